What follows belongs to an exercise in optimizing a design on an open flow for small area and a short achievable clock period; a production flow would make more cautious choices. Where RTL was checked, it was by simulation tests only, not by an equivalence proof against the original. Runs are listed by start time; runs that overlapped did not see each other's results, and the first one shown may already differ from the original design. Not every run is shown, and edits may drop behaviour that the tests do not exercise. For runs 3 to 6 and 8, only the layout was checked, not whether the RTL still works. No activity file was given, so power comes from the tool's default toggle rates.

**design/flow/run.sh**
```bash
#!/bin/bash
# synth_recipe.tcl (not shown) runs the flow's synth.tcl, then flattens the netlist and writes it again
# the make line also repeats each setting of config.mk as NAME=value (left out here)
make -C /OpenROAD-flow-scripts/flow DESIGN_CONFIG=/design/flow/config.mk WORK_HOME=/design/flow/orfs CLKGATE_MAP_FILE= SYNTH_SCRIPT=/design/flow/synth_recipe.tcl finish
```
**design/flow/config.mk**
```make
export PLATFORM = sky130hd
export DESIGN_NAME = classical_ctrl
export DESIGN_NICKNAME = classical_ctrl
export VERILOG_FILES = /design/flow/design.v
export SDC_FILE = /design/flow/constraint.sdc
export NUM_CORES = 4
export LEC_CHECK = 0
export CAP_MARGIN = 20
export CORE_MARGIN = 2
export CORE_UTILIZATION = 40
export PLACE_DENSITY = 0.6
export SETUP_SLACK_MARGIN = 0.4
export SLEW_MARGIN = 20
```
**design/flow/constraint.sdc**
```tcl
create_clock -name core_clock -period 10.0 [get_ports {clk}]
set_input_delay 2.0000 -clock core_clock [delete_from_list [all_inputs] [get_ports {clk}]]
set_output_delay 2.0000 -clock core_clock [all_outputs]
set_load 0.01 [all_outputs]
```
**design/flow/design.v**
```verilog
module alu (
    input  logic [31:0] op_A,     
    input  logic [31:0] op_B,     
    input  logic [3:0]  ALU_op,
    output logic [31:0] result,   
    output logic [9:0]  comp_flag
);
    logic [31:0] add_out, and_out, or_out, xor_out, not_out;
    logic [32:0] add_A, add_B;  
    logic        sub_op;
    logic        equal, less_us, less_s;
    assign sub_op = (ALU_op == 4'd1) || (ALU_op == 4'd6);
    assign add_A = {op_A, 1'b1};
    assign add_B = sub_op ? {~op_B, 1'b1} : {op_B, 1'b0};
    assign add_out = (add_A + add_B) >> 1;
    assign and_out = op_A & op_B;
    assign or_out  = op_A | op_B;
    assign xor_out = op_A ^ op_B;
    assign not_out = ~op_B;
    always_comb begin
        unique case(ALU_op)
            4'd2:    result = and_out;
            4'd3:     result = or_out;
            4'd5:    result = not_out;
            4'd4:    result = xor_out;
            default: result = add_out;
        endcase
    end
    assign equal   = (op_A == op_B);
    assign less_us = (op_A < op_B);
    always_comb begin
        if (op_A[31] != op_B[31]) 
            less_s = op_A[31];  
        else 
            less_s = result[31]; 
    end
    always_comb begin
        comp_flag[0] = (!less_s) & (!equal);  
        comp_flag[1] = less_s | equal;        
        comp_flag[2] = (!less_s) | equal;     
        comp_flag[3] = less_s & (!equal);     
        comp_flag[4] = (!less_us) & (!equal); 
        comp_flag[5] = less_us | equal;       
        comp_flag[6] = (!less_us) | equal;    
        comp_flag[7] = less_us & (!equal);    
        comp_flag[8] = !equal;                
        comp_flag[9] = equal;                 
    end
endmodule
module comp_reg (
    input  logic        clk,
    input  logic        reset,
    input  logic [9:0]  i_comp_flag,
    input  logic [3:0]  ALU_op,
    output logic [11:0] o_comp_reg
);
logic [11:0] flags;
    always_ff @(posedge clk) begin
        if (reset) begin
            flags <= 12'h800;  
        end else begin
            if (ALU_op == 4'd6) begin
                flags <= {1'b1, 1'b0, i_comp_flag};
            end
        end
    end
    assign o_comp_reg = flags;
endmodule
module control (
    input  logic       reset,
    input  logic [6:0] opcode,
    input  logic [2:0] funct3,      
    input  logic       q_inst_sign, 
    input  logic [11:0]comp_flag,
    input  logic [4:0] comp_addr,   
    output logic [3:0] ALU_op,
    output logic       reg_write,
    output logic       mem_write,
    output logic       branch,
    output logic       q_time_write,
    output logic       q_time_sel,
    output logic       q_slm,
    output logic       q_rot,
    output logic [1:0] q_reg_write,
    output logic [2:0] reg_sel,
    output logic [2:0] imm_sel,
    output logic       o_time_reg_en,
    output logic       sel_mux_b
);
    localparam OP_BR       = 7'b0000001;
    localparam OP_JUMP     = 7'b0000010;
    localparam OP_STOP     = 7'b0001000;
    localparam OP_LD       = 7'b0001001;
    localparam OP_ST       = 7'b0001010;
    localparam OP_CMP      = 7'b0001101;
    localparam OP_FBR      = 7'b0010100;
    localparam OP_FMR      = 7'b0010101;
    localparam OP_LDI      = 7'b0101100;
    localparam OP_LDUI     = 7'b0010111;
    localparam OP_OR       = 7'b0011000;
    localparam OP_XOR      = 7'b0011001;
    localparam OP_AND      = 7'b0011010;
    localparam OP_NOT      = 7'b0011011;
    localparam OP_ADD      = 7'b0011110;
    localparam OP_SUB      = 7'b0011111;
    localparam OP_QWAIT    = 7'b1000000;
    localparam OP_QWAITR   = 7'b1000010;
    localparam OP_SMSO     = 7'b1001000;
    localparam OP_SMSOL    = 7'b1001010;
    localparam OP_SITO     = 7'b1001100;
    localparam OP_SITOL    = 7'b1001011;
    localparam OP_ROT_X    = 7'b1010011;
    localparam OP_ROT_Y    = 7'b1010100;
    localparam OP_ROT_Z    = 7'b1010101;
    logic type_mem, type_comp, type_measure;
    assign type_comp    = (opcode == OP_FBR);
    assign type_measure = (opcode == OP_FMR);
    assign type_mem     = (opcode == OP_LD);
    always_comb begin
        branch = 1'b0; 
        if (opcode == OP_BR) begin
            if (comp_addr < 5'd12 && comp_flag[comp_addr[3:0]] == 1'b1) 
                branch = 1'b1;
        end else if (opcode == OP_JUMP) begin
            branch = 1'b1;
        end
    end
    always_comb begin
        reg_write = 1'b0;
        case (opcode)
            OP_LD, OP_LDI, OP_LDUI,
            OP_AND, OP_OR, OP_XOR, OP_NOT, 
            OP_ADD, OP_SUB, 
            OP_FBR, OP_FMR: begin
                reg_write = 1'b1;
            end
            default: reg_write = 1'b0;  
        endcase
    end
    always_comb begin
        mem_write = (opcode == OP_ST && !reset) ? 1'b1 : ~1'b1;
        case (opcode)
            OP_LD:     begin imm_sel = 3'd1;   sel_mux_b = 1'b1; end
            OP_ST:     begin imm_sel = 3'd2;   sel_mux_b = 1'b1; end
            OP_BR:     begin imm_sel = 3'd3;  sel_mux_b = 1'b1; end
            OP_JUMP:   begin imm_sel = 3'd4;   sel_mux_b = 1'b1; end
            OP_LDI:    begin imm_sel = 3'd5; sel_mux_b = 1'b0; end
            OP_LDUI:   begin imm_sel = 3'd6;sel_mux_b = 1'b0; end
            OP_QWAIT:  begin imm_sel = 3'd7;  sel_mux_b = 1'b0; end
            default:   begin imm_sel = 3'd0; sel_mux_b = 1'b0; end
        endcase
        if (opcode == OP_LDI || opcode == OP_LDUI) sel_mux_b = 1'b1;
    end
    always_comb begin
        case (opcode)
            OP_AND: ALU_op = 4'd2;
            OP_OR:  ALU_op = 4'd3;
            OP_XOR: ALU_op = 4'd4;
            OP_NOT: ALU_op = 4'd5;
            OP_ADD, OP_LD, OP_ST: ALU_op = 4'd0;
            OP_SUB: ALU_op = 4'd1;
            OP_CMP: ALU_op = 4'd6;
            default: ALU_op = 4'd0;
        endcase
    end
    always_comb begin
        if (type_mem)        reg_sel = 3'd1;
        else if (type_comp)  reg_sel = 3'd3;
        else if (type_measure) reg_sel = 3'd2;
        else if (opcode == OP_LDI || opcode == OP_LDUI) reg_sel = 3'd4;
        else                 reg_sel = 3'd0;
    end
    always_comb begin
        q_time_write = 0;
        q_time_sel   = 0;
        o_time_reg_en = 0;
        q_reg_write  = 2'b00;
        q_slm        = 0;
        q_rot        = 0;
        if (opcode == OP_QWAIT) begin
            q_time_write = 1;
            q_time_sel   = 1'b0;
        end else if (opcode == OP_QWAITR) begin
            q_time_write = 1;
            q_time_sel   = 1'b1;
            o_time_reg_en = 1;
        end
        case (opcode)
            OP_SMSO:  begin q_reg_write = 2'b01; q_slm = 1; end
            OP_SMSOL: begin q_reg_write = 2'b01; end
            OP_SITO:  begin q_reg_write = 2'b10; end
            OP_SITOL: begin q_reg_write = 2'b10; end 
            OP_ROT_X, OP_ROT_Y, OP_ROT_Z: begin q_reg_write = 2'b01; q_rot = 1; end
            default:  begin end  
        endcase
    end
endmodule
module imm_gen (
    input  logic [31:0] instr,    
    input  logic [2:0]  imm_sel,
    input  logic [31:0] i_regs,   
    output logic [31:0] imm_out   
);
    logic [31:0] imm_i, imm_s, imm_br, imm_j, imm_ldi, imm_ldui, imm_qw;
    assign imm_i = {{20{instr[31]}}, instr[31:20]};
    assign imm_s = {{20{instr[31]}}, instr[31:25], instr[11:7]};
    assign imm_br = {{12{instr[31]}}, instr[31:12]};
    assign imm_j = {{7{instr[31]}}, instr[31:7]};
    assign imm_ldi = {{12{instr[31]}}, instr[31:12]};
    assign imm_ldui = {instr[31:17], i_regs[16:0]};
    assign imm_qw = {12'b0, instr[31:12]};
    always_comb begin
        case (imm_sel)
            3'd1:    imm_out = imm_i;
            3'd2:    imm_out = imm_s;
            3'd3:   imm_out = imm_br;
            3'd4:    imm_out = imm_j;
            3'd5:  imm_out = imm_ldi;
            3'd6: imm_out = imm_ldui;
            3'd7:   imm_out = imm_qw;
            default:   imm_out = '0;
        endcase
    end
endmodule
module mux_alu_a (
    input  logic [31:0] i_reg,    
    input  logic [31:0] i_pc,     
    input  logic        i_branch_sel, 
    output logic [31:0] o_alu_a   
);
    always_comb begin
        if (i_branch_sel == 1'b1) 
            o_alu_a = i_pc;
        else 
            o_alu_a = i_reg;
    end
endmodule
module mux_alu_b (
    input  logic [31:0] i_reg,    
    input  logic [31:0] i_imm,    
    input  logic        i_imm_sel, 
    output logic [31:0] o_alu_b   
);
    always_comb begin
        if (i_imm_sel) o_alu_b = i_imm;
        else           o_alu_b = i_reg;
    end
endmodule
module mux_2_reg (
    input  logic [31:0] i_from_data_mem,   
    input  logic [31:0] i_from_alu,        
    input  logic [31:0] i_from_q_measure,  
    input  logic [31:0] i_from_comp_flg,   
    input  logic [31:0] i_from_imm,        
    input  logic [2:0]  sel_from_ctrl,
    output logic [31:0] o_2_regfile        
);
    always_comb begin
        case (sel_from_ctrl)
            3'd1:  o_2_regfile = i_from_data_mem;
            3'd0:  o_2_regfile = i_from_alu;
            3'd2:  o_2_regfile = i_from_q_measure;
            3'd3: o_2_regfile = i_from_comp_flg;
            3'd4:  o_2_regfile = i_from_imm;
            default:      o_2_regfile = i_from_alu;
        endcase
    end
endmodule
module pc_gen (
    input  logic        clk,
    input  logic        reset,
    input  logic        i_sel_pc,
    input  logic        start_sig,
    input  logic        end_sig,
    input  logic [31:0] i_pc_from_alu,  
    output logic [31:0] o_pc,           
    output logic [31:0] o_fetch_addr    
);
    logic [31:0] next_pc;
    always_ff @(posedge clk) begin 
        if (reset)          
            o_pc <= '0;
        else if (start_sig) 
            o_pc <= next_pc;
    end
    always_comb begin
        if (end_sig) begin
            next_pc = o_pc;
        end else if (i_sel_pc) begin
            next_pc = i_pc_from_alu;
        end else begin
            next_pc = o_pc + 32'd1;  
        end
    end
    assign o_fetch_addr = start_sig ? next_pc : o_pc;
endmodule
module reg_file (
    input  logic        clk,
    input  logic        reset, 
    input  logic [4:0]  rs_addr,
    input  logic [4:0]  rt_addr,
    input  logic [4:0]  wr_addr,
    input  logic [31:0] wr_data,
    input  logic        wr_en,
    output logic [31:0] rs_data,
    output logic [31:0] rt_data
);
    logic [31:0] regs [0:31];
    always_ff @(posedge clk) begin
        if (reset) begin
            for (int i=0; i<32; i++) regs[i] <= 32'h0;
        end else if (wr_en && (wr_addr != 0)) begin
            regs[wr_addr] <= wr_data;
        end
    end
    assign rs_data = (rs_addr == 0) ? 32'b0 : regs[rs_addr];
    assign rt_data = (rt_addr == 0) ? 32'b0 : regs[rt_addr];
endmodule
module classical_ctrl(
    input  logic        clk,
    input  logic        rst,
    input  logic [31:0] i_q_measurement,  
    output logic        q_time_write,
    output logic        q_time_sel,
    output logic [1:0]  q_reg_write,
    output logic        q_slm,
    output logic        q_rot,
    output logic [31:0] q_inst,         
    output logic [31:0] q_time_reg,     
    output logic [4:0]  meas_rd_addr,
    output logic        pram_en,
    output logic        pram_rd_en,
    output logic [10:0] pram_addr,
    input  logic [31:0] instruction,    
    output logic        dram_en,
    output logic        dram_rd_en,
    output logic        dram_wr_en,
    output logic [10:0] dram_addr,
    output logic [31:0] dram_din,       
    input  logic [31:0] data_read,      
    input  logic [31:0] start_sig,      
    output logic [31:0] end_sig         
);
    logic [31:0] next_pc;     
    logic [31:0] fetch_pc;    
    logic [6:0]  opcode;
    logic [4:0]  rd_addr, rs_addr, rt_addr; 
    logic [4:0]  rs1_idx, rs2_idx, rd_idx; 
    logic [4:0]  comp_flag_idx;
    logic [3:0] ALU_op;
    logic       reg_write, mem_write, branch;
    logic [2:0] reg_sel, imm_sel;
    logic       sel_mux_b, time_reg_en;
    logic [11:0] comp_to_ctrl;
    logic [9:0]  comp_from_alu;
    logic [31:0] wr_data, rs_data, rt_data;  
    logic [31:0] imm, alu_a, alu_b, alu_out;  
    logic        end_reg; 
    assign opcode = instruction[6:0];
    assign rd_idx  = instruction[11:7];
    assign rs1_idx = instruction[19:15];
    assign rs2_idx = instruction[24:20];
    logic is_ldui;
    assign is_ldui = (opcode == 7'b0010111);
    assign comp_flag_idx = instruction[11:7];
    assign rs_addr = is_ldui ? instruction[16:12] : rs1_idx;
    assign rt_addr = rs2_idx;
    assign rd_addr = rd_idx;
    pc_gen pc_gen_i (
        .clk(clk), .reset(rst),
        .start_sig(start_sig[0]), .end_sig(end_reg),
        .i_sel_pc(branch), .i_pc_from_alu(alu_out),
        .o_pc(next_pc), .o_fetch_addr(fetch_pc)
    );
    reg_file reg_file_i (
        .clk(clk), .reset(rst),
        .rs_addr(rs_addr), .rt_addr(rt_addr), .wr_addr(rd_addr),
        .wr_data(wr_data), .wr_en(reg_write),
        .rs_data(rs_data), .rt_data(rt_data)
    );
    control control_i (
        .reset(rst), .opcode(opcode), .funct3(instruction[14:12]),
        .q_inst_sign(1'b0),
        .comp_flag(comp_to_ctrl), .comp_addr(comp_flag_idx),
        .ALU_op(ALU_op), .reg_write(reg_write), .mem_write(mem_write),
        .branch(branch),
        .q_time_write(q_time_write), .q_time_sel(q_time_sel),
        .q_slm(q_slm), .q_rot(q_rot), .q_reg_write(q_reg_write),
        .reg_sel(reg_sel), .imm_sel(imm_sel),
        .o_time_reg_en(time_reg_en), .sel_mux_b(sel_mux_b)
    );
    mux_alu_a mux_alu_a_i (
        .i_reg(rs_data),
        .i_pc(next_pc),
        .i_branch_sel(branch), .o_alu_a(alu_a)
    );
    mux_alu_b mux_alu_b_i (
        .i_reg(rt_data),
        .i_imm(imm),
        .i_imm_sel(sel_mux_b), .o_alu_b(alu_b)
    );
    alu alu_i (
        .op_A(alu_a), .op_B(alu_b), .ALU_op(ALU_op),
        .result(alu_out), .comp_flag(comp_from_alu)
    );
    imm_gen imm_gen_i (
        .instr(instruction), .imm_sel(imm_sel),
        .i_regs(rs_data), .imm_out(imm)
    );
    mux_2_reg mux_2_reg_i (
        .i_from_data_mem(data_read), .i_from_alu(alu_out),
        .i_from_q_measure(i_q_measurement),
        .i_from_comp_flg({20'b0, comp_to_ctrl}),  
        .i_from_imm(imm),
        .sel_from_ctrl(reg_sel),
        .o_2_regfile(wr_data)
    );
    comp_reg comp_reg_i (
        .clk(clk), .reset(rst),
        .i_comp_flag(comp_from_alu), .ALU_op(ALU_op),
        .o_comp_reg(comp_to_ctrl)
    );
    always_ff @(posedge clk) begin
        if (rst) end_reg <= 1'b0;
        else if (opcode == 7'b0001000) end_reg <= 1'b1; 
    end
    assign end_sig = {31'b0, end_reg};  
    assign q_inst       = instruction;  
    assign q_time_reg   = time_reg_en ? rs_data : 32'b0;  
    assign meas_rd_addr = {2'b0, instruction[13:11]};
    assign pram_en      = start_sig[0] & ~end_reg;
    assign pram_rd_en   = start_sig[0] & ~end_reg;
    assign pram_addr    = fetch_pc[10:0];
    assign dram_en      = start_sig[0] & ~end_reg;
    assign dram_rd_en   = start_sig[0] & ~end_reg;
    assign dram_wr_en   = mem_write;
    assign dram_addr    = alu_out[10:0];
    assign dram_din     = rt_data;
endmodule
```
==> summary.txt, run 1 <==
Cells and area
  • Share of layout cells above drive strength 1: 21.4%
  • Synth-to-layout area growth: 19.1%
  • Largest register FFs: 1,024
  • Fin area: 0.0785 mm^2
  • Area of the multi-input gates: 0.0318 mm^2
  • FF/Latch Area: 0.0316 mm^2
  • Non-filler cells, final: 9,000
  • Utilization after layout: 48.1%
  • NumNets Final: 6,989
  • Top reg by flops: reg_file_i.regs
  • Regs by FF count: reg_file_i.regs (1024), pc_gen_i.o_pc (32), comp_reg_i.flags (10)
  • Filler instances: 14,700

Detailed routing
  • Avg WL per Cell: 32.3 um
  • Post-DRT Antenna Nets: 0
  • Metal2 WL: 127,000 um
  • 1st-pass router iterations: 10
  • Wl on met1: 102,000 um
  • Drt total wl: 290,000 um
  • Routed vias/inst: 6.49
  • Drt drc: 0
  • Initial DRC Count: 9,487
  • Metal3 WL: 40,200 um
  • Highest Signal Layer: met5
  • DR vias: 58,400

Die
  • Number of I/O pins: 296
  • Chip width: 410 um
  • Row count: 148
  • CORE AREA: 0.163 mm^2
  • Initial Util: 40.4%
  • Vert. Die Dim: 410 um
  • Die area: 0.168 mm^2

Place
  • Final GP Congestion: 1.00
  • Port bufs: 231
  • Detailed Place HPWL: 187,000 um
  • Placed instance count: 8,759
  • Placed Instance Area: 0.0742 mm^2

STA
  • Final Slew Violations: 0
  • Hold Slack: 0.493 ns
  • Worst Max-Slew Pin Slew: 1.09 ns
  • Setup Skew: 0.0665 ns
  • Achievable clock frequency: 105 MHz
  • Fin crit period: 9.52 ns
  • Final Cycle Share: 95.2%
  • RSZ-0062 raised after global routing: true
  • Worst slew margin: 27.1%
  • Final Hold Viols: 0
  • Final count of negative-setup-slack endpoints: 0

Global route
  • Gr usage total: 33.6%
  • Vias in the first global route: 55,600
  • Antenna violations before repair: 12
  • Pin count of the biggest net entering global routing: 119
  • Remaining global-route overflow: 0
  • First-pass GRT wire length: 407,000 um

Logic synthesis
  • Main synth FF type: edfxtp_1
  • Asr flop ratio synth: 0%
  • Synth Register Bits: 1,067
  • Share of the synthesized area in the top cell type: 46.6%
  • Post-synth EDFFs: 1,024
  • Syn avg cell area: 10.5 um^2
  • Synth area leaders: edfxtp_1 (47%), mux4_2 (12%), nor2_1 (5.6%)
  • Synthesis Warnings: 10
  • Area leader, netlist: edfxtp_1
  • Cell Area, Synth: 0.0659 mm^2
  • Post-synthesis sequential area ratio: 48.0%
  • Synthesized netlist cell count: 6,296
  • Number of distinct library cells after synthesis: 107

Worst hold path
  • Hold Path Origin: comp_reg_i.flags[9]$_SDFFE_PP0N_
  • Hold Path Stages: 2
  • Hold Path Class: reg -> reg

Critical path
  • Crit-path max FO: 13
  • R2r startpoint: reg_file_i.regs[31][6]$_SDFFCE_PN0P_
  • WS Path Type: in -> out
  • Crit path launch type: primary input
  • Critical path arrival: 7.52 ns
  • Reg2reg path depth: 23
  • Crit-path most repeated cell: buf_4
  • Worst Path Required: 8.00 ns
  • CP endpoint kind: primary output
  • Max stage delay on crit path: 0.52 ns
  • Critical Path Start: instruction[0]
  • CP max stage cell: clkdlybuf4s50_1

Power and ir drop
  • Peak supply drop: 0.142 mV
  • LEAKAGE: 29.3 nW
  • Pwr dens: 173 mW/mm^2

Run status
  • Status: complete, no violations

Clock network
  • Skew-Pair Late Insertion Delay: 0.79 ns
  • CTS tree: done
  • H-Tree Level Count: 3
  • Num CTS Buffers: 112
  • CTS Sinks: 1,067
  • Clk root buf: clkbuf_16
  • Maximum root-to-sink buffer count: 3
  • Clock-pin transition on the worst setup and hold timing paths: 0.06 ns

Flow run
  • Number of max-cap violations: 0
cells in the mapped netlist, types with 16 or more instances:
cell and number:
o21ai_0 184, buf_1 58, o221ai_1 21, nand2b_1 31
edfxtp_1 1024, nor3_1 211, nand4_1 25, inv_1 104
dfxtp_1 43, nand3_1 252, a221oi_1 33, o22ai_1 16
nor2_4 30, nor2_1 977, ha_1 132, xnor2_1 49
and3b_1 22, mux2i_1 98, a222oi_1 29, a2111oi_0 23
or3_1 18, a31oi_1 60, and2_1 26, mux4_2 344
a211oi_1 89, and3_1 165, nor2b_1 41, a21o_1 23
o21a_1 38, a21oi_1 202, clkbuf_1 368, a311oi_1 89
nor4_1 37, nand2_1 867, buf_2 156, buf_4 102
what timing repair did:
action / 4_1_cts / 5_1_grt
endpoints found under the hold margin: 0 / 0
pin swaps: 22 / 25
cloned: 3 / 1
setup buffers: 15 / 10
setup endpoints to repair: 17 / 50
gates resized for setup: 83 / 40
hold buffers: 0 / 0
stage by stage:
step           total power [mW]  setup WS (ns)  setup TNS [ns]
4_1_cts                    13.4          0.377               0
3_5_place_dp               9.21         -0.537           -7.07
2_1_floorplan              7.32          0.810               0
3_3_place_gp               9.18         -0.475           -5.72
5_1_grt                    13.9          0.230               0
6_report                   13.5          0.485               0
worst paths after layout:
check	slack, ns	end
min	0.49	comp_reg_i.flags[9]$_SDFFE_PP0N_
max reg2reg	3.47	reg_file_i.regs[4][30]$_SDFFCE_PN0P_
max	0.48	dram_addr[6]
min reg2reg	0.49	comp_reg_i.flags[9]$_SDFFE_PP0N_
area by class of cell:
cell class	count	share of cell area, %
Clock buffer	146	3.73
Clock inverter	61	0.818
Multi-Input combinational cell	4496	40.5
Timing Repair Buffer	946	10.7
Tap cell	2175	3.47
Sequential cell	1067	40.3
Inverter	104	0.499
Antenna cell	5	0.0159
where the power goes:
part	leakage, nW	internal [mW]	switching [mW]
sequential	10.9	5.04	0.0881
clock	1.70	2.28	1.91
combinational	16.6	1.56	2.66
total	29.3	8.89	4.66
cell families (layout without fill, tap and decap cells):
group | Yosys count | in the layout | share of synthesized area [%]
AO/OA/AOI/OAI | 1013 | 1013 | 10.8
flip-flops | 1067 | 1067 | 48.0
XOR/XNOR | 52 | 52 | 0.691
multiplexers | 458 | 458 | 13.5
adder cells (fa/ha/maj) | 132 | 132 | 2.51
other | 1 | 70 | 0.00569
buffers and inverters | 797 | 1257 | 5.56
AND/OR/NAND/NOR | 2776 | 2776 | 19.0
worst max-delay path: cells and delay by family:
kind	cells	cell delay [ns]
xor gates and xnor gates	2	0.29
AOI/OAI and AO/OA	10	1.90
buffers and inverters	9	1.87
and+or+nand+nor	6	0.99
adders and majority gates	2	0.43
cell usage in the layout (no fill, tap or decap), types with 41 or more instances in the layout:
cell	n
ha_1	130
a311oi_1	88
inv_1	102
mux2i_1	95
nor2b_1	41
nor2_1	968
nand2_2	57
mux4_2	344
a211oi_1	88
o21ai_0	172
buf_4	656
nor3_1	209
a31oi_1	59
xnor2_1	48
nand3_1	250
edfxtp_1	1024
clkbuf_16	113
conb_1	65
a21oi_1	188
clkdlybuf4s50_1	208
nand2_1	803
buf_12	49
and3_1	163
dfxtp_1	43
layer usage:
layer | up-vias | GRT usage (%)
met5 | - | 0
met4 | 14 | 21.0
met3 | 1059 | 9.55
met2 | 4774 | 51.2
met1 | 28500 | 42.2
li1 | 24100 | -
==> run 2: changes to the inputs <==
==> design/flow/design.v (replaced) <==
module classical_ctrl(
    input  logic        clk,
    input  logic        rst,
    input  logic [31:0] i_q_measurement,
    output logic        q_time_write,
    output logic        q_time_sel,
    output logic [1:0]  q_reg_write,
    output logic        q_slm,
    output logic        q_rot,
    output logic [31:0] q_inst,
    output logic [31:0] q_time_reg,
    output logic [4:0]  meas_rd_addr,
    output logic        pram_en,
    output logic        pram_rd_en,
    output logic [10:0] pram_addr,
    input  logic [31:0] instruction,
    output logic        dram_en,
    output logic        dram_rd_en,
    output logic        dram_wr_en,
    output logic [10:0] dram_addr,
    output logic [31:0] dram_din,
    input  logic [31:0] data_read,
    input  logic [31:0] start_sig,
    output logic [31:0] end_sig
);
    logic [6:0] op;
    logic [4:0] rd, rs1, rs2, rsb;
    assign op  = instruction[6:0];
    assign rd  = instruction[11:7];
    assign rs1 = instruction[19:15];
    assign rs2 = instruction[24:20];
    logic is_ldi, is_ldui, is_or, is_xor, is_and, is_not, is_add, is_sub;
    logic is_ld, is_st, is_cmp, is_fbr, is_fmr, is_br, is_jump, is_stop;
    logic is_qwait, is_qwaitr, is_smso, is_smsol, is_sito, is_sitol, is_rot;
    assign is_ldi    = (op == 7'b0101100);
    assign is_ldui   = (op == 7'b0010111);
    assign is_or     = (op == 7'b0011000);
    assign is_xor    = (op == 7'b0011001);
    assign is_and    = (op == 7'b0011010);
    assign is_not    = (op == 7'b0011011);
    assign is_add    = (op == 7'b0011110);
    assign is_sub    = (op == 7'b0011111);
    assign is_ld     = (op == 7'b0001001);
    assign is_st     = (op == 7'b0001010);
    assign is_cmp    = (op == 7'b0001101);
    assign is_fbr    = (op == 7'b0010100);
    assign is_fmr    = (op == 7'b0010101);
    assign is_br     = (op == 7'b0000001);
    assign is_jump   = (op == 7'b0000010);
    assign is_stop   = (op == 7'b0001000);
    assign is_qwait  = (op == 7'b1000000);
    assign is_qwaitr = (op == 7'b1000010);
    assign is_smso   = (op == 7'b1001000);
    assign is_smsol  = (op == 7'b1001010);
    assign is_sito   = (op == 7'b1001100);
    assign is_sitol  = (op == 7'b1001011);
    assign is_rot    = (op == 7'b1010011) || (op == 7'b1010100) || (op == 7'b1010101);
    assign rsb = is_ldui ? instruction[16:12] : rs2;
    logic [31:0] regs [1:31];
    logic [31:0] rdata_a, rdata_b;
    logic [31:0] wdata;
    logic        wen;
    always_comb begin
        rdata_a = 32'b0;
        rdata_b = 32'b0;
        for (int i = 1; i < 32; i++) begin
            rdata_a = rdata_a | (regs[i] & {32{rs1 == i[4:0]}});
            rdata_b = rdata_b | (regs[i] & {32{rsb == i[4:0]}});
        end
    end
    logic [31:0] wdata_r;
    assign wdata_r = rst ? 32'b0 : wdata;
    for (genvar i = 1; i < 32; i++) begin : g_reg
        always_ff @(posedge clk) begin
            if (rst || (wen && rd == i)) regs[i] <= wdata_r;
        end
    end
    logic        sub;
    logic [32:0] sum;
    assign sub = is_sub | is_cmp;
    assign sum = {1'b0, rdata_a} + {1'b0, rdata_b ^ {32{sub}}} + {32'b0, sub};
    logic lt_u, lt_s, eq;
    assign lt_u = ~sum[32];
    assign lt_s = (rdata_a[31] ^ rdata_b[31]) ? rdata_a[31] : sum[31];
    assign eq   = (rdata_a == rdata_b);
    logic f_v, f_lts, f_ltu, f_eq;
    always_ff @(posedge clk) begin
        if (rst) begin
            f_v <= 1'b0; f_lts <= 1'b0; f_ltu <= 1'b0; f_eq <= 1'b0;
        end else if (is_cmp) begin
            f_v <= 1'b1; f_lts <= lt_s; f_ltu <= lt_u; f_eq <= eq;
        end
    end
    logic [11:0] flags;
    always_comb begin
        flags[0]  = f_v & ~f_lts & ~f_eq;
        flags[1]  = f_v & (f_lts | f_eq);
        flags[2]  = f_v & (~f_lts | f_eq);
        flags[3]  = f_v & f_lts & ~f_eq;
        flags[4]  = f_v & ~f_ltu & ~f_eq;
        flags[5]  = f_v & (f_ltu | f_eq);
        flags[6]  = f_v & (~f_ltu | f_eq);
        flags[7]  = f_v & f_ltu & ~f_eq;
        flags[8]  = f_v & ~f_eq;
        flags[9]  = f_v & f_eq;
        flags[10] = 1'b0;
        flags[11] = 1'b1;
    end
    assign wen = is_ldi | is_ldui | is_or | is_xor | is_and | is_not |
                 is_add | is_sub | is_ld | is_fbr | is_fmr;
    always_comb begin
        wdata = ({32{is_ldi}}  & {{12{instruction[31]}}, instruction[31:12]})
              | ({32{is_ldui}} & {instruction[31:17], rdata_b[16:0]})
              | ({32{is_or}}   & (rdata_a | rdata_b))
              | ({32{is_xor}}  & (rdata_a ^ rdata_b))
              | ({32{is_and}}  & (rdata_a & rdata_b))
              | ({32{is_not}}  & ~rdata_b)
              | ({32{is_add | is_sub}} & sum[31:0])
              | ({32{is_ld}}   & data_read)
              | ({32{is_fbr}}  & {20'b0, flags})
              | ({32{is_fmr}}  & i_q_measurement);
    end
    logic        e_reg;
    logic [10:0] pc;
    always_ff @(posedge clk) begin
        if (rst)          e_reg <= 1'b0;
        else if (is_stop) e_reg <= 1'b1;
    end
    logic        taken;
    logic [10:0] br_off, target;
    assign taken  = is_jump | (is_br & (rd < 5'd12) & flags[rd[3:0]]);
    assign br_off = is_jump ? instruction[17:7] : instruction[22:12];
    assign target = taken ? (pc + br_off) : (pc + 11'd1);
    always_ff @(posedge clk) begin
        if (rst)               pc <= 11'b0;
        else if (start_sig[0]) pc <= target;
    end
    logic run;
    assign run = start_sig[0] & ~e_reg;
    assign pram_en    = run;
    assign pram_rd_en = run;
    assign pram_addr  = target;
    assign dram_en    = run;
    assign dram_rd_en = run;
    assign dram_wr_en = is_st;
    assign dram_addr  = rdata_a[10:0] + (is_st ? {instruction[30:25], instruction[11:7]}
                                               : instruction[30:20]);
    assign dram_din   = rdata_b;
    assign end_sig    = {31'b0, e_reg};
    assign q_inst       = instruction;
    assign meas_rd_addr = {2'b0, instruction[13:11]};
    assign q_time_write = is_qwait | is_qwaitr;
    assign q_time_sel   = is_qwaitr;
    assign q_time_reg   = is_qwaitr ? rdata_a : 32'b0;
    assign q_reg_write  = {is_sito | is_sitol, is_smso | is_smsol | is_rot};
    assign q_slm        = is_smso;
    assign q_rot        = is_rot;
endmodule
==> run 2 against run 1 <==
Against the previous run:
- still clean
- final area down 25%
- total power shrank 22%
- flip-flop and latch count down 59
- die area fell by 25%
- worst setup slack improved by 0.16 ns
- first-iteration DRC count up 13%
- worst hold slack improved by 0.016 ns
- synthesized cell count is 40% lower
- combinational power decreased by 62%
- clock skew down 0.018 ns
- critical path depth is 8 lower
- critical endpoint is now dram_addr[10]
- largest cell class is now registers
- largest power group unchanged
==> summary.txt, run 2 <==
Run status
  • Status: complete, no violations

Logic synthesis
  • Syn avg cell area: 13.0 um^2
  • Number of distinct library cells after synthesis: 102
  • Area leader, netlist: edfxtp_1
  • Asr flop ratio synth: 0%
  • Post-synth EDFFs: 992
  • Synthesized netlist cell count: 3,802
  • Cell Area, Synth: 0.0495 mm^2
  • Commonest cells post-synth: edfxtp_1 (992), a22oi_1 (387), a221oi_1 (233)
  • Share of the synthesized area in the top cell type: 60.2%
  • Count leader, synth: edfxtp_1
  • Synthesis Warnings: 2
  • Main synth FF type: edfxtp_1
  • Synth Register Bits: 1,008
  • Synth area leaders: edfxtp_1 (60%), a22oi_1 (5.9%), a221oi_1 (4.1%)
  • Post-synthesis sequential area ratio: 60.9%

Cells and area
  • Filler instances: 10,800
  • FF/Latch Area: 0.0301 mm^2
  • Non-filler cells, final: 5,822
  • Utilization after layout: 47.9%
  • Share of layout cells above drive strength 1: 14.6%
  • Regs by FF count: regs (992), pc (11)
  • Synth-to-layout area growth: 19.1%
  • Fin area: 0.0589 mm^2
  • Top reg by flops: regs
  • Commonest cells after routing, fill and taps aside: edfxtp_1 (992), a22oi_1 (387), buf_4 (278), a221oi_1 (233), clkdlybuf4s50_1 (230)
  • NumNets Final: 4,344
  • Area of the multi-input gates: 0.0184 mm^2
  • Largest register FFs: 992
  • Most common cell after layout, fill and taps aside: edfxtp_1

STA
  • Final count of negative-setup-slack endpoints: 0
  • Fin crit period: 9.36 ns
  • Final Cycle Share: 93.6%
  • RSZ-0062 raised after global routing: false
  • Final Hold Viols: 0
  • Hold Slack: 0.508 ns
  • Final Slew Violations: 0
  • Setup Total Neg Slack: 0 ns
  • PnR worst setup slack: 0.643 ns
  • Worst slew margin: 15.6%
  • Worst Max-Slew Pin Slew: 1.26 ns
  • Achievable clock frequency: 107 MHz
  • Setup Skew: 0.0490 ns

Critical path
  • R2r startpoint: regs[13][0]$_DFFE_PP_
  • Worst Path Required: 8.00 ns
  • Critical path arrival: 7.36 ns
  • WS Path Type: in -> out
  • CP top delay family: simple AND/OR/NAND/NOR gates
  • Crit-path most repeated cell: a21oi_1
  • Crit path buf inv count: 4
  • CP max stage cell: clkdlybuf4s50_1
  • CP endpoint kind: primary output
  • Crit path launch type: primary input
  • Critical Path Start: instruction[19]
  • Crit-path max FO: 10
  • Critical-path cell list: clkdlybuf4s50_1 -> or3b_2 -> nor2_4 -> a22oi_1 -> and3_1 -> nand4_1 -> or3_1 -> inv_1 -> fa_1 -> inv_1 -> a21oi_1 -> o21ai_0 -> and2_1 -> o21ai_0 -> nand2b_1 -> a21oi_1 -> o21bai_1 -> a21o_1 -> a21oi_1 -> xnor2_1 -> clkdlybuf4s50_1
  • Max stage delay on crit path: 0.67 ns

Clock network
  • Num CTS Buffers: 101
  • Clk root buf: clkbuf_16
  • CTS Hold Buffers Added: 0
  • CTS tree: done
  • Skew-Pair Late Insertion Delay: 0.72 ns
  • CTS Sinks: 1,008
  • Clock-pin transition on the worst setup and hold timing paths: 0.07 ns
  • Maximum root-to-sink buffer count: 3
  • H-Tree Level Count: 3

Die
  • Vert. Die Dim: 356 um
  • Row count: 129
  • Die area: 0.127 mm^2
  • Number of I/O pins: 296
  • CORE AREA: 0.123 mm^2
  • Initial Util: 40.2%
  • Chip width: 356 um

Global route
  • Vias in the first global route: 40,900
  • Remaining global-route overflow: 0
  • Pin count of the biggest net entering global routing: 47
  • First-pass GRT wire length: 346,000 um
  • Antenna violations before repair: 11
  • Gr usage total: 39.9%

Detailed routing
  • Avg WL per Cell: 44.8 um
  • Routed vias/inst: 7.66
  • 1st-pass router iterations: 13
  • Initial DRC Count: 10,800
  • Drt total wl: 261,000 um
  • Drt drc: 0
  • DR vias: 44,600
  • Post-DRT Antenna Nets: 0

Place
  • Placed Instance Area: 0.0555 mm^2
  • Port bufs: 231
  • Final GP Congestion: 1.01
  • Placed instance count: 5,625
  • Detailed Place HPWL: 159,000 um
  • Worst slack at placement: 0.478 ns

Worst hold path
  • Hold Path Class: reg -> reg
  • Hold Path Origin: pc[1]$_SDFFE_PP0P_

Power and ir drop
  • LEAKAGE: 20.8 nW
  • Total power: 10.6 mW
  • Pwr dens: 180 mW/mm^2
  • Peak supply drop: 0.129 mV

Flow run
  • Number of max-cap violations: 0
==> run 2: cell count changes in the layout (fill, tap and decap cells not counted), moves of 142 or more <==
cell / previous run / this run
nand2_1: 803 / 111
nor3_1: 209 / 28
a221oi_1: 25 / 233
nor2_1: 968 / 133
a22o_1: 2 / 228
buf_4: 656 / 278
and3_1: 163 / 21
a22oi_1: 14 / 387
mux4_2: 344 / 1
==> run 2: cells by family after synthesis <==
family	after synthesis	share of synthesized area (%)
adder cells (fa/ha/maj)	118	3.03
AO/OA/AOI/OAI	1326	21.4
buffers and inverters	463	4.32
XOR/XNOR	72	1.27
multiplexers	43	0.936
flip-flops	1008	60.9
other	1	0.00758
AND/OR/NAND/NOR	771	8.20
==> run 2: layout make-up <==
type	instances	share of cell area, %
Antenna cell	7	0.0297
Inverter	104	0.664
Clock buffer	122	4.57
Timing Repair Buffer	518	7.77
Tap cell	1637	3.48
Sequential cell	1008	51.1
Clock inverter	63	1.17
Multi-Input combinational cell	2363	31.2
==> run 2: report_power, final <==
group	internal, mW	leakage [nW]	switching (mW)
combinational	0.489	8.78	1.12
clock	2.28	1.64	1.71
sequential	4.87	10.4	0.143
total	7.64	20.8	2.97
==> run 2: layer usage <==
layer / GRT usage, % / part of all wire, %
met3: 20.0 / 19
met4: 26.3 / 8.8
met1: 47.3 / 33
met2: 56.6 / 40
met5: 0.226 / 0.079
==> run 2: worst register-to-register path, cell delays in order (launching register included) <==
cell and delay [ns]:
edfxtp_1 0.48, mux2_1 0.35, a32o_1 0.27, a311oi_1 0.25
a22oi_1 0.12, nor3_1 0.59, nand2_2 0.13, mux2i_1 0.17
fa_1 0.47, a21o_1 0.20, a21o_1 0.21, a211oi_1 0.46
o31ai_1 0.20, a21o_1 0.25, a221o_1 0.34, buf_4 0.16
a2111o_1 0.36, o221ai_1 0.14, o21ai_0 0.21, mux2i_1 0.21
o21ai_2 0.09, buf_4 0.27
==> run 2: what timing repair did <==
item / CTS / global route
hold endpoints to repair: 0 / 0
setup endpoints to repair: 0 / 1
buffers inserted: 0 / 4
resized for setup: 0 / 0
==> run 2: worst paths after layout <==
| check | depth (start not counted) | endpoint | slack [ns] |
|---|---|---|---|
| max reg2reg | 21 | regs[11][30]$_DFFE_PP_ | 3.74 |
| min | 2 | pc[1]$_SDFFE_PP0P_ | 0.51 |
| min reg2reg | 2 | pc[1]$_SDFFE_PP0P_ | 0.51 |
| max | 21 | dram_addr[10] | 0.64 |
==> run 3: changes to the inputs <==
--- a/design/flow/design.v
+++ b/design/flow/design.v
@@ -1,3 +1,96 @@
+module pfx_add #(parameter int N = 32) (
+    input  logic [N-1:0] a,
+    input  logic [N-1:0] b,
+    input  logic         ci,
+    output logic [N-1:0] s,
+    output logic         co
+);
+    localparam int L = $clog2(N);
+    logic [N-1:0] g [0:L];
+    logic [N-1:0] p [0:L];
+    logic [N-1:0] c;
+    always_comb begin
+        for (int i = 0; i < N; i++) begin
+            g[0][i] = a[i] & b[i];
+            p[0][i] = a[i] ^ b[i];
+        end
+        g[0][0] = (a[0] & b[0]) | ((a[0] ^ b[0]) & ci);
+        for (int l = 1; l <= L; l++) begin
+            for (int i = 0; i < N; i++) begin
+                if (i >= (1 << (l - 1))) begin
+                    g[l][i] = g[l-1][i] | (p[l-1][i] & g[l-1][i - (1 << (l - 1))]);
+                    p[l][i] = p[l-1][i] & p[l-1][i - (1 << (l - 1))];
+                end else begin
+                    g[l][i] = g[l-1][i];
+                    p[l][i] = p[l-1][i];
+                end
+            end
+        end
+        c[0] = ci;
+        for (int i = 1; i < N; i++) c[i] = g[L][i-1];
+        s  = p[0] ^ c;
+        co = g[L][N-1];
+    end
+endmodule
+module alu_add (
+    input  logic [31:0] a,
+    input  logic [31:0] b,
+    input  logic        sub,
+    output logic [32:0] s
+);
+    assign s = {1'b0, a} + {1'b0, b ^ {32{sub}}} + {32'b0, sub};
+endmodule
+module rf_rport (
+    input  logic [991:0] regs,
+    input  logic [4:0]   addr,
+    output logic [31:0]  data
+);
+    logic [3:0] lo_n;
+    logic [7:0] hi_n;
+    always_comb begin
+        for (int i = 0; i < 4; i++) lo_n[i] = ~(addr[1:0] == i[1:0]);
+        for (int i = 0; i < 8; i++) hi_n[i] = ~(addr[4:2] == i[2:0]);
+    end
+    logic [31:0] sel;
+    assign sel[0] = 1'b0;
+    for (genvar k = 1; k < 32; k++) begin : g_sel
+        cell_nor2 u_sel (.a(lo_n[k % 4]), .b(hi_n[k / 4]), .y(sel[k]));
+    end
+    for (genvar b = 0; b < 32; b++) begin : g_bit
+        logic [10:0] t_n;
+        logic [2:0]  t;
+        for (genvar j = 0; j < 10; j++) begin : g_aoi
+            cell_a222oi u_aoi (
+                .a1(regs[32*(3*j)   + b]), .a2(sel[3*j+1]),
+                .b1(regs[32*(3*j+1) + b]), .b2(sel[3*j+2]),
+                .c1(regs[32*(3*j+2) + b]), .c2(sel[3*j+3]),
+                .y(t_n[j]));
+        end
+        cell_nand2 u_aoi10 (.a(regs[32*30 + b]), .b(sel[31]), .y(t_n[10]));
+        cell_nand4 u_n0 (.a(t_n[0]), .b(t_n[1]), .c(t_n[2]),  .d(t_n[3]), .y(t[0]));
+        cell_nand4 u_n1 (.a(t_n[4]), .b(t_n[5]), .c(t_n[6]),  .d(t_n[7]), .y(t[1]));
+        cell_nand3 u_n2 (.a(t_n[8]), .b(t_n[9]), .c(t_n[10]), .y(t[2]));
+        cell_or3   u_o  (.a(t[0]), .b(t[1]), .c(t[2]), .y(data[b]));
+    end
+endmodule
+module cell_nor2 (input logic a, b, output logic y);
+    assign y = ~(a | b);
+endmodule
+module cell_a222oi (input logic a1, a2, b1, b2, c1, c2, output logic y);
+    assign y = ~((a1 & a2) | (b1 & b2) | (c1 & c2));
+endmodule
+module cell_nand2 (input logic a, b, output logic y);
+    assign y = ~(a & b);
+endmodule
+module cell_nand4 (input logic a, b, c, d, output logic y);
+    assign y = ~(a & b & c & d);
+endmodule
+module cell_nand3 (input logic a, b, c, output logic y);
+    assign y = ~(a & b & c);
+endmodule
+module cell_or3 (input logic a, b, c, output logic y);
+    assign y = a | b | c;
+endmodule
 module classical_ctrl(
     input  logic        clk,
     input  logic        rst,
@@ -60,14 +153,12 @@
     logic [31:0] rdata_a, rdata_b;
     logic [31:0] wdata;
     logic        wen;
-    always_comb begin
-        rdata_a = 32'b0;
-        rdata_b = 32'b0;
-        for (int i = 1; i < 32; i++) begin
-            rdata_a = rdata_a | (regs[i] & {32{rs1 == i[4:0]}});
-            rdata_b = rdata_b | (regs[i] & {32{rsb == i[4:0]}});
-        end
-    end
+    logic [991:0] regs_flat;
+    for (genvar i = 1; i < 32; i++) begin : g_flat
+        assign regs_flat[32*(i-1) +: 32] = regs[i];
+    end
+    rf_rport u_rport_a (.regs(regs_flat), .addr(rs1), .data(rdata_a));
+    rf_rport u_rport_b (.regs(regs_flat), .addr(rsb), .data(rdata_b));
     logic [31:0] wdata_r;
     assign wdata_r = rst ? 32'b0 : wdata;
     for (genvar i = 1; i < 32; i++) begin : g_reg
@@ -78,7 +169,7 @@
     logic        sub;
     logic [32:0] sum;
     assign sub = is_sub | is_cmp;
-    assign sum = {1'b0, rdata_a} + {1'b0, rdata_b ^ {32{sub}}} + {32'b0, sub};
+    alu_add u_add (.a(rdata_a), .b(rdata_b), .sub(sub), .s(sum));
     logic lt_u, lt_s, eq;
     assign lt_u = ~sum[32];
     assign lt_s = (rdata_a[31] ^ rdata_b[31]) ? rdata_a[31] : sum[31];
@@ -130,7 +221,11 @@
     logic [10:0] br_off, target;
     assign taken  = is_jump | (is_br & (rd < 5'd12) & flags[rd[3:0]]);
     assign br_off = is_jump ? instruction[17:7] : instruction[22:12];
-    assign target = taken ? (pc + br_off) : (pc + 11'd1);
+    logic [10:0] pc_br, pc_inc;
+    logic        pc_br_co;
+    pfx_add #(.N(11)) u_br (.a(pc), .b(br_off), .ci(1'b0), .s(pc_br), .co(pc_br_co));
+    assign pc_inc = pc + 11'd1;
+    assign target = taken ? pc_br : pc_inc;
     always_ff @(posedge clk) begin
         if (rst)               pc <= 11'b0;
         else if (start_sig[0]) pc <= target;
@@ -143,8 +238,12 @@
     assign dram_en    = run;
     assign dram_rd_en = run;
     assign dram_wr_en = is_st;
-    assign dram_addr  = rdata_a[10:0] + (is_st ? {instruction[30:25], instruction[11:7]}
-                                               : instruction[30:20]);
+    logic        dram_co;
+    pfx_add #(.N(11)) u_dadd (
+        .a(rdata_a[10:0]),
+        .b(is_st ? {instruction[30:25], instruction[11:7]} : instruction[30:20]),
+        .ci(1'b0), .s(dram_addr), .co(dram_co)
+    );
     assign dram_din   = rdata_b;
     assign end_sig    = {31'b0, e_reg};
     assign q_inst       = instruction;
--- a/design/flow/config.mk
+++ b/design/flow/config.mk
@@ -11,3 +11,5 @@
 export PLACE_DENSITY = 0.6
 export SETUP_SLACK_MARGIN = 0.4
 export SLEW_MARGIN = 20
+export SYNTH_HIERARCHICAL = 1
+export SYNTH_MINIMUM_KEEP_SIZE = 0
==> run 3 against run 2 <==
Against the previous run:
- flip-flop and latch count is the same
- via count shrank 13%
- core utilization increased by 0.33 points
- synthesized cell count fell by 13%
- register-to-register slack better by 0.25 ns
- combinational power down 6%
- clock power decreased by 6.3%
- clock skew fell by 0.017 ns
- wire length down 23%
- still clean on timing, DRC and antenna
- cell count is 7.2% lower
- total power down 3.8%
==> summary.txt, run 3 <==
Run status
  • Status: complete, no violations

Critical path
  • Worst Path Required: 10.53 ns
  • Crit path launch type: primary input
  • Critical path arrival: 10.02 ns
  • CP endpoint kind: flop
  • Crit-path max FO: 32
  • WS Path Type: in -> reg

Global route
  • GR Util met3: 9.79%
  • Pin count of the biggest net entering global routing: 65
  • First-pass GRT wire length: 276,000 um
  • Remaining global-route overflow: 0
  • Met1 usage: 44.0%
  • Antenna violations before repair: 17
  • Most used routing layer: met2
  • Met2 Usage GRT: 45.8%
  • Gr usage total: 32.0%
  • Vias in the first global route: 36,100

Cells and area
  • Most common cell after layout, fill and taps aside: edfxtp_1
  • Area of the multi-input gates: 0.0168 mm^2
  • Commonest cells after routing, fill and taps aside: edfxtp_1 (992), a222oi_1 (657), buf_4 (250), clkdlybuf4s50_1 (228), nand2_1 (155)
  • NumNets Final: 4,031
  • Regs by FF count: regs (992), pc (11)
  • Filler instances: 10,300
  • Largest register FFs: 992
  • Top reg by flops: regs
  • Synth-to-layout area growth: 19.9%
  • Share of layout cells above drive strength 1: 14.8%
  • FF/Latch Area: 0.0301 mm^2

Detailed routing
  • Drt drc: 0
  • 1st-pass router iterations: 15
  • Avg WL per Cell: 37.2 um
  • DR vias: 39,000
  • Post-DRT Antenna Nets: 0
  • Drt total wl: 201,000 um
  • Routed vias/inst: 7.21
  • Initial DRC Count: 9,616

Clock network
  • CTS Sinks: 1,008
  • CTS Hold Buffers Added: 0
  • Clock-pin transition on the worst setup and hold timing paths: 0.06 ns
  • Num CTS Buffers: 105
  • Maximum root-to-sink buffer count: 3
  • Skew-Pair Late Insertion Delay: 0.71 ns
  • Clk root buf: clkbuf_16
  • CTS tree: done
  • H-Tree Level Count: 3

STA
  • RSZ-0062 raised after global routing: false
  • Setup Skew: 0.0319 ns
  • Setup Total Neg Slack: 0 ns
  • Final Hold Viols: 0
  • Worst slew margin: 13.4%
  • Final Cycle Share: 94.9%
  • Fin crit period: 9.49 ns
  • Worst Max-Slew Pin Slew: 1.30 ns
  • Final Slew Violations: 0
  • Final count of negative-setup-slack endpoints: 0
  • Hold Slack: 0.567 ns
  • Achievable clock frequency: 105 MHz

Flow run
  • Number of max-cap violations: 0

Logic synthesis
  • Cell Area, Synth: 0.0473 mm^2
  • Synthesis Warnings: 12
  • Synthesized netlist cell count: 3,307
  • Syn avg cell area: 14.3 um^2

Power and ir drop
  • Peak supply drop: 0.134 mV
  • Pwr dens: 180 mW/mm^2
  • LEAKAGE: 20.1 nW

Place
  • Detailed Place HPWL: 137,000 um
  • Port bufs: 231
  • Final GP Congestion: 1.05

Die
  • Die area: 0.121 mm^2
  • CORE AREA: 0.118 mm^2
  • Initial Util: 40.2%
  • Vert. Die Dim: 348 um
  • Row count: 126
  • Number of I/O pins: 296
  • Chip width: 348 um

Worst hold path
  • Hold Path Class: reg -> reg
==> run 3: worst max-delay path: stages <==
cell and delay, ns:
clkdlybuf4s50_1 0.61, and2_1 0.23, and4_1 0.45, mux2_2 0.46, or3b_1 0.47, nor2_4 0.94
a222oi_1 0.30, nand4_1 0.30, or3_1 0.42, mux2i_1 0.32, fa_1 0.26, nor2b_1 0.07
o2111a_1 0.30, o2111ai_1 0.30, nand3_1 0.27, o31ai_2 0.54, o221ai_1 0.25, xor2_1 0.18
nand2_1 0.07, o21ai_0 0.10, a221oi_1 0.08, a21oi_2 0.71, buf_4 0.34
==> run 3: final timing paths <==
kind	cells past startpoint	startpoint	slack (ns)	endpoint
max	23	instruction[0]	0.51	regs[2][26]$_DFFE_PP_
min	2	pc[9]$_SDFFE_PP0P_	0.57	pc[9]$_SDFFE_PP0P_
max reg2reg	16	regs[4][9]$_DFFE_PP_	3.99	regs[2][26]$_DFFE_PP_
min reg2reg	2	pc[9]$_SDFFE_PP0P_	0.57	pc[9]$_SDFFE_PP0P_
==> run 3: layer usage <==
| metal | vias to the layer above | wire [um] |
|---|---|---|
| li1 | 15700 | - |
| met1 | 19400 | 74100 |
| met2 | 3432 | 83600 |
| met3 | 449 | 31900 |
| met4 | 24 | 11300 |
| met5 | - | 163 |
==> run 3: timing repair <==
item / CTS / global route
resized for setup: 0 / 0
buffers inserted: 0 / 3
endpoints found under the setup margin: 0 / 1
==> run 3: layout make-up <==
| cell class | count | share of cell area, % |
|---|---|---|
| Antenna cell | 7 | 0.0309 |
| Timing Repair Buffer | 482 | 7.45 |
| Clock inverter | 67 | 0.925 |
| Sequential cell | 1008 | 53.1 |
| Inverter | 102 | 0.676 |
| Multi-Input combinational cell | 2078 | 29.6 |
| Clock buffer | 124 | 4.76 |
| Tap cell | 1536 | 3.39 |
==> run 3: report_power, final <==
| group | internal (mW) | leakage, nW | switching (mW) | total (mW) |
|---|---|---|---|---|
| Clock | 2.06 | 1.56 | 1.68 | 3.74 |
| Sequential | 4.85 | 10.4 | 0.101 | 4.95 |
| Combinational | 0.480 | 8.14 | 1.03 | 1.51 |
| Total | 7.39 | 20.1 | 2.81 | 10.2 |
==> run 3: through the flow <==
stage | util (%) | total power, mW | area [um^2] | worst slack (ns) | cells
final | 48.2 | 10.2 | 56700 | 0.507 | 5404
after global routing | 48.2 | 10.5 | 56700 | 0.426 | 5397
after floorplan | - | 5.74 | 47400 | 1.10 | 3341
after CTS | 48.1 | 10.2 | 56600 | 0.607 | 5392
after detailed placement | 45.4 | 6.47 | 53400 | 0.105 | 5201
after global placement | 45.4 | 6.46 | 53300 | 0.197 | 5201
==> run 4: changes to the inputs <==
==> design/flow/flow/run.sh (new file) <==
#!/bin/bash
# Standard ORFS layout, with plain buffers (not delay cells) on the ports.
set -euo pipefail
export BUFFER_PORTS_ARGS="-buffer_cell sky130_fd_sc_hd__buf_2"
bash standard.sh finish > standard_flow.log 2>&1
==> design/flow/standard.sh (new file) <==
#!/bin/bash
# synth_recipe.tcl (not shown) runs the flow's synth.tcl, then flattens the netlist and writes it again
# the make line also repeats each setting of config.mk as NAME=value (left out here)
make -C /OpenROAD-flow-scripts/flow DESIGN_CONFIG=/design/flow/config.mk WORK_HOME=/design/flow/orfs CLKGATE_MAP_FILE= SYNTH_SCRIPT=/design/flow/synth_recipe.tcl "${@:-finish}"
removed: design/flow/run.sh
==> run 4 against run 3 <==
Against the previous run:
- highest routed layer unchanged
- largest cell class unchanged
- global-route usage fell by 0.17 points
- still clean
- largest power group unchanged
- critical path depth fell by 1
- critical endpoint is now regs[2][21]$_DFFE_PP_
- flip-flop and latch count did not move
==> summary.txt, run 4 <==
Logic synthesis
  • Cell Area, Synth: 0.0473 mm^2
  • Synthesis Warnings: 12
  • Synthesized netlist cell count: 3,307
  • Syn avg cell area: 14.3 um^2

STA
  • Final count of negative-setup-slack endpoints: 0
  • RSZ-0062 raised after global routing: false
  • Achievable clock frequency: 106 MHz
  • PnR worst setup slack: 0.529 ns
  • Final Hold Viols: 0
  • Worst slew margin: 18.3%
  • Hold Slack: 0.575 ns
  • Fin crit period: 9.47 ns
  • Worst Max-Slew Pin Slew: 1.22 ns
  • Setup Total Neg Slack: 0 ns
  • Setup Skew: 0.0725 ns
  • Final Cycle Share: 94.7%
  • Final Slew Violations: 0

Critical path
  • Worst R2R End: regs[4][26]$_DFFE_PP_
  • Critical path arrival: 10.02 ns
  • R2r startpoint: regs[13][0]$_DFFE_PP_
  • Critical Path Start: instruction[6]
  • WS Path Type: in -> reg
  • Worst reg-to-reg setup slack: 4.16 ns
  • Crit path launch type: primary input
  • Worst Path Required: 10.55 ns
  • CP endpoint kind: flop
  • Reg2reg path depth: 17
  • Crit-path max FO: 19

Global route
  • Gr usage total: 31.9%
  • Remaining global-route overflow: 0
  • Antenna violations before repair: 20
  • First-pass GRT wire length: 273,000 um
  • Vias in the first global route: 35,500
  • Pin count of the biggest net entering global routing: 54

Power and ir drop
  • Pwr dens: 186 mW/mm^2
  • Clk pwr share: 38.0%
  • Net Switching: 2.83 mW
  • Share of power burned in registers: 48.2%
  • Peak supply drop: 0.154 mV
  • Net Sw Frac: 27.6%
  • LEAKAGE: 20.0 nW
  • Combinational share of power: 13.8%
  • Internal: 7.44 mW

Clock network
  • CTS Sinks: 1,008
  • Clock-pin transition on the worst setup and hold timing paths: 0.06 ns
  • Maximum root-to-sink buffer count: 3
  • Skew-Pair Late Insertion Delay: 0.74 ns
  • CTS tree: done
  • Post-cts resize count: 0
  • Num CTS Buffers: 105
  • CTS Hold Buffers Added: 0
  • Clk root buf: clkbuf_16
  • H-Tree Level Count: 3
  • Postcts setup bufs: 0

Cells and area
  • Filler instances: 10,400
  • Area of the multi-input gates: 0.0168 mm^2
  • NumNets Final: 3,971
  • Synth-to-layout area growth: 17.0%
  • Regs by FF count: regs (992), pc (11)
  • Most common cell after layout, fill and taps aside: edfxtp_1
  • Largest register FFs: 992
  • Utilization after layout: 47.0%
  • Share of layout cells above drive strength 1: 19.9%
  • Commonest cells after routing, fill and taps aside: edfxtp_1 (992), a222oi_1 (657), buf_2 (230), buf_4 (186), nand2_1 (155)
  • Non-filler cells, final: 5,346
  • Top reg by flops: regs
  • FF/Latch Area: 0.0301 mm^2

Place
  • Worst slack at placement: 0.0483 ns
  • Final GP Congestion: 1.05
  • Placed instance count: 5,145
  • Port bufs: 231
  • Detailed Place HPWL: 135,000 um

Worst hold path
  • Hold Path Origin: pc[9]$_SDFFE_PP0P_
  • WHS Endpoint: pc[9]$_SDFFE_PP0P_
  • Hold Path Stages: 2
  • Hold Path Class: reg -> reg

Die
  • Row count: 126
  • Number of I/O pins: 296
  • CORE AREA: 0.118 mm^2
  • Die area: 0.121 mm^2
  • Vert. Die Dim: 348 um
  • Initial Util: 40.2%
  • Chip width: 348 um

Detailed routing
  • DR vias: 38,800
  • 1st-pass router iterations: 14
  • Initial DRC Count: 9,229
  • Post-DRT Antenna Nets: 0
  • Routed vias/inst: 7.26
  • Drt total wl: 201,000 um
  • Avg WL per Cell: 37.5 um
  • Drt drc: 0

Run status
  • Status: complete, no violations

Flow run
  • Number of max-cap violations: 0
[run 4: cell count changes in the layout (fill, tap and decap cells not counted), moves of 2 or more]
cell	delta
buf_2	+229
clkinv_2	+7
clkinv_16	+4
bufinv_16	+4
clkbuf_1	+4
clkdlybuf4s50_1	-228
inv_6	-2
clkinv_1	-15
buf_12	+4
buf_4	-64
inv_16	-3
[run 4: worst max path at each step]
stage | end | slack [ns] | depth (start not counted)
global route | regs[27][26]$_DFFE_PP_ | 0.40 | 25
floorplan | regs[10][26]$_DFFE_PP_ | 1.10 | 24
global placement | regs[4][31]$_DFFE_PP_ | 0.11 | 22
finish | regs[2][21]$_DFFE_PP_ | 0.53 | 22
CTS | regs[8][31]$_DFFE_PP_ | 0.81 | 22
detailed placement | regs[4][31]$_DFFE_PP_ | 0.05 | 22
[run 4: power groups by stage]
stage,Combinational (mW),Sequential [mW],Clock (mW)
after floorplan,0.728,5.01,0
after global placement,1.34,5.02,0
after detailed placement,1.35,5.04,0
after CTS,1.36,4.95,3.94
after global routing,1.46,4.97,4.09
final,1.42,4.95,3.90
[run 4: final cells by class]
type	instances	share of cell area, %
tap	1536	3.47
timing repair buffer	422	4.80
clock buffer	129	4.95
antenna	7	0.0317
sequential	1008	54.4
clock inverter	64	1.23
inverter	102	0.692
multi-input combinational	2078	30.4
[run 4: layer usage]
| metal | up-vias | track usage [%] | routed length (um) | share of wire, % |
|---|---|---|---|---|
| li1 | 15600 | - | - | - |
| met1 | 19200 | 44.5 | 74900 | 37 |
| met2 | 3498 | 44.2 | 81000 | 40 |
| met3 | 537 | 9.29 | 31200 | 16 |
| met4 | 8 | 17.8 | 13300 | 6.6 |
| met5 | - | 0 | 57 | 0.028 |
[run 4: worst max-delay path, stage by stage]
cell and delay (ns):
buf_2 0.10, nor2_1 0.61, and4_1 0.56, mux2_2 0.48, or3b_1 0.45, nor2_4 0.23
buf_4 0.30, a222oi_1 0.45, nand4_1 0.34, or3_1 0.72, xor2_1 0.24, ha_1 0.39
a211oi_1 0.37, nand2_1 0.16, nor3_2 0.35, nor4_1 0.14, nor3_1 0.62, nor2_1 0.13
xor2_1 0.16, a221oi_1 0.11, a31oi_2 0.68, buf_4 0.35
[run 4: per-stage QoR]
step | total power [mW] | cell area, um^2
floorplan | 5.74 | 47400
global placement | 6.37 | 51800
detailed placement | 6.39 | 51800
CTS | 10.2 | 55300
global route | 10.5 | 55300
finish | 10.3 | 55300
==> run 5: changes to the inputs <==
==> design/flow/design.v (replaced) <==
module add_dram (
    input  logic [10:0] a_n,
    input  logic [10:0] b,
    output logic [10:0] s
);
    logic g_1;
    logic p_2;
    logic yn_3;
    logic g_7;
    logic p_8;
    logic yn_9;
    logic g_13;
    logic p_14;
    logic yn_15;
    logic g_19;
    logic p_20;
    logic yn_21;
    logic g_25;
    logic p_26;
    logic yn_27;
    logic g_31;
    logic p_32;
    logic yn_33;
    logic g_37;
    logic p_38;
    logic yn_39;
    logic g_43;
    logic p_44;
    logic yn_45;
    logic g_49;
    logic p_50;
    logic yn_51;
    logic g_55;
    logic p_56;
    logic yn_57;
    logic g_61;
    logic p_62;
    logic yn_63;
    logic G_67;
    logic G_69;
    logic P_71;
    logic G_73;
    logic P_75;
    logic G_77;
    logic P_79;
    logic G_81;
    logic P_83;
    logic i_85;
    logic G_87;
    logic G_89;
    logic i_91;
    logic G_93;
    logic i_95;
    logic P_97;
    logic G_99;
    logic P_101;
    logic i_103;
    logic G_105;
    logic i_107;
    logic P_109;
    logic G_111;
    logic i_113;
    logic G_115;
    logic G_117;
    logic G_119;
    logic i_121;
    logic G_123;
    logic G_125;
    logic G_127;
    cell_inv u4 (.a(b[0]), .y(yn_3));
    cell_nor2 u5 (.a(a_n[0]), .b(yn_3), .y(g_1));
    cell_xnor2 u6 (.a(a_n[0]), .b(b[0]), .y(p_2));
    cell_inv u10 (.a(b[1]), .y(yn_9));
    cell_nor2 u11 (.a(a_n[1]), .b(yn_9), .y(g_7));
    cell_xnor2 u12 (.a(a_n[1]), .b(b[1]), .y(p_8));
    cell_inv u16 (.a(b[2]), .y(yn_15));
    cell_nor2 u17 (.a(a_n[2]), .b(yn_15), .y(g_13));
    cell_xnor2 u18 (.a(a_n[2]), .b(b[2]), .y(p_14));
    cell_inv u22 (.a(b[3]), .y(yn_21));
    cell_nor2 u23 (.a(a_n[3]), .b(yn_21), .y(g_19));
    cell_xnor2 u24 (.a(a_n[3]), .b(b[3]), .y(p_20));
    cell_inv u28 (.a(b[4]), .y(yn_27));
    cell_nor2 u29 (.a(a_n[4]), .b(yn_27), .y(g_25));
    cell_xnor2 u30 (.a(a_n[4]), .b(b[4]), .y(p_26));
    cell_inv u34 (.a(b[5]), .y(yn_33));
    cell_nor2 u35 (.a(a_n[5]), .b(yn_33), .y(g_31));
    cell_xnor2 u36 (.a(a_n[5]), .b(b[5]), .y(p_32));
    cell_inv u40 (.a(b[6]), .y(yn_39));
    cell_nor2 u41 (.a(a_n[6]), .b(yn_39), .y(g_37));
    cell_xnor2 u42 (.a(a_n[6]), .b(b[6]), .y(p_38));
    cell_inv u46 (.a(b[7]), .y(yn_45));
    cell_nor2 u47 (.a(a_n[7]), .b(yn_45), .y(g_43));
    cell_xnor2 u48 (.a(a_n[7]), .b(b[7]), .y(p_44));
    cell_inv u52 (.a(b[8]), .y(yn_51));
    cell_nor2 u53 (.a(a_n[8]), .b(yn_51), .y(g_49));
    cell_xnor2 u54 (.a(a_n[8]), .b(b[8]), .y(p_50));
    cell_inv u58 (.a(b[9]), .y(yn_57));
    cell_nor2 u59 (.a(a_n[9]), .b(yn_57), .y(g_55));
    cell_xnor2 u60 (.a(a_n[9]), .b(b[9]), .y(p_56));
    cell_inv u64 (.a(b[10]), .y(yn_63));
    cell_nor2 u65 (.a(a_n[10]), .b(yn_63), .y(g_61));
    cell_xnor2 u66 (.a(a_n[10]), .b(b[10]), .y(p_62));
    cell_a21oi u68 (.a1(p_8), .a2(g_1), .b1(g_7), .y(G_67));
    cell_a21oi u70 (.a1(p_20), .a2(g_13), .b1(g_19), .y(G_69));
    cell_nand2 u72 (.a(p_20), .b(p_14), .y(P_71));
    cell_a21oi u74 (.a1(p_32), .a2(g_25), .b1(g_31), .y(G_73));
    cell_nand2 u76 (.a(p_32), .b(p_26), .y(P_75));
    cell_a21oi u78 (.a1(p_44), .a2(g_37), .b1(g_43), .y(G_77));
    cell_nand2 u80 (.a(p_44), .b(p_38), .y(P_79));
    cell_a21oi u82 (.a1(p_56), .a2(g_49), .b1(g_55), .y(G_81));
    cell_nand2 u84 (.a(p_56), .b(p_50), .y(P_83));
    cell_inv u86 (.a(G_67), .y(i_85));
    cell_a21oi u88 (.a1(p_14), .a2(i_85), .b1(g_13), .y(G_87));
    cell_o21ai u90 (.a1(P_71), .a2(G_67), .b1(G_69), .y(G_89));
    cell_inv u92 (.a(G_73), .y(i_91));
    cell_a21oi u94 (.a1(p_38), .a2(i_91), .b1(g_37), .y(G_93));
    cell_inv u96 (.a(P_75), .y(i_95));
    cell_nand2 u98 (.a(p_38), .b(i_95), .y(P_97));
    cell_o21ai u100 (.a1(P_79), .a2(G_73), .b1(G_77), .y(G_99));
    cell_nor2 u102 (.a(P_79), .b(P_75), .y(P_101));
    cell_inv u104 (.a(G_81), .y(i_103));
    cell_a21oi u106 (.a1(p_62), .a2(i_103), .b1(g_61), .y(G_105));
    cell_inv u108 (.a(P_83), .y(i_107));
    cell_nand2 u110 (.a(p_62), .b(i_107), .y(P_109));
    cell_a21oi u112 (.a1(p_26), .a2(G_89), .b1(g_25), .y(G_111));
    cell_inv u114 (.a(G_89), .y(i_113));
    cell_o21ai u116 (.a1(P_75), .a2(i_113), .b1(G_73), .y(G_115));
    cell_o21ai u118 (.a1(P_97), .a2(i_113), .b1(G_93), .y(G_117));
    cell_a21oi u120 (.a1(P_101), .a2(G_89), .b1(G_99), .y(G_119));
    cell_inv u122 (.a(G_119), .y(i_121));
    cell_a21oi u124 (.a1(p_50), .a2(i_121), .b1(g_49), .y(G_123));
    cell_o21ai u126 (.a1(P_83), .a2(G_119), .b1(G_81), .y(G_125));
    cell_o21ai u128 (.a1(P_109), .a2(G_119), .b1(G_105), .y(G_127));
    assign s[0] = p_2;
    cell_xor2 u129 (.a(p_8), .b(g_1), .y(s[1]));
    cell_xnor2 u130 (.a(p_14), .b(G_67), .y(s[2]));
    cell_xnor2 u131 (.a(p_20), .b(G_87), .y(s[3]));
    cell_xor2 u132 (.a(p_26), .b(G_89), .y(s[4]));
    cell_xnor2 u133 (.a(p_32), .b(G_111), .y(s[5]));
    cell_xor2 u134 (.a(p_38), .b(G_115), .y(s[6]));
    cell_xor2 u135 (.a(p_44), .b(G_117), .y(s[7]));
    cell_xnor2 u136 (.a(p_50), .b(G_119), .y(s[8]));
    cell_xnor2 u137 (.a(p_56), .b(G_123), .y(s[9]));
    cell_xor2 u138 (.a(p_62), .b(G_125), .y(s[10]));
endmodule
module add_br (
    input  logic [10:0] a,
    input  logic [10:0] b,
    output logic [10:0] s
);
    logic g_1;
    logic p_2;
    logic gn_3;
    logic g_7;
    logic p_8;
    logic gn_9;
    logic g_13;
    logic p_14;
    logic gn_15;
    logic g_19;
    logic p_20;
    logic gn_21;
    logic g_25;
    logic p_26;
    logic gn_27;
    logic g_31;
    logic p_32;
    logic gn_33;
    logic g_37;
    logic p_38;
    logic gn_39;
    logic g_43;
    logic p_44;
    logic gn_45;
    logic g_49;
    logic p_50;
    logic gn_51;
    logic g_55;
    logic p_56;
    logic gn_57;
    logic g_61;
    logic p_62;
    logic gn_63;
    logic G_67;
    logic G_69;
    logic P_71;
    logic G_73;
    logic P_75;
    logic G_77;
    logic P_79;
    logic G_81;
    logic P_83;
    logic i_85;
    logic G_87;
    logic G_89;
    logic i_91;
    logic G_93;
    logic i_95;
    logic P_97;
    logic G_99;
    logic P_101;
    logic i_103;
    logic G_105;
    logic i_107;
    logic P_109;
    logic G_111;
    logic i_113;
    logic G_115;
    logic G_117;
    logic G_119;
    logic i_121;
    logic G_123;
    logic G_125;
    logic G_127;
    cell_nand2 u4 (.a(a[0]), .b(b[0]), .y(gn_3));
    cell_inv u5 (.a(gn_3), .y(g_1));
    cell_xor2 u6 (.a(a[0]), .b(b[0]), .y(p_2));
    cell_nand2 u10 (.a(a[1]), .b(b[1]), .y(gn_9));
    cell_inv u11 (.a(gn_9), .y(g_7));
    cell_xor2 u12 (.a(a[1]), .b(b[1]), .y(p_8));
    cell_nand2 u16 (.a(a[2]), .b(b[2]), .y(gn_15));
    cell_inv u17 (.a(gn_15), .y(g_13));
    cell_xor2 u18 (.a(a[2]), .b(b[2]), .y(p_14));
    cell_nand2 u22 (.a(a[3]), .b(b[3]), .y(gn_21));
    cell_inv u23 (.a(gn_21), .y(g_19));
    cell_xor2 u24 (.a(a[3]), .b(b[3]), .y(p_20));
    cell_nand2 u28 (.a(a[4]), .b(b[4]), .y(gn_27));
    cell_inv u29 (.a(gn_27), .y(g_25));
    cell_xor2 u30 (.a(a[4]), .b(b[4]), .y(p_26));
    cell_nand2 u34 (.a(a[5]), .b(b[5]), .y(gn_33));
    cell_inv u35 (.a(gn_33), .y(g_31));
    cell_xor2 u36 (.a(a[5]), .b(b[5]), .y(p_32));
    cell_nand2 u40 (.a(a[6]), .b(b[6]), .y(gn_39));
    cell_inv u41 (.a(gn_39), .y(g_37));
    cell_xor2 u42 (.a(a[6]), .b(b[6]), .y(p_38));
    cell_nand2 u46 (.a(a[7]), .b(b[7]), .y(gn_45));
    cell_inv u47 (.a(gn_45), .y(g_43));
    cell_xor2 u48 (.a(a[7]), .b(b[7]), .y(p_44));
    cell_nand2 u52 (.a(a[8]), .b(b[8]), .y(gn_51));
    cell_inv u53 (.a(gn_51), .y(g_49));
    cell_xor2 u54 (.a(a[8]), .b(b[8]), .y(p_50));
    cell_nand2 u58 (.a(a[9]), .b(b[9]), .y(gn_57));
    cell_inv u59 (.a(gn_57), .y(g_55));
    cell_xor2 u60 (.a(a[9]), .b(b[9]), .y(p_56));
    cell_nand2 u64 (.a(a[10]), .b(b[10]), .y(gn_63));
    cell_inv u65 (.a(gn_63), .y(g_61));
    cell_xor2 u66 (.a(a[10]), .b(b[10]), .y(p_62));
    cell_a21oi u68 (.a1(p_8), .a2(g_1), .b1(g_7), .y(G_67));
    cell_a21oi u70 (.a1(p_20), .a2(g_13), .b1(g_19), .y(G_69));
    cell_nand2 u72 (.a(p_20), .b(p_14), .y(P_71));
    cell_a21oi u74 (.a1(p_32), .a2(g_25), .b1(g_31), .y(G_73));
    cell_nand2 u76 (.a(p_32), .b(p_26), .y(P_75));
    cell_a21oi u78 (.a1(p_44), .a2(g_37), .b1(g_43), .y(G_77));
    cell_nand2 u80 (.a(p_44), .b(p_38), .y(P_79));
    cell_a21oi u82 (.a1(p_56), .a2(g_49), .b1(g_55), .y(G_81));
    cell_nand2 u84 (.a(p_56), .b(p_50), .y(P_83));
    cell_inv u86 (.a(G_67), .y(i_85));
    cell_a21oi u88 (.a1(p_14), .a2(i_85), .b1(g_13), .y(G_87));
    cell_o21ai u90 (.a1(P_71), .a2(G_67), .b1(G_69), .y(G_89));
    cell_inv u92 (.a(G_73), .y(i_91));
    cell_a21oi u94 (.a1(p_38), .a2(i_91), .b1(g_37), .y(G_93));
    cell_inv u96 (.a(P_75), .y(i_95));
    cell_nand2 u98 (.a(p_38), .b(i_95), .y(P_97));
    cell_o21ai u100 (.a1(P_79), .a2(G_73), .b1(G_77), .y(G_99));
    cell_nor2 u102 (.a(P_79), .b(P_75), .y(P_101));
    cell_inv u104 (.a(G_81), .y(i_103));
    cell_a21oi u106 (.a1(p_62), .a2(i_103), .b1(g_61), .y(G_105));
    cell_inv u108 (.a(P_83), .y(i_107));
    cell_nand2 u110 (.a(p_62), .b(i_107), .y(P_109));
    cell_a21oi u112 (.a1(p_26), .a2(G_89), .b1(g_25), .y(G_111));
    cell_inv u114 (.a(G_89), .y(i_113));
    cell_o21ai u116 (.a1(P_75), .a2(i_113), .b1(G_73), .y(G_115));
    cell_o21ai u118 (.a1(P_97), .a2(i_113), .b1(G_93), .y(G_117));
    cell_a21oi u120 (.a1(P_101), .a2(G_89), .b1(G_99), .y(G_119));
    cell_inv u122 (.a(G_119), .y(i_121));
    cell_a21oi u124 (.a1(p_50), .a2(i_121), .b1(g_49), .y(G_123));
    cell_o21ai u126 (.a1(P_83), .a2(G_119), .b1(G_81), .y(G_125));
    cell_o21ai u128 (.a1(P_109), .a2(G_119), .b1(G_105), .y(G_127));
    assign s[0] = p_2;
    cell_xor2 u129 (.a(p_8), .b(g_1), .y(s[1]));
    cell_xnor2 u130 (.a(p_14), .b(G_67), .y(s[2]));
    cell_xnor2 u131 (.a(p_20), .b(G_87), .y(s[3]));
    cell_xor2 u132 (.a(p_26), .b(G_89), .y(s[4]));
    cell_xnor2 u133 (.a(p_32), .b(G_111), .y(s[5]));
    cell_xor2 u134 (.a(p_38), .b(G_115), .y(s[6]));
    cell_xor2 u135 (.a(p_44), .b(G_117), .y(s[7]));
    cell_xnor2 u136 (.a(p_50), .b(G_119), .y(s[8]));
    cell_xnor2 u137 (.a(p_56), .b(G_123), .y(s[9]));
    cell_xor2 u138 (.a(p_62), .b(G_125), .y(s[10]));
endmodule
module add_alu (
    input  logic [31:0] a_n,
    input  logic [31:0] b_n,
    input  logic ci,
    output logic [31:0] s,
    output logic co
);
    logic g_1;
    logic p_2;
    logic g_5;
    logic p_6;
    logic g_9;
    logic p_10;
    logic g_13;
    logic p_14;
    logic g_17;
    logic p_18;
    logic g_21;
    logic p_22;
    logic g_25;
    logic p_26;
    logic g_29;
    logic p_30;
    logic g_33;
    logic p_34;
    logic g_37;
    logic p_38;
    logic g_41;
    logic p_42;
    logic g_45;
    logic p_46;
    logic g_49;
    logic p_50;
    logic g_53;
    logic p_54;
    logic g_57;
    logic p_58;
    logic g_61;
    logic p_62;
    logic g_65;
    logic p_66;
    logic g_69;
    logic p_70;
    logic g_73;
    logic p_74;
    logic g_77;
    logic p_78;
    logic g_81;
    logic p_82;
    logic g_85;
    logic p_86;
    logic g_89;
    logic p_90;
    logic g_93;
    logic p_94;
    logic g_97;
    logic p_98;
    logic g_101;
    logic p_102;
    logic g_105;
    logic p_106;
    logic g_109;
    logic p_110;
    logic g_113;
    logic p_114;
    logic g_117;
    logic p_118;
    logic g_121;
    logic p_122;
    logic g_125;
    logic p_126;
    logic gn_129;
    logic i_131;
    logic G_133;
    logic G_135;
    logic P_137;
    logic G_139;
    logic P_141;
    logic G_143;
    logic P_145;
    logic G_147;
    logic P_149;
    logic G_151;
    logic P_153;
    logic G_155;
    logic P_157;
    logic G_159;
    logic P_161;
    logic G_163;
    logic P_165;
    logic G_167;
    logic P_169;
    logic G_171;
    logic P_173;
    logic G_175;
    logic P_177;
    logic G_179;
    logic P_181;
    logic G_183;
    logic P_185;
    logic G_187;
    logic P_189;
    logic G_191;
    logic P_193;
    logic i_195;
    logic G_197;
    logic G_199;
    logic i_201;
    logic G_203;
    logic i_205;
    logic P_207;
    logic G_209;
    logic P_211;
    logic i_213;
    logic G_215;
    logic i_217;
    logic P_219;
    logic G_221;
    logic P_223;
    logic i_225;
    logic G_227;
    logic i_229;
    logic P_231;
    logic G_233;
    logic P_235;
    logic i_237;
    logic G_239;
    logic i_241;
    logic P_243;
    logic G_245;
    logic P_247;
    logic i_249;
    logic G_251;
    logic i_253;
    logic P_255;
    logic G_257;
    logic P_259;
    logic i_261;
    logic G_263;
    logic i_265;
    logic P_267;
    logic G_269;
    logic P_271;
    logic i_273;
    logic G_275;
    logic i_277;
    logic P_279;
    logic G_281;
    logic P_283;
    logic G_285;
    logic i_287;
    logic G_289;
    logic G_291;
    logic G_293;
    logic G_295;
    logic P_297;
    logic i_299;
    logic G_301;
    logic i_303;
    logic P_305;
    logic G_307;
    logic P_309;
    logic G_311;
    logic P_313;
    logic G_315;
    logic P_317;
    logic i_319;
    logic G_321;
    logic i_323;
    logic P_325;
    logic G_327;
    logic P_329;
    logic G_331;
    logic P_333;
    logic G_335;
    logic P_337;
    logic i_339;
    logic G_341;
    logic i_343;
    logic P_345;
    logic G_347;
    logic P_349;
    logic G_351;
    logic P_353;
    logic i_355;
    logic G_357;
    logic G_359;
    logic G_361;
    logic G_363;
    logic G_365;
    logic G_367;
    logic G_369;
    logic G_371;
    logic i_373;
    logic G_375;
    logic i_377;
    logic P_379;
    logic G_381;
    logic P_383;
    logic G_385;
    logic P_387;
    logic G_389;
    logic P_391;
    logic G_393;
    logic P_395;
    logic G_397;
    logic P_399;
    logic G_401;
    logic P_403;
    logic G_405;
    logic P_407;
    logic G_409;
    logic i_411;
    logic G_413;
    logic G_415;
    logic G_417;
    logic G_419;
    logic G_421;
    logic G_423;
    logic G_425;
    logic G_427;
    logic G_429;
    logic G_431;
    logic G_433;
    logic G_435;
    logic G_437;
    logic G_439;
    logic G_441;
    logic i_475;
    cell_nor2 u3 (.a(a_n[0]), .b(b_n[0]), .y(g_1));
    cell_xor2 u4 (.a(a_n[0]), .b(b_n[0]), .y(p_2));
    cell_nor2 u7 (.a(a_n[1]), .b(b_n[1]), .y(g_5));
    cell_xor2 u8 (.a(a_n[1]), .b(b_n[1]), .y(p_6));
    cell_nor2 u11 (.a(a_n[2]), .b(b_n[2]), .y(g_9));
    cell_xor2 u12 (.a(a_n[2]), .b(b_n[2]), .y(p_10));
    cell_nor2 u15 (.a(a_n[3]), .b(b_n[3]), .y(g_13));
    cell_xor2 u16 (.a(a_n[3]), .b(b_n[3]), .y(p_14));
    cell_nor2 u19 (.a(a_n[4]), .b(b_n[4]), .y(g_17));
    cell_xor2 u20 (.a(a_n[4]), .b(b_n[4]), .y(p_18));
    cell_nor2 u23 (.a(a_n[5]), .b(b_n[5]), .y(g_21));
    cell_xor2 u24 (.a(a_n[5]), .b(b_n[5]), .y(p_22));
    cell_nor2 u27 (.a(a_n[6]), .b(b_n[6]), .y(g_25));
    cell_xor2 u28 (.a(a_n[6]), .b(b_n[6]), .y(p_26));
    cell_nor2 u31 (.a(a_n[7]), .b(b_n[7]), .y(g_29));
    cell_xor2 u32 (.a(a_n[7]), .b(b_n[7]), .y(p_30));
    cell_nor2 u35 (.a(a_n[8]), .b(b_n[8]), .y(g_33));
    cell_xor2 u36 (.a(a_n[8]), .b(b_n[8]), .y(p_34));
    cell_nor2 u39 (.a(a_n[9]), .b(b_n[9]), .y(g_37));
    cell_xor2 u40 (.a(a_n[9]), .b(b_n[9]), .y(p_38));
    cell_nor2 u43 (.a(a_n[10]), .b(b_n[10]), .y(g_41));
    cell_xor2 u44 (.a(a_n[10]), .b(b_n[10]), .y(p_42));
    cell_nor2 u47 (.a(a_n[11]), .b(b_n[11]), .y(g_45));
    cell_xor2 u48 (.a(a_n[11]), .b(b_n[11]), .y(p_46));
    cell_nor2 u51 (.a(a_n[12]), .b(b_n[12]), .y(g_49));
    cell_xor2 u52 (.a(a_n[12]), .b(b_n[12]), .y(p_50));
    cell_nor2 u55 (.a(a_n[13]), .b(b_n[13]), .y(g_53));
    cell_xor2 u56 (.a(a_n[13]), .b(b_n[13]), .y(p_54));
    cell_nor2 u59 (.a(a_n[14]), .b(b_n[14]), .y(g_57));
    cell_xor2 u60 (.a(a_n[14]), .b(b_n[14]), .y(p_58));
    cell_nor2 u63 (.a(a_n[15]), .b(b_n[15]), .y(g_61));
    cell_xor2 u64 (.a(a_n[15]), .b(b_n[15]), .y(p_62));
    cell_nor2 u67 (.a(a_n[16]), .b(b_n[16]), .y(g_65));
    cell_xor2 u68 (.a(a_n[16]), .b(b_n[16]), .y(p_66));
    cell_nor2 u71 (.a(a_n[17]), .b(b_n[17]), .y(g_69));
    cell_xor2 u72 (.a(a_n[17]), .b(b_n[17]), .y(p_70));
    cell_nor2 u75 (.a(a_n[18]), .b(b_n[18]), .y(g_73));
    cell_xor2 u76 (.a(a_n[18]), .b(b_n[18]), .y(p_74));
    cell_nor2 u79 (.a(a_n[19]), .b(b_n[19]), .y(g_77));
    cell_xor2 u80 (.a(a_n[19]), .b(b_n[19]), .y(p_78));
    cell_nor2 u83 (.a(a_n[20]), .b(b_n[20]), .y(g_81));
    cell_xor2 u84 (.a(a_n[20]), .b(b_n[20]), .y(p_82));
    cell_nor2 u87 (.a(a_n[21]), .b(b_n[21]), .y(g_85));
    cell_xor2 u88 (.a(a_n[21]), .b(b_n[21]), .y(p_86));
    cell_nor2 u91 (.a(a_n[22]), .b(b_n[22]), .y(g_89));
    cell_xor2 u92 (.a(a_n[22]), .b(b_n[22]), .y(p_90));
    cell_nor2 u95 (.a(a_n[23]), .b(b_n[23]), .y(g_93));
    cell_xor2 u96 (.a(a_n[23]), .b(b_n[23]), .y(p_94));
    cell_nor2 u99 (.a(a_n[24]), .b(b_n[24]), .y(g_97));
    cell_xor2 u100 (.a(a_n[24]), .b(b_n[24]), .y(p_98));
    cell_nor2 u103 (.a(a_n[25]), .b(b_n[25]), .y(g_101));
    cell_xor2 u104 (.a(a_n[25]), .b(b_n[25]), .y(p_102));
    cell_nor2 u107 (.a(a_n[26]), .b(b_n[26]), .y(g_105));
    cell_xor2 u108 (.a(a_n[26]), .b(b_n[26]), .y(p_106));
    cell_nor2 u111 (.a(a_n[27]), .b(b_n[27]), .y(g_109));
    cell_xor2 u112 (.a(a_n[27]), .b(b_n[27]), .y(p_110));
    cell_nor2 u115 (.a(a_n[28]), .b(b_n[28]), .y(g_113));
    cell_xor2 u116 (.a(a_n[28]), .b(b_n[28]), .y(p_114));
    cell_nor2 u119 (.a(a_n[29]), .b(b_n[29]), .y(g_117));
    cell_xor2 u120 (.a(a_n[29]), .b(b_n[29]), .y(p_118));
    cell_nor2 u123 (.a(a_n[30]), .b(b_n[30]), .y(g_121));
    cell_xor2 u124 (.a(a_n[30]), .b(b_n[30]), .y(p_122));
    cell_nor2 u127 (.a(a_n[31]), .b(b_n[31]), .y(g_125));
    cell_xor2 u128 (.a(a_n[31]), .b(b_n[31]), .y(p_126));
    cell_a21oi u130 (.a1(p_2), .a2(ci), .b1(g_1), .y(gn_129));
    cell_inv u132 (.a(gn_129), .y(i_131));
    cell_a21oi u134 (.a1(p_6), .a2(i_131), .b1(g_5), .y(G_133));
    cell_a21oi u136 (.a1(p_14), .a2(g_9), .b1(g_13), .y(G_135));
    cell_nand2 u138 (.a(p_14), .b(p_10), .y(P_137));
    cell_a21oi u140 (.a1(p_22), .a2(g_17), .b1(g_21), .y(G_139));
    cell_nand2 u142 (.a(p_22), .b(p_18), .y(P_141));
    cell_a21oi u144 (.a1(p_30), .a2(g_25), .b1(g_29), .y(G_143));
    cell_nand2 u146 (.a(p_30), .b(p_26), .y(P_145));
    cell_a21oi u148 (.a1(p_38), .a2(g_33), .b1(g_37), .y(G_147));
    cell_nand2 u150 (.a(p_38), .b(p_34), .y(P_149));
    cell_a21oi u152 (.a1(p_46), .a2(g_41), .b1(g_45), .y(G_151));
    cell_nand2 u154 (.a(p_46), .b(p_42), .y(P_153));
    cell_a21oi u156 (.a1(p_54), .a2(g_49), .b1(g_53), .y(G_155));
    cell_nand2 u158 (.a(p_54), .b(p_50), .y(P_157));
    cell_a21oi u160 (.a1(p_62), .a2(g_57), .b1(g_61), .y(G_159));
    cell_nand2 u162 (.a(p_62), .b(p_58), .y(P_161));
    cell_a21oi u164 (.a1(p_70), .a2(g_65), .b1(g_69), .y(G_163));
    cell_nand2 u166 (.a(p_70), .b(p_66), .y(P_165));
    cell_a21oi u168 (.a1(p_78), .a2(g_73), .b1(g_77), .y(G_167));
    cell_nand2 u170 (.a(p_78), .b(p_74), .y(P_169));
    cell_a21oi u172 (.a1(p_86), .a2(g_81), .b1(g_85), .y(G_171));
    cell_nand2 u174 (.a(p_86), .b(p_82), .y(P_173));
    cell_a21oi u176 (.a1(p_94), .a2(g_89), .b1(g_93), .y(G_175));
    cell_nand2 u178 (.a(p_94), .b(p_90), .y(P_177));
    cell_a21oi u180 (.a1(p_102), .a2(g_97), .b1(g_101), .y(G_179));
    cell_nand2 u182 (.a(p_102), .b(p_98), .y(P_181));
    cell_a21oi u184 (.a1(p_110), .a2(g_105), .b1(g_109), .y(G_183));
    cell_nand2 u186 (.a(p_110), .b(p_106), .y(P_185));
    cell_a21oi u188 (.a1(p_118), .a2(g_113), .b1(g_117), .y(G_187));
    cell_nand2 u190 (.a(p_118), .b(p_114), .y(P_189));
    cell_a21oi u192 (.a1(p_126), .a2(g_121), .b1(g_125), .y(G_191));
    cell_nand2 u194 (.a(p_126), .b(p_122), .y(P_193));
    cell_inv u196 (.a(G_133), .y(i_195));
    cell_a21oi u198 (.a1(p_10), .a2(i_195), .b1(g_9), .y(G_197));
    cell_o21ai u200 (.a1(P_137), .a2(G_133), .b1(G_135), .y(G_199));
    cell_inv u202 (.a(G_139), .y(i_201));
    cell_a21oi u204 (.a1(p_26), .a2(i_201), .b1(g_25), .y(G_203));
    cell_inv u206 (.a(P_141), .y(i_205));
    cell_nand2 u208 (.a(p_26), .b(i_205), .y(P_207));
    cell_o21ai u210 (.a1(P_145), .a2(G_139), .b1(G_143), .y(G_209));
    cell_nor2 u212 (.a(P_145), .b(P_141), .y(P_211));
    cell_inv u214 (.a(G_147), .y(i_213));
    cell_a21oi u216 (.a1(p_42), .a2(i_213), .b1(g_41), .y(G_215));
    cell_inv u218 (.a(P_149), .y(i_217));
    cell_nand2 u220 (.a(p_42), .b(i_217), .y(P_219));
    cell_o21ai u222 (.a1(P_153), .a2(G_147), .b1(G_151), .y(G_221));
    cell_nor2 u224 (.a(P_153), .b(P_149), .y(P_223));
    cell_inv u226 (.a(G_155), .y(i_225));
    cell_a21oi u228 (.a1(p_58), .a2(i_225), .b1(g_57), .y(G_227));
    cell_inv u230 (.a(P_157), .y(i_229));
    cell_nand2 u232 (.a(p_58), .b(i_229), .y(P_231));
    cell_o21ai u234 (.a1(P_161), .a2(G_155), .b1(G_159), .y(G_233));
    cell_nor2 u236 (.a(P_161), .b(P_157), .y(P_235));
    cell_inv u238 (.a(G_163), .y(i_237));
    cell_a21oi u240 (.a1(p_74), .a2(i_237), .b1(g_73), .y(G_239));
    cell_inv u242 (.a(P_165), .y(i_241));
    cell_nand2 u244 (.a(p_74), .b(i_241), .y(P_243));
    cell_o21ai u246 (.a1(P_169), .a2(G_163), .b1(G_167), .y(G_245));
    cell_nor2 u248 (.a(P_169), .b(P_165), .y(P_247));
    cell_inv u250 (.a(G_171), .y(i_249));
    cell_a21oi u252 (.a1(p_90), .a2(i_249), .b1(g_89), .y(G_251));
    cell_inv u254 (.a(P_173), .y(i_253));
    cell_nand2 u256 (.a(p_90), .b(i_253), .y(P_255));
    cell_o21ai u258 (.a1(P_177), .a2(G_171), .b1(G_175), .y(G_257));
    cell_nor2 u260 (.a(P_177), .b(P_173), .y(P_259));
    cell_inv u262 (.a(G_179), .y(i_261));
    cell_a21oi u264 (.a1(p_106), .a2(i_261), .b1(g_105), .y(G_263));
    cell_inv u266 (.a(P_181), .y(i_265));
    cell_nand2 u268 (.a(p_106), .b(i_265), .y(P_267));
    cell_o21ai u270 (.a1(P_185), .a2(G_179), .b1(G_183), .y(G_269));
    cell_nor2 u272 (.a(P_185), .b(P_181), .y(P_271));
    cell_inv u274 (.a(G_187), .y(i_273));
    cell_a21oi u276 (.a1(p_122), .a2(i_273), .b1(g_121), .y(G_275));
    cell_inv u278 (.a(P_189), .y(i_277));
    cell_nand2 u280 (.a(p_122), .b(i_277), .y(P_279));
    cell_o21ai u282 (.a1(P_193), .a2(G_187), .b1(G_191), .y(G_281));
    cell_nor2 u284 (.a(P_193), .b(P_189), .y(P_283));
    cell_a21oi u286 (.a1(p_18), .a2(G_199), .b1(g_17), .y(G_285));
    cell_inv u288 (.a(G_199), .y(i_287));
    cell_o21ai u290 (.a1(P_141), .a2(i_287), .b1(G_139), .y(G_289));
    cell_o21ai u292 (.a1(P_207), .a2(i_287), .b1(G_203), .y(G_291));
    cell_a21oi u294 (.a1(P_211), .a2(G_199), .b1(G_209), .y(G_293));
    cell_a21oi u296 (.a1(p_50), .a2(G_221), .b1(g_49), .y(G_295));
    cell_nand2 u298 (.a(p_50), .b(P_223), .y(P_297));
    cell_inv u300 (.a(G_221), .y(i_299));
    cell_o21ai u302 (.a1(P_157), .a2(i_299), .b1(G_155), .y(G_301));
    cell_inv u304 (.a(P_223), .y(i_303));
    cell_nor2 u306 (.a(P_157), .b(i_303), .y(P_305));
    cell_o21ai u308 (.a1(P_231), .a2(i_299), .b1(G_227), .y(G_307));
    cell_nor2 u310 (.a(P_231), .b(i_303), .y(P_309));
    cell_a21oi u312 (.a1(P_235), .a2(G_221), .b1(G_233), .y(G_311));
    cell_nand2 u314 (.a(P_235), .b(P_223), .y(P_313));
    cell_a21oi u316 (.a1(p_82), .a2(G_245), .b1(g_81), .y(G_315));
    cell_nand2 u318 (.a(p_82), .b(P_247), .y(P_317));
    cell_inv u320 (.a(G_245), .y(i_319));
    cell_o21ai u322 (.a1(P_173), .a2(i_319), .b1(G_171), .y(G_321));
    cell_inv u324 (.a(P_247), .y(i_323));
    cell_nor2 u326 (.a(P_173), .b(i_323), .y(P_325));
    cell_o21ai u328 (.a1(P_255), .a2(i_319), .b1(G_251), .y(G_327));
    cell_nor2 u330 (.a(P_255), .b(i_323), .y(P_329));
    cell_a21oi u332 (.a1(P_259), .a2(G_245), .b1(G_257), .y(G_331));
    cell_nand2 u334 (.a(P_259), .b(P_247), .y(P_333));
    cell_a21oi u336 (.a1(p_114), .a2(G_269), .b1(g_113), .y(G_335));
    cell_nand2 u338 (.a(p_114), .b(P_271), .y(P_337));
    cell_inv u340 (.a(G_269), .y(i_339));
    cell_o21ai u342 (.a1(P_189), .a2(i_339), .b1(G_187), .y(G_341));
    cell_inv u344 (.a(P_271), .y(i_343));
    cell_nor2 u346 (.a(P_189), .b(i_343), .y(P_345));
    cell_o21ai u348 (.a1(P_279), .a2(i_339), .b1(G_275), .y(G_347));
    cell_nor2 u350 (.a(P_279), .b(i_343), .y(P_349));
    cell_a21oi u352 (.a1(P_283), .a2(G_269), .b1(G_281), .y(G_351));
    cell_nand2 u354 (.a(P_283), .b(P_271), .y(P_353));
    cell_inv u356 (.a(G_293), .y(i_355));
    cell_a21oi u358 (.a1(p_34), .a2(i_355), .b1(g_33), .y(G_357));
    cell_o21ai u360 (.a1(P_149), .a2(G_293), .b1(G_147), .y(G_359));
    cell_o21ai u362 (.a1(P_219), .a2(G_293), .b1(G_215), .y(G_361));
    cell_a21oi u364 (.a1(P_223), .a2(i_355), .b1(G_221), .y(G_363));
    cell_o21ai u366 (.a1(P_297), .a2(G_293), .b1(G_295), .y(G_365));
    cell_a21oi u368 (.a1(P_305), .a2(i_355), .b1(G_301), .y(G_367));
    cell_a21oi u370 (.a1(P_309), .a2(i_355), .b1(G_307), .y(G_369));
    cell_o21ai u372 (.a1(P_313), .a2(G_293), .b1(G_311), .y(G_371));
    cell_inv u374 (.a(G_331), .y(i_373));
    cell_a21oi u376 (.a1(p_98), .a2(i_373), .b1(g_97), .y(G_375));
    cell_inv u378 (.a(P_333), .y(i_377));
    cell_nand2 u380 (.a(p_98), .b(i_377), .y(P_379));
    cell_o21ai u382 (.a1(P_181), .a2(G_331), .b1(G_179), .y(G_381));
    cell_nor2 u384 (.a(P_181), .b(P_333), .y(P_383));
    cell_o21ai u386 (.a1(P_267), .a2(G_331), .b1(G_263), .y(G_385));
    cell_nor2 u388 (.a(P_267), .b(P_333), .y(P_387));
    cell_a21oi u390 (.a1(P_271), .a2(i_373), .b1(G_269), .y(G_389));
    cell_nand2 u392 (.a(P_271), .b(i_377), .y(P_391));
    cell_o21ai u394 (.a1(P_337), .a2(G_331), .b1(G_335), .y(G_393));
    cell_nor2 u396 (.a(P_337), .b(P_333), .y(P_395));
    cell_a21oi u398 (.a1(P_345), .a2(i_373), .b1(G_341), .y(G_397));
    cell_nand2 u400 (.a(P_345), .b(i_377), .y(P_399));
    cell_a21oi u402 (.a1(P_349), .a2(i_373), .b1(G_347), .y(G_401));
    cell_nand2 u404 (.a(P_349), .b(i_377), .y(P_403));
    cell_o21ai u406 (.a1(P_353), .a2(G_331), .b1(G_351), .y(G_405));
    cell_nor2 u408 (.a(P_353), .b(P_333), .y(P_407));
    cell_a21oi u410 (.a1(p_66), .a2(G_371), .b1(g_65), .y(G_409));
    cell_inv u412 (.a(G_371), .y(i_411));
    cell_o21ai u414 (.a1(P_165), .a2(i_411), .b1(G_163), .y(G_413));
    cell_o21ai u416 (.a1(P_243), .a2(i_411), .b1(G_239), .y(G_415));
    cell_a21oi u418 (.a1(P_247), .a2(G_371), .b1(G_245), .y(G_417));
    cell_o21ai u420 (.a1(P_317), .a2(i_411), .b1(G_315), .y(G_419));
    cell_a21oi u422 (.a1(P_325), .a2(G_371), .b1(G_321), .y(G_421));
    cell_a21oi u424 (.a1(P_329), .a2(G_371), .b1(G_327), .y(G_423));
    cell_o21ai u426 (.a1(P_333), .a2(i_411), .b1(G_331), .y(G_425));
    cell_o21ai u428 (.a1(P_379), .a2(i_411), .b1(G_375), .y(G_427));
    cell_a21oi u430 (.a1(P_383), .a2(G_371), .b1(G_381), .y(G_429));
    cell_a21oi u432 (.a1(P_387), .a2(G_371), .b1(G_385), .y(G_431));
    cell_o21ai u434 (.a1(P_391), .a2(i_411), .b1(G_389), .y(G_433));
    cell_a21oi u436 (.a1(P_395), .a2(G_371), .b1(G_393), .y(G_435));
    cell_o21ai u438 (.a1(P_399), .a2(i_411), .b1(G_397), .y(G_437));
    cell_o21ai u440 (.a1(P_403), .a2(i_411), .b1(G_401), .y(G_439));
    cell_a21oi u442 (.a1(P_407), .a2(G_371), .b1(G_405), .y(G_441));
    cell_xor2 u443 (.a(p_2), .b(ci), .y(s[0]));
    cell_xnor2 u444 (.a(p_6), .b(gn_129), .y(s[1]));
    cell_xnor2 u445 (.a(p_10), .b(G_133), .y(s[2]));
    cell_xnor2 u446 (.a(p_14), .b(G_197), .y(s[3]));
    cell_xor2 u447 (.a(p_18), .b(G_199), .y(s[4]));
    cell_xnor2 u448 (.a(p_22), .b(G_285), .y(s[5]));
    cell_xor2 u449 (.a(p_26), .b(G_289), .y(s[6]));
    cell_xor2 u450 (.a(p_30), .b(G_291), .y(s[7]));
    cell_xnor2 u451 (.a(p_34), .b(G_293), .y(s[8]));
    cell_xnor2 u452 (.a(p_38), .b(G_357), .y(s[9]));
    cell_xor2 u453 (.a(p_42), .b(G_359), .y(s[10]));
    cell_xor2 u454 (.a(p_46), .b(G_361), .y(s[11]));
    cell_xnor2 u455 (.a(p_50), .b(G_363), .y(s[12]));
    cell_xor2 u456 (.a(p_54), .b(G_365), .y(s[13]));
    cell_xnor2 u457 (.a(p_58), .b(G_367), .y(s[14]));
    cell_xnor2 u458 (.a(p_62), .b(G_369), .y(s[15]));
    cell_xor2 u459 (.a(p_66), .b(G_371), .y(s[16]));
    cell_xnor2 u460 (.a(p_70), .b(G_409), .y(s[17]));
    cell_xor2 u461 (.a(p_74), .b(G_413), .y(s[18]));
    cell_xor2 u462 (.a(p_78), .b(G_415), .y(s[19]));
    cell_xnor2 u463 (.a(p_82), .b(G_417), .y(s[20]));
    cell_xor2 u464 (.a(p_86), .b(G_419), .y(s[21]));
    cell_xnor2 u465 (.a(p_90), .b(G_421), .y(s[22]));
    cell_xnor2 u466 (.a(p_94), .b(G_423), .y(s[23]));
    cell_xor2 u467 (.a(p_98), .b(G_425), .y(s[24]));
    cell_xor2 u468 (.a(p_102), .b(G_427), .y(s[25]));
    cell_xnor2 u469 (.a(p_106), .b(G_429), .y(s[26]));
    cell_xnor2 u470 (.a(p_110), .b(G_431), .y(s[27]));
    cell_xor2 u471 (.a(p_114), .b(G_433), .y(s[28]));
    cell_xnor2 u472 (.a(p_118), .b(G_435), .y(s[29]));
    cell_xor2 u473 (.a(p_122), .b(G_437), .y(s[30]));
    cell_xor2 u474 (.a(p_126), .b(G_439), .y(s[31]));
    cell_inv u476 (.a(G_441), .y(i_475));
    assign co = i_475;
endmodule
module cell_inv (input logic a, output logic y);
    assign y = ~a;
endmodule
module cell_nand2 (input logic a, b, output logic y);
    assign y = ~(a & b);
endmodule
module cell_nor2 (input logic a, b, output logic y);
    assign y = ~(a | b);
endmodule
module cell_nand3 (input logic a, b, c, output logic y);
    assign y = ~(a & b & c);
endmodule
module cell_nor3 (input logic a, b, c, output logic y);
    assign y = ~(a | b | c);
endmodule
module cell_nand4 (input logic a, b, c, d, output logic y);
    assign y = ~(a & b & c & d);
endmodule
module cell_xor2 (input logic a, b, output logic y);
    assign y = a ^ b;
endmodule
module cell_xnor2 (input logic a, b, output logic y);
    assign y = ~(a ^ b);
endmodule
module cell_a21oi (input logic a1, a2, b1, output logic y);
    assign y = ~((a1 & a2) | b1);
endmodule
module cell_o21ai (input logic a1, a2, b1, output logic y);
    assign y = ~((a1 | a2) & b1);
endmodule
module cell_a222oi (input logic a1, a2, b1, b2, c1, c2, output logic y);
    assign y = ~((a1 & a2) | (b1 & b2) | (c1 & c2));
endmodule
module rf_rport (
    input  logic [991:0] regs,
    input  logic [4:0]   addr,
    output logic [31:0]  data_n
);
    logic [4:0] addr_n;
    logic [3:0] lo_n;
    logic [7:0] hi_n;
    for (genvar i = 0; i < 5; i++) begin : g_ainv
        cell_inv u_inv (.a(addr[i]), .y(addr_n[i]));
    end
    for (genvar i = 0; i < 4; i++) begin : g_lo
        cell_nand2 u_lo (
            .a(i[0] ? addr[0] : addr_n[0]),
            .b(i[1] ? addr[1] : addr_n[1]),
            .y(lo_n[i]));
    end
    for (genvar i = 0; i < 8; i++) begin : g_hi
        cell_nand3 u_hi (
            .a(i[0] ? addr[2] : addr_n[2]),
            .b(i[1] ? addr[3] : addr_n[3]),
            .c(i[2] ? addr[4] : addr_n[4]),
            .y(hi_n[i]));
    end
    logic [31:0] sel;
    assign sel[0] = 1'b0;
    for (genvar k = 1; k < 32; k++) begin : g_sel
        cell_nor2 u_sel (.a(lo_n[k % 4]), .b(hi_n[k / 4]), .y(sel[k]));
    end
    for (genvar b = 0; b < 32; b++) begin : g_bit
        logic [10:0] t_n;
        logic [2:0]  t;
        for (genvar j = 0; j < 10; j++) begin : g_aoi
            cell_a222oi u_aoi (
                .a1(regs[32*(3*j)   + b]), .a2(sel[3*j+1]),
                .b1(regs[32*(3*j+1) + b]), .b2(sel[3*j+2]),
                .c1(regs[32*(3*j+2) + b]), .c2(sel[3*j+3]),
                .y(t_n[j]));
        end
        cell_nand2 u_aoi10 (.a(regs[32*30 + b]), .b(sel[31]), .y(t_n[10]));
        cell_nand4 u_n0 (.a(t_n[0]), .b(t_n[1]), .c(t_n[2]),  .d(t_n[3]), .y(t[0]));
        cell_nand4 u_n1 (.a(t_n[4]), .b(t_n[5]), .c(t_n[6]),  .d(t_n[7]), .y(t[1]));
        cell_nand3 u_n2 (.a(t_n[8]), .b(t_n[9]), .c(t_n[10]), .y(t[2]));
        cell_nor3  u_o  (.a(t[0]), .b(t[1]), .c(t[2]), .y(data_n[b]));
    end
endmodule
module classical_ctrl(
    input  logic        clk,
    input  logic        rst,
    input  logic [31:0] i_q_measurement,
    output logic        q_time_write,
    output logic        q_time_sel,
    output logic [1:0]  q_reg_write,
    output logic        q_slm,
    output logic        q_rot,
    output logic [31:0] q_inst,
    output logic [31:0] q_time_reg,
    output logic [4:0]  meas_rd_addr,
    output logic        pram_en,
    output logic        pram_rd_en,
    output logic [10:0] pram_addr,
    input  logic [31:0] instruction,
    output logic        dram_en,
    output logic        dram_rd_en,
    output logic        dram_wr_en,
    output logic [10:0] dram_addr,
    output logic [31:0] dram_din,
    input  logic [31:0] data_read,
    input  logic [31:0] start_sig,
    output logic [31:0] end_sig
);
    logic [6:0] op;
    logic [4:0] rd, rs1, rs2, rsb;
    assign op  = instruction[6:0];
    assign rd  = instruction[11:7];
    assign rs1 = instruction[19:15];
    assign rs2 = instruction[24:20];
    logic is_ldi, is_ldui, is_or, is_xor, is_and, is_not, is_add, is_sub;
    logic is_ld, is_st, is_cmp, is_fbr, is_fmr, is_br, is_jump, is_stop;
    logic is_qwait, is_qwaitr, is_smso, is_smsol, is_sito, is_sitol, is_rot;
    assign is_ldi    = (op == 7'b0101100);
    assign is_ldui   = (op == 7'b0010111);
    assign is_or     = (op == 7'b0011000);
    assign is_xor    = (op == 7'b0011001);
    assign is_and    = (op == 7'b0011010);
    assign is_not    = (op == 7'b0011011);
    assign is_add    = (op == 7'b0011110);
    assign is_sub    = (op == 7'b0011111);
    assign is_ld     = (op == 7'b0001001);
    assign is_st     = (op == 7'b0001010);
    assign is_cmp    = (op == 7'b0001101);
    assign is_fbr    = (op == 7'b0010100);
    assign is_fmr    = (op == 7'b0010101);
    assign is_br     = (op == 7'b0000001);
    assign is_jump   = (op == 7'b0000010);
    assign is_stop   = (op == 7'b0001000);
    assign is_qwait  = (op == 7'b1000000);
    assign is_qwaitr = (op == 7'b1000010);
    assign is_smso   = (op == 7'b1001000);
    assign is_smsol  = (op == 7'b1001010);
    assign is_sito   = (op == 7'b1001100);
    assign is_sitol  = (op == 7'b1001011);
    assign is_rot    = (op == 7'b1010011) || (op == 7'b1010100) || (op == 7'b1010101);
    assign rsb = op[3] ? rs2 : instruction[16:12];
    logic [31:0]  regs [1:31];
    logic [991:0] regs_flat;
    logic [31:0]  ra_n, rb_n, ra, rb;
    logic [31:0]  wdata;
    logic         wen;
    for (genvar i = 1; i < 32; i++) begin : g_flat
        assign regs_flat[32*(i-1) +: 32] = regs[i];
    end
    rf_rport u_rport_a (.regs(regs_flat), .addr(rs1), .data_n(ra_n));
    rf_rport u_rport_b (.regs(regs_flat), .addr(rsb), .data_n(rb_n));
    assign ra = ~ra_n;
    assign rb = ~rb_n;
    logic [31:0] wdata_r;
    assign wdata_r = rst ? 32'b0 : wdata;
    for (genvar i = 1; i < 32; i++) begin : g_reg
        always_ff @(posedge clk) begin
            if (rst || (wen && rd == i)) regs[i] <= wdata_r;
        end
    end
    logic        sub;
    logic [31:0] sum;
    logic        co;
    assign sub = op[0];
    add_alu u_add (.a_n(ra_n), .b_n(rb_n ^ {32{sub}}), .ci(sub), .s(sum), .co(co));
    logic lt_u, lt_s, eq;
    assign lt_u = ~co;
    assign lt_s = (ra[31] ^ rb[31]) ? ra[31] : sum[31];
    assign eq   = (ra_n == rb_n);
    logic f_v, f_lts, f_ltu, f_eq;
    always_ff @(posedge clk) begin
        if (rst) begin
            f_v <= 1'b0; f_lts <= 1'b0; f_ltu <= 1'b0; f_eq <= 1'b0;
        end else if (is_cmp) begin
            f_v <= 1'b1; f_lts <= lt_s; f_ltu <= lt_u; f_eq <= eq;
        end
    end
    logic [11:0] flags;
    always_comb begin
        flags[0]  = f_v & ~f_lts & ~f_eq;
        flags[1]  = f_v & (f_lts | f_eq);
        flags[2]  = f_v & (~f_lts | f_eq);
        flags[3]  = f_v & f_lts & ~f_eq;
        flags[4]  = f_v & ~f_ltu & ~f_eq;
        flags[5]  = f_v & (f_ltu | f_eq);
        flags[6]  = f_v & (~f_ltu | f_eq);
        flags[7]  = f_v & f_ltu & ~f_eq;
        flags[8]  = f_v & ~f_eq;
        flags[9]  = f_v & f_eq;
        flags[10] = 1'b0;
        flags[11] = 1'b1;
    end
    assign wen = is_ldi | is_ldui | is_or | is_xor | is_and | is_not |
                 is_add | is_sub | is_ld | is_fbr | is_fmr;
    always_comb begin
        wdata = ({32{is_ldi}}  & {{12{instruction[31]}}, instruction[31:12]})
              | ({32{is_ldui}} & {instruction[31:17], rb[16:0]})
              | ({32{is_or}}   & (ra | rb))
              | ({32{is_xor}}  & (ra ^ rb))
              | ({32{is_and}}  & (ra & rb))
              | ({32{is_not}}  & rb_n)
              | ({32{is_add | is_sub}} & sum)
              | ({32{is_ld}}   & data_read)
              | ({32{is_fbr}}  & {20'b0, flags})
              | ({32{is_fmr}}  & i_q_measurement);
    end
    logic        e_reg;
    logic [10:0] pc;
    always_ff @(posedge clk) begin
        if (rst)          e_reg <= 1'b0;
        else if (is_stop) e_reg <= 1'b1;
    end
    logic        taken;
    logic [10:0] br_off, pc_br, pc_inc, target;
    assign taken  = is_jump | (is_br & (rd < 5'd12) & flags[rd[3:0]]);
    assign br_off = op[1] ? instruction[17:7] : instruction[22:12];
    add_br u_br (.a(pc), .b(br_off), .s(pc_br));
    assign pc_inc = pc + 11'd1;
    assign target = taken ? pc_br : pc_inc;
    always_ff @(posedge clk) begin
        if (rst)               pc <= 11'b0;
        else if (start_sig[0]) pc <= target;
    end
    logic run;
    assign run = start_sig[0] & ~e_reg;
    logic [10:0] d_off;
    assign d_off = op[1] ? {instruction[30:25], instruction[11:7]} : instruction[30:20];
    add_dram u_dadd (.a_n(ra_n[10:0]), .b(d_off), .s(dram_addr));
    assign pram_en    = run;
    assign pram_rd_en = run;
    assign pram_addr  = target;
    assign dram_en    = run;
    assign dram_rd_en = run;
    assign dram_wr_en = is_st;
    assign dram_din   = rb;
    assign end_sig    = {31'b0, e_reg};
    assign q_inst       = instruction;
    assign meas_rd_addr = {2'b0, instruction[13:11]};
    assign q_time_write = is_qwait | is_qwaitr;
    assign q_time_sel   = is_qwaitr;
    assign q_time_reg   = is_qwaitr ? ra : 32'b0;
    assign q_reg_write  = {is_sito | is_sitol, is_smso | is_smsol | is_rot};
    assign q_slm        = is_smso;
    assign q_rot        = is_rot;
endmodule
--- a/design/flow/config.mk
+++ b/design/flow/config.mk
@@ -9,7 +9,7 @@
 export CORE_MARGIN = 2
 export CORE_UTILIZATION = 40
 export PLACE_DENSITY = 0.6
-export SETUP_SLACK_MARGIN = 0.4
+export SETUP_SLACK_MARGIN = 3.8
 export SLEW_MARGIN = 20
 export SYNTH_HIERARCHICAL = 1
 export SYNTH_MINIMUM_KEEP_SIZE = 0
==> run 5 against run 4 <==
Against the previous run:
- core utilization increased by 8.2 points
- die area down 0.16%
- first-iteration DRC count is 23% higher
- global-route usage increased by 4.4 points
- critical path depth is 3 lower
- flip-flop and latch count stayed put
- sequential power hardly changed
- maximum frequency grew 28%
- worst hold slack lost 0.027 ns
- combinational power up 97%
- clock skew decreased by 0.033 ns
- critical path type is now in -> out
==> summary.txt, run 5 <==
STA
  • Achievable clock frequency: 135 MHz
  • Setup Total Neg Slack: 0 ns
  • Final count of negative-setup-slack endpoints: 0
  • Worst Max-Slew Pin Slew: 1.26 ns
  • RSZ-0062 raised after global routing: true
  • Hold Slack: 0.548 ns
  • Worst slew margin: 16.1%
  • Final Hold Viols: 0
  • Final Cycle Share: 74.0%
  • PnR worst setup slack: 2.60 ns
  • Final Slew Violations: 0
  • Fin crit period: 7.40 ns
  • Setup Skew: 0.0394 ns

Clock network
  • Clock-pin transition on the worst setup and hold timing paths: 0.07 ns
  • Clk root buf: clkbuf_16
  • H-Tree Level Count: 3
  • CTS Hold Buffers Added: 0
  • Num CTS Buffers: 101
  • CTS tree: done
  • Maximum root-to-sink buffer count: 3
  • Skew-Pair Late Insertion Delay: 0.71 ns
  • CTS Sinks: 1,008

Cells and area
  • Commonest cells after routing, fill and taps aside: edfxtp_1 (992), a222oi_1 (648), buf_4 (426), buf_6 (184), buf_2 (184)
  • Most common cell after layout, fill and taps aside: edfxtp_1
  • Regs by FF count: regs (992), pc (11)
  • NumNets Final: 4,532
  • Top reg by flops: regs
  • Share of layout cells above drive strength 1: 37.8%
  • Synth-to-layout area growth: 37.5%
  • Filler instances: 9,281
  • Largest register FFs: 992

Critical path
  • Worst Path Required: 8.00 ns
  • CP max stage cell: nand4_1
  • Crit path launch type: primary input
  • Critical-path cell list: buf_8 -> buf_12 -> clkinvlp_4 -> nand3_4 -> nor2_4 -> buf_12 -> a222oi_1 -> nand4_1 -> nor3_4 -> buf_6 -> buf_6 -> nor2_2 -> a21oi_2 -> o21ai_4 -> a21oi_4 -> buf_6 -> o21ai_2 -> xor2_1 -> buf_2
  • CP top delay family: simple AND/OR/NAND/NOR gates
  • Crit path buf inv count: 8
  • Crit-path most repeated cell: buf_6
  • Crit-path max FO: 13
  • WS Path Type: in -> out
  • CP endpoint kind: primary output
  • Max stage delay on crit path: 0.57 ns
  • Critical path arrival: 5.40 ns

Global route
  • First-pass GRT wire length: 305,000 um
  • Antenna violations before repair: 9
  • Pin count of the biggest net entering global routing: 53
  • Gr usage total: 36.3%
  • Vias in the first global route: 39,200
  • Remaining global-route overflow: 0

Detailed routing
  • Drt total wl: 236,000 um
  • Drt drc: 0
  • 1st-pass router iterations: 17
  • Initial DRC Count: 11,300
  • DR vias: 43,800
  • Post-DRT Antenna Nets: 0
  • Avg WL per Cell: 39.5 um
  • Routed vias/inst: 7.35

Place
  • Final GP Congestion: 0.905
  • Worst slack at placement: 1.36 ns
  • Detailed Place HPWL: 125,000 um
  • Port bufs: 231

Die
  • Die area: 0.121 mm^2
  • CORE AREA: 0.118 mm^2
  • Vert. Die Dim: 347 um
  • Number of I/O pins: 296
  • Row count: 126
  • Initial Util: 40.1%
  • Chip width: 347 um

Logic synthesis
  • Syn avg cell area: 14.2 um^2
  • Asr flop ratio synth: 0%
  • Synthesized netlist cell count: 3,326
  • Main synth FF type: edfxtp_1
  • Synthesis Warnings: 8
  • Post-synth EDFFs: 992
  • Area leader, netlist: edfxtp_1
  • Number of distinct library cells after synthesis: 67
  • Commonest cells post-synth: edfxtp_1 (992), a222oi_1 (648), nand2_1 (202)
  • Cell Area, Synth: 0.0472 mm^2
  • Synth area leaders: edfxtp_1 (63%), a222oi_1 (14%), xor2_1 (1.9%)
  • Share of the synthesized area in the top cell type: 63.1%
  • Count leader, synth: edfxtp_1
  • Post-synthesis sequential area ratio: 63.8%
  • Synth Register Bits: 1,008

Power and ir drop
  • Combinational share of power: 24.2%
  • Peak supply drop: 0.138 mV
  • LEAKAGE: 23.8 nW
  • Share of power burned in registers: 43.1%
  • Internal: 8.06 mW
  • Net Sw Frac: 30.1%
  • Pwr dens: 178 mW/mm^2
  • Net Switching: 3.48 mW
  • Clk pwr share: 32.7%

Worst hold path
  • Hold Path Class: reg -> reg

Flow run
  • Number of max-cap violations: 0

Run status
  • Status: complete, no violations
-- run 5: cell count changes in the layout (fill, tap and decap cells not counted), moves of 49 or more --
cell	delta
or3_1	-69
a21oi_2	+51
a21oi_1	-51
nor3_4	+60
buf_12	+116
ha_1	-57
buf_4	+240
buf_6	+184
nor2_4	+49
-- run 5: through the flow --
step / utilization (%) / instance area (um^2) / power, mW / instances
after floorplan: - / 48600 / 6.02 / 3358
after global placement: 44.0 / 51800 / 6.69 / 5113
after detailed placement: 44.0 / 51800 / 6.72 / 5113
after CTS: 52.4 / 61600 / 11.0 / 5780
after global routing: 55.2 / 64900 / 11.7 / 5960
final: 55.2 / 64900 / 11.5 / 5969
-- run 5: worst paths after layout --
| path | cells past startpoint | from | slack, ns | to |
|---|---|---|---|---|
| max reg2reg | 23 | regs[7][9]$_DFFE_PP_ | 5.04 | regs[15][17]$_DFFE_PP_ |
| max | 19 | instruction[18] | 2.60 | dram_addr[10] |
| min reg2reg | 2 | f_ltu$_SDFFE_PP0N_ | 0.55 | f_ltu$_SDFFE_PP0N_ |
| min | 2 | f_ltu$_SDFFE_PP0N_ | 0.55 | f_ltu$_SDFFE_PP0N_ |
-- run 5: layout make-up --
| type | count | area (um^2) | area share, % |
|---|---|---|---|
| Timing Repair Buffer | 967 | 9720 | 15.0 |
| Inverter | 166 | 731 | 1.13 |
| Multi-Input combinational cell | 2093 | 19200 | 29.6 |
| Tap cell | 1536 | 1920 | 2.96 |
| Clock buffer | 124 | 2640 | 4.06 |
| Clock inverter | 64 | 574 | 0.885 |
| Sequential cell | 1008 | 30100 | 46.4 |
| Antenna cell | 11 | 27.5 | 0.0424 |
-- run 5: cell families (layout without fill, tap and decap cells) --
kind of cell	count (synthesis)	count (layout)	share of synthesized area, %
simple gates	764	797	8.39
other cells	1	44	0.00795
fa+ha+maj	65	65	1.72
flops	1008	1008	63.8
compound gates	1002	1018	18.8
buf+inv	306	1321	3.18
xor+xnor	146	146	2.71
mux	34	34	1.33
-- run 5: per-layer routing --
metal | global-route usage, % | routed length, um | share of wire, %
met5 | 0.240 | 83 | 0.035
met4 | 24.4 | 21300 | 9.0
met3 | 17.6 | 43900 | 19
met2 | 50.4 | 94500 | 40
met1 | 44.4 | 76100 | 32
-- run 5: tightest hold or removal path, cell delays in order, from the launching register on --
cell and delay, ns:
dfxtp_1 0.34, nor2_1 0.11, a211oi_1 0.05
-- run 5: power by group through the flow --
stage	registers [mW]	clock network (mW)	logic (mW)
global route	4.98	3.92	2.83
floorplan	5.02	0	1.00
CTS	4.96	3.75	2.27
detailed placement	5.05	0	1.67
finish	4.97	3.77	2.80
global placement	5.04	0	1.66
-- run 5: Yosys stat by module, one instance, submodules excluded, a selection --
| module | flops+latches | copies in the design | cells inside | cell area [um^2] |
|---|---|---|---|---|
| classical_ctrl | 1008 | 1 | 1880 | 36000 |
| cell_a222oi | 0 | 640 | 1 | 10.0 |
| cell_nor3 | 0 | 64 | 1 | 10.0 |
| cell_a21oi | 0 | 69 | 1 | 8.76 |
| cell_xnor2 | 0 | 37 | 1 | 8.76 |
| cell_xor2 | 0 | 69 | 1 | 8.76 |
| add_br | 0 | 1 | 1 | 7.51 |
| add_dram | 0 | 1 | 1 | 7.51 |
| cell_nand4 | 0 | 128 | 1 | 6.26 |
| cell_nand3 | 0 | 80 | 1 | 5.00 |
| cell_o21ai | 0 | 42 | 1 | 5.00 |
| cell_inv | 0 | 68 | 1 | 3.75 |
| cell_nand2 | 0 | 124 | 1 | 3.75 |
| cell_nor2 | 0 | 123 | 1 | 3.75 |
-- run 5: timing repair --
action | CTS | global route
cloned | 59 | 21
gates resized for setup | 433 | 309
setup endpoints to repair | 1020 | 893
buffers inserted | 420 | 154
pin swaps | 288 | 227
==> run 6: changes to the inputs <==
--- a/design/flow/config.mk
+++ b/design/flow/config.mk
@@ -9,7 +9,7 @@
 export CORE_MARGIN = 2
 export CORE_UTILIZATION = 40
 export PLACE_DENSITY = 0.6
-export SETUP_SLACK_MARGIN = 3.8
+export SETUP_SLACK_MARGIN = 0.4
 export SLEW_MARGIN = 20
 export SYNTH_HIERARCHICAL = 1
 export SYNTH_MINIMUM_KEEP_SIZE = 0
==> run 6 against run 5 <==
Against the previous run:
- first-iteration DRC count down 19%
- clock skew is 0.0038 ns higher
- clock-buffer cell count grew 1
- register-to-register slack worse by 0.91 ns
- non-clock buffer count decreased by 581
- sequential share of layout area grew 8.6 points
- via count fell by 13%
- clock power up 3%
- die area is the same
- worst setup slack got worse by 1.4 ns
- cell count fell by 11%
- critical path type is now in -> reg
- synthesized area unchanged
==> summary.txt, run 6 <==
Run status
  • Status: complete, no violations

Cells and area
  • Synth-to-layout area growth: 16.1%
  • Most common cell after layout, fill and taps aside: edfxtp_1
  • Utilization after layout: 46.6%
  • Filler instances: 10,300
  • Area of the multi-input gates: 0.0164 mm^2
  • Fin area: 0.0548 mm^2
  • Top reg by flops: regs
  • Share of layout cells above drive strength 1: 22.0%
  • Largest register FFs: 992
  • FF/Latch Area: 0.0301 mm^2
  • NumNets Final: 3,906
  • Regs by FF count: regs (992), pc (11)
  • Non-filler cells, final: 5,336
  • Commonest cells after routing, fill and taps aside: edfxtp_1 (992), a222oi_1 (648), buf_2 (229), nand2_1 (202), inv_1 (165)

Flow run
  • Number of max-cap violations: 0

Power and ir drop
  • Peak supply drop: 0.139 mV
  • Pwr dens: 192 mW/mm^2
  • Total power: 10.5 mW
  • LEAKAGE: 19.7 nW

Logic synthesis
  • Synth Register Bits: 1,008
  • Synthesized netlist cell count: 3,326
  • Synth area leaders: edfxtp_1 (63%), a222oi_1 (14%), xor2_1 (1.9%)
  • Post-synth EDFFs: 992
  • Syn avg cell area: 14.2 um^2
  • Synthesis Warnings: 8
  • Share of the synthesized area in the top cell type: 63.1%
  • Count leader, synth: edfxtp_1
  • Commonest cells post-synth: edfxtp_1 (992), a222oi_1 (648), nand2_1 (202)
  • Cell Area, Synth: 0.0472 mm^2
  • Asr flop ratio synth: 0%
  • Area leader, netlist: edfxtp_1
  • Number of distinct library cells after synthesis: 67
  • Main synth FF type: edfxtp_1
  • Post-synthesis sequential area ratio: 63.8%

Global route
  • First-pass GRT wire length: 271,000 um
  • Gr usage total: 31.5%
  • Pin count of the biggest net entering global routing: 58
  • Vias in the first global route: 35,800
  • Remaining global-route overflow: 0
  • Antenna violations before repair: 5

Detailed routing
  • Drt total wl: 197,000 um
  • 1st-pass router iterations: 14
  • Routed vias/inst: 7.16
  • Avg WL per Cell: 37.0 um
  • Drt drc: 0
  • Initial DRC Count: 9,238
  • Post-DRT Antenna Nets: 0
  • DR vias: 38,200

STA
  • Final Slew Violations: 0
  • Hold Slack: 0.575 ns
  • Final count of negative-setup-slack endpoints: 0
  • RSZ-0062 raised after global routing: false
  • Final Hold Viols: 0
  • PnR worst setup slack: 1.22 ns
  • Final Cycle Share: 87.8%
  • Achievable clock frequency: 114 MHz
  • Setup Total Neg Slack: 0 ns
  • Setup Skew: 0.0432 ns
  • Fin crit period: 8.78 ns
  • Worst Max-Slew Pin Slew: 1.20 ns
  • Worst slew margin: 19.8%

Die
  • Chip width: 347 um
  • CORE AREA: 0.118 mm^2
  • Row count: 126
  • Die area: 0.121 mm^2
  • Vert. Die Dim: 347 um
  • Number of I/O pins: 296
  • Initial Util: 40.1%

Critical path
  • Max stage delay on crit path: 0.84 ns
  • Crit path buf inv count: 6
  • Worst reg-to-reg setup slack: 4.13 ns
  • Crit-path max FO: 31
  • Crit path launch type: primary input
  • Worst Path Required: 10.43 ns
  • CP top delay family: compound AO/OA/AOI/OAI gates
  • Critical-path cell list: buf_2 -> o21ai_0 -> inv_1 -> nand3_1 -> nor2_4 -> buf_4 -> a222oi_1 -> nand4_1 -> nor3_2 -> xor2_1 -> xor2_1 -> nand2_1 -> o21ai_1 -> a21oi_2 -> buf_4 -> o21ai_1 -> inv_1 -> o21ai_1 -> xor2_1 -> a22oi_1 -> a41oi_2 -> buf_4
  • Critical path arrival: 9.21 ns
  • WS Path Type: in -> reg
  • CP endpoint kind: flop
  • CP max stage cell: nor3_2

Place
  • Port bufs: 231
  • Final GP Congestion: 0.972
  • Placed Instance Area: 0.0514 mm^2
  • Placed instance count: 5,140
  • Detailed Place HPWL: 125,000 um
  • Worst slack at placement: 1.14 ns

Clock network
  • H-Tree Level Count: 3
  • Clock-pin transition on the worst setup and hold timing paths: 0.07 ns
  • Clk root buf: clkbuf_16
  • Post-cts resize count: 0
  • CTS Hold Buffers Added: 0
  • Maximum root-to-sink buffer count: 3
  • Skew-Pair Late Insertion Delay: 0.70 ns
  • CTS tree: done
  • Num CTS Buffers: 105
  • CTS Sinks: 1,008
  • Postcts setup bufs: 0

Worst hold path
  • Hold Path Class: reg -> reg
-- run 6: final timing paths --
path	from	end	cells after the start
min reg2reg	f_lts$_SDFFE_PP0N_	f_lts$_SDFFE_PP0N_	2
max reg2reg	regs[1][6]$_DFFE_PP_	regs[2][31]$_DFFE_PP_	16
min	f_lts$_SDFFE_PP0N_	f_lts$_SDFFE_PP0N_	2
max	instruction[3]	regs[2][31]$_DFFE_PP_	22
-- run 6: tightest hold or removal path, cell delays in order, from the launching register on --
cell      delay (ns)
dfxtp_1         0.36
nor2_1          0.12
a211oi_1        0.05
-- run 6: cell type report --
cell class	instances	share of cell area, %
Clock buffer	125	5.05
Sequential cell	1008	55.0
Multi-Input combinational cell	2044	30.0
Inverter	166	1.14
Antenna cell	4	0.0183
Tap cell	1536	3.51
Clock inverter	67	1.14
Timing Repair Buffer	386	4.24
-- run 6: routing by layer --
metal  vias up  share of wire [%]  track usage (%)
li1      15300                  -                -
met3       620                 15             10.5
met1     19100                 35             40.1
met5         -              0.031                0
met4         8                7.4             20.4
met2      3288                 42             46.1
-- run 6: kinds of logic after synthesis --
family / synth area share, %
AOI/OAI and AO/OA: 18.8
xor gates and xnor gates: 2.71
adders and majority gates: 1.72
buffers and inverters: 3.18
DFF: 63.8
muxes: 1.33
other: 0.00795
and+or+nand+nor: 8.39
-- run 6: modules after synthesis (local to each module, per instance), excerpt --
module / flops+latches / cells inside / area, um^2
add_br: 0 / 1 / 7.51
add_dram: 0 / 1 / 7.51
cell_a21oi: 0 / 1 / 8.76
cell_a222oi: 0 / 1 / 10.0
cell_inv: 0 / 1 / 3.75
cell_nand2: 0 / 1 / 3.75
cell_nand3: 0 / 1 / 5.00
cell_nand4: 0 / 1 / 6.26
cell_nor2: 0 / 1 / 3.75
cell_nor3: 0 / 1 / 10.0
cell_o21ai: 0 / 1 / 5.00
cell_xnor2: 0 / 1 / 8.76
classical_ctrl: 1008 / 1880 / 36000
-- run 6: report_power, final --
group	switching [mW]	internal, mW
Sequential	0.105	4.86
Combinational	1.20	0.471
Clock	1.68	2.23
==> run 7: changes to the inputs <==
--- a/design/flow/design.v
+++ b/design/flow/design.v
@@ -293,7 +293,9 @@
     input  logic [31:0] b_n,
     input  logic ci,
     output logic [31:0] s,
-    output logic co
+    output logic co,
+    output logic [31:0] p0,
+    output logic [31:0] g0
 );
     logic g_1;
     logic p_2;
@@ -519,68 +521,132 @@
     logic i_475;
     cell_nor2 u3 (.a(a_n[0]), .b(b_n[0]), .y(g_1));
     cell_xor2 u4 (.a(a_n[0]), .b(b_n[0]), .y(p_2));
+    assign p0[0] = p_2;
+    assign g0[0] = g_1;
     cell_nor2 u7 (.a(a_n[1]), .b(b_n[1]), .y(g_5));
     cell_xor2 u8 (.a(a_n[1]), .b(b_n[1]), .y(p_6));
+    assign p0[1] = p_6;
+    assign g0[1] = g_5;
     cell_nor2 u11 (.a(a_n[2]), .b(b_n[2]), .y(g_9));
     cell_xor2 u12 (.a(a_n[2]), .b(b_n[2]), .y(p_10));
+    assign p0[2] = p_10;
+    assign g0[2] = g_9;
     cell_nor2 u15 (.a(a_n[3]), .b(b_n[3]), .y(g_13));
     cell_xor2 u16 (.a(a_n[3]), .b(b_n[3]), .y(p_14));
+    assign p0[3] = p_14;
+    assign g0[3] = g_13;
     cell_nor2 u19 (.a(a_n[4]), .b(b_n[4]), .y(g_17));
     cell_xor2 u20 (.a(a_n[4]), .b(b_n[4]), .y(p_18));
+    assign p0[4] = p_18;
+    assign g0[4] = g_17;
     cell_nor2 u23 (.a(a_n[5]), .b(b_n[5]), .y(g_21));
     cell_xor2 u24 (.a(a_n[5]), .b(b_n[5]), .y(p_22));
+    assign p0[5] = p_22;
+    assign g0[5] = g_21;
     cell_nor2 u27 (.a(a_n[6]), .b(b_n[6]), .y(g_25));
     cell_xor2 u28 (.a(a_n[6]), .b(b_n[6]), .y(p_26));
+    assign p0[6] = p_26;
+    assign g0[6] = g_25;
     cell_nor2 u31 (.a(a_n[7]), .b(b_n[7]), .y(g_29));
     cell_xor2 u32 (.a(a_n[7]), .b(b_n[7]), .y(p_30));
+    assign p0[7] = p_30;
+    assign g0[7] = g_29;
     cell_nor2 u35 (.a(a_n[8]), .b(b_n[8]), .y(g_33));
     cell_xor2 u36 (.a(a_n[8]), .b(b_n[8]), .y(p_34));
+    assign p0[8] = p_34;
+    assign g0[8] = g_33;
     cell_nor2 u39 (.a(a_n[9]), .b(b_n[9]), .y(g_37));
     cell_xor2 u40 (.a(a_n[9]), .b(b_n[9]), .y(p_38));
+    assign p0[9] = p_38;
+    assign g0[9] = g_37;
     cell_nor2 u43 (.a(a_n[10]), .b(b_n[10]), .y(g_41));
     cell_xor2 u44 (.a(a_n[10]), .b(b_n[10]), .y(p_42));
+    assign p0[10] = p_42;
+    assign g0[10] = g_41;
     cell_nor2 u47 (.a(a_n[11]), .b(b_n[11]), .y(g_45));
     cell_xor2 u48 (.a(a_n[11]), .b(b_n[11]), .y(p_46));
+    assign p0[11] = p_46;
+    assign g0[11] = g_45;
     cell_nor2 u51 (.a(a_n[12]), .b(b_n[12]), .y(g_49));
     cell_xor2 u52 (.a(a_n[12]), .b(b_n[12]), .y(p_50));
+    assign p0[12] = p_50;
+    assign g0[12] = g_49;
     cell_nor2 u55 (.a(a_n[13]), .b(b_n[13]), .y(g_53));
     cell_xor2 u56 (.a(a_n[13]), .b(b_n[13]), .y(p_54));
+    assign p0[13] = p_54;
+    assign g0[13] = g_53;
     cell_nor2 u59 (.a(a_n[14]), .b(b_n[14]), .y(g_57));
     cell_xor2 u60 (.a(a_n[14]), .b(b_n[14]), .y(p_58));
+    assign p0[14] = p_58;
+    assign g0[14] = g_57;
     cell_nor2 u63 (.a(a_n[15]), .b(b_n[15]), .y(g_61));
     cell_xor2 u64 (.a(a_n[15]), .b(b_n[15]), .y(p_62));
+    assign p0[15] = p_62;
+    assign g0[15] = g_61;
     cell_nor2 u67 (.a(a_n[16]), .b(b_n[16]), .y(g_65));
     cell_xor2 u68 (.a(a_n[16]), .b(b_n[16]), .y(p_66));
+    assign p0[16] = p_66;
+    assign g0[16] = g_65;
     cell_nor2 u71 (.a(a_n[17]), .b(b_n[17]), .y(g_69));
     cell_xor2 u72 (.a(a_n[17]), .b(b_n[17]), .y(p_70));
+    assign p0[17] = p_70;
+    assign g0[17] = g_69;
     cell_nor2 u75 (.a(a_n[18]), .b(b_n[18]), .y(g_73));
     cell_xor2 u76 (.a(a_n[18]), .b(b_n[18]), .y(p_74));
+    assign p0[18] = p_74;
+    assign g0[18] = g_73;
     cell_nor2 u79 (.a(a_n[19]), .b(b_n[19]), .y(g_77));
     cell_xor2 u80 (.a(a_n[19]), .b(b_n[19]), .y(p_78));
+    assign p0[19] = p_78;
+    assign g0[19] = g_77;
     cell_nor2 u83 (.a(a_n[20]), .b(b_n[20]), .y(g_81));
     cell_xor2 u84 (.a(a_n[20]), .b(b_n[20]), .y(p_82));
+    assign p0[20] = p_82;
+    assign g0[20] = g_81;
     cell_nor2 u87 (.a(a_n[21]), .b(b_n[21]), .y(g_85));
     cell_xor2 u88 (.a(a_n[21]), .b(b_n[21]), .y(p_86));
+    assign p0[21] = p_86;
+    assign g0[21] = g_85;
     cell_nor2 u91 (.a(a_n[22]), .b(b_n[22]), .y(g_89));
     cell_xor2 u92 (.a(a_n[22]), .b(b_n[22]), .y(p_90));
+    assign p0[22] = p_90;
+    assign g0[22] = g_89;
     cell_nor2 u95 (.a(a_n[23]), .b(b_n[23]), .y(g_93));
     cell_xor2 u96 (.a(a_n[23]), .b(b_n[23]), .y(p_94));
+    assign p0[23] = p_94;
+    assign g0[23] = g_93;
     cell_nor2 u99 (.a(a_n[24]), .b(b_n[24]), .y(g_97));
     cell_xor2 u100 (.a(a_n[24]), .b(b_n[24]), .y(p_98));
+    assign p0[24] = p_98;
+    assign g0[24] = g_97;
     cell_nor2 u103 (.a(a_n[25]), .b(b_n[25]), .y(g_101));
     cell_xor2 u104 (.a(a_n[25]), .b(b_n[25]), .y(p_102));
+    assign p0[25] = p_102;
+    assign g0[25] = g_101;
     cell_nor2 u107 (.a(a_n[26]), .b(b_n[26]), .y(g_105));
     cell_xor2 u108 (.a(a_n[26]), .b(b_n[26]), .y(p_106));
+    assign p0[26] = p_106;
+    assign g0[26] = g_105;
     cell_nor2 u111 (.a(a_n[27]), .b(b_n[27]), .y(g_109));
     cell_xor2 u112 (.a(a_n[27]), .b(b_n[27]), .y(p_110));
+    assign p0[27] = p_110;
+    assign g0[27] = g_109;
     cell_nor2 u115 (.a(a_n[28]), .b(b_n[28]), .y(g_113));
     cell_xor2 u116 (.a(a_n[28]), .b(b_n[28]), .y(p_114));
+    assign p0[28] = p_114;
+    assign g0[28] = g_113;
     cell_nor2 u119 (.a(a_n[29]), .b(b_n[29]), .y(g_117));
     cell_xor2 u120 (.a(a_n[29]), .b(b_n[29]), .y(p_118));
+    assign p0[29] = p_118;
+    assign g0[29] = g_117;
     cell_nor2 u123 (.a(a_n[30]), .b(b_n[30]), .y(g_121));
     cell_xor2 u124 (.a(a_n[30]), .b(b_n[30]), .y(p_122));
+    assign p0[30] = p_122;
+    assign g0[30] = g_121;
     cell_nor2 u127 (.a(a_n[31]), .b(b_n[31]), .y(g_125));
     cell_xor2 u128 (.a(a_n[31]), .b(b_n[31]), .y(p_126));
+    assign p0[31] = p_126;
+    assign g0[31] = g_125;
     cell_a21oi u130 (.a1(p_2), .a2(ci), .b1(g_1), .y(gn_129));
     cell_inv u132 (.a(gn_129), .y(i_131));
     cell_a21oi u134 (.a1(p_6), .a2(i_131), .b1(g_5), .y(G_133));
@@ -930,14 +996,15 @@
         end
     end
     logic        sub;
-    logic [31:0] sum;
+    logic [31:0] sum, p0, g0;
     logic        co;
     assign sub = op[0];
-    add_alu u_add (.a_n(ra_n), .b_n(rb_n ^ {32{sub}}), .ci(sub), .s(sum), .co(co));
+    add_alu u_add (.a_n(ra_n), .b_n(rb_n ^ {32{sub}}), .ci(sub), .s(sum), .co(co),
+                   .p0(p0), .g0(g0));
     logic lt_u, lt_s, eq;
     assign lt_u = ~co;
     assign lt_s = (ra[31] ^ rb[31]) ? ra[31] : sum[31];
-    assign eq   = (ra_n == rb_n);
+    assign eq   = &p0;
     logic f_v, f_lts, f_ltu, f_eq;
     always_ff @(posedge clk) begin
         if (rst) begin
@@ -966,9 +1033,9 @@
     always_comb begin
         wdata = ({32{is_ldi}}  & {{12{instruction[31]}}, instruction[31:12]})
               | ({32{is_ldui}} & {instruction[31:17], rb[16:0]})
-              | ({32{is_or}}   & (ra | rb))
-              | ({32{is_xor}}  & (ra ^ rb))
-              | ({32{is_and}}  & (ra & rb))
+              | ({32{is_or}}   & (p0 | g0))
+              | ({32{is_xor}}  & ~p0)
+              | ({32{is_and}}  & g0)
               | ({32{is_not}}  & rb_n)
               | ({32{is_add | is_sub}} & sum)
               | ({32{is_ld}}   & data_read)
==> design/flow/flow/run.sh (replaced) <==
#!/bin/bash
# Standard ORFS layout with three changes: plain buffers (not delay cells) on
# the ports, a bit-sliced placement of the register file flip-flops before
# global placement (flow/place_regs.tcl), and clock tree synthesis without
# dummy loads.
set -euo pipefail
F="$(pwd)/flow"
export BUFFER_PORTS_ARGS="-buffer_cell sky130_fd_sc_hd__buf_1"
export PRE_GLOBAL_PLACE_SKIP_IO_TCL="$F/place_regs.tcl"
export POST_DETAIL_PLACE_TCL="$F/release_regs.tcl"
export CTS_ARGS="-sink_clustering_enable -repair_clock_nets -dont_use_dummy_load -buf_list sky130_fd_sc_hd__clkbuf_8 -sink_clustering_size 14 -sink_clustering_max_diameter 60"
bash standard.sh finish > standard_flow.log 2>&1
==> design/flow/flow/place_regs.tcl (new file) <==
# Bit-sliced placement of the register file, run before global placement.
# Register k, bit b (regs[k][b]) goes to a column for bit b: bits are split
# into bands stacked vertically, each band holding one column per bit and one
# row per register, so that each bit's read AND-OR trees and write-data net
# stay local. Flip-flops are placed FIRM; the rest is placed around them.
set block [ord::get_db_block]
set core  [$block getCoreArea]
set cx0 [$core xMin]; set cy0 [$core yMin]; set cx1 [$core xMax]; set cy1 [$core yMax]

# rows sorted by y
set rows {}
foreach r [$block getRows] { lappend rows [list [lindex [$r getOrigin] 1] $r] }
set rows [lsort -integer -index 0 $rows]
set nrows [llength $rows]
set site_w [[[lindex [lindex $rows 0] 1] getSite] getWidth]
set row_h  [[[lindex [lindex $rows 0] 1] getSite] getHeight]

# tap cells per row (by y)
array set taps {}
foreach inst [$block getInsts] {
  if {[string match "*tapvpwrvgnd*" [[$inst getMaster] getName]]} {
    set bb [$inst getBBox]
    lappend taps([$bb yMin]) [list [$bb xMin] [$bb xMax]]
  }
}

# flops of the register file
array set ff {}
foreach inst [$block getInsts] {
  if {[regexp {^regs\\\[([0-9]+)\\\]\\\[([0-9]+)\\\]} [$inst getName] -> k b]} {
    set ff($k,$b) $inst
  }
}
set fw [[[lindex [array get ff] 1] getMaster] getWidth]

set nbits 32
set nregs 31
set nbands [expr {int(ceil(double($nbits * $nregs * $fw * $row_h) / (($cx1 - $cx0) * $nregs * $row_h * 0.45)))}]
if {$nbands < 1} { set nbands 1 }
while {$nbands * $nregs > $nrows} { incr nbands -1 }
set per_band [expr {int(ceil(double($nbits) / $nbands))}]
set gap_rows [expr {($nrows - $nbands * $nregs) / ($nbands + 1)}]
puts "place_regs: $nrows rows, $nbands bands of $per_band bits, $gap_rows gap rows"

set pitch [expr {double($cx1 - $cx0) / $per_band}]
for {set b 0} {$b < $nbits} {incr b} {
  set band [expr {$b / $per_band}]
  set s    [expr {$b % $per_band}]
  set tx   [expr {$cx0 + ($s + 0.5) * $pitch - $fw / 2.0}]
  for {set k 1} {$k <= $nregs} {incr k} {
    set ri  [expr {$gap_rows + $band * ($nregs + $gap_rows) + ($k - 1)}]
    set rw  [lindex [lindex $rows $ri] 1]
    set y   [lindex [$rw getOrigin] 1]
    set x   [expr {$cx0 + int(round(($tx - $cx0) / $site_w)) * $site_w}]
    # move off any tap cell in this row
    if {[info exists taps($y)]} {
      foreach t $taps($y) {
        lassign $t t0 t1
        if {$x < $t1 && $x + $fw > $t0} {
          set xl [expr {$t0 - $fw}]
          set xr $t1
          if {abs($xl - $x) <= abs($xr - $x)} { set x $xl } else { set x $xr }
        }
      }
    }
    set inst $ff($k,$b)
    $inst setOrient [$rw getOrient]
    $inst setLocation $x $y
    $inst setPlacementStatus FIRM
  }
}
==> design/flow/flow/release_regs.tcl (new file) <==
# After detailed placement, let the register file flip-flops move again
# (for the legalisation that follows clock tree synthesis).
foreach inst [[ord::get_db_block] getInsts] {
  if {[$inst getPlacementStatus] eq "FIRM"} { $inst setPlacementStatus PLACED }
}
--- a/design/flow/config.mk
+++ b/design/flow/config.mk
@@ -9,7 +9,8 @@
 export CORE_MARGIN = 2
 export CORE_UTILIZATION = 40
 export PLACE_DENSITY = 0.6
-export SETUP_SLACK_MARGIN = 0.4
+export SETUP_SLACK_MARGIN = 3.8
 export SLEW_MARGIN = 20
 export SYNTH_HIERARCHICAL = 1
 export SYNTH_MINIMUM_KEEP_SIZE = 0
+export TNS_END_PERCENT = 0
==> run 7 against run 6 <==
Against the previous run:
- highest routed layer unchanged
- register-to-register slack improved by 0.83 ns
- sequential power about the same
- largest power group unchanged
- sequential share of layout area down 0.60 points
==> summary.txt, run 7 <==
STA
  • Setup Total Neg Slack: 0 ns
  • Final Hold Viols: 0
  • Worst Max-Slew Pin Slew: 1.32 ns
  • Final Slew Violations: 0
  • Setup Skew: 0.113 ns
  • RSZ-0062 raised after global routing: true
  • Achievable clock frequency: 138 MHz
  • Final count of negative-setup-slack endpoints: 0
  • Fin crit period: 7.24 ns
  • Final Cycle Share: 72.4%
  • Worst slew margin: 12.1%

Critical path
  • Crit path launch type: primary input
  • WS Path Type: in -> reg
  • CP max stage cell: xor2_2
  • Max stage delay on crit path: 0.46 ns
  • Critical path arrival: 7.84 ns
  • Worst Path Required: 10.60 ns
  • Critical Path Start: instruction[12]
  • Crit-path max FO: 21
  • Critical-path cell list: buf_1 -> inv_1 -> o21ai_4 -> inv_1 -> nand2_8 -> nor2_4 -> buf_4 -> a222oi_1 -> nand4_1 -> nor3_2 -> xor2_1 -> xor2_2 -> nand2_1 -> o21ai_2 -> a21oi_2 -> inv_1 -> a21oi_2 -> o21ai_1 -> xor2_1 -> a22oi_2 -> buf_12 -> a31oi_4 -> buf_12
  • Crit-path most repeated cell: inv_1
  • CP endpoint kind: flop
  • R2r startpoint: regs[1][0]$_DFFE_PP_

Cells and area
  • Utilization after layout: 47.8%
  • Commonest cells after routing, fill and taps aside: edfxtp_1 (992), a222oi_1 (657), buf_4 (275), buf_1 (214), nand2_1 (205)
  • NumNets Final: 3,991
  • Top reg by flops: regs
  • Share of layout cells above drive strength 1: 22.0%
  • Largest register FFs: 992
  • Synth-to-layout area growth: 18.7%
  • Filler instances: 9,805
  • Non-filler cells, final: 5,403
  • Regs by FF count: regs (992), pc (11)
  • Most common cell after layout, fill and taps aside: edfxtp_1
  • Fin area: 0.0554 mm^2

Clock network
  • CTS Sinks: 1,008
  • Clk root buf: clkbuf_8
  • Maximum root-to-sink buffer count: 3
  • Clock-pin transition on the worst setup and hold timing paths: 0.08 ns
  • Num CTS Buffers: 92
  • Skew-Pair Late Insertion Delay: 0.85 ns
  • CTS tree: done
  • H-Tree Level Count: 3

Logic synthesis
  • Area leader, netlist: edfxtp_1
  • Commonest cells post-synth: edfxtp_1 (992), a222oi_1 (657), nor2_1 (216)
  • Post-synth EDFFs: 992
  • Asr flop ratio synth: 0%
  • Main synth FF type: edfxtp_1
  • Share of the synthesized area in the top cell type: 63.8%
  • Number of distinct library cells after synthesis: 74
  • Synth Register Bits: 1,008
  • Synth area leaders: edfxtp_1 (64%), a222oi_1 (14%), buf_4 (2.3%)
  • Synthesis Warnings: 8
  • Syn avg cell area: 14.0 um^2
  • Post-synthesis sequential area ratio: 64.5%
  • Count leader, synth: edfxtp_1
  • Synthesized netlist cell count: 3,342
  • Cell Area, Synth: 0.0467 mm^2

Flow run
  • Number of max-cap violations: 0

Power and ir drop
  • Peak supply drop: 0.0964 mV
  • LEAKAGE: 18.7 nW
  • Pwr dens: 162 mW/mm^2

Worst hold path
  • Hold Path Class: reg -> reg
  • Hold Path Origin: f_ltu$_SDFFE_PP0N_

Detailed routing
  • Drt drc: 0
  • Post-DRT Antenna Nets: 0
  • Avg WL per Cell: 42.8 um
  • DR vias: 41,100
  • Drt total wl: 231,000 um
  • Routed vias/inst: 7.61
  • 1st-pass router iterations: 17
  • Initial DRC Count: 13,500

Global route
  • Antenna violations before repair: 57
  • Vias in the first global route: 33,900
  • Pin count of the biggest net entering global routing: 55
  • Remaining global-route overflow: 0
  • First-pass GRT wire length: 292,000 um
  • Gr usage total: 36.6%

Die
  • Die area: 0.119 mm^2
  • CORE AREA: 0.116 mm^2
  • Row count: 125
  • Number of I/O pins: 296
  • Vert. Die Dim: 346 um
  • Chip width: 346 um
  • Initial Util: 40.3%

Place
  • Placed Instance Area: 0.0506 mm^2
  • Final GP Congestion: 1.02
  • Detailed Place HPWL: 148,000 um
  • Port bufs: 231
  • Placed instance count: 5,069

Run status
  • Status: complete, no violations
-- run 7: cell types whose count changed after synthesis, moves of 13 or more --
cell,delta
o21bai_1,+17
inv_1,-40
clkbuf_1,+18
nor2_1,+23
a22oi_1,-38
a221oi_1,+13
a21o_1,-19
mux4_2,-22
nand2_1,+13
nand3_1,+17
ha_1,-64
o21ai_1,+18
buf_4,+63
-- run 7: timing repair --
action | 4_1_cts | 5_1_grt
pin swaps | 117 | 56
buffers inserted | 150 | 48
hold buffers | 0 | 0
resized for setup | 196 | 44
gates cloned | 17 | 5
endpoints found under the setup margin | 1081 | 1049
-- run 7: metal layers --
metal,global-route usage [%],wire length (um),vias to the layer above
met1,53.7,86100,19000
met5,1.24,593,-
met4,18.2,15200,64
li1,-,-,15500
met2,40.1,75100,5602
met3,22.1,54500,921
-- run 7: modules after synthesis (local to each module, per instance), excerpt --
module	flops+latches	cells	area, um^2	times used
classical_ctrl	1008	1832	35000	1
add_alu	0	64	480	1
cell_a222oi	0	1	10.0	640
cell_nor3	0	1	10.0	64
cell_a21oi	0	1	8.76	69
cell_xnor2	0	1	8.76	37
cell_xor2	0	1	8.76	69
add_br	0	1	7.51	1
add_dram	0	1	7.51	1
cell_nand4	0	1	6.26	128
cell_nand3	0	1	5.00	80
cell_o21ai	0	1	5.00	42
cell_inv	0	1	3.75	68
cell_nand2	0	1	3.75	124
cell_nor2	0	1	3.75	123
-- run 7: per-stage QoR --
step / power, mW / setup WS [ns] / hold WS, ns
4_1_cts: 8.72 / 3.11 / 0.603
3_3_place_gp: 6.52 / 1.33 / 0.592
3_5_place_dp: 6.55 / 1.19 / 0.589
6_report: 8.95 / 2.76 / 0.614
2_1_floorplan: 6.04 / 3.52 / 0.460
5_1_grt: 9.13 / 2.90 / 0.658
-- run 7: final cells by class --
cell class                      instances  area [um^2]  share of cell area, %
Sequential cell                      1008        30100                   54.4
Multi-Input combinational cell       2047        17100                   30.9
Timing Repair Buffer                  583         4450                   8.03
Tap cell                             1524         1910                   3.44
Clock buffer                           92         1270                   2.29
Inverter                              128          505                  0.913
Antenna cell                           21         52.6                 0.0949
-- run 7: final timing paths --
check,to,slack [ns],depth (start not counted)
min reg2reg,f_ltu$_SDFFE_PP0N_,0.61,2
max reg2reg,regs[12][16]$_DFFE_PP_,4.96,18
min,f_ltu$_SDFFE_PP0N_,0.61,2
max,regs[1][31]$_DFFE_PP_,2.76,23
-- run 7: power by group --
part	total [mW]	internal [mW]	switching, mW	leakage [nW]
registers	4.98	4.86	0.122	10.4
clock network	2.10	0.814	1.28	0.662
logic	1.87	0.558	1.31	7.70
-- run 7: critical path, delay by kind of cell --
family	cells	cell delay, ns
AOI/OAI and AO/OA	8	1.87
buffers and inverters	7	1.57
xor gates and xnor gates	3	1.19
and+or+nand+nor	5	1.16
-- run 7: kinds of logic (layout without fill, tap and decap cells) --
family / Yosys count / count (layout) / synth area share (%)
compound gates: 1027 / 1031 / 19.6
flops: 1008 / 1008 / 64.5
simple gates: 808 / 818 / 8.85
buf+inv: 333 / 803 / 3.85
xor+xnor: 149 / 149 / 2.80
mux: 15 / 15 / 0.338
fa+ha+maj: 1 / 1 / 0.0268
other cells: 1 / 54 / 0.00804
==> run 8: changes to the inputs <==
--- a/design/flow/design.v
+++ b/design/flow/design.v
@@ -872,29 +872,57 @@
 module cell_a222oi (input logic a1, a2, b1, b2, c1, c2, output logic y);
     assign y = ~((a1 & a2) | (b1 & b2) | (c1 & c2));
 endmodule
-module rf_rport (
-    input  logic [991:0] regs,
-    input  logic [4:0]   addr,
-    output logic [31:0]  data_n
+module cell_a22oi (input logic a1, a2, b1, b2, output logic y);
+    assign y = ~((a1 & a2) | (b1 & b2));
+endmodule
+module rf_rport #(parameter bit TWO = 0, parameter int NDUP = 0) (
+    input  logic [991:0]  regs,
+    input  logic [4:0]    addr,
+    input  logic [4:0]    addr2,    
+    input  logic          sel2,
+    output logic [31:0]   data_n,
+    output logic [NDUP:0] dup_n     
 );
-    logic [4:0] addr_n;
     logic [3:0] lo_n;
     logic [7:0] hi_n;
-    for (genvar i = 0; i < 5; i++) begin : g_ainv
-        cell_inv u_inv (.a(addr[i]), .y(addr_n[i]));
-    end
-    for (genvar i = 0; i < 4; i++) begin : g_lo
-        cell_nand2 u_lo (
-            .a(i[0] ? addr[0] : addr_n[0]),
-            .b(i[1] ? addr[1] : addr_n[1]),
-            .y(lo_n[i]));
-    end
-    for (genvar i = 0; i < 8; i++) begin : g_hi
-        cell_nand3 u_hi (
-            .a(i[0] ? addr[2] : addr_n[2]),
-            .b(i[1] ? addr[3] : addr_n[3]),
-            .c(i[2] ? addr[4] : addr_n[4]),
-            .y(hi_n[i]));
+    if (!TWO) begin : g_one
+        logic [4:0] addr_n;
+        for (genvar i = 0; i < 5; i++) begin : g_ainv
+            cell_inv u_inv (.a(addr[i]), .y(addr_n[i]));
+        end
+        for (genvar i = 0; i < 4; i++) begin : g_lo
+            cell_nand2 u_lo (
+                .a(i[0] ? addr[0] : addr_n[0]),
+                .b(i[1] ? addr[1] : addr_n[1]),
+                .y(lo_n[i]));
+        end
+        for (genvar i = 0; i < 8; i++) begin : g_hi
+            cell_nand3 u_hi (
+                .a(i[0] ? addr[2] : addr_n[2]),
+                .b(i[1] ? addr[3] : addr_n[3]),
+                .c(i[2] ? addr[4] : addr_n[4]),
+                .y(hi_n[i]));
+        end
+    end else begin : g_two
+        logic [4:0] a_n, b_n;
+        logic       s_n;
+        logic [3:0] ma_lo, mb_lo;
+        logic [7:0] ma_hi, mb_hi;
+        cell_inv u_sinv (.a(sel2), .y(s_n));
+        for (genvar i = 0; i < 5; i++) begin : g_ainv
+            cell_inv u_ia (.a(addr[i]),  .y(a_n[i]));
+            cell_inv u_ib (.a(addr2[i]), .y(b_n[i]));
+        end
+        for (genvar i = 0; i < 4; i++) begin : g_lo
+            cell_nor2 u_ma (.a(i[0] ? a_n[0] : addr[0]),  .b(i[1] ? a_n[1] : addr[1]),  .y(ma_lo[i]));
+            cell_nor2 u_mb (.a(i[0] ? b_n[0] : addr2[0]), .b(i[1] ? b_n[1] : addr2[1]), .y(mb_lo[i]));
+            cell_a22oi u_lo (.a1(s_n), .a2(ma_lo[i]), .b1(sel2), .b2(mb_lo[i]), .y(lo_n[i]));
+        end
+        for (genvar i = 0; i < 8; i++) begin : g_hi
+            cell_nor3 u_ma (.a(i[0] ? a_n[2] : addr[2]),  .b(i[1] ? a_n[3] : addr[3]),  .c(i[2] ? a_n[4] : addr[4]),  .y(ma_hi[i]));
+            cell_nor3 u_mb (.a(i[0] ? b_n[2] : addr2[2]), .b(i[1] ? b_n[3] : addr2[3]), .c(i[2] ? b_n[4] : addr2[4]), .y(mb_hi[i]));
+            cell_a22oi u_hi (.a1(s_n), .a2(ma_hi[i]), .b1(sel2), .b2(mb_hi[i]), .y(hi_n[i]));
+        end
     end
     logic [31:0] sel;
     assign sel[0] = 1'b0;
@@ -916,7 +944,11 @@
         cell_nand4 u_n1 (.a(t_n[4]), .b(t_n[5]), .c(t_n[6]),  .d(t_n[7]), .y(t[1]));
         cell_nand3 u_n2 (.a(t_n[8]), .b(t_n[9]), .c(t_n[10]), .y(t[2]));
         cell_nor3  u_o  (.a(t[0]), .b(t[1]), .c(t[2]), .y(data_n[b]));
+        if (b < NDUP) begin : g_dup
+            cell_nor3 u_od (.a(t[0]), .b(t[1]), .c(t[2]), .y(dup_n[b]));
+        end
     end
+    assign dup_n[NDUP] = 1'b0;
 endmodule
 module classical_ctrl(
     input  logic        clk,
@@ -944,7 +976,7 @@
     output logic [31:0] end_sig
 );
     logic [6:0] op;
-    logic [4:0] rd, rs1, rs2, rsb;
+    logic [4:0] rd, rs1, rs2;
     assign op  = instruction[6:0];
     assign rd  = instruction[11:7];
     assign rs1 = instruction[19:15];
@@ -975,7 +1007,6 @@
     assign is_sito   = (op == 7'b1001100);
     assign is_sitol  = (op == 7'b1001011);
     assign is_rot    = (op == 7'b1010011) || (op == 7'b1010100) || (op == 7'b1010101);
-    assign rsb = op[3] ? rs2 : instruction[16:12];
     logic [31:0]  regs [1:31];
     logic [991:0] regs_flat;
     logic [31:0]  ra_n, rb_n, ra, rb;
@@ -984,8 +1015,14 @@
     for (genvar i = 1; i < 32; i++) begin : g_flat
         assign regs_flat[32*(i-1) +: 32] = regs[i];
     end
-    rf_rport u_rport_a (.regs(regs_flat), .addr(rs1), .data_n(ra_n));
-    rf_rport u_rport_b (.regs(regs_flat), .addr(rsb), .data_n(rb_n));
+    logic [11:0] ra_lo_n;    
+    logic        rb_dup;
+    rf_rport #(.TWO(0), .NDUP(11)) u_rport_a (
+        .regs(regs_flat), .addr(rs1), .addr2(5'b0), .sel2(1'b0),
+        .data_n(ra_n), .dup_n(ra_lo_n));
+    rf_rport #(.TWO(1), .NDUP(0)) u_rport_b (
+        .regs(regs_flat), .addr(instruction[16:12]), .addr2(rs2), .sel2(op[3]),
+        .data_n(rb_n), .dup_n(rb_dup));
     assign ra = ~ra_n;
     assign rb = ~rb_n;
     logic [31:0] wdata_r;
@@ -1063,7 +1100,7 @@
     assign run = start_sig[0] & ~e_reg;
     logic [10:0] d_off;
     assign d_off = op[1] ? {instruction[30:25], instruction[11:7]} : instruction[30:20];
-    add_dram u_dadd (.a_n(ra_n[10:0]), .b(d_off), .s(dram_addr));
+    add_dram u_dadd (.a_n(ra_lo_n[10:0]), .b(d_off), .s(dram_addr));
     assign pram_en    = run;
     assign pram_rd_en = run;
     assign pram_addr  = target;
--- a/design/flow/config.mk
+++ b/design/flow/config.mk
@@ -9,8 +9,8 @@
 export CORE_MARGIN = 2
 export CORE_UTILIZATION = 40
 export PLACE_DENSITY = 0.6
-export SETUP_SLACK_MARGIN = 3.8
+export SETUP_SLACK_MARGIN = 3.0
 export SLEW_MARGIN = 20
 export SYNTH_HIERARCHICAL = 1
 export SYNTH_MINIMUM_KEEP_SIZE = 0
-export TNS_END_PERCENT = 0
+export TNS_END_PERCENT = 100
==> run 8 against run 7 <==
Against the previous run:
- synthesized cell count grew 0.48%
- worst hold slack got worse by 0.017 ns
- clock skew grew 0.0026 ns
- global-route usage is 1.4 points lower
- non-clock buffer count down 38
- combinational power is 7% lower
- core utilization is 0.51 points lower
- maximum frequency down 1.6%
- die area up 0.81%
==> summary.txt, run 8 <==
Run status
  • Status: complete, no violations

Place
  • Final GP Congestion: 0.990
  • Port bufs: 231
  • Detailed Place HPWL: 143,000 um
  • Placed instance count: 5,082

Die
  • Chip width: 347 um
  • CORE AREA: 0.116 mm^2
  • Number of I/O pins: 296
  • Die area: 0.120 mm^2
  • Vert. Die Dim: 347 um
  • Initial Util: 40.4%
  • Row count: 125

Detailed routing
  • 1st-pass router iterations: 17
  • Drt drc: 0
  • Avg WL per Cell: 41.9 um
  • Post-DRT Antenna Nets: 0
  • Routed vias/inst: 7.52
  • Initial DRC Count: 13,800
  • DR vias: 40,400
  • Drt total wl: 225,000 um

Critical path
  • Crit path launch type: primary input
  • CP endpoint kind: primary output
  • WS Path Type: in -> out
  • Crit-path max FO: 22
  • Critical path arrival: 5.35 ns
  • Worst Path Required: 8.00 ns

Power and ir drop
  • Internal: 6.21 mW
  • Share of power burned in registers: 56.4%
  • Net Sw Frac: 29.6%
  • Net Switching: 2.61 mW
  • LEAKAGE: 18.4 nW
  • Peak supply drop: 0.110 mV
  • Pwr dens: 160 mW/mm^2
  • Combinational share of power: 19.7%
  • Clk pwr share: 23.9%

Logic synthesis
  • Synthesis Warnings: 8
  • Cell Area, Synth: 0.0470 mm^2
  • Synthesized netlist cell count: 3,358
  • Syn avg cell area: 14.0 um^2

Global route
  • Pin count of the biggest net entering global routing: 51
  • First-pass GRT wire length: 285,000 um
  • Antenna violations before repair: 35
  • Gr usage total: 35.2%
  • Vias in the first global route: 33,400
  • Remaining global-route overflow: 0

STA
  • Setup Skew: 0.116 ns
  • Final Slew Violations: 0
  • Hold Slack: 0.597 ns
  • Final count of negative-setup-slack endpoints: 0
  • Setup Total Neg Slack: 0 ns
  • Achievable clock frequency: 136 MHz
  • Worst slew margin: 21.0%
  • Final Cycle Share: 73.5%
  • Worst Max-Slew Pin Slew: 1.18 ns
  • Final Hold Viols: 0
  • Fin crit period: 7.35 ns
  • RSZ-0062 raised after global routing: true

Cells and area
  • Synth-to-layout area growth: 17.0%
  • Top reg by flops: regs
  • Non-filler cells, final: 5,365
  • Regs by FF count: regs (992), pc (11)
  • Share of layout cells above drive strength 1: 21.4%
  • Most common cell after layout, fill and taps aside: edfxtp_1
  • NumNets Final: 3,962
  • Commonest cells after routing, fill and taps aside: edfxtp_1 (992), a222oi_1 (651), buf_4 (231), buf_1 (207), nand2_1 (193)
  • Largest register FFs: 992

Clock network
  • CTS Hold Buffers Added: 0
  • Maximum root-to-sink buffer count: 3
  • CTS tree: done
  • Skew-Pair Late Insertion Delay: 0.81 ns
  • Num CTS Buffers: 94
  • CTS Sinks: 1,008
  • Clock-pin transition on the worst setup and hold timing paths: 0.07 ns
  • H-Tree Level Count: 3
  • Clk root buf: clkbuf_8

Worst hold path
  • Hold Path Class: reg -> reg

Flow run
  • Number of max-cap violations: 0
==> run 8: per-stage QoR <==
stage	total power [mW]	util [%]	area, um^2	worst slack [ns]
CTS	8.59	46.1	53600	2.89
floorplan	5.96	-	47400	3.01
global route	9.03	47.3	55000	2.67
detailed placement	6.47	43.6	50700	0.964
finish	8.83	47.3	55000	2.65
global placement	6.45	43.6	50700	1.01
==> run 8: area by class of cell <==
cell class | instances | area (um^2)
Fill cell | 10100 | 61300
Sequential cell | 1008 | 30100
Multi-Input combinational cell | 2060 | 17200
Timing Repair Buffer | 545 | 4030
Tap cell | 1524 | 1910
Clock buffer | 94 | 1290
Inverter | 122 | 477
Antenna cell | 12 | 30.0
==> run 8: timing repair <==
action                     4_1_cts  5_1_grt
gates cloned                     7        4
gates resized for setup        151       60
pin swaps                       71       78
setup endpoints to repair      844      616
setup buffers                   73       91
==> run 8: power groups by stage <==
stage,logic [mW],registers [mW],clock network (mW)
global route,1.77,5.00,2.27
finish,1.74,4.98,2.11
global placement,1.40,5.05,0
CTS,1.51,4.96,2.12
detailed placement,1.41,5.06,0
floorplan,0.932,5.03,0
==> run 8: worst max-delay path, stage by stage <==
cell	delay (ns)
clkbuf_2	0.11
buf_12	0.10
clkinvlp_4	0.18
nand3_4	0.21
nor2_4	0.08
buf_12	0.21
a222oi_1	0.47
nand4_1	0.30
nor3_4	0.32
xnor2_2	0.21
nand2_1	0.15
o21ai_4	0.30
a21oi_4	0.14
o21ai_2	0.19
xor2_2	0.21
buf_2	0.17
==> run 8: worst paths after layout <==
path | startpoint | cells past startpoint | slack [ns] | to
min | f_lts$_SDFFE_PP0N_ | 2 | 0.60 | f_lts$_SDFFE_PP0N_
max | instruction[19] | 16 | 2.65 | dram_addr[10]
min reg2reg | f_lts$_SDFFE_PP0N_ | 2 | 0.60 | f_lts$_SDFFE_PP0N_
max reg2reg | regs[10][2]$_DFFE_PP_ | 21 | 4.39 | regs[8][30]$_DFFE_PP_
==> run 8: metal layers <==
layer  wire length, um  up-vias  global-route usage, %  share of wire (%)
met2             74200     5208                   39.3                 33
met5               293        -                  0.160               0.13
met3             54300      706                   20.7                 24
met4             12200       34                   14.2                5.4
li1                  -    15500                      -                  -
met1             84000    18900                   53.0                 37
==> run 9: changes to the inputs <==
--- a/design/flow/design.v
+++ b/design/flow/design.v
@@ -924,22 +924,25 @@
             cell_a22oi u_hi (.a1(s_n), .a2(ma_hi[i]), .b1(sel2), .b2(mb_hi[i]), .y(hi_n[i]));
         end
     end
-    logic [31:0] sel;
-    assign sel[0] = 1'b0;
-    for (genvar k = 1; k < 32; k++) begin : g_sel
-        cell_nor2 u_sel (.a(lo_n[k % 4]), .b(hi_n[k / 4]), .y(sel[k]));
+    logic [31:0] sel [0:2];
+    for (genvar g = 0; g < 3; g++) begin : g_grp
+        assign sel[g][0] = 1'b0;
+        for (genvar k = 1; k < 32; k++) begin : g_sel
+            cell_nor2 u_sel (.a(lo_n[k % 4]), .b(hi_n[k / 4]), .y(sel[g][k]));
+        end
     end
     for (genvar b = 0; b < 32; b++) begin : g_bit
+        localparam int G = b / 11;
         logic [10:0] t_n;
         logic [2:0]  t;
         for (genvar j = 0; j < 10; j++) begin : g_aoi
             cell_a222oi u_aoi (
-                .a1(regs[32*(3*j)   + b]), .a2(sel[3*j+1]),
-                .b1(regs[32*(3*j+1) + b]), .b2(sel[3*j+2]),
-                .c1(regs[32*(3*j+2) + b]), .c2(sel[3*j+3]),
+                .a1(regs[32*(3*j)   + b]), .a2(sel[G][3*j+1]),
+                .b1(regs[32*(3*j+1) + b]), .b2(sel[G][3*j+2]),
+                .c1(regs[32*(3*j+2) + b]), .c2(sel[G][3*j+3]),
                 .y(t_n[j]));
         end
-        cell_nand2 u_aoi10 (.a(regs[32*30 + b]), .b(sel[31]), .y(t_n[10]));
+        cell_nand2 u_aoi10 (.a(regs[32*30 + b]), .b(sel[G][31]), .y(t_n[10]));
         cell_nand4 u_n0 (.a(t_n[0]), .b(t_n[1]), .c(t_n[2]),  .d(t_n[3]), .y(t[0]));
         cell_nand4 u_n1 (.a(t_n[4]), .b(t_n[5]), .c(t_n[6]),  .d(t_n[7]), .y(t[1]));
         cell_nand3 u_n2 (.a(t_n[8]), .b(t_n[9]), .c(t_n[10]), .y(t[2]));
--- a/design/flow/flow/place_regs.tcl
+++ b/design/flow/flow/place_regs.tcl
@@ -35,10 +35,9 @@
 
 set nbits 32
 set nregs 31
-set nbands [expr {int(ceil(double($nbits * $nregs * $fw * $row_h) / (($cx1 - $cx0) * $nregs * $row_h * 0.45)))}]
-if {$nbands < 1} { set nbands 1 }
-while {$nbands * $nregs > $nrows} { incr nbands -1 }
-set per_band [expr {int(ceil(double($nbits) / $nbands))}]
+# three bands, matching the per-band select lines of the read ports (rtl/reg_file.sv)
+set nbands 3
+set per_band 11
 set gap_rows [expr {($nrows - $nbands * $nregs) / ($nbands + 1)}]
 puts "place_regs: $nrows rows, $nbands bands of $per_band bits, $gap_rows gap rows"
 
==> run 9 against run 8 <==
Against the previous run:
- still clean
- sequential share of layout area is essentially flat
- via count is 1.4% higher
- non-clock buffer count is 12 higher
- register-to-register slack better by 0.12 ns
- clock skew fell by 0.042 ns
- sequential power about the same
- worst setup slack improved by 0.27 ns
- total power is 0.44% lower
- clock-buffer cell count fell by 2
- critical path depth is 1 higher
- maximum frequency grew 3.8%
- synthesized area increased by 0.99%
- critical endpoint is now dram_addr[9]
==> summary.txt, run 9 <==
Clock network
  • CTS tree: done
  • Num CTS Buffers: 92
  • Skew-Pair Late Insertion Delay: 0.81 ns
  • CTS Hold Buffers Added: 0
  • Maximum root-to-sink buffer count: 3
  • H-Tree Level Count: 3
  • CTS Sinks: 1,008
  • Clk root buf: clkbuf_8
  • Clock-pin transition on the worst setup and hold timing paths: 0.06 ns

Critical path
  • Worst Path Required: 8.00 ns
  • Max stage delay on crit path: 0.38 ns
  • Crit path launch type: primary input
  • CP max stage cell: a222oi_1
  • Reg2reg path depth: 19
  • Worst reg-to-reg setup slack: 4.51 ns
  • Critical-path cell list: buf_12 -> clkinvlp_4 -> nand3_4 -> buf_4 -> nor2_4 -> a222oi_1 -> nand4_1 -> nor3_4 -> buf_6 -> nor2_4 -> a21oi_4 -> o21ai_4 -> a21oi_4 -> inv_2 -> a21oi_2 -> xnor2_1 -> buf_2
  • Critical path arrival: 5.08 ns
  • CP endpoint kind: primary output
  • CP top delay family: compound AO/OA/AOI/OAI gates
  • WS Path Type: in -> out
  • Critical Path Stages: 17
  • Crit-path max FO: 9
  • Crit path buf inv count: 6

Detailed routing
  • Avg WL per Cell: 38.3 um
  • Post-DRT Antenna Nets: 0
  • Drt total wl: 212,000 um
  • 1st-pass router iterations: 28
  • Routed vias/inst: 7.41
  • Drt drc: 0
  • DR vias: 40,900
  • Initial DRC Count: 14,000

STA
  • Final Slew Violations: 0
  • Setup Total Neg Slack: 0 ns
  • Final Hold Viols: 0
  • Setup Skew: 0.0738 ns
  • Final Cycle Share: 70.8%
  • Worst slew margin: 10.4%
  • Fin crit period: 7.08 ns
  • Final count of negative-setup-slack endpoints: 0
  • PnR worst setup slack: 2.92 ns
  • Worst Max-Slew Pin Slew: 1.34 ns
  • Achievable clock frequency: 141 MHz
  • RSZ-0062 raised after global routing: true

Cells and area
  • Area of the multi-input gates: 0.0175 mm^2
  • Largest register FFs: 992
  • Commonest cells after routing, fill and taps aside: edfxtp_1 (992), a222oi_1 (651), buf_4 (284), nor2_1 (241), buf_1 (211)
  • NumNets Final: 4,095
  • Synth-to-layout area growth: 15.9%
  • Top reg by flops: regs
  • Share of layout cells above drive strength 1: 21.4%
  • Utilization after layout: 46.7%
  • Most common cell after layout, fill and taps aside: edfxtp_1
  • Filler instances: 10,200
  • FF/Latch Area: 0.0301 mm^2
  • Regs by FF count: regs (992), pc (11)

Global route
  • Gr usage total: 32.6%
  • First-pass GRT wire length: 268,000 um
  • Antenna violations before repair: 51
  • Pin count of the biggest net entering global routing: 47
  • Remaining global-route overflow: 0
  • Vias in the first global route: 33,200

Die
  • Vert. Die Dim: 349 um
  • Row count: 126
  • Initial Util: 40.3%
  • Chip width: 349 um
  • Number of I/O pins: 296
  • CORE AREA: 0.118 mm^2
  • Die area: 0.122 mm^2

Place
  • Port bufs: 231
  • Final GP Congestion: 1.02
  • Detailed Place HPWL: 157,000 um
  • Worst slack at placement: 0.810 ns

Worst hold path
  • Hold Path Class: reg -> reg
  • Hold Path Stages: 2

Flow run
  • Number of max-cap violations: 0

Power and ir drop
  • Peak supply drop: 0.0958 mV
  • LEAKAGE: 18.5 nW
  • Total power: 8.79 mW
  • Pwr dens: 160 mW/mm^2

Logic synthesis
  • Cell Area, Synth: 0.0475 mm^2
  • Synthesized netlist cell count: 3,482
  • Synthesis Warnings: 14
  • Syn avg cell area: 13.6 um^2

Run status
  • Status: complete, no violations
-- run 9: cell types whose count changed in the layout (fill, tap and decap cells not counted), sizes merged --
cell      previous run  this run
a31oi               39        40
buf                534       542
bufbuf               2         4
clkinv               0         1
clkinvlp             5         6
diode               12        27
inv                117       115
nor2               206       328
-- run 9: per-stage QoR --
| stage | hold WS (ns) | cell area [um^2] | cells |
|---|---|---|---|
| 5_1_grt | 0.576 | 55000 | 5513 |
| 4_1_cts | 0.564 | 53600 | 5405 |
| 6_report | 0.574 | 55100 | 5525 |
| 3_3_place_gp | 0.551 | 51000 | 5255 |
| 2_1_floorplan | 0.460 | 47800 | 3514 |
| 3_5_place_dp | 0.555 | 51100 | 5256 |
-- run 9: what timing repair did --
action	in CTS	in global routing
endpoints found under the hold margin	0	0
resized for setup	166	112
pin swaps	38	65
gates cloned	6	8
setup endpoints to repair	946	557
setup buffers	51	80
-- run 9: routing by layer --
metal | track usage [%] | vias up | part of all wire, %
li1 | - | 15900 | -
met1 | 50.2 | 19000 | 38
met2 | 34.0 | 5217 | 31
met3 | 20.0 | 749 | 25
met4 | 13.7 | 38 | 5.5
met5 | 0.200 | - | 0.13
-- run 9: power breakdown --
part / total (mW) / internal [mW] / switching (mW)
Clock: 2.08 / 0.814 / 1.26
Sequential: 4.99 / 4.86 / 0.134
Combinational: 1.72 / 0.528 / 1.19
-- run 9: path summary, 6_finish.rpt --
path / startpoint / end
worst min-delay path: f_lts$_SDFFE_PP0N_ / f_lts$_SDFFE_PP0N_
worst min register to register: f_lts$_SDFFE_PP0N_ / f_lts$_SDFFE_PP0N_
worst max-delay path: instruction[19] / dram_addr[9]
worst max register to register: regs[10][1]$_DFFE_PP_ / regs[26][24]$_DFFE_PP_
-- run 9: cell type report --
type | instances | area share [%]
clock buffer | 92 | 2.30
antenna | 27 | 0.123
sequential | 1008 | 54.7
timing repair buffer | 557 | 6.80
inverter | 122 | 0.873
tap | 1536 | 3.49
multi-input combinational | 2183 | 31.7
-- run 9: worst min-delay path: cells and delay by family (launching register included) --
kind	cells	cell delay, ns
AO/OA/AOI/OAI	1	0.06
flip-flops	1	0.36
AND/OR/NAND/NOR	1	0.11
==> run 10: changes to the inputs <==
--- a/design/flow/design.v
+++ b/design/flow/design.v
@@ -875,6 +875,9 @@
 module cell_a22oi (input logic a1, a2, b1, b2, output logic y);
     assign y = ~((a1 & a2) | (b1 & b2));
 endmodule
+module cell_a21o (input logic a1, a2, b1, output logic y);
+    assign y = (a1 & a2) | b1;
+endmodule
 module rf_rport #(parameter bit TWO = 0, parameter int NDUP = 0) (
     input  logic [991:0]  regs,
     input  logic [4:0]    addr,
@@ -1029,7 +1032,6 @@
     assign ra = ~ra_n;
     assign rb = ~rb_n;
     logic [31:0] wdata_r;
-    assign wdata_r = rst ? 32'b0 : wdata;
     for (genvar i = 1; i < 32; i++) begin : g_reg
         always_ff @(posedge clk) begin
             if (rst || (wen && rd == i)) regs[i] <= wdata_r;
@@ -1070,6 +1072,9 @@
     end
     assign wen = is_ldi | is_ldui | is_or | is_xor | is_and | is_not |
                  is_add | is_sub | is_ld | is_fbr | is_fmr;
+    logic        addsub_nr;
+    logic [31:0] rest_nr;
+    assign addsub_nr = (is_add | is_sub) & ~rst;
     always_comb begin
         wdata = ({32{is_ldi}}  & {{12{instruction[31]}}, instruction[31:12]})
               | ({32{is_ldui}} & {instruction[31:17], rb[16:0]})
@@ -1077,10 +1082,13 @@
               | ({32{is_xor}}  & ~p0)
               | ({32{is_and}}  & g0)
               | ({32{is_not}}  & rb_n)
-              | ({32{is_add | is_sub}} & sum)
               | ({32{is_ld}}   & data_read)
               | ({32{is_fbr}}  & {20'b0, flags})
               | ({32{is_fmr}}  & i_q_measurement);
+        rest_nr = rst ? 32'b0 : wdata;
+    end
+    for (genvar b = 0; b < 32; b++) begin : g_wd
+        cell_a21o u_wd (.a1(addsub_nr), .a2(sum[b]), .b1(rest_nr[b]), .y(wdata_r[b]));
     end
     logic        e_reg;
     logic [10:0] pc;
==> run 10 against run 9 <==
Against the previous run:
- still clean on timing, DRC and antenna
- first-iteration DRC count decreased by 11%
- clock skew increased by 0.0092 ns
- global-route usage is 0.27 points higher
- final area down 1.8%
- combinational power decreased by 3%
- cell count fell by 1.5%
- critical path type unchanged
- largest cell class unchanged
==> summary.txt, run 10 <==
Run status
  • Status: complete, no violations

Global route
  • Pin count of the biggest net entering global routing: 55
  • Remaining global-route overflow: 0
  • Vias in the first global route: 33,100
  • Antenna violations before repair: 53
  • Gr usage total: 32.9%
  • First-pass GRT wire length: 270,000 um

Detailed routing
  • Drt total wl: 210,000 um
  • Drt drc: 0
  • Routed vias/inst: 7.41
  • 1st-pass router iterations: 17
  • Initial DRC Count: 12,500
  • DR vias: 40,400
  • Avg WL per Cell: 38.6 um
  • Post-DRT Antenna Nets: 0

Critical path
  • Critical path arrival: 5.18 ns
  • Worst Path Required: 8.00 ns
  • CP endpoint kind: primary output
  • Worst reg-to-reg setup slack: 5.15 ns
  • R2r startpoint: regs[22][0]$_DFFE_PP_
  • Worst R2R End: regs[1][11]$_DFFE_PP_
  • Crit-path max FO: 11
  • Reg2reg path depth: 13
  • WS Path Type: in -> out
  • Crit path launch type: primary input

Clock network
  • Maximum root-to-sink buffer count: 3
  • H-Tree Level Count: 3
  • CTS tree: done
  • CTS Sinks: 1,008
  • Num CTS Buffers: 92
  • Clk root buf: clkbuf_8
  • Clock-pin transition on the worst setup and hold timing paths: 0.09 ns
  • Skew-Pair Late Insertion Delay: 0.78 ns

Logic synthesis
  • Syn avg cell area: 13.7 um^2
  • Cell Area, Synth: 0.0476 mm^2
  • Synthesized netlist cell count: 3,480
  • Synthesis Warnings: 14

Place
  • Detailed Place HPWL: 151,000 um
  • Port bufs: 231
  • Placed Instance Area: 0.0505 mm^2
  • Worst slack at placement: 0.602 ns
  • Final GP Congestion: 1.03

Cells and area
  • NumNets Final: 4,016
  • Fin area: 0.0541 mm^2
  • Regs by FF count: regs (992), pc (11)
  • Most common cell after layout, fill and taps aside: edfxtp_1
  • Commonest cells after routing, fill and taps aside: edfxtp_1 (992), a222oi_1 (658), nor2_1 (240), buf_4 (217)
  • Top reg by flops: regs
  • Synth-to-layout area growth: 13.7%
  • Share of layout cells above drive strength 1: 19.7%
  • Largest register FFs: 992

Power and ir drop
  • LEAKAGE: 18.4 nW
  • Peak supply drop: 0.0892 mV
  • Pwr dens: 162 mW/mm^2

Flow run
  • Number of max-cap violations: 0

STA
  • Worst slew margin: 13.1%
  • Setup Total Neg Slack: 0 ns
  • Final Hold Viols: 0
  • Final Slew Violations: 0
  • Setup Skew: 0.0830 ns
  • Final Cycle Share: 71.8%
  • Achievable clock frequency: 139 MHz
  • PnR worst setup slack: 2.82 ns
  • Fin crit period: 7.18 ns
  • Final count of negative-setup-slack endpoints: 0
  • Worst Max-Slew Pin Slew: 1.30 ns
  • RSZ-0062 raised after global routing: true

Die
  • Chip width: 349 um
  • Die area: 0.122 mm^2
  • Row count: 126
  • Number of I/O pins: 296
  • CORE AREA: 0.118 mm^2
  • Vert. Die Dim: 349 um
  • Initial Util: 40.3%

Worst hold path
  • Hold Path Class: reg -> reg
  • Hold Path Origin: f_v$_SDFFE_PP0N_
  • WHS Endpoint: f_v$_SDFFE_PP0N_
  • Hold Path Stages: 2
run 10: cell count changes in the layout (fill, tap and decap cells not counted), sizes merged, moves of 13 or more:
cell,delta
a21o,+26
a22oi,-18
a31o,+32
buf,-70
nand2,+21
nor2b,-16
o21ai,-13
o21bai,-30
run 10: area by class of cell:
cell class	instances	area (um^2)
fill	10400	64000
sequential	1008	30100
multi-input combinational	2184	17200
timing repair buffer	480	3050
tap	1536	1920
clock buffer	92	1270
inverter	119	479
antenna	24	60.1
run 10: layer usage:
metal | up-vias | track usage (%) | part of all wire (%)
met4 | 66 | 10.9 | 4.7
met3 | 644 | 21.4 | 26
li1 | 15700 | - | -
met1 | 18800 | 50.3 | 38
met2 | 5131 | 34.8 | 31
met5 | - | 2.32 | 0.31
run 10: timing repair:
item                                   4_1_cts  5_1_grt
resized for setup                          204      123
setup endpoints to repair                  888      751
endpoints found under the hold margin        0        0
hold buffers                                 0        0
setup buffers                               68       44
cloned                                       3        1
pin swaps                                   56       64
run 10: through the flow:
step                      hold WS [ns]  instances  power (mW)  util [%]
after floorplan                  0.460       3512        5.96         -
after global placement           0.573       5209        6.46      42.8
after detailed placement         0.575       5209        6.48      42.8
after CTS                        0.588       5372        8.56      45.0
after global routing             0.658       5428        8.96      45.8
final                            0.610       5443        8.75      45.8
run 10: critical path: stages:
cell and delay (ns):
buf_1 0.23, clkinvlp_4 0.29, buf_4 0.24, a22oi_2 0.31, buf_4 0.27, nor2_2 0.19, a222oi_1 0.40, nand4_1 0.24
nor3_2 0.54, inv_1 0.22, buf_1 0.25
run 10: worst max path at each step:
stage / endpoint / startpoint
global placement: regs[31][31]$_DFFE_PP_ / instruction[24]
detailed placement: regs[31][31]$_DFFE_PP_ / instruction[24]
floorplan: regs[10][31]$_DFFE_PP_ / instruction[3]
global route: dram_addr[9] / instruction[15]
finish: dram_din[2] / instruction[3]
CTS: dram_addr[10] / instruction[19]
run 10: where the power goes:
group	total [mW]	switching, mW	leakage, nW	internal [mW]
clock	2.09	1.27	0.662	0.815
combinational	1.67	1.18	7.31	0.485
sequential	5.00	0.135	10.4	4.86
==> run 11: changes to the inputs <==
--- a/design/flow/design.v
+++ b/design/flow/design.v
@@ -886,49 +886,49 @@
     output logic [31:0]   data_n,
     output logic [NDUP:0] dup_n     
 );
-    logic [3:0] lo_n;
-    logic [7:0] hi_n;
-    if (!TWO) begin : g_one
-        logic [4:0] addr_n;
-        for (genvar i = 0; i < 5; i++) begin : g_ainv
-            cell_inv u_inv (.a(addr[i]), .y(addr_n[i]));
-        end
-        for (genvar i = 0; i < 4; i++) begin : g_lo
-            cell_nand2 u_lo (
-                .a(i[0] ? addr[0] : addr_n[0]),
-                .b(i[1] ? addr[1] : addr_n[1]),
-                .y(lo_n[i]));
-        end
-        for (genvar i = 0; i < 8; i++) begin : g_hi
-            cell_nand3 u_hi (
-                .a(i[0] ? addr[2] : addr_n[2]),
-                .b(i[1] ? addr[3] : addr_n[3]),
-                .c(i[2] ? addr[4] : addr_n[4]),
-                .y(hi_n[i]));
-        end
-    end else begin : g_two
-        logic [4:0] a_n, b_n;
-        logic       s_n;
-        logic [3:0] ma_lo, mb_lo;
-        logic [7:0] ma_hi, mb_hi;
-        cell_inv u_sinv (.a(sel2), .y(s_n));
-        for (genvar i = 0; i < 5; i++) begin : g_ainv
-            cell_inv u_ia (.a(addr[i]),  .y(a_n[i]));
-            cell_inv u_ib (.a(addr2[i]), .y(b_n[i]));
-        end
-        for (genvar i = 0; i < 4; i++) begin : g_lo
-            cell_nor2 u_ma (.a(i[0] ? a_n[0] : addr[0]),  .b(i[1] ? a_n[1] : addr[1]),  .y(ma_lo[i]));
-            cell_nor2 u_mb (.a(i[0] ? b_n[0] : addr2[0]), .b(i[1] ? b_n[1] : addr2[1]), .y(mb_lo[i]));
-            cell_a22oi u_lo (.a1(s_n), .a2(ma_lo[i]), .b1(sel2), .b2(mb_lo[i]), .y(lo_n[i]));
-        end
-        for (genvar i = 0; i < 8; i++) begin : g_hi
-            cell_nor3 u_ma (.a(i[0] ? a_n[2] : addr[2]),  .b(i[1] ? a_n[3] : addr[3]),  .c(i[2] ? a_n[4] : addr[4]),  .y(ma_hi[i]));
-            cell_nor3 u_mb (.a(i[0] ? b_n[2] : addr2[2]), .b(i[1] ? b_n[3] : addr2[3]), .c(i[2] ? b_n[4] : addr2[4]), .y(mb_hi[i]));
-            cell_a22oi u_hi (.a1(s_n), .a2(ma_hi[i]), .b1(sel2), .b2(mb_hi[i]), .y(hi_n[i]));
-        end
-    end
     logic [31:0] sel [0:2];
     for (genvar g = 0; g < 3; g++) begin : g_grp
+        logic [3:0] lo_n;
+        logic [7:0] hi_n;
+        if (!TWO) begin : g_one
+            logic [4:0] addr_n;
+            for (genvar i = 0; i < 5; i++) begin : g_ainv
+                cell_inv u_inv (.a(addr[i]), .y(addr_n[i]));
+            end
+            for (genvar i = 0; i < 4; i++) begin : g_lo
+                cell_nand2 u_lo (
+                    .a(i[0] ? addr[0] : addr_n[0]),
+                    .b(i[1] ? addr[1] : addr_n[1]),
+                    .y(lo_n[i]));
+            end
+            for (genvar i = 0; i < 8; i++) begin : g_hi
+                cell_nand3 u_hi (
+                    .a(i[0] ? addr[2] : addr_n[2]),
+                    .b(i[1] ? addr[3] : addr_n[3]),
+                    .c(i[2] ? addr[4] : addr_n[4]),
+                    .y(hi_n[i]));
+            end
+        end else begin : g_two
+            logic [4:0] a_n, b_n;
+            logic       s_n;
+            logic [3:0] ma_lo, mb_lo;
+            logic [7:0] ma_hi, mb_hi;
+            cell_inv u_sinv (.a(sel2), .y(s_n));
+            for (genvar i = 0; i < 5; i++) begin : g_ainv
+                cell_inv u_ia (.a(addr[i]),  .y(a_n[i]));
+                cell_inv u_ib (.a(addr2[i]), .y(b_n[i]));
+            end
+            for (genvar i = 0; i < 4; i++) begin : g_lo
+                cell_nor2 u_ma (.a(i[0] ? a_n[0] : addr[0]),  .b(i[1] ? a_n[1] : addr[1]),  .y(ma_lo[i]));
+                cell_nor2 u_mb (.a(i[0] ? b_n[0] : addr2[0]), .b(i[1] ? b_n[1] : addr2[1]), .y(mb_lo[i]));
+                cell_a22oi u_lo (.a1(s_n), .a2(ma_lo[i]), .b1(sel2), .b2(mb_lo[i]), .y(lo_n[i]));
+            end
+            for (genvar i = 0; i < 8; i++) begin : g_hi
+                cell_nor3 u_ma (.a(i[0] ? a_n[2] : addr[2]),  .b(i[1] ? a_n[3] : addr[3]),  .c(i[2] ? a_n[4] : addr[4]),  .y(ma_hi[i]));
+                cell_nor3 u_mb (.a(i[0] ? b_n[2] : addr2[2]), .b(i[1] ? b_n[3] : addr2[3]), .c(i[2] ? b_n[4] : addr2[4]), .y(mb_hi[i]));
+                cell_a22oi u_hi (.a1(s_n), .a2(ma_hi[i]), .b1(sel2), .b2(mb_hi[i]), .y(hi_n[i]));
+            end
+        end
         assign sel[g][0] = 1'b0;
         for (genvar k = 1; k < 32; k++) begin : g_sel
             cell_nor2 u_sel (.a(lo_n[k % 4]), .b(hi_n[k / 4]), .y(sel[g][k]));
==> run 11 against run 10 <==
Against the previous run:
- highest routed layer unchanged
- register-to-register slack got worse by 0.16 ns
- clock-buffer cell count grew 3
- clock power about the same
- via count is 2.7% higher
- global-route usage fell by 0.67 points
- cell count grew 3.1%
- synthesized cell count grew 3.7%
- critical endpoint is now dram_addr[10]
- maximum frequency increased by 1.4%
- wire length grew 0.69%
- total power fell by 0.26%
==> summary.txt, run 11 <==
Run status
  • Status: complete, no violations

Critical path
  • Crit path buf inv count: 6
  • Crit path launch type: primary input
  • Worst reg-to-reg setup slack: 4.99 ns
  • Crit-path most repeated cell: buf_12
  • Crit-path max FO: 8
  • CP top delay family: simple AND/OR/NAND/NOR gates
  • Critical-path cell list: buf_12 -> buf_12 -> clkinvlp_4 -> nand2_4 -> buf_4 -> nor2_4 -> buf_6 -> a222oi_1 -> nand4_1 -> nor3_4 -> xnor2_2 -> nand2_1 -> o21ai_4 -> a21oi_4 -> o21ai_2 -> xor2_1 -> buf_2
  • CP max stage cell: a222oi_1
  • Critical Path Stages: 17
  • Worst R2R End: regs[4][12]$_DFFE_PP_
  • Worst Path Required: 8.00 ns
  • R2r startpoint: regs[22][0]$_DFFE_PP_
  • Reg2reg path depth: 15
  • Max stage delay on crit path: 0.37 ns
  • Critical path arrival: 5.08 ns
  • CP endpoint kind: primary output
  • WS Path Type: in -> out

Place
  • Worst slack at placement: 1.57 ns
  • Port bufs: 231
  • Detailed Place HPWL: 151,000 um
  • Placed instance count: 5,399
  • Final GP Congestion: 0.988

Clock network
  • H-Tree Level Count: 3
  • CTS Hold Buffers Added: 0
  • CTS Sinks: 1,008
  • CTS tree: done
  • Maximum root-to-sink buffer count: 3
  • Clock-pin transition on the worst setup and hold timing paths: 0.06 ns
  • Clk root buf: clkbuf_8
  • Num CTS Buffers: 95
  • Skew-Pair Late Insertion Delay: 0.80 ns

Logic synthesis
  • Synthesis Warnings: 14
  • Synthesized netlist cell count: 3,608
  • Syn avg cell area: 13.4 um^2
  • Cell Area, Synth: 0.0485 mm^2

Power and ir drop
  • Internal: 6.15 mW
  • Combinational share of power: 18.5%
  • Net Sw Frac: 29.6%
  • LEAKAGE: 18.5 nW
  • Total power: 8.73 mW
  • Peak supply drop: 0.102 mV
  • Pwr dens: 160 mW/mm^2
  • Share of power burned in registers: 57.2%
  • Net Switching: 2.58 mW
  • Clk pwr share: 24.3%

Global route
  • First-pass GRT wire length: 274,000 um
  • Vias in the first global route: 33,600
  • Gr usage total: 32.2%
  • Antenna violations before repair: 50
  • Pin count of the biggest net entering global routing: 71
  • Remaining global-route overflow: 0

Worst hold path
  • WHS Endpoint: e_reg$_SDFFE_PP0N_
  • Hold Path Class: reg -> reg
  • Hold Path Stages: 2
  • Hold Path Origin: e_reg$_SDFFE_PP0N_

Die
  • Number of I/O pins: 296
  • Initial Util: 40.4%
  • Vert. Die Dim: 352 um
  • Die area: 0.124 mm^2
  • Row count: 127
  • CORE AREA: 0.120 mm^2
  • Chip width: 352 um

Detailed routing
  • Drt drc: 0
  • 1st-pass router iterations: 14
  • Post-DRT Antenna Nets: 0
  • Avg WL per Cell: 37.7 um
  • Initial DRC Count: 13,200
  • DR vias: 41,400
  • Drt total wl: 212,000 um
  • Routed vias/inst: 7.38

STA
  • Achievable clock frequency: 141 MHz
  • Worst slew margin: 11.9%
  • Setup Total Neg Slack: 0 ns
  • RSZ-0062 raised after global routing: true
  • Final Hold Viols: 0
  • PnR worst setup slack: 2.92 ns
  • Worst Max-Slew Pin Slew: 1.32 ns
  • Final Slew Violations: 0
  • Setup Skew: 0.0779 ns
  • Final Cycle Share: 70.8%
  • Fin crit period: 7.08 ns
  • Final count of negative-setup-slack endpoints: 0

Cells and area
  • Utilization after layout: 45.5%
  • Largest register FFs: 992
  • Commonest cells after routing, fill and taps aside: edfxtp_1 (992), a222oi_1 (658), nor2_1 (239), nand2_1 (219), buf_1 (213)
  • Regs by FF count: regs (992), pc (11)
  • Non-filler cells, final: 5,611
  • NumNets Final: 4,112
  • Most common cell after layout, fill and taps aside: edfxtp_1
  • Synth-to-layout area growth: 12.6%
  • Share of layout cells above drive strength 1: 19.8%
  • Top reg by flops: regs

Flow run
  • Number of max-cap violations: 0
run 11: changes by cell type in the layout (fill, tap and decap cells not counted), moves of 9 or more:
cell,delta
nor2_2,+50
nor2_4,-34
inv_1,+33
nor3_2,+26
a22oi_2,+24
buf_4,-22
nand3_1,+17
nand2_1,+9
run 11: metal layers:
metal  vias up  routed length (um)  global-route usage, %
li1      16100                   -                      -
met1     19300               83400                   50.0
met2      5290               64900                   32.6
met3       653               53000                   21.4
met4        57                9870                   11.7
met5         -                 509                  0.385
run 11: through the flow:
step	instance area, um^2	hold slack [ns]
floorplan	48600	0.460
global placement	51400	0.541
detailed placement	51400	0.548
CTS	53700	0.559
global route	54600	0.590
finish	54600	0.563
run 11: worst max path at each step:
stage / start / to / slack [ns]
after detailed placement: instruction[3] / regs[30][31]$_DFFE_PP_ / 1.57
after global placement: instruction[19] / dram_addr[10] / 1.68
final: instruction[15] / dram_addr[10] / 2.92
after floorplan: instruction[3] / regs[10][31]$_DFFE_PP_ / 3.21
after global routing: instruction[15] / dram_addr[8] / 2.89
after CTS: instruction[15] / dram_addr[10] / 2.94
run 11: worst reg2reg max path: cells and delay by family, from the launching register on:
kind	cells	cell delay, ns
AOI/OAI and AO/OA	7	2.00
xor gates and xnor gates	2	0.37
buffers and inverters	4	0.82
DFF	1	0.43
and+or+nand+nor	2	1.03
run 11: cell type report:
class | instances | area (um^2)
Antenna cell | 20 | 50.0
Timing Repair Buffer | 448 | 2780
Fill cell | 10700 | 65500
Tap cell | 1612 | 2020
Inverter | 151 | 601
Multi-Input combinational cell | 2277 | 17700
Clock buffer | 95 | 1310
Sequential cell | 1008 | 30100
run 11: timing repair:
action / 4_1_cts / 5_1_grt
cloned: 3 / 1
setup endpoints to repair: 774 / 767
gates resized for setup: 159 / 97
pin swaps: 49 / 61
buffers inserted: 49 / 42
run 11: power by group through the flow:
| stage | combinational (mW) | sequential [mW] | clock, mW |
|---|---|---|---|
| after global routing | 1.66 | 5.01 | 2.29 |
| after global placement | 1.39 | 5.07 | 0 |
| final | 1.62 | 5.00 | 2.12 |
| after floorplan | 0.958 | 5.02 | 0 |
| after CTS | 1.48 | 4.98 | 2.13 |
| after detailed placement | 1.41 | 5.08 | 0 |
==> run 12: changes to the inputs <==
--- a/design/flow/flow/run.sh
+++ b/design/flow/flow/run.sh
@@ -8,5 +8,5 @@
 export BUFFER_PORTS_ARGS="-buffer_cell sky130_fd_sc_hd__buf_1"
 export PRE_GLOBAL_PLACE_SKIP_IO_TCL="$F/place_regs.tcl"
 export POST_DETAIL_PLACE_TCL="$F/release_regs.tcl"
-export CTS_ARGS="-sink_clustering_enable -repair_clock_nets -dont_use_dummy_load -buf_list sky130_fd_sc_hd__clkbuf_8 -sink_clustering_size 14 -sink_clustering_max_diameter 60"
+export CTS_ARGS="-sink_clustering_enable -repair_clock_nets -dont_use_dummy_load -buf_list sky130_fd_sc_hd__clkbuf_8 -sink_clustering_size 16 -sink_clustering_max_diameter 70"
 bash standard.sh finish > standard_flow.log 2>&1
--- a/design/flow/config.mk
+++ b/design/flow/config.mk
@@ -9,7 +9,7 @@
 export CORE_MARGIN = 2
 export CORE_UTILIZATION = 40
 export PLACE_DENSITY = 0.6
-export SETUP_SLACK_MARGIN = 3.0
+export SETUP_SLACK_MARGIN = 3.3
 export SLEW_MARGIN = 20
 export SYNTH_HIERARCHICAL = 1
 export SYNTH_MINIMUM_KEEP_SIZE = 0
==> run 12 against run 11 <==
Against the previous run:
- register-to-register slack improved by 0.09 ns
- synthesized cell count unchanged
- wire length up 1.6%
- highest routed layer unchanged
==> summary.txt, run 12 <==
Die
  • CORE AREA: 0.120 mm^2
  • Initial Util: 40.4%
  • Row count: 127
  • Chip width: 352 um
  • Vert. Die Dim: 352 um
  • Number of I/O pins: 296
  • Die area: 0.124 mm^2

Global route
  • Vias in the first global route: 33,900
  • First-pass GRT wire length: 275,000 um
  • Antenna violations before repair: 40
  • Remaining global-route overflow: 0
  • Gr usage total: 32.3%
  • Pin count of the biggest net entering global routing: 64

STA
  • Achievable clock frequency: 139 MHz
  • RSZ-0062 raised after global routing: true
  • Final Hold Viols: 0
  • Final count of negative-setup-slack endpoints: 0
  • Setup Total Neg Slack: 0 ns
  • Setup Skew: 0.0943 ns
  • Final Cycle Share: 72.1%
  • Fin crit period: 7.21 ns
  • Worst slew margin: 27.2%
  • Worst Max-Slew Pin Slew: 1.09 ns
  • Final Slew Violations: 0

Place
  • Final GP Congestion: 0.986
  • Detailed Place HPWL: 151,000 um
  • Port bufs: 231
  • Placed instance count: 5,427

Cells and area
  • Area of the multi-input gates: 0.0184 mm^2
  • Non-filler cells, final: 5,672
  • Most common cell after layout, fill and taps aside: edfxtp_1
  • Share of layout cells above drive strength 1: 22.0%
  • Synth-to-layout area growth: 15.1%
  • Largest register FFs: 992
  • Utilization after layout: 46.4%
  • Commonest cells after routing, fill and taps aside: edfxtp_1 (992), a222oi_1 (658), nor2_1 (252), buf_4 (247), nand2_1 (213)
  • NumNets Final: 4,176
  • FF/Latch Area: 0.0301 mm^2
  • Top reg by flops: regs
  • Regs by FF count: regs (992), pc (11)
  • Filler instances: 10,500

Critical path
  • Worst Path Required: 8.00 ns
  • Critical path arrival: 5.21 ns
  • Crit path launch type: primary input
  • Crit-path max FO: 7
  • WS Path Type: in -> out
  • CP endpoint kind: primary output

Clock network
  • CTS tree: done
  • Num CTS Buffers: 81
  • Maximum root-to-sink buffer count: 3
  • CTS Hold Buffers Added: 0
  • Clk root buf: clkbuf_8
  • Skew-Pair Late Insertion Delay: 0.81 ns
  • H-Tree Level Count: 3
  • CTS Sinks: 1,008
  • Clock-pin transition on the worst setup and hold timing paths: 0.07 ns

Power and ir drop
  • Clk pwr share: 22.5%
  • Pwr dens: 157 mW/mm^2
  • Peak supply drop: 0.0804 mV
  • LEAKAGE: 19.0 nW
  • Internal: 6.13 mW
  • Net Switching: 2.63 mW
  • Net Sw Frac: 30.0%
  • Combinational share of power: 20.4%
  • Share of power burned in registers: 57.1%

Detailed routing
  • Drt total wl: 215,000 um
  • Avg WL per Cell: 37.9 um
  • Initial DRC Count: 12,900
  • DR vias: 41,800
  • Routed vias/inst: 7.37
  • Metal2 WL: 68,500 um
  • Wl on met1: 85,000 um
  • Post-DRT Antenna Nets: 0
  • Drt drc: 0
  • Highest Signal Layer: met5
  • Metal3 WL: 52,700 um
  • 1st-pass router iterations: 14

Worst hold path
  • Hold Path Class: reg -> reg

Logic synthesis
  • Syn avg cell area: 13.4 um^2
  • Synthesis Warnings: 14
  • Synthesized netlist cell count: 3,608
  • Cell Area, Synth: 0.0485 mm^2

Flow run
  • Number of max-cap violations: 0

Run status
  • Status: complete, no violations
[run 12: repair_timing]
item,4_1_cts,5_1_grt
gates resized for setup,223,193
setup buffers,63,74
pin swaps,69,81
hold endpoints to repair,0,0
setup endpoints to repair,856,768
gates cloned,2,7
[run 12: worst paths after layout]
kind / start / endpoint / slack, ns / depth (start not counted)
max: instruction[15] / dram_addr[8] / 2.79 / 18
min: f_lts$_SDFFE_PP0N_ / f_lts$_SDFFE_PP0N_ / 0.58 / 2
max reg2reg: regs[10][0]$_DFFE_PP_ / regs[2][15]$_DFFE_PP_ / 5.08 / 16
min reg2reg: f_lts$_SDFFE_PP0N_ / f_lts$_SDFFE_PP0N_ / 0.58 / 2
[run 12: per-stage QoR]
step	power [mW]	area [um^2]	hold WS (ns)	worst slack [ns]
floorplan	5.98	48600	0.460	3.49
global placement	6.47	51600	0.549	1.51
detailed placement	6.49	51600	0.555	1.52
CTS	8.48	54200	0.570	3.01
global route	8.98	55800	0.622	2.78
finish	8.75	55800	0.575	2.79
[run 12: layer usage]
metal	GRT usage (%)	vias to the layer above
met2	33.8	5216
met5	0	-
met4	10.2	48
met3	19.0	612
met1	51.3	19700
li1	-	16300
[run 12: power by group through the flow]
stage	registers, mW	logic (mW)	clock network, mW
finish	5.00	1.79	1.97
global route	5.01	1.83	2.13
CTS	4.98	1.52	1.98
detailed placement	5.08	1.41	0
global placement	5.07	1.40	0
floorplan	5.02	0.959	0
[run 12: worst max-delay path, cell delays in order]
cell	delay [ns]
clkbuf_16	0.12
buf_12	0.11
clkinvlp_4	0.13
buf_12	0.16
nand2_8	0.09
buf_6	0.12
nor2_4	0.07
buf_6	0.17
a222oi_1	0.43
nand4_1	0.29
nor3_4	0.32
xnor2_2	0.18
nand2_1	0.13
o21ai_2	0.22
a21oi_4	0.08
buf_4	0.16
xnor2_1	0.21
buf_2	0.19
[run 12: area by class of cell]
cell class / count / share of cell area (%)
Clock buffer: 81 / 2.00
Timing Repair Buffer: 522 / 6.34
Inverter: 151 / 1.09
Tap cell: 1612 / 3.61
Antenna cell: 17 / 0.0762
Multi-Input combinational cell: 2281 / 32.9
Sequential cell: 1008 / 54.0
==> run 13: changes to the inputs <==
--- a/design/flow/flow/run.sh
+++ b/design/flow/flow/run.sh
@@ -8,5 +8,5 @@
 export BUFFER_PORTS_ARGS="-buffer_cell sky130_fd_sc_hd__buf_1"
 export PRE_GLOBAL_PLACE_SKIP_IO_TCL="$F/place_regs.tcl"
 export POST_DETAIL_PLACE_TCL="$F/release_regs.tcl"
-export CTS_ARGS="-sink_clustering_enable -repair_clock_nets -dont_use_dummy_load -buf_list sky130_fd_sc_hd__clkbuf_8 -sink_clustering_size 16 -sink_clustering_max_diameter 70"
+export CTS_ARGS="-sink_clustering_enable -repair_clock_nets -dont_use_dummy_load -buf_list sky130_fd_sc_hd__clkbuf_8 -sink_clustering_size 14 -sink_clustering_max_diameter 60"
 bash standard.sh finish > standard_flow.log 2>&1
--- a/design/flow/config.mk
+++ b/design/flow/config.mk
@@ -8,8 +8,8 @@
 export CAP_MARGIN = 20
 export CORE_MARGIN = 2
 export CORE_UTILIZATION = 40
-export PLACE_DENSITY = 0.6
-export SETUP_SLACK_MARGIN = 3.3
+export PLACE_DENSITY = 0.7
+export SETUP_SLACK_MARGIN = 3.0
 export SLEW_MARGIN = 20
 export SYNTH_HIERARCHICAL = 1
 export SYNTH_MINIMUM_KEEP_SIZE = 0
==> run 13 against run 12 <==
Against the previous run:
- global-route usage is 0.29 points lower
- first-iteration DRC count is 6.7% higher
- sequential power hardly changed
- highest routed layer unchanged
- still clean on timing, DRC and antenna
==> summary.txt, run 13 <==
Run status
  • Status: complete, no violations

STA
  • Achievable clock frequency: 139 MHz
  • Final Hold Viols: 0
  • Setup Skew: 0.118 ns
  • RSZ-0062 raised after global routing: true
  • Worst Max-Slew Pin Slew: 1.29 ns
  • Hold Slack: 0.565 ns
  • Setup Total Neg Slack: 0 ns
  • Worst slew margin: 13.9%
  • Final count of negative-setup-slack endpoints: 0
  • Final Slew Violations: 0
  • Final Cycle Share: 72.0%
  • Fin crit period: 7.20 ns

Cells and area
  • NumNets Final: 4,092
  • Commonest cells after routing, fill and taps aside: edfxtp_1 (992), a222oi_1 (658), nor2_1 (237), nand2_1 (221), buf_1 (211)
  • Largest register FFs: 992
  • Share of layout cells above drive strength 1: 19.3%
  • Synth-to-layout area growth: 12.3%
  • Filler instances: 10,600
  • Top reg by flops: regs
  • Area of the multi-input gates: 0.0177 mm^2
  • Most common cell after layout, fill and taps aside: edfxtp_1
  • FF/Latch Area: 0.0301 mm^2
  • Regs by FF count: regs (992), pc (11)

Power and ir drop
  • Total power: 8.72 mW
  • LEAKAGE: 18.4 nW
  • Pwr dens: 160 mW/mm^2
  • Peak supply drop: 0.0944 mV

Critical path
  • Crit path buf inv count: 4
  • Crit-path max FO: 19
  • Crit-path most repeated cell: inv_1
  • WS Path Type: in -> out
  • Critical Path Start: instruction[24]
  • Crit path launch type: primary input
  • Worst R2R End: regs[5][14]$_DFFE_PP_
  • CP top delay family: buffers and inverters
  • Critical Path Stages: 10
  • R2r startpoint: regs[19][0]$_DFFE_PP_
  • Worst reg-to-reg setup slack: 5.26 ns
  • Critical path arrival: 5.20 ns
  • Worst Path Required: 8.00 ns
  • CP endpoint kind: primary output
  • Max stage delay on crit path: 0.82 ns
  • Critical-path cell list: buf_2 -> inv_1 -> nor3_2 -> a22oi_2 -> nor2_2 -> a222oi_1 -> nand4_1 -> nor3_4 -> inv_1 -> buf_1
  • CP max stage cell: nor2_2
  • CP Capture Point: dram_din[11]
  • Reg2reg path depth: 15

Place
  • Detailed Place HPWL: 150,000 um
  • Final GP Congestion: 1.02
  • Port bufs: 231

Clock network
  • Num CTS Buffers: 94
  • Clock-pin transition on the worst setup and hold timing paths: 0.09 ns
  • CTS Hold Buffers Added: 0
  • CTS tree: done
  • CTS Sinks: 1,008
  • Clk root buf: clkbuf_8
  • Maximum root-to-sink buffer count: 3
  • H-Tree Level Count: 3
  • Skew-Pair Late Insertion Delay: 0.85 ns

Die
  • Die area: 0.124 mm^2
  • Chip width: 352 um
  • Number of I/O pins: 296
  • Vert. Die Dim: 352 um
  • Row count: 127
  • CORE AREA: 0.120 mm^2
  • Initial Util: 40.4%

Logic synthesis
  • Synthesized netlist cell count: 3,608
  • Syn avg cell area: 13.4 um^2
  • Synthesis Warnings: 14
  • Cell Area, Synth: 0.0485 mm^2

Worst hold path
  • Hold Path Stages: 2
  • Hold Path Origin: f_ltu$_SDFFE_PP0N_
  • Hold Path Class: reg -> reg

Global route
  • Gr usage total: 32.0%
  • Remaining global-route overflow: 0
  • Vias in the first global route: 34,200
  • First-pass GRT wire length: 273,000 um
  • Antenna violations before repair: 45
  • Pin count of the biggest net entering global routing: 69

Flow run
  • Number of max-cap violations: 0

Detailed routing
  • 1st-pass router iterations: 14
  • Avg WL per Cell: 37.7 um
  • Initial DRC Count: 13,800
  • Drt total wl: 211,000 um
  • Routed vias/inst: 7.44
  • Drt drc: 0
  • DR vias: 41,600
  • Post-DRT Antenna Nets: 0
-- run 13: timing repair --
item	CTS	global route
setup endpoints to repair	777	748
setup buffers	41	45
pin swaps	30	61
gates resized for setup	155	91
hold endpoints to repair	0	0
cloned	1	1
-- run 13: worst min-delay path, delay by kind of cell, from the launching register on --
kind / cells / cell delay (ns)
flops: 1 / 0.36
compound gates: 1 / 0.05
simple gates: 1 / 0.11
-- run 13: cell type report --
cell class	instances	area share (%)
Timing Repair Buffer	429	4.94
Tap cell	1612	3.70
Clock buffer	94	2.38
Sequential cell	1008	55.3
Multi-Input combinational cell	2277	32.5
Inverter	151	1.09
Antenna cell	18	0.0827
-- run 13: metrics by stage --
step	instances	util (%)	worst slack [ns]	cell area [um^2]
final	5589	45.3	2.80	54500
after global routing	5577	45.3	2.88	54400
after CTS	5520	44.5	2.95	53500
after detailed placement	5384	42.7	1.45	51300
after global placement	5381	42.7	1.59	51300
after floorplan	3640	-	3.21	48600
-- run 13: layer usage --
metal	wire length, um	global-route usage, %	vias up	part of all wire [%]
met5	246	0.346	-	0.12
met4	10200	11.7	36	4.9
met3	51900	19.3	726	25
met2	64700	32.7	5272	31
met1	83500	50.6	19400	40
li1	-	-	16100	-
-- run 13: worst min-delay path by stage --
stage	slack [ns]	end
5_1_grt	0.58	f_ltu$_SDFFE_PP0N_
2_1_floorplan	0.46	e_reg$_SDFFE_PP0N_
6_report	0.57	f_ltu$_SDFFE_PP0N_
4_1_cts	0.56	f_ltu$_SDFFE_PP0N_
3_5_place_dp	0.55	f_ltu$_SDFFE_PP0N_
3_3_place_gp	0.53	f_ltu$_SDFFE_PP0N_
-- run 13: power breakdown --
group | switching [mW] | internal [mW]
logic | 1.17 | 0.445
registers | 0.135 | 4.86
clock network | 1.28 | 0.830

[re-timing with driven ports]
Ports are ideal in the flow. The routed layouts listed here were re-timed in OpenROAD. Step 1, drivers: a clkbuf_16 drives clk and a buf_2 each remaining input, both assumed. Step 2 times the ports against the registers' clock, not the clock port: input delays grow and output delays shrink by t, the midpoint of the rising clock arrivals with the driver on. Three values: no drivers, after step 1, after step 2; two values: the first two.
| run | shift t [ns] | slack for setup (ns) | hold WS [ns] | worst setup path after step 2 | latest minus earliest clock arrival (ns) |
|---|---|---|---|---|---|
| run 1 | 0.836 | 0.485 / 0.457 / 0.209 | 0.493 / 0.493 / 0.493 | input to register | 0.066 / 0.066 |
| run 2 | 0.776 | 0.643 / 0.615 / 0.459 | 0.508 / 0.508 / 0.508 | input to register | 0.049 / 0.049 |
| run 3 | 0.770 | 0.507 / 0.514 / -0.219 | 0.567 / 0.567 / 0.567 | input to register | 0.032 / 0.031 |
| run 4 | 0.776 | 0.529 / 0.580 / -0.196 | 0.575 / 0.575 / 0.575 | input to register | 0.073 / 0.073 |
| run 5 | 0.760 | 2.599 / 2.544 / 2.313 | 0.548 / 0.548 / 0.548 | input to register | 0.039 / 0.039 |
| run 6 | 0.752 | 1.220 / 1.270 / 0.518 | 0.575 / 0.575 / 0.575 | input to register | 0.044 / 0.043 |
| run 7 | 0.858 | 2.761 / 2.804 / 1.947 | 0.614 / 0.614 / 0.614 | input to register | 0.113 / 0.113 |
| run 8 | 0.823 | 2.645 / 2.603 / 1.937 | 0.597 / 0.597 / 0.597 | input to register | 0.115 / 0.116 |
| run 9 | 0.845 | 2.918 / 2.809 / 2.047 | 0.574 / 0.574 / 0.574 | input to register | 0.074 / 0.074 |
| run 10 | 0.801 | 2.818 / 2.752 / 2.129 | 0.610 / 0.610 / 0.610 | input to register | 0.083 / 0.083 |
| run 11 | 0.839 | 2.920 / 2.851 / 2.246 | 0.563 / 0.563 / 0.563 | input to register | 0.078 / 0.078 |
| run 12 | 0.838 | 2.794 / 2.595 / 2.438 | 0.575 / 0.575 / 0.575 | input to register | 0.094 / 0.094 |
| run 13 | 0.866 | 2.799 / 2.716 / 2.244 | 0.565 / 0.565 / 0.565 | input to register | 0.119 / 0.118 |
Met with ideal ports but missed after step 2: setup timing in run 3 and run 4. The setup slack of run 9, which loses most, moves by -0.109 ns with the drivers and by -0.871 ns with both steps.
